Background: an optimization exercise with open tools, aiming at small area and a short achievable clock period. Do not read the settings as production practice. At most, simulation tests tie the RTL to the original design; equivalence was not proved. Order is by start time. A run may have started before the one above it ended, and the first run may already hold edits. The series may have gaps, and a smaller design here may also do less where the tests do not look. The RTL of runs 1 to 12, 15, 17 to 19 and 21 was laid out without a check of its function.

==> design/flow/design.v <==
`timescale 1ps/1ps
module neural_predictor(input clk, input rst, input current_pc_valid, input[15:0]current_pc, input result_valid, input [15:0]result_pc, input result,
	output current_should_jump);
	wire [3:0]hash_addr = current_pc[3 - 1:0];
	wire [3:0]result_hash_addr = result_pc[3 - 1:0];
	wire [6:0]hash_base = {hash_addr[2:0], 4'd0};
	wire [6:0]result_hash_base = {result_hash_addr[2:0], 4'd0};
	reg [8 - 1 : 0]history;
	reg [8 - 1 : 0]history_valid;
	reg signed [8 - 1:0]perceptron_table[2**3 * 16 - 1 : 0];
	wire signed [8 - 1 : 0]current_perceptron_weights[8 : 0];  
	wire signed [8 - 1 : 0]result_perceptron_weights[8 : 0];
	wire signed [31:0]adder_outs[8 : 0];
	assign adder_outs[0] = 1 * current_perceptron_weights[0];
	integer init;
	generate
		genvar i;
		for(i = 0; i < 8 + 1; i = i + 1) begin
			localparam [6:0] OFF = i;
			assign current_perceptron_weights[i] = perceptron_table[hash_base + OFF];
		end
		for(i = 0; i < 8 + 1; i = i + 1) begin
			localparam [6:0] OFF = i;
			assign result_perceptron_weights[i] = perceptron_table[result_hash_base + OFF];
		end
		for(i = 1; i < 8 + 1; i = i + 1) begin
			wire signed [31:0]mult = ~history_valid[i-1] ? 0 : (history[i-1] == 1 ? current_perceptron_weights[i] * 1 : current_perceptron_weights[i] * -1);
			adder a(adder_outs[i-1], mult, adder_outs[i]);
		end
	endgenerate
	wire signed [31:0]Y_weight_dot = adder_outs[8];
	assign current_should_jump = Y_weight_dot > 0;
	wire buff_valid;
	wire signed [31:0]buff_next;
	buffer wait_for_results(clk, rst, result_valid, current_pc_valid, Y_weight_dot, buff_valid, buff_next);
	wire [31:0]abs_Y_buff = buff_next[31] ? -buff_next : buff_next;
	integer j;
	always @(posedge clk) begin
		if(rst) begin
			for(init = 0; init < 2**3 * 16; init = init + 1) begin
				perceptron_table[init] <= 0;
			end
			history <= 0;
			history_valid <= 0;
		end
		else if(result_valid & buff_valid) begin
			if((~result ^ buff_next[31]) | (abs_Y_buff < 29)) begin  
				for(j = 0; j < 8 + 1; j = j + 1) begin
					if(result) begin
						if(j == 0) begin
							perceptron_table[result_hash_base + j[6:0]] <= result_perceptron_weights[j] + 1;
						end
						else if(history_valid[j-1]) begin
							perceptron_table[result_hash_base + j[6:0]] <= result_perceptron_weights[j] + history[j-1];
						end
					end
					else begin
						if(j == 0) begin
							perceptron_table[result_hash_base + j[6:0]] <= result_perceptron_weights[j] - 1;
						end
						else if(history_valid[j-1]) begin
							perceptron_table[result_hash_base + j[6:0]] <= result_perceptron_weights[j] - history[j-1];
						end
					end
				end
			end
			history <= (history << 1) | result;
			history_valid <= (history_valid << 1) | 1;
		end
	end
endmodule
module adder(input [31:0]p1, input [31:0]p2, output [31:0]out);
	assign out = p1 + p2;
endmodule
module buffer(input clk, input rst, input taken, input v_in, input [31:0]next, output v_out, output [31:0]next_Y);
reg [7:0]next_empty;
reg [7:0]next_pointer;
reg [31:0]data[7:0];
reg valid[7:0];
integer p;
assign next_Y = data[next_pointer];
assign v_out = valid[next_pointer];
always @(posedge clk) begin
	if(rst) begin
		for(p = 0; p < 8; p = p+1) begin
			valid[p] <= 0;
		end
		next_empty <= 0;
		next_pointer <= 0;
	end
	else begin
	if(v_in) begin
		data[next_empty] <= next;
		valid[next_empty] <= 1;
		next_empty <= (next_empty + 1) % 8;
	end
	if(taken) begin
		valid[next_pointer] <= 0;
		data[next_pointer] <= 0;
		next_pointer <= (next_pointer + 1) % 8;
	end
	end
end
endmodule
==> design/flow/run.sh <==
#!/bin/bash
# synth_recipe.tcl (not shown) runs the flow's synth.tcl, then flattens the netlist and writes it again
# the make line also repeats each setting of config.mk as NAME=value (left out here)
make -C /OpenROAD-flow-scripts/flow DESIGN_CONFIG=/design/flow/config.mk WORK_HOME=/design/flow/orfs CLKGATE_MAP_FILE= SYNTH_SCRIPT=/design/flow/synth_recipe.tcl finish
==> design/flow/config.mk <==
export PLATFORM = sky130hd
export DESIGN_NAME = neural_predictor
export DESIGN_NICKNAME = neural_predictor
export VERILOG_FILES = /design/flow/design.v
export SDC_FILE = /design/flow/constraint.sdc
export NUM_CORES = 4
export LEC_CHECK = 0
export CAP_MARGIN = 20
export CORE_MARGIN = 2
export CORE_UTILIZATION = 35
export PLACE_DENSITY = 0.55
export SLEW_MARGIN = 20
==> design/flow/constraint.sdc <==
create_clock -name core_clock -period 17.0 [get_ports {clk}]
set_input_delay 3.4000 -clock core_clock [delete_from_list [all_inputs] [get_ports {clk}]]
set_output_delay 3.4000 -clock core_clock [all_outputs]
set_load 0.01 [all_outputs]
==> notes.md, run 1 <==
Post-Synthesis Cells=roughly 5400; top-area cell type share of the netlist area=31.9%; Area contributors post-synth=edfxtp_1, dfxtp_1, fa_1, mux4_2, nor2_1; vias=between 40000 and 50000; Design Area, Final=between 0.05 and 0.06 mm²; starting density of the core=35.2%; final setup vio count=0; Core Area=around 0.15 mm²; endpoints failing hold=0; Filler Cell Count=between 15000 and 20000; Critical Path Source Type=input port; measured slew at the worst slew-check pin=~1.1 ns; fmax=61.6 MHz; Fin Setup TNS=0 ns; period utilisation layout=~96%; multi-input combinational cell area=around 0.029 mm²; die width=398 µm; first-pass GRT wire length=279 mm; Post-Syn Area=0.0543 mm²; DR DRC count=0; largest net degree at the start of global routing=59; chip height=a little under 400 µm; # H-tree levels=3; Slew Viols, Final=0; Post-Place Worst Slack=just under 0.7 ns; Layout Skew=roughly 0.076 ns; leading area contributor after synthesis=edfxtp_1; Worst EP arrival=roughly 13 ns; overall routed net length=189 mm; post-CTS setup buffers=0; CTS Hold Buffers Added=0; final core utilization=just under 40%; post-synthesis adder-cell area fraction=11.5%; Slew headroom=between 20% and 30%; P&R area growth vs syn=10.4%; drt initial violations=approximately 4600; synthesis-stage register bit count=~870; # rows=around 140; number of global-route vias before repair=about 42000; type of the worst setup path=input port to primary output; antenna-violating nets left=0; initial antenna violation count=2; DRT Pass-1 Iters=6; DP Area=between 0.05 and 0.06 mm²; Congestion Overflow GR=0; post-route worst setup slack=between 0.7 and 0.8 ns; register area share after synthesis=between 40 and 50%; Clock Latency Late Sink=between 0.7 and 0.8 ns; hold crit path type=register to register; post-DR wirelength/cell=about 26 µm; top_reg_cell synth=edfxtp_1; Synth Area in Simple Gates=between 10% and 20%; Synth Area in XOR/XNOR=between 1.5 and 2%; vias per inst=about 5.8; num ports=38; gr usage total=between 20% and 30%; post-DP HPWL=between 100 and 150 mm; layout cells sized above 1=between 10% and 20%; clk buf depth=3; data required time at the worst endpoint=13.60 ns; Storage cell area=between 0.02 and 0.025 mm²; Synth Area per Inst=10.0 µm²; Syn Nets=5832; Die Footprint=approximately 0.16 mm²; Setup crit end kind=primary output; CTS buffer count=96; status=no timing/DRC/antenna violations; combinational family with the most area after synthesis=simple AND/OR/NAND/NOR gates; gpl congestion=roughly 0.94; Async S/R FF share, synth=0%; Clk pin slew, worst setup/hold paths=roughly 0.06 ns; multiplexer area fraction after synthesis=around 11%; Final nets=approximately 5700; minimum clock period=around 16 ns; crit path max fanout=34; Post-synth EDFFs=roughly 580; top cells by count, synth=nor2_1, edfxtp_1, nand2_1; CTS tree=built; clk root buf=clkbuf_16; clock sink count=about 870; Compound-Gate Fraction of Synth Area=between 10 and 15%; yosys warns=2; IO buf count=11; diodes inserted=0; Unique masters post-synth=between 80 and 90; max_cap viols=0; top-count cell post-synth=nor2_1; unrepaired setup endpoints after global routing=false
final timing paths:
kind / from / end / slack, ns / depth (start not counted)
worst min register to register: wait_for_results.data[5][8] / wait_for_results.data[5][8] / 0.45 / 2
worst max-delay path: current_pc[1] / current_should_jump / 0.76 / 28
worst min-delay path: wait_for_results.data[5][8] / wait_for_results.data[5][8] / 0.45 / 2
worst max register to register: perceptron_table[118][1] / wait_for_results.data[5][30] / 7.39 / 28
critical path, stage by stage:
cell,delay [ns]
buf_6,0.32
buf_4,0.50
mux4_2,0.37
mux2i_1,0.55
and2_1,0.26
and3_1,0.36
nand3_1,0.13
ha_1,0.28
a21oi_1,0.25
fa_1,0.53
fa_1,0.56
fa_1,0.55
fa_1,0.54
ha_1,0.36
o21a_1,0.12
o21a_1,0.18
o21ai_0,0.24
o21ba_2,0.25
a311oi_1,0.59
o31ai_1,0.22
o21ai_0,0.35
nor2_1,0.17
a211oi_1,0.28
xnor2_1,0.18
buf_4,0.24
nand2b_1,0.13
o31a_1,0.27
clkdlybuf4s50_1,0.59
logic make-up after synthesis:
kind of cell,after synthesis
simple gates,1901
compound gates,1072
flops,865
buf+inv,709
mux,378
fa+ha+maj,376
xor+xnor,118
area by class of cell:
type / instances / share of cell area, %
timing repair buffer: 141 / 2.04
inverter: 321 / 2.01
multi-input combinational: 3845 / 47.8
sequential: 865 / 38.5
clock inverter: 49 / 1.05
tap: 2044 / 4.27
clock buffer: 128 / 4.34
metal layers:
layer	global-route usage (%)	up-vias	wire length (µm)
li1	-	19000	-
met1	32.3	21400	79700
met2	37.6	2070	86800
met3	3.73	365	16200
met4	8.22	0	6260
met5	0	-	0
sequential cells by signal, indices dropped and copies added, names as in the netlist, named ones only:
signal and count:
wait_for_results.next_pointer 3, wait_for_results.data 256, perceptron_table 576, wait_for_results.valid 8
history 8, wait_for_results.next_empty 3, history_valid 8
per-stage QoR:
step	cells	hold WS (ns)
floorplan	5419	0.433
global placement	7211	0.439
CTS	7390	0.454
detailed placement	7213	0.446
finish	7393	0.453
global route	7393	0.473
placed cells by master, fill, tap and decap left out, types with 39 or more instances in the layout:
master / instances
mux4_2: 172
a21o_1: 116
ha_1: 169
nand3_1: 107
fa_1: 207
a22oi_1: 70
clkbuf_16: 96
a211oi_1: 48
o22ai_1: 230
nand2b_1: 39
buf_4: 123
dfxtp_1: 287
edfxtp_1: 576
xnor2_1: 79
nor4_1: 63
a21oi_1: 321
o21ai_0: 117
inv_1: 320
nand2_1: 496
nor2_1: 922
mux2i_1: 166
timing repair:
| item | 4_1_cts | 5_1_grt |
|---|---|---|
| hold endpoints to repair | 0 | 0 |
| endpoints found under the setup margin | 0 | 1 |
| gates resized for setup | 0 | 1 |
Power of run 1 is not shown: the default activity estimate is doubtful for this run.
==> inputs of run 2 (changes only) <==
==> design/flow/design.v (replaced) <==
module neural_predictor(input clk, input rst, input current_pc_valid, input [15:0] current_pc,
	input result_valid, input [15:0] result_pc, input result,
	output current_should_jump);
	localparam THRESHOLD = 29;
	reg [7:0] history;
	reg [7:0] history_valid;
	reg [575:0] wt;
	reg [7:0] slot_valid;
	reg [7:0] slot_neg;
	reg [7:0] slot_small;
	reg [2:0] wp;
	reg [2:0] rp;
	wire [7:0] pos_sel = history_valid & history;    
	wire [7:0] neg_sel = history_valid & ~history;   
	wire [3:0] neg_cnt = neg_sel[0] + neg_sel[1] + neg_sel[2] + neg_sel[3]
	                   + neg_sel[4] + neg_sel[5] + neg_sel[6] + neg_sel[7];
	wire [2:0] cp = current_pc[2:0];
	wire [7:0] cw [0:8];
	wire signed [11:0] term [0:8];
	genvar p, k;
	generate
		for (k = 0; k < 9; k = k + 1) begin : rd
			wire [63:0] col;
			for (p = 0; p < 8; p = p + 1) begin : c
				assign col[p*8 +: 8] = wt[(p*9+k)*8 +: 8];
			end
			assign cw[k] = col[cp*8 +: 8];
			if (k == 0) begin : b
				assign term[0] = {{4{cw[0][7]}}, cw[0]};
			end else begin : t
				wire [7:0] m = (cw[k] & {8{pos_sel[k-1]}}) | (~cw[k] & {8{neg_sel[k-1]}});
				assign term[k] = {{4{m[7]}}, m};
			end
		end
	endgenerate
	wire signed [11:0] y = term[0] + term[1] + term[2] + term[3] + term[4]
	                     + term[5] + term[6] + term[7] + term[8] + $signed({8'd0, neg_cnt});
	assign current_should_jump = y > 0;
	wire cur_neg = y[11];
	wire cur_small = (y > -THRESHOLD) && (y < THRESHOLD);
	wire [2:0] r = result_pc[2:0];
	wire pop_valid = result_valid & slot_valid[rp];
	wire s_neg = slot_neg[rp];
	wire s_small = slot_small[rp];
	wire train = pop_valid & (s_small | (result ? s_neg : ~s_neg));
	wire [7:0] rw [0:8];
	wire [7:0] nw [0:8];
	generate
		for (k = 0; k < 9; k = k + 1) begin : upd
			wire [63:0] col;
			for (p = 0; p < 8; p = p + 1) begin : c
				assign col[p*8 +: 8] = wt[(p*9+k)*8 +: 8];
			end
			assign rw[k] = col[r*8 +: 8];
			assign nw[k] = rst ? 8'd0 : (rw[k] + {{7{~result}}, 1'b1});
		end
	endgenerate
	generate
		for (p = 0; p < 8; p = p + 1) begin : wr
			for (k = 0; k < 9; k = k + 1) begin : wk
				wire hbit;
				if (k == 0) begin : b
					assign hbit = 1'b1;
				end else begin : h
					assign hbit = pos_sel[k-1];
				end
				always @(posedge clk)
					if (rst | (train & (r == p) & hbit))
						wt[(p*9+k)*8 +: 8] <= nw[k];
			end
		end
	endgenerate
	always @(posedge clk) begin
		if (rst) begin
			history <= 8'd0;
			history_valid <= 8'd0;
			slot_valid <= 8'd0;
			wp <= 3'd0;
			rp <= 3'd0;
		end else begin
			if (pop_valid) begin
				history <= {history[6:0], result};
				history_valid <= {history_valid[6:0], 1'b1};
			end
			if (current_pc_valid) begin
				slot_valid[wp] <= 1'b1;
				slot_neg[wp] <= cur_neg;
				slot_small[wp] <= cur_small;
				wp <= wp + 3'd1;
			end
			if (result_valid) begin
				slot_valid[rp] <= 1'b0;
				rp <= rp + 3'd1;
			end
		end
	end
endmodule
==> notes.md, run 2 <==
clk root buf=clkbuf_16; post-CTS setup buffers=0; most frequent cells in the layout=edfxtp_1, mux4_2, nand2_1, nor2_1, mux2i_1; top cells by count, synth=edfxtp_1, mux4_2, nand2_1; Worst EP arrival=~11 ns; P&R area growth vs syn=10.7%; CTS tree=built; Post-synth EDFFs=about 600; synthesis-stage register bit count=roughly 620; Hold Crit Depth=2; crit path max fanout=68; type of the worst setup path=input port to primary output; CP Cell Sequence=buf_8 -> buf_4 -> mux4_2 -> mux2i_1 -> xor2_1 -> and2_1 -> fa_1 -> fa_1 -> inv_1 -> fa_1 -> fa_1 -> inv_1 -> fa_1 -> ha_1 -> a211o_1 -> a211oi_2 -> nor3_1 -> or3_1 -> nor4_1 -> a21boi_0 -> clkdlybuf4s50_1; post-DR wirelength/cell=approximately 24 µm; Area contributors post-synth=edfxtp_1, mux4_2, fa_1, ha_1, mux2i_1; number of global-route vias before repair=21100; FF-to-FF path depth=25; DR DRC count=0; critical path's most frequent cell=fa_1; Fin Setup TNS=0 ns; antenna-violating nets left=0; Congestion Overflow GR=0; num ports=38; Worst R2R Start=history[3]; Slew Viols, Final=0; top-area cell type share of the netlist area=51.3%; Syn Nets=2482; worst path bufs/invs=5; Post-Syn Area=~0.035 mm²; post_cts resized=0; yosys warns=1; hold crit path type=register to register; Layout Skew=approximately 0.029 ns; Critical Path Source Type=input port; vias=19800; Core Area=~0.1 mm²; CTS Hold Buffers Added=0; Synth Area per Inst=between 15 and 20 µm²; register area share after synthesis=approximately 53%; largest net degree at the start of global routing=112; Final nets=roughly 2500; Post-Synthesis Cells=roughly 2300; unrepaired setup endpoints after global routing=false; diodes inserted=0; clk buf depth=3; layout cells sized above 1=between 20% and 30%; vias per inst=5.49; final setup vio count=0; crit path launch=current_pc[0]; post-DP HPWL=54.7 mm; CTS buffer count=slightly above 70; DRT Pass-1 Iters=7; gpl congestion=0.805; chip height=about 320 µm; Unique masters post-synth=63; data required time at the worst endpoint=roughly 14 ns; Async S/R FF share, synth=0%; Slew headroom=24.7%; max_cap viols=0; period utilisation layout=85.1%; status=no timing/DRC/antenna violations; initial antenna violation count=0; top-count cell post-synth=edfxtp_1; Clock Latency Late Sink=roughly 0.64 ns; CP delay by family, top=adder cells; Largest Register=wt; minimum clock period=between 10 and 15 ns; hold_ws=between 0.5 and 0.6 ns; Setup crit end kind=primary output; leading area contributor after synthesis=edfxtp_1; drt initial violations=about 1800; first-pass GRT wire length=about 130 mm; measured slew at the worst slew-check pin=approximately 1.1 ns; RR Endpoint=slot_small[5]; Clk pin slew, worst setup/hold paths=around 0.06 ns; crit path to=current_should_jump; clock sink count=roughly 620; endpoints failing hold=0; fmax=69.1 MHz; IO buf count=11; # rows=~120; WP depth=21; Worst R2R Setup Slack=between 8 and 9 ns; CP peak stage delay=~0.65 ns; overall routed net length=slightly below 90 mm; most common cell after layout, fill and taps aside=edfxtp_1; starting density of the core=approximately a third; Slowest cell on crit path=buf_8; top_reg_cell synth=edfxtp_1; die width=roughly 320 µm; max reg flops=about 580; gr usage total=~17%; Die Footprint=0.102 mm²; # H-tree levels=3
==> run 2: cell types whose count changed after synthesis, sizes merged, moves of 69 or more <==
cell,delta
dfxtp,-259
a21o,-89
mux4,+122
clkbuf,-224
a21oi,-289
a22oi,-69
inv,-231
nor2,-766
ha,-79
nand2,-248
o22ai,-230
fa,-133
mux2i,-72
nand3,-108
==> run 2: through the flow <==
step                util, %  setup WS [ns]  cells  cell area, µm²
global route           39.1           2.06   3606           38400
floorplan                 -           4.16   2281           34700
detailed placement     36.7           2.42   3477           36100
global placement       36.7           2.48   3477           36100
finish                 39.1           2.52   3606           38400
CTS                    39.0           2.42   3603           38400
==> run 2: worst register-to-register path, cell delays in order, from the launching register on <==
cell,delay (ns)
dfxtp_1,0.67
nor2b_1,0.16
fa_1,0.57
inv_1,0.06
fa_1,0.50
fa_1,0.55
inv_1,0.05
ha_1,0.23
fa_1,0.44
xnor2_1,0.19
fa_1,0.46
fa_1,0.40
fa_1,0.51
inv_1,0.05
fa_1,0.48
inv_1,0.05
fa_1,0.47
inv_1,0.04
ha_1,0.34
o211a_1,0.28
a211oi_2,0.31
nor3_1,0.11
or3_1,0.36
nor4_1,0.38
a2bb2oi_2,0.23
o21ai_0,0.23
==> run 2: routing by layer <==
metal	GRT usage (%)	routed length, µm	up-vias
met5	0	0	-
met3	2.90	4910	117
met2	29.0	43300	534
met1	22.6	36600	10400
met4	5.22	2010	0
li1	-	-	8796
==> run 2: area by class of cell <==
class                      instances  area, µm²
fill                            8980      59900
sequential                       622      18400
multi-input combinational       1441      15400
clock buffer                      86       1890
tap                             1287       1610
clock inverter                    40        410
timing repair buffer              40        365
inverter                          90        339
==> run 2: worst min-delay path by stage <==
stage,start,to,slack (ns)
final,slot_valid[4],slot_valid[4],0.54
after global routing,slot_valid[0],slot_valid[0],0.56
after CTS,slot_valid[4],slot_valid[4],0.54
after detailed placement,slot_valid[4],slot_valid[4],0.53
after global placement,slot_valid[4],slot_valid[4],0.52
after floorplan,slot_valid[4],slot_valid[4],0.48
==> run 2: logic make-up (layout without fill, tap and decap cells) <==
family / count (synthesis) / count (layout) / share of synthesized area (%)
DFF: 622 / 622 / 53.0
and+or+nand+nor: 553 / 553 / 7.05
muxes: 411 / 411 / 22.7
buffers and inverters: 218 / 256 / 2.62
AOI/OAI and AO/OA: 203 / 203 / 4.30
adders and majority gates: 164 / 164 / 7.52
xor gates and xnor gates: 110 / 110 / 2.82
Power of run 2 is not shown: the default activity estimate is doubtful for this run.
==> inputs of run 3 (changes only) <==
==> design/flow/design.v (replaced) <==
module neural_predictor(input clk, input rst, input current_pc_valid, input [15:0] current_pc,
	input result_valid, input [15:0] result_pc, input result,
	output current_should_jump);
	reg [7:0] history;
	reg [7:0] history_valid;
	reg [575:0] wt;
	reg [7:0] slot_valid;
	reg [7:0] slot_neg;
	reg [7:0] slot_small;
	reg [2:0] wp;
	reg [2:0] rp;
	wire [7:0] pos_sel = history_valid & history;
	wire [7:0] neg_sel = history_valid & ~history;
	wire [3:0] pos_cnt = pos_sel[0] + pos_sel[1] + pos_sel[2] + pos_sel[3]
	                   + pos_sel[4] + pos_sel[5] + pos_sel[6] + pos_sel[7];
	wire y0 = pos_cnt >= 4'd2;
	wire y1 = pos_cnt >= 4'd4;
	wire [3:0] pa = pos_cnt - {2'd0, y0 & y1, y0 ^ y1, 1'b0};
	wire x0 = pa > 4'd0;
	wire x1 = pa > 4'd1;
	wire x2 = pa > 4'd2;
	wire x3 = pa > 4'd3;
	wire [7:0] cp_oh = 8'd1 << current_pc[2:0];
	wire [7:0] r_oh = 8'd1 << result_pc[2:0];
	wire [7:0] cw [0:8];   
	wire [7:0] rw [0:8];   
	genvar p, k, l;
	generate
		for (k = 0; k < 9; k = k + 1) begin : rd
			wire [7:0] ca [0:8];
			wire [7:0] ra [0:8];
			assign ca[0] = 8'd0;
			assign ra[0] = 8'd0;
			for (p = 0; p < 8; p = p + 1) begin : o
				assign ca[p+1] = ca[p] | (wt[(p*9+k)*8 +: 8] & {8{cp_oh[p]}});
				assign ra[p+1] = ra[p] | (wt[(p*9+k)*8 +: 8] & {8{r_oh[p]}});
			end
			assign cw[k] = ca[8];
			assign rw[k] = ra[8];
		end
	endgenerate
	wire [7:0] op0 = cw[0];
	wire [7:0] op1, op2, op3, op4, op5, op6, op7, op8;
	wire [7:0] m [1:8];
	generate
		for (k = 1; k < 9; k = k + 1) begin : sel
			assign m[k] = (~cw[k] & {8{pos_sel[k-1]}}) | (cw[k] & {8{neg_sel[k-1]}});
		end
	endgenerate
	assign op1 = m[1];
	assign op2 = m[2];
	assign op3 = m[3];
	assign op4 = m[4];
	assign op5 = m[5];
	assign op6 = m[6];
	assign op7 = m[7];
	assign op8 = m[8];
	wire s1 = op0[0] ^ op1[0] ^ op2[0];
	wire c2 = (op0[0] & op1[0]) | (op0[0] & op2[0]) | (op1[0] & op2[0]);
	wire s3 = x0 ^ op3[0] ^ op4[0];
	wire c4 = (x0 & op3[0]) | (x0 & op4[0]) | (op3[0] & op4[0]);
	wire s5 = op0[1] ^ op1[1] ^ op2[1];
	wire c6 = (op0[1] & op1[1]) | (op0[1] & op2[1]) | (op1[1] & op2[1]);
	wire s7 = op3[1] ^ op4[1] ^ op5[1];
	wire c8 = (op3[1] & op4[1]) | (op3[1] & op5[1]) | (op4[1] & op5[1]);
	wire s9 = y0 ^ op6[1] ^ op7[1];
	wire c10 = (y0 & op6[1]) | (y0 & op7[1]) | (op6[1] & op7[1]);
	wire s11 = op0[2] ^ op1[2] ^ op2[2];
	wire c12 = (op0[2] & op1[2]) | (op0[2] & op2[2]) | (op1[2] & op2[2]);
	wire s13 = op3[2] ^ op4[2] ^ op5[2];
	wire c14 = (op3[2] & op4[2]) | (op3[2] & op5[2]) | (op4[2] & op5[2]);
	wire s15 = op6[2] ^ op7[2] ^ op8[2];
	wire c16 = (op6[2] & op7[2]) | (op6[2] & op8[2]) | (op7[2] & op8[2]);
	wire s17 = op0[3] ^ op1[3] ^ op2[3];
	wire c18 = (op0[3] & op1[3]) | (op0[3] & op2[3]) | (op1[3] & op2[3]);
	wire s19 = op3[3] ^ op4[3] ^ op5[3];
	wire c20 = (op3[3] & op4[3]) | (op3[3] & op5[3]) | (op4[3] & op5[3]);
	wire s21 = op6[3] ^ op7[3] ^ op8[3];
	wire c22 = (op6[3] & op7[3]) | (op6[3] & op8[3]) | (op7[3] & op8[3]);
	wire s23 = op0[4] ^ op1[4] ^ op2[4];
	wire c24 = (op0[4] & op1[4]) | (op0[4] & op2[4]) | (op1[4] & op2[4]);
	wire s25 = op3[4] ^ op4[4] ^ op5[4];
	wire c26 = (op3[4] & op4[4]) | (op3[4] & op5[4]) | (op4[4] & op5[4]);
	wire s27 = op6[4] ^ op7[4] ^ op8[4];
	wire c28 = (op6[4] & op7[4]) | (op6[4] & op8[4]) | (op7[4] & op8[4]);
	wire s29 = op0[5] ^ op1[5] ^ op2[5];
	wire c30 = (op0[5] & op1[5]) | (op0[5] & op2[5]) | (op1[5] & op2[5]);
	wire s31 = op3[5] ^ op4[5] ^ op5[5];
	wire c32 = (op3[5] & op4[5]) | (op3[5] & op5[5]) | (op4[5] & op5[5]);
	wire s33 = op6[5] ^ op7[5] ^ op8[5];
	wire c34 = (op6[5] & op7[5]) | (op6[5] & op8[5]) | (op7[5] & op8[5]);
	wire s35 = op0[6] ^ op1[6] ^ op2[6];
	wire c36 = (op0[6] & op1[6]) | (op0[6] & op2[6]) | (op1[6] & op2[6]);
	wire s37 = op3[6] ^ op4[6] ^ op5[6];
	wire c38 = (op3[6] & op4[6]) | (op3[6] & op5[6]) | (op4[6] & op5[6]);
	wire s39 = op6[6] ^ op7[6] ^ op8[6];
	wire c40 = (op6[6] & op7[6]) | (op6[6] & op8[6]) | (op7[6] & op8[6]);
	wire s41 = op0[7] ^ ~op1[7] ^ ~op2[7];
	wire c42 = (op0[7] & ~op1[7]) | (op0[7] & ~op2[7]) | (~op1[7] & ~op2[7]);
	wire s43 = ~op3[7] ^ ~op4[7] ^ ~op5[7];
	wire c44 = (~op3[7] & ~op4[7]) | (~op3[7] & ~op5[7]) | (~op4[7] & ~op5[7]);
	wire s45 = ~op6[7] ^ ~op7[7] ^ ~op8[7];
	wire c46 = (~op6[7] & ~op7[7]) | (~op6[7] & ~op8[7]) | (~op7[7] & ~op8[7]);
	wire s47 = op5[0] ^ op6[0] ^ op7[0];
	wire c48 = (op5[0] & op6[0]) | (op5[0] & op7[0]) | (op6[0] & op7[0]);
	wire s49 = op8[1] ^ c2 ^ c4;
	wire c50 = (op8[1] & c2) | (op8[1] & c4) | (c2 & c4);
	wire s51 = y1 ^ s5 ^ s7;
	wire c52 = (y1 & s5) | (y1 & s7) | (s5 & s7);
	wire s53 = c10 ^ c6 ^ c8;
	wire c54 = (c10 & c6) | (c10 & c8) | (c6 & c8);
	wire s55 = s11 ^ s13 ^ s15;
	wire c56 = (s11 & s13) | (s11 & s15) | (s13 & s15);
	wire s57 = c12 ^ c14 ^ c16;
	wire c58 = (c12 & c14) | (c12 & c16) | (c14 & c16);
	wire s59 = s17 ^ s19 ^ s21;
	wire c60 = (s17 & s19) | (s17 & s21) | (s19 & s21);
	wire s61 = c18 ^ c20 ^ c22;
	wire c62 = (c18 & c20) | (c18 & c22) | (c20 & c22);
	wire s63 = s23 ^ s25 ^ s27;
	wire c64 = (s23 & s25) | (s23 & s27) | (s25 & s27);
	wire s65 = c24 ^ c26 ^ c28;
	wire c66 = (c24 & c26) | (c24 & c28) | (c26 & c28);
	wire s67 = s29 ^ s31 ^ s33;
	wire c68 = (s29 & s31) | (s29 & s33) | (s31 & s33);
	wire s69 = c30 ^ c32 ^ c34;
	wire c70 = (c30 & c32) | (c30 & c34) | (c32 & c34);
	wire s71 = s35 ^ s37 ^ s39;
	wire c72 = (s35 & s37) | (s35 & s39) | (s37 & s39);
	wire s73 = c36 ^ c38 ^ c40;
	wire c74 = (c36 & c38) | (c36 & c40) | (c38 & c40);
	wire s75 = s41 ^ s43 ^ s45;
	wire c76 = (s41 & s43) | (s41 & s45) | (s43 & s45);
	wire s77 = op0[7] ^ c42 ^ c44;
	wire c78 = (op0[7] & c42) | (op0[7] & c44) | (c42 & c44);
	wire s79 = x1 ^ op8[0] ^ s1;
	wire c80 = (x1 & op8[0]) | (x1 & s1) | (op8[0] & s1);
	wire s81 = c48 ^ s9 ^ s49;
	wire c82 = (c48 & s9) | (c48 & s49) | (s9 & s49);
	wire s83 = c50 ^ c52 ^ s53;
	wire c84 = (c50 & c52) | (c50 & s53) | (c52 & s53);
	wire s85 = c54 ^ c56 ^ s57;
	wire c86 = (c54 & c56) | (c54 & s57) | (c56 & s57);
	wire s87 = c58 ^ c60 ^ s61;
	wire c88 = (c58 & c60) | (c58 & s61) | (c60 & s61);
	wire s89 = c62 ^ c64 ^ s65;
	wire c90 = (c62 & c64) | (c62 & s65) | (c64 & s65);
	wire s91 = c66 ^ c68 ^ s69;
	wire c92 = (c66 & c68) | (c66 & s69) | (c68 & s69);
	wire s93 = c70 ^ c72 ^ s73;
	wire c94 = (c70 & c72) | (c70 & s73) | (c72 & s73);
	wire s95 = c46 ^ c74 ^ c76;
	wire c96 = (c46 & c74) | (c46 & c76) | (c74 & c76);
	wire s97 = x2 ^ s3 ^ s47;
	wire c98 = (x2 & s3) | (x2 & s47) | (s3 & s47);
	wire s99 = c80 ^ s51 ^ s81;
	wire c100 = (c80 & s51) | (c80 & s81) | (s51 & s81);
	wire s101 = s55 ^ c82 ^ s83;
	wire c102 = (s55 & c82) | (s55 & s83) | (c82 & s83);
	wire s103 = s59 ^ c84 ^ s85;
	wire c104 = (s59 & c84) | (s59 & s85) | (c84 & s85);
	wire s105 = s63 ^ c86 ^ s87;
	wire c106 = (s63 & c86) | (s63 & s87) | (c86 & s87);
	wire s107 = s67 ^ c88 ^ s89;
	wire c108 = (s67 & c88) | (s67 & s89) | (c88 & s89);
	wire s109 = s71 ^ c90 ^ s91;
	wire c110 = (s71 & c90) | (s71 & s91) | (c90 & s91);
	wire s111 = s75 ^ c92 ^ s93;
	wire c112 = (s75 & c92) | (s75 & s93) | (c92 & s93);
	wire s113 = s77 ^ c94 ^ s95;
	wire c114 = (s77 & c94) | (s77 & s95) | (c94 & s95);
	wire s115 = op0[7] ^ c78 ^ c96;
	wire c116 = (op0[7] & c78) | (op0[7] & c96) | (c78 & c96);
	wire [11:0] ts = {1'b1, ~op0[7], c114, c112, c110, c108, c106, c104, c102, c100, c98, s79};
	wire [11:0] tc = {1'b0, c116, s115, s113, s111, s109, s107, s105, s103, s101, s99, s97};
	wire [11:0] gg [0:4];
	wire [11:0] pp [0:4];
	assign gg[0] = (ts & tc) | {11'd0, (ts[0] ^ tc[0]) & x3};
	assign pp[0] = ts ^ tc;
	generate
		for (l = 0; l < 4; l = l + 1) begin : ks
			for (k = 0; k < 12; k = k + 1) begin : b
				if (k >= (1 << l)) begin : c
					assign gg[l+1][k] = gg[l][k] | (pp[l][k] & gg[l][k - (1 << l)]);
					assign pp[l+1][k] = pp[l][k] & pp[l][k - (1 << l)];
				end else begin : n
					assign gg[l+1][k] = gg[l][k];
					assign pp[l+1][k] = pp[l][k];
				end
			end
		end
	endgenerate
	wire [11:0] z = pp[0] ^ {gg[4][10:0], x3};
	assign current_should_jump = z[11];
	wire cur_neg = ~z[11] & (|z[10:0]);
	wire cur_small = $signed(z) >= -12'sd28 && $signed(z) <= 12'sd28;
	wire pop_valid = result_valid & slot_valid[rp];
	wire s_neg = slot_neg[rp];
	wire s_small = slot_small[rp];
	wire train = pop_valid & (s_small | (result ? s_neg : ~s_neg));
	wire [7:0] nw [0:8];
	generate
		for (k = 0; k < 9; k = k + 1) begin : upd
			if (k == 0) begin : nb
				assign nw[k] = rst ? 8'd0 : (rw[k] + {{7{result}}, 1'b1});
			end else begin : nk
				assign nw[k] = rst ? 8'd0 : (rw[k] + {{7{~result}}, 1'b1});
			end
		end
		for (p = 0; p < 8; p = p + 1) begin : wr
			for (k = 0; k < 9; k = k + 1) begin : wk
				wire hbit;
				if (k == 0) begin : b
					assign hbit = 1'b1;
				end else begin : h
					assign hbit = pos_sel[k-1];
				end
				always @(posedge clk)
					if (rst | (train & r_oh[p] & hbit))
						wt[(p*9+k)*8 +: 8] <= nw[k];
			end
		end
	endgenerate
	always @(posedge clk) begin
		if (rst) begin
			history <= 8'd0;
			history_valid <= 8'd0;
			slot_valid <= 8'd0;
			wp <= 3'd0;
			rp <= 3'd0;
		end else begin
			if (pop_valid) begin
				history <= {history[6:0], result};
				history_valid <= {history_valid[6:0], 1'b1};
			end
			if (current_pc_valid) begin
				slot_valid[wp] <= 1'b1;
				slot_neg[wp] <= cur_neg;
				slot_small[wp] <= cur_small;
				wp <= wp + 3'd1;
			end
			if (result_valid) begin
				slot_valid[rp] <= 1'b0;
				rp <= rp + 3'd1;
			end
		end
	end
endmodule
==> notes.md, run 3 <==
Post-Synthesis Cells=about 2600; diodes inserted=0; Largest Register=wt; Critical Path Source Type=input port; overall routed net length=109 mm; measured slew at the worst slew-check pin=~1.2 ns; Filler Cell Count=about 8400; clk root buf=clkbuf_16; Layout Skew=between 0.06 and 0.07 ns; Unique masters post-synth=71; CTS tree=built; fmax=between 70 and 80 MHz; type of the worst setup path=input port to primary output; Slowest cell on crit path=and3b_4; data required time at the worst endpoint=about 14 ns; initial antenna violation count=0; gpl congestion=between 0.9 and 1; post-DP HPWL=around 65 mm; most frequent cells in the layout=edfxtp_1, a22oi_1, nor2_1, nand2_1, nand4_1; unrepaired setup endpoints after global routing=false; multi-input combinational cell area=approximately 0.013 mm²; endpoints failing hold=0; chip height=a little over 300 µm; first-pass GRT wire length=between 150 and 200 mm; DRT Pass-1 Iters=6; Post-synth EDFFs=approximately 590; final setup vio count=0; Syn Nets=approximately 2800; max reg flops=between 500 and 600; CTS buffer count=72; minimum clock period=around 14 ns; # rows=111; synthesis-stage register bit count=a little over 600; CP delay by family, top=adder cells; Core Area=0.0918 mm²; drt initial violations=~3500; gr usage total=roughly 23%; yosys warns=1; post-DR wirelength/cell=28.5 µm; vias per inst=6.26; clk buf depth=3; worst path bufs/invs=5; post-CTS setup buffers=0; Storage cell area=~0.018 mm²; top_reg_cell synth=edfxtp_1; Congestion Overflow GR=0; largest net degree at the start of global routing=between 70 and 80; Async S/R FF share, synth=0%; crit path max fanout=37; Synth Area per Inst=about 13 µm²; clock sink count=622; Clock Latency Late Sink=approximately 0.65 ns; vias=about 24000; number of global-route vias before repair=23800; Area contributors post-synth=edfxtp_1, a22oi_1, fa_1, ha_1, xor2_1; CP Cell Sequence=clkdlybuf4s50_1 -> and3b_4 -> buf_4 -> a22oi_1 -> nand4_1 -> xor2_1 -> nand2_1 -> fa_1 -> fa_1 -> inv_1 -> fa_1 -> fa_1 -> ha_1 -> and2_4 -> a221o_1 -> or3_4 -> a41o_1 -> inv_1 -> clkdlybuf4s50_1; max_cap viols=0; P&R area growth vs syn=11.5%; status=no timing/DRC/antenna violations; hold_ws=around 0.53 ns; critical path's most frequent cell=fa_1; Setup crit end kind=primary output; top-area cell type share of the netlist area=a little over half; Slew Viols, Final=0; period utilisation layout=a little over four fifths; die width=roughly 310 µm; antenna-violating nets left=0; DR DRC count=0; Final nets=between 2000 and 3000; top-count cell post-synth=edfxtp_1; leading area contributor after synthesis=edfxtp_1; num ports=38; CP peak stage delay=0.92 ns; IO buf count=11; register area share after synthesis=56.6%; # H-tree levels=3; most common cell after layout, fill and taps aside=edfxtp_1; top cells by count, synth=edfxtp_1, a22oi_1, nor2_1; post_cts resized=0; starting density of the core=roughly 35%; Slew headroom=around 22%; CTS Hold Buffers Added=0; Worst EP arrival=roughly 11 ns; Post-Syn Area=about 0.032 mm²; hold crit path type=register to register; Clk pin slew, worst setup/hold paths=~0.060 ns; Fin Setup TNS=0 ns; layout cells sized above 1=9.39%; Die Footprint=approximately 0.095 mm²
[run 3: final cells by class]
class,count,area share [%]
sequential,622,50.7
multi-input combinational,1698,36.3
clock buffer,84,5.18
tap,1243,4.29
timing repair buffer,59,1.46
clock inverter,48,1.12
inverter,87,0.905
[run 3: path summary, 6_finish.rpt]
path / start / slack (ns) / cells after the start / endpoint
max: current_pc[1] / 2.80 / 19 / current_should_jump
min: slot_valid[4] / 0.53 / 2 / slot_valid[4]
max reg2reg: history_valid[0] / 8.49 / 24 / slot_small[5]
min reg2reg: slot_valid[4] / 0.53 / 2 / slot_valid[4]
[run 3: kinds of logic after synthesis]
kind of cell | after synthesis | synth area share [%]
flip-flops | 622 | 56.6
AO/OA/AOI/OAI | 758 | 17.3
buffers and inverters | 267 | 3.17
adder cells (fa/ha/maj) | 150 | 7.47
multiplexers | 86 | 3.37
XOR/XNOR | 115 | 3.10
AND/OR/NAND/NOR | 589 | 8.96
[run 3: tightest hold or removal path: cells and delay by family, from the launching register on]
family	cells	cell delay, ns
AND/OR/NAND/NOR	1	0.05
AO/OA/AOI/OAI	1	0.11
flip-flops	1	0.32
[run 3: stage by stage]
step | utilization (%) | worst slack [ns] | cell area, µm² | instances
floorplan | - | 4.86 | 32500 | 2587
global placement | 36.9 | 2.91 | 33900 | 3708
detailed placement | 36.9 | 2.85 | 33900 | 3708
CTS | 39.4 | 2.84 | 36200 | 3840
global route | 39.5 | 2.55 | 36200 | 3841
finish | 39.5 | 2.80 | 36200 | 3841
[run 3: metal layers]
layer	global-route usage, %	wire, µm	vias to the layer above
met2	35.6	49600	1498
met5	0	0	-
met4	8.88	4420	0
met3	3.97	10700	281
li1	-	-	10100
met1	30.9	44700	12100
Power of run 3 is not shown: the default activity estimate is doubtful for this run.
==> inputs of run 4 (changes only) <==
--- a/design/flow/config.mk
+++ b/design/flow/config.mk
@@ -10,3 +10,4 @@
 export CORE_UTILIZATION = 35
 export PLACE_DENSITY = 0.55
+export SETUP_SLACK_MARGIN = 5
 export SLEW_MARGIN = 20
==> notes.md, run 4 <==
status=no timing/DRC/antenna violations; top cells by count, synth=edfxtp_1, a22oi_1, nor2_1; max_cap viols=0; CP delay by family, top=adder cells; top-area cell type share of the netlist area=between 50 and 60%; register area share after synthesis=around 57%; worst path bufs/invs=6; yosys warns=1; Clock Latency Late Sink=about 0.63 ns; Syn Nets=~2800; overall routed net length=between 100 and 150 mm; endpoints failing hold=0; Clk pin slew, worst setup/hold paths=~0.06 ns; clk buf depth=3; Slew Viols, Final=0; largest net degree at the start of global routing=54; Fin Setup TNS=0 ns; Post-Synthesis Cells=around 2600; period utilisation layout=about 70%; multi-input combinational cell area=0.0134 mm²; CTS buffer count=between 70 and 80; measured slew at the worst slew-check pin=roughly 1.2 ns; crit path max fanout=12; hold crit path type=register to register; top-count cell post-synth=edfxtp_1; clock sink count=about 620; unrepaired setup endpoints after global routing=true; data required time at the worst endpoint=around 14 ns; final core utilization=about two fifths; Async S/R FF share, synth=0%; Storage cell area=0.0184 mm²; most common cell after layout, fill and taps aside=edfxtp_1; CP peak stage delay=~0.60 ns; vias=24600; initial antenna violation count=3; minimum clock period=between 10 and 15 ns; Setup crit end kind=primary output; IO buf count=11; Largest Register=wt; # H-tree levels=3; Slowest cell on crit path=fa_1; Unique masters post-synth=71; Congestion Overflow GR=0; fmax=around 83 MHz; Filler Cell Count=8491; gpl congestion=approximately 0.92; CTS Hold Buffers Added=0; max reg flops=approximately 580; number of global-route vias before repair=roughly 24000; synthesis-stage register bit count=622; antenna-violating nets left=0; clk root buf=clkbuf_16; gr usage total=about 24%; post-DR wirelength/cell=roughly 30 µm; DRT Pass-1 Iters=6; starting density of the core=between 30% and 40%; top_reg_cell synth=edfxtp_1; Core Area=roughly 0.09 mm²; Post-synth EDFFs=592; P&R area growth vs syn=14.8%; leading area contributor after synthesis=edfxtp_1; die width=between 300 and 400 µm; num ports=38; Die Footprint=about 0.095 mm²; layout cells sized above 1=between 10 and 15%; chip height=between 300 and 400 µm; vias per inst=between 6 and 7; DR DRC count=0; Worst EP arrival=8.66 ns; Worst R2R Setup Slack=between 8 and 9 ns; Layout Skew=around 0.028 ns; type of the worst setup path=input port to primary output; Area contributors post-synth=edfxtp_1, a22oi_1, fa_1, ha_1, xor2_1; Post-Syn Area=0.0325 mm²; final setup vio count=0; post-DP HPWL=between 60 and 70 mm; CTS tree=built; Final nets=between 2000 and 3000; first-pass GRT wire length=about 170 mm; # rows=between 100 and 150; drt initial violations=roughly 3600; CP Cell Sequence=buf_8 -> and3b_4 -> buf_6 -> buf_12 -> a22oi_2 -> nand4_1 -> xor2_1 -> nand2_1 -> fa_2 -> inv_1 -> fa_2 -> fa_1 -> fa_1 -> ha_4 -> and2_4 -> a221o_1 -> or3_4 -> a41o_4 -> inv_2 -> buf_6; Synth Area per Inst=12.6 µm²; most frequent cells in the layout=edfxtp_1, a22oi_1, nor2_1, nand2_1, nand4_1; Critical Path Source Type=input port; Slew headroom=between 20% and 30%
## run 4: worst min-delay path, cell delays in order, from the launching register on
cell,delay [ns]
dfxtp_1,0.32
a21oi_1,0.11
nor3_1,0.05
## run 4: layout make-up
| type | instances | area share (%) |
|---|---|---|
| well taps | 1243 | 4.17 |
| clock buffers | 96 | 5.21 |
| clock inverters | 30 | 0.806 |
| inverters | 87 | 0.880 |
| diodes | 1 | 0.00671 |
| multi-input cells | 1703 | 35.8 |
| repair buffers | 114 | 3.79 |
| flip-flops and latches | 622 | 49.3 |
## run 4: repair_timing
action	4_1_cts	5_1_grt
pin swaps	34	21
setup endpoints to repair	1	1
gates cloned	15	5
gates resized for setup	91	21
buffers inserted	24	13
## run 4: final timing paths
kind	start	end	cells after the start
worst min-delay path	slot_valid[4]	slot_valid[4]	2
worst max register to register	history[3]	slot_neg[7]	27
worst max-delay path	current_pc[2]	current_should_jump	20
worst min register to register	slot_valid[4]	slot_valid[4]	2
## run 4: kinds of logic (layout without fill, tap and decap cells)
kind of cell | after synthesis | count (layout) | share of synthesized area, %
xor+xnor | 115 | 115 | 3.10
simple gates | 589 | 594 | 8.96
flops | 622 | 622 | 56.6
fa+ha+maj | 150 | 150 | 7.47
buf+inv | 267 | 327 | 3.17
other cells | 0 | 1 | 0
mux | 86 | 86 | 3.37
compound gates | 758 | 758 | 17.3
## run 4: through the flow
step | cells | instance area [µm²] | hold WS (ns) | setup WS, ns
global placement | 3711 | 34000 | 0.531 | 2.89
finish | 3896 | 37300 | 0.532 | 4.94
floorplan | 2587 | 32500 | 0.482 | 5.00
detailed placement | 3711 | 34000 | 0.529 | 2.81
global route | 3895 | 37300 | 0.562 | 4.88
CTS | 3876 | 37000 | 0.540 | 5.00
## run 4: layer usage
metal	wire length (µm)	track usage, %	vias to the layer above
met3	13100	4.93	272
met2	53300	37.6	1553
met1	47900	32.7	12500
li1	-	-	10300
met4	4820	9.70	0
met5	0	0	-
Power of run 4 is not shown: the default activity estimate is doubtful for this run.
==> inputs of run 5 (changes only) <==
--- a/design/flow/config.mk
+++ b/design/flow/config.mk
@@ -6,4 +6,5 @@
 export NUM_CORES = 4
 export LEC_CHECK = 0
+export ABC_CLOCK_PERIOD_IN_PS = 3000
 export CAP_MARGIN = 20
 export CORE_MARGIN = 2
==> notes.md, run 5 <==
status=no timing/DRC/antenna violations; minimum clock period=about 12 ns; Post-Syn Area=between 0.03 and 0.04 mm²; leading area contributor after synthesis=edfxtp_1; chip height=just over 300 µm; most frequent cells in the layout=edfxtp_1, a22oi_1, nor2_1, nand2_1, nand4_1; Core Area=between 0.09 and 0.1 mm²; period utilisation layout=70.9%; RR Endpoint=slot_neg[7]; Clock Latency Late Sink=0.63 ns; DRT Pass-1 Iters=6; unrepaired setup endpoints after global routing=true; top_reg_cell synth=edfxtp_1; gr usage total=24.0%; Final nets=between 2000 and 3000; Layout Skew=about 0.028 ns; num ports=38; Synth Area per Inst=12.6 µm²; Slew Viols, Final=0; # rows=approximately 110; register area share after synthesis=a little under three fifths; Storage cell area=about 0.018 mm²; Largest Register=wt; CTS tree=built; Critical Path Source Type=input port; type of the worst setup path=input port to primary output; most common cell after layout, fill and taps aside=edfxtp_1; post-DR wirelength/cell=30.6 µm; antenna-violating nets left=0; Post-synth EDFFs=a little under 600; Die Footprint=0.0952 mm²; overall routed net length=about 120 mm; synthesis-stage register bit count=622; Hold Crit Depth=2; endpoints failing hold=0; multi-input combinational cell area=roughly 0.013 mm²; Area contributors post-synth=edfxtp_1, a22oi_1, fa_1, ha_1, xor2_1; clock sink count=roughly 620; Congestion Overflow GR=0; Filler Cell Count=between 8000 and 9000; number of global-route vias before repair=roughly 24000; CTS Hold Buffers Added=0; Worst R2R Start=history[3]; max_cap viols=0; top cells by count, synth=edfxtp_1, a22oi_1, nor2_1; yosys warns=1; Syn Nets=2774; crit path max fanout=12; DR DRC count=0; Post-Synthesis Cells=~2600; Worst R2R Setup Slack=between 8 and 9 ns; measured slew at the worst slew-check pin=between 1 and 1.5 ns; post-route worst setup slack=4.94 ns; top-area cell type share of the netlist area=between 50% and 60%; die width=just over 300 µm; starting density of the core=between 30% and 40%; vias per inst=6.30; clk root buf=clkbuf_16; clk buf depth=3; FF-to-FF path depth=27; Post-Place Worst Slack=2.81 ns; Hold Crit Start=slot_valid[4]; post-DP HPWL=around 65 mm; Clk pin slew, worst setup/hold paths=roughly 0.060 ns; hold_ws=approximately 0.53 ns; Setup crit end kind=primary output; hold crit path type=register to register; layout cells sized above 1=12.1%; initial antenna violation count=3; gpl congestion=just over 0.9; # H-tree levels=3; max reg flops=576; Slew headroom=between 20% and 30%; top-count cell post-synth=edfxtp_1; largest net degree at the start of global routing=54; CTS buffer count=71; vias=roughly 25000; worst min-delay path endpoint=slot_valid[4]; final setup vio count=0; fmax=between 80 and 90 MHz; data required time at the worst endpoint=between 10 and 15 ns; P&R area growth vs syn=14.8%; Async S/R FF share, synth=0%; first-pass GRT wire length=~170 mm; Worst EP arrival=slightly below 9 ns; drt initial violations=3572; Fin Setup TNS=0 ns; Unique masters post-synth=between 70 and 80; IO buf count=11
-- run 5: logic make-up after synthesis --
kind of cell             share of synthesized area (%)
AO/OA/AOI/OAI                                     17.3
flip-flops                                        56.6
AND/OR/NAND/NOR                                   8.96
buffers and inverters                             3.17
adder cells (fa/ha/maj)                           7.47
XOR/XNOR                                          3.10
multiplexers                                      3.37
-- run 5: worst max-delay path: stages --
cell and delay [ns]:
buf_8 0.15, and3b_4 0.24, buf_6 0.15, buf_12 0.16, a22oi_2 0.18, nand4_1 0.38, xor2_1 0.28, nand2_1 0.11
fa_2 0.56, inv_1 0.06, fa_2 0.36, fa_1 0.47, fa_1 0.60, ha_4 0.24, and2_4 0.14, a221o_1 0.33
or3_4 0.36, a41o_4 0.28, inv_2 0.08, buf_6 0.10
-- run 5: final cells by class --
cell class	instances	share of cell area, %
multi-input cells	1703	35.8
flip-flops and latches	622	49.3
clock buffers	96	5.21
inverters	87	0.880
diodes	1	0.00671
well taps	1243	4.17
repair buffers	114	3.79
clock inverters	30	0.806
-- run 5: what timing repair did --
action                                  CTS  global route
cloned                                   15             5
endpoints found under the setup margin    1             1
pin swaps                                34            21
setup buffers                            24            13
resized for setup                        91            21
-- run 5: per-layer routing --
metal	global-route usage, %	routed length, µm	vias to the layer above
met2	37.6	53300	1553
met1	32.7	47900	12500
met5	0	0	-
li1	-	-	10300
met3	4.93	13100	272
met4	9.70	4820	0
-- run 5: metrics by stage --
step           instances  cell area [µm²]  utilization [%]
2_1_floorplan       2587            32500                -
3_3_place_gp        3711            34000             37.0
3_5_place_dp        3711            34000             37.0
4_1_cts             3876            37000             40.3
5_1_grt             3895            37300             40.6
6_report            3896            37300             40.6
-- run 5: how the worst max path moves through the flow --
stage                       start                   to  slack [ns]  cells past startpoint
floorplan           current_pc[1]  current_should_jump        5.00                     20
global placement    current_pc[1]  current_should_jump        2.89                     19
detailed placement  current_pc[1]  current_should_jump        2.81                     19
CTS                 current_pc[0]  current_should_jump        5.00                     19
global route        current_pc[0]  current_should_jump        4.88                     20
finish              current_pc[2]  current_should_jump        4.94                     20
Power of run 5 is not shown: the default activity estimate is doubtful for this run.
==> inputs of run 6 (changes only) <==
==> design/flow/flow/run.sh (new file) <==
#!/bin/bash
# The standard layout, with timing repair aiming for 9 ns of setup slack.
set -euo pipefail
bash standard.sh SETUP_SLACK_MARGIN=9 finish > make_finish.log 2>&1
==> design/flow/standard.sh (new file) <==
#!/bin/bash
# synth_recipe.tcl (not shown) runs the flow's synth.tcl, then flattens the netlist and writes it again
# the make line also repeats each setting of config.mk as NAME=value (left out here)
make -C /OpenROAD-flow-scripts/flow DESIGN_CONFIG=/design/flow/config.mk WORK_HOME=/design/flow/orfs CLKGATE_MAP_FILE= SYNTH_SCRIPT=/design/flow/synth_recipe.tcl "${@:-finish}"
--- a/design/flow/config.mk
+++ b/design/flow/config.mk
@@ -6,9 +6,7 @@
 export NUM_CORES = 4
 export LEC_CHECK = 0
-export ABC_CLOCK_PERIOD_IN_PS = 3000
 export CAP_MARGIN = 20
 export CORE_MARGIN = 2
 export CORE_UTILIZATION = 35
 export PLACE_DENSITY = 0.55
-export SETUP_SLACK_MARGIN = 5
 export SLEW_MARGIN = 20
removed: design/flow/run.sh
==> notes.md, run 6 <==
status=no timing/DRC/antenna violations; Critical Path Source Type=input port; CTS tree=built; Area contributors post-synth=edfxtp_1, a22oi_1, fa_1, ha_1, xor2_1; most common cell after layout, fill and taps aside=edfxtp_1; most frequent cells in the layout=edfxtp_1, a22oi_1, nor2_1, buf_4, nand2_1; top-count cell post-synth=edfxtp_1; largest net degree at the start of global routing=68; P&R area growth vs syn=19.6%; max_cap viols=0; post-DR wirelength/cell=approximately 31 µm; clk buf depth=3; # rows=between 100 and 150; crit path max fanout=7; starting density of the core=35.4%; Slew Viols, Final=0; antenna-violating nets left=0; top cells by count, synth=edfxtp_1, a22oi_1, nor2_1; Final nets=~2900; Worst EP arrival=~8.7 ns; leading area contributor after synthesis=edfxtp_1; # H-tree levels=3; Post-Syn Area=0.0325 mm²; chip height=309 µm; IO buf count=11; max reg flops=between 500 and 600; Storage cell area=between 0.015 and 0.02 mm²; Fin Setup TNS=0 ns; initial antenna violation count=2; Post-synth EDFFs=slightly below 600; unrepaired setup endpoints after global routing=true; hold crit path type=register to register; DR DRC count=0; post-DP HPWL=66.4 mm; number of global-route vias before repair=25200; drt initial violations=between 3000 and 4000; data required time at the worst endpoint=~14 ns; Layout Skew=approximately 0.035 ns; vias=roughly 25000; gr usage total=between 20% and 30%; period utilisation layout=71.1%; Core Area=slightly above 0.09 mm²; multi-input combinational cell area=roughly 0.014 mm²; final setup vio count=0; CTS buffer count=72; Largest Register=wt; measured slew at the worst slew-check pin=approximately 1.2 ns; overall routed net length=about 120 mm; Syn Nets=between 2000 and 3000; synthesis-stage register bit count=about 620; DRT Pass-1 Iters=8; clock sink count=~620; register area share after synthesis=a little under three fifths; Clk pin slew, worst setup/hold paths=about 0.05 ns; gpl congestion=~0.94; type of the worst setup path=input port to primary output; Clock Latency Late Sink=0.65 ns; Unique masters post-synth=71; die width=about 300 µm; layout cells sized above 1=about 18%; Slew headroom=between 10% and 20%; top_reg_cell synth=edfxtp_1; Synth Area per Inst=around 13 µm²; Die Footprint=between 0.09 and 0.1 mm²; yosys warns=1; Async S/R FF share, synth=0%; Congestion Overflow GR=0; Filler Cell Count=8289; CTS Hold Buffers Added=0; endpoints failing hold=0; Setup crit end kind=primary output; fmax=between 80 and 90 MHz; first-pass GRT wire length=roughly 180 mm; minimum clock period=12.09 ns; Post-Synthesis Cells=2587; num ports=38; top-area cell type share of the netlist area=54.7%; clk root buf=clkbuf_16; vias per inst=approximately 6.4
run 6: metal layers:
layer / track usage [%] / wire length [µm] / vias to the layer above
met5: 0 / 11 / -
met4: 13.3 / 6820 / 2
met3: 7.14 / 15600 / 408
met2: 38.6 / 54500 / 1770
met1: 33.8 / 47900 / 12800
li1: - / - / 10400
run 6: final timing paths:
path	from	endpoint	slack [ns]	depth (start not counted)
worst max-delay path	current_pc[1]	current_should_jump	4.91	22
worst min-delay path	slot_valid[4]	slot_valid[4]	0.52	2
worst max register to register	history[1]	slot_small[1]	8.69	26
worst min register to register	slot_valid[4]	slot_valid[4]	0.52	2
run 6: cells by family (layout without fill, tap and decap cells):
logic type / count (synthesis) / after routing / synth area share, %
compound gates: 758 / 758 / 17.3
xor+xnor: 115 / 115 / 3.10
fa+ha+maj: 150 / 150 / 7.47
buf+inv: 267 / 414 / 3.17
flops: 622 / 622 / 56.6
mux: 86 / 86 / 3.37
other cells: 0 / 1 / 0
simple gates: 589 / 593 / 8.96
run 6: worst max-delay path, stage by stage:
cell	delay, ns
buf_16	0.11
nor3b_4	0.15
buf_12	0.13
buf_16	0.15
buf_16	0.17
buf_6	0.14
a22oi_2	0.13
nand4_1	0.28
xor2_1	0.26
nand2_1	0.13
fa_2	0.58
inv_2	0.04
fa_2	0.36
fa_1	0.47
fa_1	0.58
ha_4	0.23
and2_4	0.16
a221o_1	0.32
or3_4	0.36
a41o_4	0.32
inv_4	0.07
buf_6	0.10
run 6: timing repair:
| action | CTS | global route |
|---|---|---|
| endpoints found under the setup margin | 17 | 17 |
| setup buffers | 90 | 20 |
| hold endpoints to repair | 0 | 0 |
| gates resized for setup | 158 | 29 |
| pin swaps | 50 | 43 |
| gates cloned | 25 | 1 |
run 6: cell type report:
class / count / area share, %
flip-flops and latches: 622 / 47.3
multi-input cells: 1702 / 35.3
repair buffers: 195 / 6.43
clock buffers: 95 / 5.05
well taps: 1243 / 4.00
clock inverters: 37 / 1.07
inverters: 87 / 0.851
diodes: 1 / 0.00644
run 6: metrics by stage:
stage | cell area, µm² | hold WS, ns | utilization [%] | worst slack (ns) | std cells
after floorplan | 33000 | 0.482 | - | 5.64 | 2587
after global placement | 34100 | 0.515 | 37.1 | 2.97 | 3709
after detailed placement | 34100 | 0.507 | 37.1 | 2.93 | 3710
after CTS | 38500 | 0.518 | 41.9 | 5.03 | 3957
after global routing | 38800 | 0.561 | 42.3 | 4.85 | 3981
final | 38800 | 0.517 | 42.3 | 4.91 | 3982
Power of run 6 is not shown: the default activity estimate is doubtful for this run.
==> inputs of run 7 (changes only) <==
==> design/flow/flow/run.sh (replaced) <==
#!/bin/bash
# The standard layout, with timing repair aiming for 7 ns of setup slack.
set -euo pipefail
bash standard.sh SETUP_SLACK_MARGIN=7 finish > make_finish.log 2>&1
==> notes.md, run 7 <==
chip height=approximately 300 µm; DR DRC count=0; Area contributors post-synth=edfxtp_1, a22oi_1, fa_1, ha_1, xor2_1; Hold Crit Start=slot_valid[4]; largest net degree at the start of global routing=between 60 and 70; Core Area=0.0918 mm²; Layout Skew=0.0564 ns; clk buf depth=3; minimum clock period=12.01 ns; top-count cell post-synth=edfxtp_1; diodes inserted=0; top_reg_cell synth=edfxtp_1; starting density of the core=between 30% and 40%; yosys warns=1; initial antenna violation count=2; Worst R2R Setup Slack=between 8 and 9 ns; hold_ws=0.521 ns; Post-synth EDFFs=approximately 590; IO buf count=11; gpl congestion=0.911; die width=309 µm; fmax=between 80 and 90 MHz; Clk pin slew, worst setup/hold paths=around 0.05 ns; RR Endpoint=slot_small[5]; hold crit path type=register to register; unrepaired setup endpoints after global routing=true; Congestion Overflow GR=0; crit path max fanout=5; drt initial violations=~3700; top-area cell type share of the netlist area=between 50% and 60%; layout cells sized above 1=between 10% and 20%; number of global-route vias before repair=approximately 24000; max_cap viols=0; endpoints failing hold=0; final setup vio count=0; clock sink count=slightly above 600; max reg flops=~580; clk root buf=clkbuf_16; CTS tree=built; CTS Hold Buffers Added=0; most frequent cells in the layout=edfxtp_1, a22oi_1, nor2_1, nand2_1, nand4_1; Async S/R FF share, synth=0%; synthesis-stage register bit count=roughly 620; antenna-violating nets left=0; Slew headroom=16.9%; Post-Place Worst Slack=between 2 and 3 ns; num ports=38; Unique masters post-synth=just over 70; Hold Crit Depth=2; Setup crit end kind=primary output; vias per inst=about 6.3; Clock Latency Late Sink=0.66 ns; first-pass GRT wire length=166 mm; Critical Path Source Type=input port; overall routed net length=117 mm; data required time at the worst endpoint=between 10 and 15 ns; Post-Synthesis Cells=about 2600; final core utilization=41.2%; Post-Syn Area=0.0325 mm²; gr usage total=approximately a quarter; # rows=~110; register area share after synthesis=between 50% and 60%; # H-tree levels=3; P&R area growth vs syn=16.4%; Worst R2R Start=history[1]; Synth Area per Inst=about 13 µm²; FF-to-FF path depth=26; post-route worst setup slack=~5 ns; top cells by count, synth=edfxtp_1, a22oi_1, nor2_1; Worst EP arrival=8.61 ns; Final nets=2809; post-DR wirelength/cell=30.0 µm; Slew Viols, Final=0; DRT Pass-1 Iters=6; measured slew at the worst slew-check pin=1.24 ns; vias=between 20000 and 25000; CTS buffer count=approximately 70; status=no timing/DRC/antenna violations; worst min-delay path endpoint=slot_valid[4]; period utilisation layout=a little over 70%; leading area contributor after synthesis=edfxtp_1; post-DP HPWL=around 65 mm; Largest Register=wt; Die Footprint=between 0.09 and 0.1 mm²; most common cell after layout, fill and taps aside=edfxtp_1; type of the worst setup path=input port to primary output; Fin Setup TNS=0 ns; Syn Nets=between 2000 and 3000
[run 7: cell counts after synthesis]
No cell type changed its count.
[run 7: worst max path at each step]
stage / start / endpoint / slack (ns)
detailed placement: current_pc[1] / current_should_jump / 2.94
global placement: current_pc[1] / current_should_jump / 3.00
finish: current_pc[2] / current_should_jump / 4.99
CTS: current_pc[2] / current_should_jump / 4.98
floorplan: current_pc[1] / current_should_jump / 5.63
global route: current_pc[2] / current_should_jump / 4.91
[run 7: through the flow]
stage	cell area, µm²	cells
6_report	37800	3919
2_1_floorplan	33000	2587
4_1_cts	37400	3891
3_3_place_gp	34000	3710
5_1_grt	37800	3919
3_5_place_dp	34100	3711
[run 7: logic make-up after synthesis]
kind of cell	synth area share, %
AO/OA/AOI/OAI	17.3
flip-flops	56.6
AND/OR/NAND/NOR	8.96
buffers and inverters	3.17
adder cells (fa/ha/maj)	7.47
XOR/XNOR	3.10
multiplexers	3.37
[run 7: area by class of cell]
class | count | area (µm²)
timing repair buffer | 137 | 1750
multi-input combinational | 1702 | 13500
inverter | 87 | 330
clock inverter | 32 | 354
clock buffer | 96 | 1930
tap | 1243 | 1560
fill | 8415 | 54000
sequential | 622 | 18400
[run 7: metal layers]
layer	track usage [%]	vias up	part of all wire, %
li1	-	10300	-
met1	32.5	12400	40
met2	37.3	1579	45
met3	5.01	298	11
met4	10.6	0	4.0
met5	0	-	0
[run 7: timing repair]
action | in CTS | in global routing
gates resized for setup | 97 | 35
setup buffers | 38 | 22
endpoints found under the setup margin | 17 | 1
pin swaps | 44 | 58
gates cloned | 14 | 4
[run 7: critical path, cell delays in order]
cell and delay, ns:
buf_16 0.12, nor3b_4 0.16, buf_6 0.12, buf_16 0.14, buf_16 0.15, buf_12 0.14, a22oi_1 0.20, nand4_1 0.36
xor2_1 0.29, nand2_1 0.12, fa_2 0.56, inv_1 0.06, fa_1 0.42, fa_1 0.46, fa_2 0.58, ha_4 0.23
a21oi_2 0.17, nand2_1 0.09, or3_4 0.38, a41o_4 0.30, inv_4 0.07, buf_6 0.09
Power of run 7 is not shown: the default activity estimate is doubtful for this run.
==> inputs of run 8 (changes only) <==
--- a/design/flow/design.v
+++ b/design/flow/design.v
@@ -3,5 +3,4 @@
 	output current_should_jump);
 	reg [7:0] history;
-	reg [7:0] history_valid;
 	reg [575:0] wt;
 	reg [7:0] slot_valid;
@@ -10,11 +9,10 @@
 	reg [2:0] wp;
 	reg [2:0] rp;
-	wire [7:0] pos_sel = history_valid & history;
-	wire [7:0] neg_sel = history_valid & ~history;
-	wire [3:0] pos_cnt = pos_sel[0] + pos_sel[1] + pos_sel[2] + pos_sel[3]
-	                   + pos_sel[4] + pos_sel[5] + pos_sel[6] + pos_sel[7];
-	wire y0 = pos_cnt >= 4'd2;
-	wire y1 = pos_cnt >= 4'd4;
-	wire [3:0] pa = pos_cnt - {2'd0, y0 & y1, y0 ^ y1, 1'b0};
+	wire [7:0] one_sel = ~history;
+	wire [3:0] cnt = one_sel[0] + one_sel[1] + one_sel[2] + one_sel[3]
+	               + one_sel[4] + one_sel[5] + one_sel[6] + one_sel[7];
+	wire y0 = cnt >= 4'd2;
+	wire y1 = cnt >= 4'd4;
+	wire [3:0] pa = cnt - {2'd0, y0 & y1, y0 ^ y1, 1'b0};
 	wire x0 = pa > 4'd0;
 	wire x1 = pa > 4'd1;
@@ -23,37 +21,107 @@
 	wire [7:0] cp_oh = 8'd1 << current_pc[2:0];
 	wire [7:0] r_oh = 8'd1 << result_pc[2:0];
-	wire [7:0] cw [0:8];   
-	wire [7:0] rw [0:8];   
+	wire [7:0] z_gt;         
+	wire [95:0] z_all;       
 	genvar p, k, l;
 	generate
-		for (k = 0; k < 9; k = k + 1) begin : rd
-			wire [7:0] ca [0:8];
+		for (p = 0; p < 8; p = p + 1) begin : perc
+			wire [7:0] op [0:8];
+			assign op[0] = wt[p*72 +: 8];
+			for (k = 1; k < 9; k = k + 1) begin : sel
+				wire [7:0] w = wt[(p*9+k)*8 +: 8];
+				assign op[k] = w ^ {8{~history[k-1]}};
+			end
+			wire [11:0] ts, tc;
+			csa_tree tree(op[0], op[1], op[2], op[3], op[4], op[5], op[6], op[7], op[8],
+				x0, x1, x2, y0, y1, ts, tc);
+			wire [11:0] gg [0:4];
+			wire [11:0] pp [0:4];
+			assign gg[0] = (ts & tc) | {11'd0, (ts[0] ^ tc[0]) & x3};
+			assign pp[0] = ts ^ tc;
+			for (l = 0; l < 4; l = l + 1) begin : ks
+				for (k = 0; k < 12; k = k + 1) begin : b
+					if (k >= (1 << l)) begin : c
+						assign gg[l+1][k] = gg[l][k] | (pp[l][k] & gg[l][k - (1 << l)]);
+						assign pp[l+1][k] = pp[l][k] & pp[l][k - (1 << l)];
+					end else begin : n
+						assign gg[l+1][k] = gg[l][k];
+						assign pp[l+1][k] = pp[l][k];
+					end
+				end
+			end
+			wire [11:0] z = pp[0] ^ {gg[4][10:0], x3};
+			wire zero = &(pp[0] ~^ {ts[10:0] | tc[10:0], x3});
+			assign z_gt[p] = ~z[11] & ~zero;
+			assign z_all[p*12 +: 12] = z;
+		end
+	endgenerate
+	assign current_should_jump = |(z_gt & cp_oh);
+	wire [11:0] zs [0:8];
+	assign zs[0] = 12'd0;
+	generate
+		for (p = 0; p < 8; p = p + 1) begin : zsel
+			assign zs[p+1] = zs[p] | (z_all[p*12 +: 12] & {12{cp_oh[p]}});
+		end
+	endgenerate
+	wire [11:0] zc = zs[8];
+	wire cur_neg = zc[11];
+	wire cur_small = $signed(zc) >= -12'sd28 && $signed(zc) <= 12'sd28;
+	wire pop_valid = result_valid & slot_valid[rp];
+	wire s_neg = slot_neg[rp];
+	wire s_small = slot_small[rp];
+	wire train = pop_valid & (s_small | (result ? s_neg : ~s_neg));
+	wire [7:0] rw [0:8];   
+	wire [7:0] nw [0:8];
+	generate
+		for (k = 0; k < 9; k = k + 1) begin : upd
 			wire [7:0] ra [0:8];
-			assign ca[0] = 8'd0;
 			assign ra[0] = 8'd0;
 			for (p = 0; p < 8; p = p + 1) begin : o
-				assign ca[p+1] = ca[p] | (wt[(p*9+k)*8 +: 8] & {8{cp_oh[p]}});
 				assign ra[p+1] = ra[p] | (wt[(p*9+k)*8 +: 8] & {8{r_oh[p]}});
 			end
-			assign cw[k] = ca[8];
 			assign rw[k] = ra[8];
+			assign nw[k] = rst ? 8'd0 : (rw[k] + {{7{~result}}, 1'b1});
+		end
+		for (p = 0; p < 8; p = p + 1) begin : wr
+			for (k = 0; k < 9; k = k + 1) begin : wk
+				wire hbit;
+				if (k == 0) begin : b
+					assign hbit = 1'b1;
+				end else begin : h
+					assign hbit = history[k-1];
+				end
+				always @(posedge clk)
+					if (rst | (train & r_oh[p] & hbit))
+						wt[(p*9+k)*8 +: 8] <= nw[k];
+			end
 		end
 	endgenerate
-	wire [7:0] op0 = cw[0];
-	wire [7:0] op1, op2, op3, op4, op5, op6, op7, op8;
-	wire [7:0] m [1:8];
-	generate
-		for (k = 1; k < 9; k = k + 1) begin : sel
-			assign m[k] = (~cw[k] & {8{pos_sel[k-1]}}) | (cw[k] & {8{neg_sel[k-1]}});
-		end
-	endgenerate
-	assign op1 = m[1];
-	assign op2 = m[2];
-	assign op3 = m[3];
-	assign op4 = m[4];
-	assign op5 = m[5];
-	assign op6 = m[6];
-	assign op7 = m[7];
-	assign op8 = m[8];
+	always @(posedge clk) begin
+		if (rst) begin
+			history <= 8'd0;
+			slot_valid <= 8'd0;
+			wp <= 3'd0;
+			rp <= 3'd0;
+		end else begin
+			if (pop_valid) begin
+				history <= {history[6:0], result};
+			end
+			if (current_pc_valid) begin
+				slot_valid[wp] <= 1'b1;
+				slot_neg[wp] <= cur_neg;
+				slot_small[wp] <= cur_small;
+				wp <= wp + 3'd1;
+			end
+			if (result_valid) begin
+				slot_valid[rp] <= 1'b0;
+				rp <= rp + 3'd1;
+			end
+		end
+	end
+endmodule
+module csa_tree(input [7:0] op0, input [7:0] op1, input [7:0] op2, input [7:0] op3,
+	input [7:0] op4, input [7:0] op5, input [7:0] op6, input [7:0] op7, input [7:0] op8,
+	input x0, input x1, input x2, input y0, input y1,
+	output [11:0] ts, output [11:0] tc);
 	wire s1 = op0[0] ^ op1[0] ^ op2[0];
 	wire c2 = (op0[0] & op1[0]) | (op0[0] & op2[0]) | (op1[0] & op2[0]);
@@ -172,77 +240,5 @@
 	wire s115 = op0[7] ^ c78 ^ c96;
 	wire c116 = (op0[7] & c78) | (op0[7] & c96) | (c78 & c96);
-	wire [11:0] ts = {1'b1, ~op0[7], c114, c112, c110, c108, c106, c104, c102, c100, c98, s79};
-	wire [11:0] tc = {1'b0, c116, s115, s113, s111, s109, s107, s105, s103, s101, s99, s97};
-	wire [11:0] gg [0:4];
-	wire [11:0] pp [0:4];
-	assign gg[0] = (ts & tc) | {11'd0, (ts[0] ^ tc[0]) & x3};
-	assign pp[0] = ts ^ tc;
-	generate
-		for (l = 0; l < 4; l = l + 1) begin : ks
-			for (k = 0; k < 12; k = k + 1) begin : b
-				if (k >= (1 << l)) begin : c
-					assign gg[l+1][k] = gg[l][k] | (pp[l][k] & gg[l][k - (1 << l)]);
-					assign pp[l+1][k] = pp[l][k] & pp[l][k - (1 << l)];
-				end else begin : n
-					assign gg[l+1][k] = gg[l][k];
-					assign pp[l+1][k] = pp[l][k];
-				end
-			end
-		end
-	endgenerate
-	wire [11:0] z = pp[0] ^ {gg[4][10:0], x3};
-	assign current_should_jump = z[11];
-	wire cur_neg = ~z[11] & (|z[10:0]);
-	wire cur_small = $signed(z) >= -12'sd28 && $signed(z) <= 12'sd28;
-	wire pop_valid = result_valid & slot_valid[rp];
-	wire s_neg = slot_neg[rp];
-	wire s_small = slot_small[rp];
-	wire train = pop_valid & (s_small | (result ? s_neg : ~s_neg));
-	wire [7:0] nw [0:8];
-	generate
-		for (k = 0; k < 9; k = k + 1) begin : upd
-			if (k == 0) begin : nb
-				assign nw[k] = rst ? 8'd0 : (rw[k] + {{7{result}}, 1'b1});
-			end else begin : nk
-				assign nw[k] = rst ? 8'd0 : (rw[k] + {{7{~result}}, 1'b1});
-			end
-		end
-		for (p = 0; p < 8; p = p + 1) begin : wr
-			for (k = 0; k < 9; k = k + 1) begin : wk
-				wire hbit;
-				if (k == 0) begin : b
-					assign hbit = 1'b1;
-				end else begin : h
-					assign hbit = pos_sel[k-1];
-				end
-				always @(posedge clk)
-					if (rst | (train & r_oh[p] & hbit))
-						wt[(p*9+k)*8 +: 8] <= nw[k];
-			end
-		end
-	endgenerate
-	always @(posedge clk) begin
-		if (rst) begin
-			history <= 8'd0;
-			history_valid <= 8'd0;
-			slot_valid <= 8'd0;
-			wp <= 3'd0;
-			rp <= 3'd0;
-		end else begin
-			if (pop_valid) begin
-				history <= {history[6:0], result};
-				history_valid <= {history_valid[6:0], 1'b1};
-			end
-			if (current_pc_valid) begin
-				slot_valid[wp] <= 1'b1;
-				slot_neg[wp] <= cur_neg;
-				slot_small[wp] <= cur_small;
-				wp <= wp + 3'd1;
-			end
-			if (result_valid) begin
-				slot_valid[rp] <= 1'b0;
-				rp <= rp + 3'd1;
-			end
-		end
-	end
+	assign ts = {1'b1, ~op0[7], c114, c112, c110, c108, c106, c104, c102, c100, c98, s79};
+	assign tc = {1'b0, c116, s115, s113, s111, s109, s107, s105, s103, s101, s99, s97};
 endmodule
==> design/flow/run.sh (new file) <==
#!/bin/bash
# synth_recipe.tcl (not shown) runs the flow's synth.tcl, then flattens the netlist and writes it again
# the make line also repeats each setting of config.mk as NAME=value (left out here)
make -C /OpenROAD-flow-scripts/flow DESIGN_CONFIG=/design/flow/config.mk WORK_HOME=/design/flow/orfs CLKGATE_MAP_FILE= SYNTH_SCRIPT=/design/flow/synth_recipe.tcl finish
--- a/design/flow/config.mk
+++ b/design/flow/config.mk
@@ -10,3 +10,4 @@
 export CORE_UTILIZATION = 35
 export PLACE_DENSITY = 0.55
+export SETUP_SLACK_MARGIN = 5
 export SLEW_MARGIN = 20
removed: design/flow/flow/run.sh
removed: design/flow/standard.sh
==> notes.md, run 8 <==
measured slew at the worst slew-check pin=between 1 and 1.5 ns; Clk pin slew, worst setup/hold paths=0.06 ns; M3 GR Usage=4.83%; Slew headroom=roughly 15%; final core utilization=38.6%; Post-Synthesis Cells=just over 4000; max reg flops=about 580; Fin Setup TNS=0 ns; critical path's most frequent cell=fa_1; drt initial violations=between 4000 and 5000; leading area contributor after synthesis=edfxtp_1; period utilisation layout=a little over two thirds; status=no timing/DRC/antenna violations; top_reg_cell synth=edfxtp_1; layout cells sized above 1=under 10%; chip height=between 300 and 400 µm; initial antenna violation count=0; most frequent cells in the layout=inv_1, edfxtp_1, xor2_1, fa_1, a22oi_1; Final nets=between 4000 and 5000; M1 GR Usage=a little over a third; Post-Syn Area=0.0482 mm²; first-pass GRT wire length=between 200 and 300 mm; clk buf depth=3; Die Footprint=about 0.14 mm²; unrepaired setup endpoints after global routing=false; top-count cell post-synth=inv_1; worst path bufs/invs=6; top-area cell type share of the netlist area=between 30% and 40%; Core Area=0.137 mm²; hold_ws=between 0.5 and 0.6 ns; starting density of the core=between 30% and 40%; DR DRC count=0; CTS tree=built; endpoints failing hold=0; minimum clock period=between 10 and 15 ns; Syn Nets=between 4000 and 5000; crit path max fanout=10; hold crit path type=register to register; most common cell after layout, fill and taps aside=inv_1; clk root buf=clkbuf_16; max_cap viols=0; Unique masters post-synth=84; gpl congestion=~1.1; multi-input combinational cell area=around 0.027 mm²; Storage cell area=~0.018 mm²; diodes inserted=0; Async S/R FF share, synth=0%; fmax=roughly 84 MHz; clock sink count=614; DRT Pass-1 Iters=6; die width=roughly 380 µm; post-DR wirelength/cell=about 31 µm; IO buf count=11; number of global-route vias before repair=32300; Critical Path Source Type=register; overall routed net length=about 190 mm; register area share after synthesis=37.8%; Synth Area per Inst=between 10 and 15 µm²; yosys warns=1; Layout Skew=0.0320 ns; Slew Viols, Final=0; Clock Latency Late Sink=0.66 ns; # rows=about 140; Area contributors post-synth=edfxtp_1, fa_1, xor2_1, ha_1, inv_1; top cells by count, synth=inv_1, edfxtp_1, xor2_1; CTS Hold Buffers Added=0; num ports=38; Setup crit end kind=primary output; CP delay by family, top=adder cells; P&R area growth vs syn=9.71%; CTS buffer count=73; # H-tree levels=3; vias per inst=~5.5; synthesis-stage register bit count=614; final setup vio count=0; Congestion Overflow GR=0; CP peak stage delay=roughly 0.57 ns; most heavily used metal layer in global routing=met2; data required time at the worst endpoint=roughly 14 ns; gr usage total=between 20% and 30%; Filler Cell Count=13200; Worst EP arrival=8.44 ns; Post-synth EDFFs=592; antenna-violating nets left=0; largest net degree at the start of global routing=51; vias=~33000; met2 usage=between 30% and 40%; Largest Register=wt; type of the worst setup path=register to primary output; Slowest cell on crit path=fa_1; post-DP HPWL=around 150 mm
[run 8: timing repair]
action / 4_1_cts / 5_1_grt
resized for setup: 13 / 22
setup buffers: 8 / 1
setup endpoints to repair: 1 / 1
gates cloned: 0 / 0
hold endpoints to repair: 0 / 0
pin swaps: 0 / 3
[run 8: final timing paths]
| path | startpoint | endpoint | slack [ns] | cells past startpoint |
|---|---|---|---|---|
| hold reg to reg | slot_valid[4] | slot_valid[4] | 0.51 | 2 |
| setup / recovery | history[0] | current_should_jump | 5.16 | 26 |
| setup reg to reg | history[0] | slot_small[5] | 7.80 | 28 |
| hold / removal | slot_valid[4] | slot_valid[4] | 0.51 | 2 |
[run 8: final cells by class]
cell class	count	share of cell area, %
Clock inverter	43	0.733
Tap cell	1794	4.24
Sequential cell	614	34.5
Clock buffer	86	3.54
Inverter	641	4.55
Multi-Input combinational cell	2709	51.2
Timing Repair Buffer	80	1.22
[run 8: per-stage QoR]
step | cell area (µm²) | setup WS (ns) | cells
after floorplan | 48200 | 5.71 | 4144
after global placement | 50400 | 4.45 | 5825
after detailed placement | 50400 | 4.49 | 5826
after CTS | 52800 | 5.08 | 5963
after global routing | 52900 | 5.00 | 5967
final | 52900 | 5.16 | 5967
[run 8: per-layer routing]
layer | wire length, µm | up-vias
met2 | 81000 | 1689
li1 | - | 14000
met5 | 0 | -
met3 | 15700 | 325
met4 | 13100 | 0
met1 | 76900 | 16700
[run 8: worst register-to-register path: cells and delay by family, from the launching register on]
family / cells / cell delay [ns]
AOI/OAI and AO/OA: 8 / 1.95
adders and majority gates: 10 / 4.51
buffers and inverters: 5 / 0.43
DFF: 1 / 0.34
muxes: 1 / 0.35
and+or+nand+nor: 4 / 1.48
[run 8: cell families (layout without fill, tap and decap cells)]
| kind of cell | count (synthesis) | in the layout | synth area share, % |
|---|---|---|---|
| buf+inv | 821 | 850 | 6.46 |
| fa+ha+maj | 727 | 727 | 26.5 |
| xor+xnor | 692 | 692 | 12.6 |
| compound gates | 690 | 690 | 10.1 |
| flops | 614 | 614 | 37.8 |
| simple gates | 578 | 578 | 5.97 |
| mux | 22 | 22 | 0.638 |
Power of run 8 is not shown: the default activity estimate is doubtful for this run.
==> inputs of run 9 (changes only) <==
--- a/design/flow/design.v
+++ b/design/flow/design.v
@@ -9,62 +9,56 @@
 	reg [2:0] wp;
 	reg [2:0] rp;
-	wire [7:0] one_sel = ~history;
-	wire [3:0] cnt = one_sel[0] + one_sel[1] + one_sel[2] + one_sel[3]
-	               + one_sel[4] + one_sel[5] + one_sel[6] + one_sel[7];
-	wire y0 = cnt >= 4'd2;
-	wire y1 = cnt >= 4'd4;
-	wire [3:0] pa = cnt - {2'd0, y0 & y1, y0 ^ y1, 1'b0};
-	wire x0 = pa > 4'd0;
-	wire x1 = pa > 4'd1;
-	wire x2 = pa > 4'd2;
-	wire x3 = pa > 4'd3;
+	reg x0, x1, x2, x3, y0, y1;
+	wire [3:0] cnt_next = (!history[0] + !history[1] + !history[2] + !history[3])
+	                    + (!history[4] + !history[5] + !history[6] + !result);
+	wire ny0 = cnt_next >= 4'd2;
+	wire ny1 = cnt_next >= 4'd4;
+	wire [3:0] npa = cnt_next - {2'd0, ny0 & ny1, ny0 ^ ny1, 1'b0};
 	wire [7:0] cp_oh = 8'd1 << current_pc[2:0];
 	wire [7:0] r_oh = 8'd1 << result_pc[2:0];
-	wire [7:0] z_gt;         
-	wire [95:0] z_all;       
+	wire [7:0] cw [0:8];
 	genvar p, k, l;
 	generate
-		for (p = 0; p < 8; p = p + 1) begin : perc
-			wire [7:0] op [0:8];
-			assign op[0] = wt[p*72 +: 8];
-			for (k = 1; k < 9; k = k + 1) begin : sel
-				wire [7:0] w = wt[(p*9+k)*8 +: 8];
-				assign op[k] = w ^ {8{~history[k-1]}};
-			end
-			wire [11:0] ts, tc;
-			csa_tree tree(op[0], op[1], op[2], op[3], op[4], op[5], op[6], op[7], op[8],
-				x0, x1, x2, y0, y1, ts, tc);
-			wire [11:0] gg [0:4];
-			wire [11:0] pp [0:4];
-			assign gg[0] = (ts & tc) | {11'd0, (ts[0] ^ tc[0]) & x3};
-			assign pp[0] = ts ^ tc;
-			for (l = 0; l < 4; l = l + 1) begin : ks
-				for (k = 0; k < 12; k = k + 1) begin : b
-					if (k >= (1 << l)) begin : c
-						assign gg[l+1][k] = gg[l][k] | (pp[l][k] & gg[l][k - (1 << l)]);
-						assign pp[l+1][k] = pp[l][k] & pp[l][k - (1 << l)];
-					end else begin : n
-						assign gg[l+1][k] = gg[l][k];
-						assign pp[l+1][k] = pp[l][k];
-					end
+		for (k = 0; k < 9; k = k + 1) begin : rd
+			wire [7:0] ca [0:8];
+			assign ca[0] = 8'd0;
+			for (p = 0; p < 8; p = p + 1) begin : o
+				assign ca[p+1] = ca[p] | (wt[(p*9+k)*8 +: 8] & {8{cp_oh[p]}});
+			end
+			assign cw[k] = ca[8];
+		end
+	endgenerate
+	wire [7:0] op [0:8];
+	assign op[0] = cw[0];
+	generate
+		for (k = 1; k < 9; k = k + 1) begin : sel
+			assign op[k] = cw[k] ^ {8{~history[k-1]}};
+		end
+	endgenerate
+	wire [11:0] ts, tc;
+	csa_tree tree(op[0], op[1], op[2], op[3], op[4], op[5], op[6], op[7], op[8],
+		x0, x1, x2, y0, y1, ts, tc);
+	wire [11:0] gg [0:4];
+	wire [11:0] pp [0:4];
+	assign gg[0] = (ts & tc) | {11'd0, (ts[0] ^ tc[0]) & x3};
+	assign pp[0] = ts ^ tc;
+	generate
+		for (l = 0; l < 4; l = l + 1) begin : ks
+			for (k = 0; k < 12; k = k + 1) begin : b
+				if (k >= (1 << l)) begin : c
+					assign gg[l+1][k] = gg[l][k] | (pp[l][k] & gg[l][k - (1 << l)]);
+					assign pp[l+1][k] = pp[l][k] & pp[l][k - (1 << l)];
+				end else begin : n
+					assign gg[l+1][k] = gg[l][k];
+					assign pp[l+1][k] = pp[l][k];
 				end
 			end
-			wire [11:0] z = pp[0] ^ {gg[4][10:0], x3};
-			wire zero = &(pp[0] ~^ {ts[10:0] | tc[10:0], x3});
-			assign z_gt[p] = ~z[11] & ~zero;
-			assign z_all[p*12 +: 12] = z;
-		end
-	endgenerate
-	assign current_should_jump = |(z_gt & cp_oh);
-	wire [11:0] zs [0:8];
-	assign zs[0] = 12'd0;
-	generate
-		for (p = 0; p < 8; p = p + 1) begin : zsel
-			assign zs[p+1] = zs[p] | (z_all[p*12 +: 12] & {12{cp_oh[p]}});
-		end
-	endgenerate
-	wire [11:0] zc = zs[8];
-	wire cur_neg = zc[11];
-	wire cur_small = $signed(zc) >= -12'sd28 && $signed(zc) <= 12'sd28;
+		end
+	endgenerate
+	wire [11:0] y = pp[0] ^ {gg[4][10:0], x3};
+	wire zero = &(pp[0] ~^ {ts[10:0] | tc[10:0], x3});
+	assign current_should_jump = ~y[11] & ~zero;
+	wire cur_neg = y[11];
+	wire cur_small = $signed(y) >= -12'sd28 && $signed(y) <= 12'sd28;
 	wire pop_valid = result_valid & slot_valid[rp];
 	wire s_neg = slot_neg[rp];
@@ -100,4 +94,5 @@
 		if (rst) begin
 			history <= 8'd0;
+			{x0, x1, x2, x3, y0, y1} <= 6'b111111;
 			slot_valid <= 8'd0;
 			wp <= 3'd0;
@@ -106,4 +101,5 @@
 			if (pop_valid) begin
 				history <= {history[6:0], result};
+				{x0, x1, x2, x3, y0, y1} <= {npa > 4'd0, npa > 4'd1, npa > 4'd2, npa > 4'd3, ny0, ny1};
 			end
 			if (current_pc_valid) begin
==> notes.md, run 9 <==
CP Cell Sequence=buf_12 -> nor3b_4 -> buf_6 -> buf_16 -> buf_12 -> a22oi_2 -> nand4_1 -> xnor2_2 -> fa_1 -> fa_2 -> fa_1 -> fa_2 -> ha_4 -> o21a_1 -> o22ai_2 -> a21o_1 -> o21bai_1 -> a21oi_1 -> o21a_4 -> a41oi_4 -> buf_6; status=no timing/DRC/antenna violations; top-area cell type share of the netlist area=about 56%; num ports=38; Final nets=about 2700; clk buf depth=3; vias=23900; data required time at the worst endpoint=13.60 ns; CTS buffer count=70; Worst R2R Setup Slack=10.77 ns; Die Footprint=0.0937 mm²; DRT Pass-1 Iters=8; vias per inst=around 6.5; Critical Path Source Type=input port; crit path max fanout=10; initial antenna violation count=1; overall routed net length=117 mm; Post-Syn Area=around 0.032 mm²; worst min-delay path endpoint=x3; Worst R2R Start=history[2]; hold_ws=0.498 ns; clock sink count=620; WP depth=21; Layout Skew=between 0.02 and 0.025 ns; Hold Crit Start=x3; synthesis-stage register bit count=620; measured slew at the worst slew-check pin=approximately 1.2 ns; DR DRC count=0; drt initial violations=approximately 3600; P&R area growth vs syn=16.0%; fmax=roughly 83 MHz; most common cell after layout, fill and taps aside=edfxtp_1; clk root buf=clkbuf_16; type of the worst setup path=input port to primary output; Area contributors post-synth=edfxtp_1, a22oi_1, fa_1, ha_1, nand4_1; Clock Latency Late Sink=slightly above 0.6 ns; Slew headroom=between 15 and 20%; minimum clock period=approximately 12 ns; starting density of the core=a little over a third; antenna-violating nets left=0; Largest Register=wt; top_reg_cell synth=edfxtp_1; Post-synth EDFFs=592; Fin Setup TNS=0 ns; Hold Crit Depth=2; die width=around 310 µm; yosys warns=1; final setup vio count=0; placed insts=between 3000 and 4000; top-count cell post-synth=edfxtp_1; leading area contributor after synthesis=edfxtp_1; CTS Hold Buffers Added=0; layout cells sized above 1=13.9%; Async S/R FF share, synth=0%; Post-Synthesis Cells=~2400; top cells by count, synth=edfxtp_1, a22oi_1, nor2_1; first-pass GRT wire length=162 mm; Congestion Overflow GR=0; Setup crit end kind=primary output; # H-tree levels=3; IO buf count=11; max_cap viols=0; Clk pin slew, worst setup/hold paths=0.06 ns; CP peak stage delay=between 0.5 and 0.6 ns; endpoints failing hold=0; Slew Viols, Final=0; hold crit path type=register to register; post-DR wirelength/cell=31.7 µm; Syn Nets=~2600; register area share after synthesis=57.4%; Slowest cell on crit path=fa_1; largest net degree at the start of global routing=between 40 and 50; CTS tree=built; post-DP HPWL=roughly 62 mm; CP delay by family, top=adder cells; Worst EP arrival=roughly 8.6 ns; number of global-route vias before repair=23600; Synth Area per Inst=about 13 µm²; fin cells=between 3000 and 4000; most frequent cells in the layout=edfxtp_1, a22oi_1, nor2_1, nand4_1, inv_1; Unique masters post-synth=between 70 and 80; FF-to-FF path depth=15; unrepaired setup endpoints after global routing=true; chip height=306 µm; max reg flops=between 500 and 600; RR Endpoint=slot_small[4]; Core Area=around 0.09 mm²; gpl congestion=a little under 0.9; worst path bufs/invs=5; period utilisation layout=70.5%; gr usage total=23.7%; # rows=110
-- run 9: changes by cell type in the layout (fill, tap and decap cells not counted), sizes merged, moves of 70 or more --
cell	delta
xor2	-461
fa	-420
xnor2	-108
nor2	-98
inv	-552
a22oi	+216
a21oi	-70
ha	-146
-- run 9: timing repair --
action / in CTS / in global routing
cloned: 10 / 9
setup buffers: 25 / 11
endpoints found under the setup margin: 1 / 1
gates resized for setup: 102 / 73
pin swaps: 39 / 54
hold endpoints to repair: 0 / 0
-- run 9: layout make-up --
| type | count | area, µm² |
|---|---|---|
| sequential | 620 | 18300 |
| multi-input combinational | 1575 | 13200 |
| clock buffer | 93 | 1940 |
| timing repair buffer | 103 | 1450 |
| clock inverter | 32 | 263 |
| tap | 1176 | 1470 |
| antenna | 2 | 5.00 |
| fill | 8212 | 53200 |
| inverter | 92 | 348 |
-- run 9: worst max-delay path by stage --
stage | start | endpoint | slack [ns]
after floorplan | current_pc[1] | current_should_jump | 5.28
after global placement | current_pc[0] | current_should_jump | 2.64
after detailed placement | current_pc[1] | current_should_jump | 2.66
after CTS | current_pc[1] | current_should_jump | 5.02
after global routing | current_pc[2] | current_should_jump | 4.88
final | current_pc[2] | current_should_jump | 5.01
-- run 9: per-layer routing --
metal	share of wire (%)	vias up	track usage (%)
met2	45	1708	36.8
met1	39	12100	31.9
li1	-	9826	-
met3	12	311	4.85
met5	0	-	0
met4	4.1	0	10.8
-- run 9: through the flow --
stage	setup WS (ns)	instance area (µm²)	utilization (%)
6_report	5.01	37000	41.0
5_1_grt	4.88	37000	41.0
4_1_cts	5.02	36300	40.2
3_5_place_dp	2.66	33300	36.8
3_3_place_gp	2.64	33300	36.8
2_1_floorplan	5.28	32000	-
-- run 9: cell families (layout without fill, tap and decap cells) --
logic type / after synthesis / in the layout / share of synthesized area, %
AO/OA/AOI/OAI: 772 / 772 / 18.0
XOR/XNOR: 123 / 123 / 3.37
adder cells (fa/ha/maj): 161 / 161 / 8.02
buffers and inverters: 255 / 320 / 3.19
flip-flops: 620 / 620 / 57.4
multiplexers: 70 / 70 / 2.59
other: 0 / 2 / 0
AND/OR/NAND/NOR: 447 / 449 / 7.45
-- run 9: worst reg2reg max path, cell delays in order, from the launching register on --
cell	delay, ns
dfxtp_1	0.69
clkinv_1	0.44
xnor2_1	0.26
fa_2	0.36
fa_1	0.53
inv_1	0.05
fa_1	0.56
fa_2	0.49
fa_1	0.46
a211oi_2	0.33
o211ai_1	0.21
and4b_1	0.23
nor3_1	0.25
nand4_1	0.13
o2bb2ai_1	0.78
mux2_2	0.30
Power of run 9 is not shown: the default activity estimate is doubtful for this run.
==> inputs of run 10 (changes only) <==
==> design/flow/flow/run.sh (new file) <==
#!/bin/bash
# The standard layout, with timing repair aiming for 7 ns of setup slack.
set -euo pipefail
bash standard.sh SETUP_SLACK_MARGIN=7 finish > standard_finish.log 2>&1
==> design/flow/standard.sh (new file) <==
#!/bin/bash
# synth_recipe.tcl (not shown) runs the flow's synth.tcl, then flattens the netlist and writes it again
# the make line also repeats each setting of config.mk as NAME=value (left out here)
make -C /OpenROAD-flow-scripts/flow DESIGN_CONFIG=/design/flow/config.mk WORK_HOME=/design/flow/orfs CLKGATE_MAP_FILE= SYNTH_SCRIPT=/design/flow/synth_recipe.tcl "${@:-finish}"
--- a/design/flow/config.mk
+++ b/design/flow/config.mk
@@ -10,4 +10,3 @@
 export CORE_UTILIZATION = 35
 export PLACE_DENSITY = 0.55
-export SETUP_SLACK_MARGIN = 5
 export SLEW_MARGIN = 20
removed: design/flow/run.sh
==> notes.md, run 10 <==
status=no timing/DRC/antenna violations; gpl congestion=about 0.87; overall routed net length=between 100 and 150 mm; RR Endpoint=slot_small[0]; Layout Skew=just under 0.03 ns; final setup vio count=0; top-area cell type share of the netlist area=between 50% and 60%; Slew Viols, Final=0; Storage cell area=~0.018 mm²; Fin Setup TNS=0 ns; drt initial violations=roughly 3600; Clk pin slew, worst setup/hold paths=around 0.060 ns; number of global-route vias before repair=23700; top-count cell post-synth=edfxtp_1; antenna-violating nets left=0; Post-synth EDFFs=between 500 and 600; Largest Register=wt; CP delay by family, top=adder cells; CP Cell Sequence=buf_12 -> nor3b_4 -> buf_6 -> buf_16 -> buf_12 -> a22oi_1 -> nand4_1 -> xnor2_2 -> fa_2 -> inv_2 -> fa_2 -> fa_1 -> fa_2 -> ha_4 -> o21a_1 -> o22ai_2 -> a21o_1 -> o21bai_1 -> a21oi_1 -> o21a_2 -> a41oi_2 -> buf_4; gr usage total=around 24%; Final nets=between 2000 and 3000; Slowest cell on crit path=fa_2; Setup crit end kind=primary output; leading area contributor after synthesis=edfxtp_1; # rows=110; max reg flops=roughly 580; # H-tree levels=3; Post-Synthesis Cells=roughly 2400; diodes inserted=0; Clock Latency Late Sink=roughly 0.63 ns; Hold Crit Start=y1; Synth Area per Inst=between 10 and 15 µm²; Slew headroom=10.9%; yosys warns=1; Syn Nets=~2600; post-DR wirelength/cell=approximately 32 µm; Critical Path Source Type=input port; first-pass GRT wire length=approximately 170 mm; layout cells sized above 1=14.8%; DRT Pass-1 Iters=6; CP peak stage delay=0.54 ns; Area contributors post-synth=edfxtp_1, a22oi_1, fa_1, ha_1, nand4_1; Core Area=roughly 0.090 mm²; worst path bufs/invs=6; largest net degree at the start of global routing=53; chip height=a little over 300 µm; register area share after synthesis=~57%; Worst R2R Start=history[1]; Congestion Overflow GR=0; Worst R2R Setup Slack=~11 ns; hold_ws=0.482 ns; clk buf depth=3; num ports=38; top_reg_cell synth=edfxtp_1; P&R area growth vs syn=16.4%; Hold Crit Depth=2; endpoints failing hold=0; data required time at the worst endpoint=about 14 ns; max_cap viols=0; initial antenna violation count=1; vias=23800; die width=between 300 and 400 µm; clk root buf=clkbuf_16; period utilisation layout=a little over two thirds; Async S/R FF share, synth=0%; measured slew at the worst slew-check pin=1.34 ns; minimum clock period=around 12 ns; Die Footprint=0.0937 mm²; fmax=roughly 84 MHz; Unique masters post-synth=72; most frequent cells in the layout=edfxtp_1, a22oi_1, nor2_1, nand4_1, inv_1; worst min-delay path endpoint=y1; Worst EP arrival=8.45 ns; clock sink count=620; DR DRC count=0; vias per inst=approximately 6.4; top cells by count, synth=edfxtp_1, a22oi_1, nor2_1; multi-input combinational cell area=between 0.01 and 0.015 mm²; FF-to-FF path depth=15; starting density of the core=between 30% and 40%; most common cell after layout, fill and taps aside=edfxtp_1; Filler Cell Count=around 8000; IO buf count=11; critical path's most frequent cell=fa_2; crit path max fanout=10; Post-Syn Area=approximately 0.032 mm²; unrepaired setup endpoints after global routing=true; post-DP HPWL=roughly 63 mm; CTS tree=built; hold crit path type=register to register; type of the worst setup path=input port to primary output; synthesis-stage register bit count=between 600 and 700; CTS buffer count=70
run 10: layout make-up:
cell class / count / area share (%)
Sequential cell: 620 / 49.3
Multi-Input combinational cell: 1576 / 35.6
Clock buffer: 90 / 5.11
Timing Repair Buffer: 114 / 4.35
Tap cell: 1176 / 3.96
Inverter: 92 / 0.935
Clock inverter: 36 / 0.784
run 10: layer usage:
layer	global-route usage (%)	vias up	part of all wire [%]	wire length [µm]
li1	-	9885	-	-
met2	38.5	1584	45	52900
met5	0	-	0.012	14
met4	10.9	2	4.8	5580
met1	31.5	12000	39	45200
met3	6.68	353	11	13400
run 10: kinds of logic (layout without fill, tap and decap cells):
group | after synthesis | count (layout) | synth area share (%)
xor+xnor | 123 | 123 | 3.37
mux | 70 | 70 | 2.59
fa+ha+maj | 161 | 161 | 8.02
simple gates | 447 | 450 | 7.45
compound gates | 772 | 772 | 18.0
flops | 620 | 620 | 57.4
buf+inv | 255 | 332 | 3.19
run 10: worst max path at each step:
stage | start | endpoint | slack [ns] | depth (start not counted)
3_3_place_gp | current_pc[0] | current_should_jump | 3.14 | 20
6_report | current_pc[0] | current_should_jump | 5.15 | 22
3_5_place_dp | current_pc[1] | current_should_jump | 3.08 | 22
5_1_grt | current_pc[1] | current_should_jump | 5.04 | 23
2_1_floorplan | current_pc[2] | current_should_jump | 5.82 | 20
4_1_cts | current_pc[1] | current_should_jump | 5.24 | 22
run 10: timing repair:
action	CTS	global route
pin swaps	67	44
gates resized for setup	149	16
hold endpoints to repair	0	0
hold buffers	0	0
buffers inserted	45	4
cloned	18	0
setup endpoints to repair	9	1
run 10: metrics by stage:
| step | worst slack (ns) | utilization, % | instance area (µm²) | instances |
|---|---|---|---|---|
| 3_3_place_gp | 3.14 | 37.0 | 33400 | 3511 |
| 3_5_place_dp | 3.08 | 37.0 | 33400 | 3511 |
| 4_1_cts | 5.24 | 41.0 | 37100 | 3700 |
| 5_1_grt | 5.04 | 41.2 | 37200 | 3704 |
| 2_1_floorplan | 5.82 | - | 32300 | 2448 |
| 6_report | 5.15 | 41.2 | 37200 | 3704 |
run 10: worst register-to-register path, delay by kind of cell, from the launching register on:
| kind | cells | cell delay, ns |
|---|---|---|
| multiplexers | 1 | 0.29 |
| AND/OR/NAND/NOR | 3 | 0.67 |
| AO/OA/AOI/OAI | 3 | 1.19 |
| adder cells (fa/ha/maj) | 5 | 2.44 |
| flip-flops | 1 | 0.97 |
| buffers and inverters | 2 | 0.23 |
| XOR/XNOR | 1 | 0.24 |
Power of run 10 is not shown: the default activity estimate is doubtful for this run.
==> inputs of run 11 (changes only) <==
==> design/flow/run.sh (new file) <==
#!/bin/bash
# synth_recipe.tcl (not shown) runs the flow's synth.tcl, then flattens the netlist and writes it again
# the make line also repeats each setting of config.mk as NAME=value (left out here)
make -C /OpenROAD-flow-scripts/flow DESIGN_CONFIG=/design/flow/config.mk WORK_HOME=/design/flow/orfs CLKGATE_MAP_FILE= SYNTH_SCRIPT=/design/flow/synth_recipe.tcl finish
--- a/design/flow/config.mk
+++ b/design/flow/config.mk
@@ -9,4 +9,8 @@
 export CORE_MARGIN = 2
 export CORE_UTILIZATION = 35
+export CTS_BUF_LIST = sky130_fd_sc_hd__clkbuf_16
+export CTS_CLUSTER_DIAMETER = 80
+export CTS_CLUSTER_SIZE = 28
 export PLACE_DENSITY = 0.55
+export SETUP_SLACK_MARGIN = 5
 export SLEW_MARGIN = 20
removed: design/flow/flow/run.sh
removed: design/flow/standard.sh
==> notes.md, run 11 <==
status=no timing/DRC/antenna violations; Slew Viols, Final=0; period utilisation layout=70.7%; post-route worst setup slack=roughly 5.0 ns; max reg flops=576; drt initial violations=approximately 3400; Filler Cell Count=roughly 8300; Slew headroom=16.9%; initial antenna violation count=0; num ports=38; starting density of the core=between 30 and 40%; first-pass GRT wire length=161 mm; Syn Nets=2646; gpl congestion=around 0.9; clk root buf=clkbuf_16; measured slew at the worst slew-check pin=1.24 ns; max_cap viols=0; synthesis-stage register bit count=620; vias per inst=6.49; Largest Register=wt; hold_ws=roughly 0.5 ns; Unique masters post-synth=between 70 and 80; vias=about 23000; P&R area growth vs syn=12.0%; IO buf count=11; hold crit path type=register to register; crit path max fanout=17; gr usage total=a little under a quarter; layout cells sized above 1=between 10% and 20%; Post-Synthesis Cells=~2400; Area contributors post-synth=edfxtp_1, a22oi_1, fa_1, ha_1, nand4_1; post-DP HPWL=just over 60 mm; CTS tree=built; number of global-route vias before repair=approximately 23000; clock sink count=620; unrepaired setup endpoints after global routing=false; # rows=110; Critical Path Source Type=input port; type of the worst setup path=input port to primary output; die width=around 310 µm; Final nets=around 2600; CTS buffer count=31; Clock Latency Late Sink=about 0.65 ns; yosys warns=1; Worst EP arrival=between 8 and 9 ns; Die Footprint=0.0937 mm²; chip height=306 µm; Post-Place Worst Slack=~2.7 ns; Post-synth EDFFs=slightly below 600; Async S/R FF share, synth=0%; data required time at the worst endpoint=13.60 ns; diodes inserted=0; top_reg_cell synth=edfxtp_1; fmax=roughly 83 MHz; multi-input combinational cell area=about 0.013 mm²; Layout Skew=~0.02 ns; endpoints failing hold=0; # H-tree levels=1; final setup vio count=0; Worst R2R Start=history[2]; Hold Crit Start=x3; leading area contributor after synthesis=edfxtp_1; top-area cell type share of the netlist area=55.6%; register area share after synthesis=a little under three fifths; Storage cell area=approximately 0.018 mm²; Clk pin slew, worst setup/hold paths=0.09 ns; crit path launch=current_pc[2]; overall routed net length=114 mm; Setup crit end kind=primary output; Core Area=between 0.09 and 0.1 mm²; top-count cell post-synth=edfxtp_1; clk buf depth=3; Fin Setup TNS=0 ns; most common cell after layout, fill and taps aside=edfxtp_1; largest net degree at the start of global routing=46; most frequent cells in the layout=edfxtp_1, a22oi_1, nor2_1, nand4_1, inv_1; DR DRC count=0; top cells by count, synth=edfxtp_1, a22oi_1, nor2_1; antenna-violating nets left=0; Congestion Overflow GR=0; post-DR wirelength/cell=31.7 µm; Synth Area per Inst=13.1 µm²; DRT Pass-1 Iters=5; minimum clock period=12.01 ns; Post-Syn Area=between 0.03 and 0.04 mm²
run 11: cell counts after synthesis:
No cell type changed its count.
run 11: layer usage:
metal / track usage [%] / vias up / wire length, µm
li1: - / 9717 / -
met1: 31.7 / 12000 / 45800
met2: 37.3 / 1499 / 52800
met3: 4.54 / 242 / 12000
met4: 8.69 / 0 / 3730
met5: 0 / - / 0
run 11: layout make-up:
cell class,instances,share of cell area (%)
clock buffer,31,2.17
inverter,92,0.972
clock inverter,22,1.00
timing repair buffer,97,3.49
tap,1176,4.11
sequential,620,51.2
multi-input combinational,1575,37.0
run 11: repair_timing:
item,4_1_cts,5_1_grt
gates cloned,12,4
setup endpoints to repair,1,1
pin swaps,33,63
resized for setup,103,69
hold buffers,0,0
setup buffers,25,8
run 11: worst paths after layout:
path | end | slack, ns | cells past startpoint
hold / removal | x3 | 0.50 | 2
hold reg to reg | x3 | 0.50 | 2
setup / recovery | current_should_jump | 4.99 | 21
setup reg to reg | slot_small[4] | 10.72 | 15
run 11: logic make-up (layout without fill, tap and decap cells):
logic type      Yosys count  in the layout  share of synthesized area [%]
mux                      70             70                           2.59
compound gates          772            772                           18.0
fa+ha+maj               161            161                           8.02
flops                   620            620                           57.4
xor+xnor                123            123                           3.37
buf+inv                 255            242                           3.19
simple gates            447            449                           7.45
run 11: per-stage QoR:
step	instance area (µm²)	std cells	util, %
floorplan	32000	2448	-
global placement	33300	3508	36.8
finish	35800	3613	39.6
global route	35800	3613	39.6
detailed placement	33300	3509	36.8
CTS	35300	3599	39.1
run 11: critical path, stage by stage:
cell and delay (ns):
buf_8 0.14, nor3b_4 0.16, buf_4 0.15, buf_16 0.18
a22oi_1 0.19, nand4_1 0.39, xnor2_2 0.31, fa_2 0.59
inv_1 0.06, fa_2 0.39, fa_1 0.52, fa_2 0.48
ha_4 0.31, o21a_1 0.16, o22ai_2 0.09, a21o_1 0.18
o21bai_1 0.12, a21oi_1 0.09, o21a_4 0.22, a41oi_4 0.30
buf_6 0.16
Power of run 11 is not shown: the default activity estimate is doubtful for this run.
==> inputs of run 12 (changes only) <==
==> design/flow/config.mk (replaced) <==
export PLATFORM = sky130hd
export DESIGN_NAME = neural_predictor
export DESIGN_NICKNAME = neural_predictor
export VERILOG_FILES = /design/flow/design.v
export SDC_FILE = /design/flow/constraint.sdc
export NUM_CORES = 4
export LEC_CHECK = 0
export CAP_MARGIN = 20
export CORE_MARGIN = 2
export CORE_UTILIZATION = 55
export CTS_BUF_LIST = sky130_fd_sc_hd__clkbuf_8
export CTS_CLUSTER_DIAMETER = 50
export CTS_CLUSTER_SIZE = 16
export PLACE_DENSITY = 0.7
export SETUP_SLACK_MARGIN = 5
export SLEW_MARGIN = 20
==> notes.md, run 12 <==
status=no timing/DRC/antenna violations; final setup vio count=0; vias per inst=approximately 7.3; Worst EP arrival=8.51 ns; top cells by count, synth=edfxtp_1, a22oi_1, nor2_1; measured slew at the worst slew-check pin=around 1.3 ns; CTS Hold Buffers Added=0; max reg flops=576; Syn Nets=between 2000 and 3000; gr usage total=about 34%; post-DR wirelength/cell=32.0 µm; Slew Viols, Final=0; minimum clock period=~12 ns; unrepaired setup endpoints after global routing=false; most frequent cells in the layout=edfxtp_1, a22oi_1, nor2_1, nand4_1, inv_1; Critical Path Source Type=input port; DR DRC count=0; Synth Area per Inst=13.1 µm²; Congestion Overflow GR=0; Slowest cell on crit path=fa_1; overall routed net length=between 100 and 150 mm; fmax=approximately 84 MHz; M1 WL=38.3 mm; max_cap viols=0; endpoints failing hold=0; Largest Register=wt; vias=23700; CTS tree=built; top_reg_cell synth=edfxtp_1; Area contributors post-synth=edfxtp_1, a22oi_1, fa_1, ha_1, nand4_1; number of global-route vias before repair=approximately 23000; Unique masters post-synth=between 70 and 80; P&R area growth vs syn=9.89%; leading area contributor after synthesis=edfxtp_1; Clk pin slew, worst setup/hold paths=0.07 ns; CP Cell Sequence=buf_6 -> nor3b_4 -> buf_12 -> buf_4 -> buf_16 -> a22oi_1 -> nand4_1 -> xor2_1 -> fa_1 -> fa_1 -> fa_1 -> fa_1 -> ha_4 -> xor2_1 -> nand3b_1 -> nor4_4 -> a41oi_2 -> buf_2; initial antenna violation count=1; Slew headroom=between 10% and 20%; largest net degree at the start of global routing=54; crit path max fanout=16; clock sink count=a little over 600; critical path's most frequent cell=fa_1; DRT Pass-1 Iters=6; Post-Syn Area=0.0320 mm²; IO buf count=11; # H-tree levels=3; Clock Latency Late Sink=0.72 ns; clk root buf=clkbuf_8; top-count cell post-synth=edfxtp_1; Layout Skew=between 0.05 and 0.06 ns; data required time at the worst endpoint=~14 ns; antenna-violating nets left=0; synthesis-stage register bit count=620; layout cells sized above 1=a little under an eighth; metal3 WL=around 14 mm; post-DP HPWL=57.5 mm; hold_ws=approximately 0.49 ns; Fin Setup TNS=0 ns; # rows=between 80 and 90; yosys warns=1; starting density of the core=a little under three fifths; Max Used Layer=met4; gpl congestion=around 0.94; hold crit path type=register to register; period utilisation layout=about 70%; Post-synth EDFFs=between 500 and 600; most common cell after layout, fill and taps aside=edfxtp_1; Post-Synthesis Cells=approximately 2400; num ports=38; Async S/R FF share, synth=0%; chip height=between 200 and 250 µm; clk buf depth=3; Die Footprint=around 0.06 mm²; drt initial violations=~3700; CP peak stage delay=0.56 ns; die width=245 µm; type of the worst setup path=input port to primary output; register area share after synthesis=a little under three fifths; Core Area=~0.058 mm²; top-area cell type share of the netlist area=between 50% and 60%; Final nets=about 2600; first-pass GRT wire length=149 mm; CTS buffer count=between 60 and 70; Setup crit end kind=primary output; met2 WL=45.7 mm
## run 12: routing by layer
| layer | vias up | track usage [%] |
|---|---|---|
| li1 | 9784 | - |
| met1 | 11700 | 45.8 |
| met2 | 1868 | 51.0 |
| met3 | 368 | 8.85 |
| met4 | 0 | 18.9 |
| met5 | - | 0 |
## run 12: timing repair
| item | 4_1_cts | 5_1_grt |
|---|---|---|
| setup buffers | 19 | 3 |
| gates cloned | 8 | 2 |
| gates resized for setup | 76 | 32 |
| pin swaps | 22 | 33 |
| endpoints found under the setup margin | 1 | 1 |
## run 12: final cells by class
type | count | area [µm²]
fill | 4301 | 22500
sequential | 620 | 18300
multi-input combinational | 1576 | 13000
clock buffer | 72 | 991
tap | 765 | 957
timing repair buffer | 74 | 885
clock inverter | 55 | 568
inverter | 92 | 348
antenna | 2 | 5.00
## run 12: metrics by stage
stage	worst slack [ns]	cell area [µm²]	utilization (%)	instances
after floorplan	5.28	32000	-	2448
after global placement	3.11	32700	56.8	3095
after detailed placement	3.06	32700	56.8	3095
after CTS	5.03	34900	60.6	3249
after global routing	5.00	35100	61.0	3255
final	5.09	35100	61.0	3256
## run 12: logic make-up after synthesis
kind of cell / synth area share (%)
buffers and inverters: 3.19
muxes: 2.59
and+or+nand+nor: 7.45
xor gates and xnor gates: 3.37
adders and majority gates: 8.02
AOI/OAI and AO/OA: 18.0
DFF: 57.4
## run 12: path summary, 6_finish.rpt
| path | start | to | slack, ns | cells past startpoint |
|---|---|---|---|---|
| max | current_pc[1] | current_should_jump | 5.09 | 18 |
| min | y1 | y1 | 0.49 | 2 |
| max reg2reg | wt[520] | slot_small[5] | 10.98 | 17 |
| min reg2reg | y1 | y1 | 0.49 | 2 |
## run 12: worst max-delay path, delay by kind of cell
family	cells	cell delay, ns
xor+xnor	2	0.43
compound gates	2	0.36
fa+ha+maj	5	2.44
simple gates	4	1.00
buf+inv	5	0.84
Power of run 12 is not shown: the default activity estimate is doubtful for this run.
==> inputs of run 13 (changes only) <==
--- a/design/flow/design.v
+++ b/design/flow/design.v
@@ -60,5 +60,5 @@
 	assign current_should_jump = ~y[11] & ~zero;
 	wire cur_neg = y[11];
-	wire cur_small = $signed(y) >= -12'sd28 && $signed(y) <= 12'sd28;
+	wire cur_small = (y + 12'd28) <= 12'd56;
 	wire pop_valid = result_valid & slot_valid[rp];
 	wire s_neg = slot_neg[rp];
==> design/flow/config.mk (replaced) <==
export PLATFORM = sky130hd
export DESIGN_NAME = neural_predictor
export DESIGN_NICKNAME = neural_predictor
export VERILOG_FILES = /design/flow/design.v
export SDC_FILE = /design/flow/constraint.sdc
export NUM_CORES = 4
export LEC_CHECK = 0
export CAP_MARGIN = 20
export CORE_MARGIN = 2
export CORE_UTILIZATION = 35
export CTS_BUF_LIST = sky130_fd_sc_hd__clkbuf_16
export CTS_CLUSTER_DIAMETER = 80
export CTS_CLUSTER_SIZE = 28
export PLACE_DENSITY = 0.55
export SETUP_SLACK_MARGIN = 5
export SLEW_MARGIN = 20
==> notes.md, run 13 <==
status=no timing/DRC/antenna violations; post-DR wirelength/cell=31.1 µm; clk root buf=clkbuf_16; Filler Cell Count=roughly 8400; Die Footprint=a little over 0.09 mm²; vias=around 23000; max_cap viols=0; Slowest cell on crit path=fa_2; IO buf count=11; unrepaired setup endpoints after global routing=false; chip height=a little over 300 µm; CTS Hold Buffers Added=0; met2 WL=51.8 mm; Post-synth EDFFs=592; CP Cell Sequence=buf_6 -> nor3b_4 -> buf_12 -> buf_16 -> a22oi_1 -> nand4_1 -> xnor2_2 -> fa_1 -> fa_2 -> fa_2 -> inv_1 -> fa_2 -> ha_4 -> a21o_4 -> and2_1 -> a41o_1 -> o21a_1 -> nor2_4 -> nor2_2 -> buf_2; Largest Register=wt; drt initial violations=about 3300; Critical Path Source Type=input port; period utilisation layout=about 70%; clk buf depth=3; num ports=38; Post-Syn Area=0.0318 mm²; worst path bufs/invs=5; CP delay by family, top=adder cells; Async S/R FF share, synth=0%; Setup crit end kind=primary output; minimum clock period=approximately 12 ns; max reg flops=576; Layout Skew=a little under 0.05 ns; synthesis-stage register bit count=620; Unique masters post-synth=between 70 and 80; Slew headroom=between 10% and 20%; most common cell after layout, fill and taps aside=edfxtp_1; Slew Viols, Final=0; Syn Nets=between 2000 and 3000; overall routed net length=roughly 110 mm; multi-input combinational cell area=around 0.013 mm²; layout cells sized above 1=between 10% and 20%; top_reg_cell synth=edfxtp_1; Worst EP arrival=8.46 ns; metal3 WL=between 10 and 15 mm; initial antenna violation count=2; type of the worst setup path=input port to primary output; hold crit path type=register to register; P&R area growth vs syn=12.2%; leading area contributor after synthesis=edfxtp_1; most frequent cells in the layout=edfxtp_1, a22oi_1, nor2_1, nand4_1, inv_1; critical path's most frequent cell=fa_2; Post-Synthesis Cells=roughly 2500; Storage cell area=between 0.015 and 0.02 mm²; Core Area=between 0.09 and 0.1 mm²; post-DP HPWL=59.8 mm; number of global-route vias before repair=between 20000 and 25000; final setup vio count=0; DRT Pass-1 Iters=7; Final nets=roughly 2600; top-area cell type share of the netlist area=about 56%; fmax=approximately 84 MHz; gr usage total=between 20% and 30%; starting density of the core=35.3%; Area contributors post-synth=edfxtp_1, a22oi_1, fa_1, ha_1, nand4_1; Synth Area per Inst=~13 µm²; Clk pin slew, worst setup/hold paths=0.09 ns; M1 WL=~43 mm; DR DRC count=0; Congestion Overflow GR=0; yosys warns=1; measured slew at the worst slew-check pin=1.26 ns; data required time at the worst endpoint=between 10 and 15 ns; clock sink count=between 600 and 700; # rows=110; endpoints failing hold=0; Fin Setup TNS=0 ns; CP peak stage delay=approximately 0.64 ns; register area share after synthesis=57.6%; die width=between 300 and 400 µm; gpl congestion=between 0.8 and 0.9; largest net degree at the start of global routing=roughly 50; top-count cell post-synth=edfxtp_1; Clock Latency Late Sink=~0.6 ns; antenna-violating nets left=0; CTS buffer count=37; first-pass GRT wire length=~160 mm; vias per inst=~6.4; # H-tree levels=2; crit path max fanout=18; top cells by count, synth=edfxtp_1, a22oi_1, nor2_1; CTS tree=built; Max Used Layer=met5
-- run 13: cells by family after synthesis --
| logic type | after synthesis | synth area share (%) |
|---|---|---|
| AOI/OAI and AO/OA | 739 | 17.2 |
| xor gates and xnor gates | 132 | 3.63 |
| adders and majority gates | 162 | 8.10 |
| buffers and inverters | 255 | 3.14 |
| DFF | 620 | 57.6 |
| muxes | 43 | 1.99 |
| and+or+nand+nor | 502 | 8.28 |
-- run 13: cell type report --
class                      count  area share, %
sequential                   620           51.4
multi-input combinational   1582           36.4
tap                         1176           4.12
timing repair buffer          90           3.22
clock buffer                  39           2.73
clock inverter                26           1.09
inverter                      95           1.01
antenna                        1        0.00701
-- run 13: what timing repair did --
item / CTS / global route
setup endpoints to repair: 1 / 1
gates cloned: 14 / 4
pin swaps: 31 / 41
resized for setup: 109 / 31
setup buffers: 20 / 9
-- run 13: final timing paths --
| path | slack [ns] | depth (start not counted) | from | end |
|---|---|---|---|---|
| setup / recovery | 5.14 | 20 | current_pc[1] | current_should_jump |
| hold / removal | 0.50 | 2 | x1 | x1 |
| setup reg to reg | 10.32 | 17 | history[0] | slot_small[5] |
| hold reg to reg | 0.50 | 2 | x1 | x1 |
-- run 13: through the flow --
step / cell area, µm² / utilization [%] / std cells / setup WS (ns) / hold WS (ns)
after detailed placement: 33100 / 36.8 / 3515 / 2.76 / 0.484
after global routing: 35700 / 39.6 / 3628 / 5.06 / 0.554
final: 35700 / 39.6 / 3629 / 5.14 / 0.503
after floorplan: 31800 / - / 2453 / 5.16 / 0.445
after global placement: 33100 / 36.8 / 3515 / 2.83 / 0.477
after CTS: 35300 / 39.3 / 3614 / 5.01 / 0.508
-- run 13: layer usage --
metal,vias up,track usage [%]
li1,9708,-
met1,11700,29.8
met2,1579,37.3
met3,300,4.83
met4,2,11.0
met5,-,0
-- run 13: tightest hold or removal path, delay by kind of cell, from the launching register on --
family        cells  cell delay, ns
flops             1            0.35
mux               1            0.07
simple gates      1            0.06
Power of run 13 is not shown: the default activity estimate is doubtful for this run.
==> inputs of run 14 (changes only) <==
--- a/design/flow/config.mk
+++ b/design/flow/config.mk
@@ -8,9 +8,9 @@
 export CAP_MARGIN = 20
 export CORE_MARGIN = 2
-export CORE_UTILIZATION = 35
+export CORE_UTILIZATION = 55
 export CTS_BUF_LIST = sky130_fd_sc_hd__clkbuf_16
 export CTS_CLUSTER_DIAMETER = 80
 export CTS_CLUSTER_SIZE = 28
-export PLACE_DENSITY = 0.55
+export PLACE_DENSITY = 0.7
 export SETUP_SLACK_MARGIN = 5
 export SLEW_MARGIN = 20
==> notes.md, run 14 <==
CTS tree=built; Final nets=~2600; largest net degree at the start of global routing=between 60 and 70; Post-Synthesis Cells=roughly 2500; DR DRC count=0; starting density of the core=about 55%; most frequent cells in the layout=edfxtp_1, a22oi_1, nor2_1, nand4_1, inv_1; unrepaired setup endpoints after global routing=false; P&R area growth vs syn=9.68%; leading area contributor after synthesis=edfxtp_1; num ports=38; top-count cell post-synth=edfxtp_1; Unique masters post-synth=77; crit path max fanout=14; overall routed net length=just over 100 mm; initial antenna violation count=2; Clock Latency Late Sink=around 0.6 ns; Clk pin slew, worst setup/hold paths=0.10 ns; layout cells sized above 1=10.8%; Largest Register=wt; post-synthesis adder-cell area fraction=just over 8%; Worst R2R Start=wt[152]; Synth Area in Simple Gates=8.28%; Filler Cell Count=between 4000 and 5000; Syn Nets=2652; Hold Crit Depth=2; max reg flops=between 500 and 600; multi-input combinational cell area=approximately 0.013 mm²; endpoints failing hold=0; clk buf depth=3; Core Area=0.0575 mm²; top_reg_cell synth=edfxtp_1; period utilisation layout=a little over two thirds; CP peak stage delay=0.61 ns; number of global-route vias before repair=22900; Async S/R FF share, synth=0%; Slowest cell on crit path=fa_2; max_cap viols=0; Worst R2R Setup Slack=between 10 and 15 ns; multiplexer area fraction after synthesis=approximately 2%; antenna-violating nets left=0; DRT Pass-1 Iters=6; Synth Area per Inst=about 13 µm²; register area share after synthesis=roughly 58%; CP delay by family, top=adder cells; data required time at the worst endpoint=roughly 14 ns; RR Endpoint=slot_small[1]; Congestion Overflow GR=0; top-area cell type share of the netlist area=~56%; CP Cell Sequence=buf_6 -> and3_4 -> buf_6 -> a22oi_1 -> nand4_1 -> xor2_2 -> fa_2 -> fa_1 -> fa_1 -> inv_1 -> fa_2 -> ha_4 -> a211oi_4 -> o311ai_4 -> a41o_1 -> o21a_1 -> nor2_4 -> nor2_1 -> buf_2; vias per inst=7.31; Slew Viols, Final=0; Setup crit end kind=primary output; worst path bufs/invs=4; gpl congestion=0.918; Storage cell area=~0.018 mm²; yosys warns=1; Critical Path Source Type=input port; fmax=~84 MHz; Fin Setup TNS=0 ns; post-DP HPWL=55.1 mm; # H-tree levels=2; post-DR wirelength/cell=about 32 µm; Area contributors post-synth=edfxtp_1, a22oi_1, fa_1, ha_1, nand4_1; Slew headroom=about 17%; drt initial violations=~3700; Post-synth EDFFs=roughly 590; final setup vio count=0; IO buf count=11; Synth Area in XOR/XNOR=between 3 and 4%; minimum clock period=around 12 ns; die width=between 200 and 250 µm; gr usage total=~34%; top cells by count, synth=edfxtp_1, a22oi_1, nor2_1; Compound-Gate Fraction of Synth Area=between 15 and 20%; measured slew at the worst slew-check pin=around 1.2 ns; Worst EP arrival=8.51 ns; vias=roughly 23000; diodes inserted=0; most common cell after layout, fill and taps aside=edfxtp_1; Layout Skew=0.0256 ns; Hold Crit Start=x2; clock sink count=620; CTS buffer count=34; type of the worst setup path=input port to primary output; Post-Syn Area=roughly 0.032 mm²; hold crit path type=register to register; Die Footprint=~0.060 mm²; chip height=roughly 240 µm; CTS Hold Buffers Added=0; status=no timing/DRC/antenna violations; first-pass GRT wire length=around 150 mm; FF-to-FF path depth=19; worst min-delay path endpoint=x2; clk root buf=clkbuf_16; # rows=slightly below 90; combinational family with the most area after synthesis=compound AO/OA/AOI/OAI gates; synthesis-stage register bit count=620
run 14: cell counts after synthesis:
Identical to the previous run, type by type.
run 14: worst max path at each step:
stage	from	to	cells after the start
after floorplan	current_pc[1]	current_should_jump	18
after global placement	current_pc[1]	current_should_jump	19
after detailed placement	current_pc[2]	current_should_jump	20
after CTS	current_pc[1]	current_should_jump	19
after global routing	current_pc[1]	current_should_jump	20
final	current_pc[1]	current_should_jump	19
run 14: what timing repair did:
item	in CTS	in global routing
gates resized for setup	107	34
endpoints found under the setup margin	1	1
gates cloned	13	3
pin swaps	34	40
setup buffers	24	4
run 14: layout make-up:
| type | count | share of cell area [%] |
|---|---|---|
| repair buffers | 83 | 3.06 |
| multi-input cells | 1584 | 37.2 |
| well taps | 765 | 2.74 |
| clock buffers | 37 | 2.65 |
| clock inverters | 23 | 0.800 |
| inverters | 95 | 1.03 |
| flip-flops and latches | 620 | 52.6 |
run 14: cell families (layout without fill, tap and decap cells):
| logic type | after synthesis | count (layout) |
|---|---|---|
| AOI/OAI and AO/OA | 739 | 739 |
| xor gates and xnor gates | 132 | 132 |
| adders and majority gates | 162 | 162 |
| buffers and inverters | 255 | 238 |
| DFF | 620 | 620 |
| muxes | 43 | 43 |
| and+or+nand+nor | 502 | 508 |
run 14: tightest hold or removal path: stages (launching register included):
cell,delay (ns)
dfxtp_1,0.37
a21oi_1,0.07
nand2_1,0.05
run 14: per-layer routing:
| metal | GRT usage [%] | wire [µm] | up-vias | part of all wire (%) |
|---|---|---|---|---|
| li1 | - | - | 9691 | - |
| met1 | 44.7 | 37100 | 11500 | 36 |
| met2 | 51.3 | 45600 | 1871 | 44 |
| met3 | 9.73 | 14800 | 397 | 14 |
| met4 | 17.8 | 6120 | 6 | 5.9 |
| met5 | 0 | 63 | - | 0.061 |
run 14: per-stage QoR:
step           std cells  setup slack, ns  hold WS (ns)  cell area, µm²  util (%)
3_5_place_dp        3103             2.76         0.470           32600      56.7
2_1_floorplan       2453             5.16         0.445           31800         -
6_report            3207             5.09         0.513           34900      60.7
3_3_place_gp        3103             2.86         0.458           32600      56.7
4_1_cts             3200             5.01         0.492           34600      60.3
5_1_grt             3207             4.98         0.539           34900      60.7
Power of run 14 is not shown: the default activity estimate is doubtful for this run.
==> inputs of run 15 (changes only) <==
--- a/design/flow/design.v
+++ b/design/flow/design.v
@@ -4,4 +4,5 @@
 	reg [7:0] history;
 	reg [575:0] wt;
+	reg [7:0] bh;
 	reg [7:0] slot_valid;
 	reg [7:0] slot_neg;
@@ -29,6 +30,7 @@
 		end
 	endgenerate
-	wire [7:0] op [0:8];
-	assign op[0] = cw[0];
+	wire cbh = |(bh & cp_oh);
+	wire [7:0] op [1:8];
+	wire [8:0] op0 = {cbh, cw[0]};
 	generate
 		for (k = 1; k < 9; k = k + 1) begin : sel
@@ -37,10 +39,10 @@
 	endgenerate
 	wire [11:0] ts, tc;
-	csa_tree tree(op[0], op[1], op[2], op[3], op[4], op[5], op[6], op[7], op[8],
+	csa_tree tree(op0, op[1], op[2], op[3], op[4], op[5], op[6], op[7], op[8],
 		x0, x1, x2, y0, y1, ts, tc);
 	wire [11:0] gg [0:4];
 	wire [11:0] pp [0:4];
-	assign gg[0] = (ts & tc) | {11'd0, (ts[0] ^ tc[0]) & x3};
-	assign pp[0] = ts ^ tc;
+	assign gg[0] = (ts & tc) | {11'd0, (ts[0] | tc[0]) & x3};
+	assign pp[0] = ts | tc;
 	generate
 		for (l = 0; l < 4; l = l + 1) begin : ks
@@ -56,9 +58,8 @@
 		end
 	endgenerate
-	wire [11:0] y = pp[0] ^ {gg[4][10:0], x3};
-	wire zero = &(pp[0] ~^ {ts[10:0] | tc[10:0], x3});
-	assign current_should_jump = ~y[11] & ~zero;
-	wire cur_neg = y[11];
-	wire cur_small = (y + 12'd28) <= 12'd56;
+	assign current_should_jump = ~(ts[11] ^ tc[11] ^ gg[4][10]);
+	wire [11:0] tv = ts ^ tc ^ {gg[4][10:0], x3};
+	wire cur_neg = tv[11] & ~(&tv[10:0]);
+	wire cur_small = (tv + 12'd29) <= 12'd56;
 	wire pop_valid = result_valid & slot_valid[rp];
 	wire s_neg = slot_neg[rp];
@@ -67,4 +68,8 @@
 	wire [7:0] rw [0:8];   
 	wire [7:0] nw [0:8];
+	wire [7:0] rb = rw[0] + 8'd1;
+	wire [7:0] nb = rb + {{7{~result}}, 1'b1};
+	wire [8:0] nb9 = {nb[7], nb} - 9'd1;
+	wire nbh = rst | nb9[8];
 	generate
 		for (k = 0; k < 9; k = k + 1) begin : upd
@@ -75,5 +80,9 @@
 			end
 			assign rw[k] = ra[8];
-			assign nw[k] = rst ? 8'd0 : (rw[k] + {{7{~result}}, 1'b1});
+			if (k == 0) begin : nb
+				assign nw[k] = rst ? 8'hff : nb9[7:0];
+			end else begin : nk
+				assign nw[k] = rst ? 8'd0 : (rw[k] + {{7{~result}}, 1'b1});
+			end
 		end
 		for (p = 0; p < 8; p = p + 1) begin : wr
@@ -88,4 +97,9 @@
 					if (rst | (train & r_oh[p] & hbit))
 						wt[(p*9+k)*8 +: 8] <= nw[k];
+				if (k == 0) begin : bhr
+					always @(posedge clk)
+						if (rst | (train & r_oh[p]))
+							bh[p] <= nbh;
+				end
 			end
 		end
@@ -116,5 +130,5 @@
 	end
 endmodule
-module csa_tree(input [7:0] op0, input [7:0] op1, input [7:0] op2, input [7:0] op3,
+module csa_tree(input [8:0] op0, input [7:0] op1, input [7:0] op2, input [7:0] op3,
 	input [7:0] op4, input [7:0] op5, input [7:0] op6, input [7:0] op7, input [7:0] op8,
 	input x0, input x1, input x2, input y0, input y1,
@@ -196,6 +210,6 @@
 	wire s75 = s41 ^ s43 ^ s45;
 	wire c76 = (s41 & s43) | (s41 & s45) | (s43 & s45);
-	wire s77 = op0[7] ^ c42 ^ c44;
-	wire c78 = (op0[7] & c42) | (op0[7] & c44) | (c42 & c44);
+	wire s77 = op0[8] ^ c42 ^ c44;
+	wire c78 = (op0[8] & c42) | (op0[8] & c44) | (c42 & c44);
 	wire s79 = x1 ^ op8[0] ^ s1;
 	wire c80 = (x1 & op8[0]) | (x1 & s1) | (op8[0] & s1);
@@ -234,7 +248,7 @@
 	wire s113 = s77 ^ c94 ^ s95;
 	wire c114 = (s77 & c94) | (s77 & s95) | (c94 & s95);
-	wire s115 = op0[7] ^ c78 ^ c96;
-	wire c116 = (op0[7] & c78) | (op0[7] & c96) | (c78 & c96);
-	assign ts = {1'b1, ~op0[7], c114, c112, c110, c108, c106, c104, c102, c100, c98, s79};
+	wire s115 = op0[8] ^ c78 ^ c96;
+	wire c116 = (op0[8] & c78) | (op0[8] & c96) | (c78 & c96);
+	assign ts = {1'b1, ~op0[8], c114, c112, c110, c108, c106, c104, c102, c100, c98, s79};
 	assign tc = {1'b0, c116, s115, s113, s111, s109, s107, s105, s103, s101, s99, s97};
 endmodule
--- a/design/flow/config.mk
+++ b/design/flow/config.mk
@@ -9,7 +9,7 @@
 export CORE_MARGIN = 2
 export CORE_UTILIZATION = 55
-export CTS_BUF_LIST = sky130_fd_sc_hd__clkbuf_16
-export CTS_CLUSTER_DIAMETER = 80
-export CTS_CLUSTER_SIZE = 28
+export CTS_BUF_LIST = sky130_fd_sc_hd__clkbuf_8
+export CTS_CLUSTER_DIAMETER = 50
+export CTS_CLUSTER_SIZE = 16
 export PLACE_DENSITY = 0.7
 export SETUP_SLACK_MARGIN = 5
==> notes.md, run 15 <==
most frequent cells in the layout=edfxtp_1, a22oi_1, nor2_1, nand4_1, inv_1; Worst R2R Setup Slack=between 10 and 15 ns; Fin Setup TNS=0 ns; synthesis-stage register bit count=between 600 and 700; clock sink count=around 630; met2 usage=around 52%; leading area contributor after synthesis=edfxtp_1; Synth Area per Inst=approximately 13 µm²; Unique masters post-synth=between 70 and 80; vias=about 24000; initial antenna violation count=5; top cells by count, synth=edfxtp_1, a22oi_1, nor2_1; num ports=38; Syn Nets=approximately 2700; yosys warns=1; Setup crit end kind=primary output; Slew headroom=between 20% and 30%; Post-Synthesis Cells=roughly 2500; Layout Skew=0.0389 ns; endpoints failing hold=0; post-DP HPWL=roughly 56 mm; fmax=roughly 84 MHz; first-pass GRT wire length=about 150 mm; Slew Viols, Final=0; Hold Crit Start=x3; M3 GR Usage=between 10% and 20%; measured slew at the worst slew-check pin=around 1.2 ns; worst min-delay path endpoint=x3; Post-Syn Area=around 0.032 mm²; Die Footprint=approximately 0.060 mm²; Area contributors post-synth=edfxtp_1, a22oi_1, fa_1, ha_1, nand4_1; DR DRC count=0; die width=roughly 250 µm; overall routed net length=~100 mm; top-area cell type share of the netlist area=between 50% and 60%; Worst R2R Start=history[2]; final setup vio count=0; Clk pin slew, worst setup/hold paths=0.09 ns; largest net degree at the start of global routing=slightly above 60; CTS Hold Buffers Added=0; CTS buffer count=66; Core Area=between 0.05 and 0.06 mm²; Post-synth EDFFs=600; number of global-route vias before repair=between 20000 and 25000; clk buf depth=3; IO buf count=11; most heavily used metal layer in global routing=met2; Congestion Overflow GR=0; top-count cell post-synth=edfxtp_1; Final nets=2646; max_cap viols=0; chip height=245 µm; hold crit path type=register to register; data required time at the worst endpoint=13.60 ns; M1 GR Usage=a little over two fifths; Largest Register=wt; gr usage total=33.5%; FF-to-FF path depth=16; max reg flops=between 500 and 600; # H-tree levels=3; post-DR wirelength/cell=around 31 µm; layout cells sized above 1=10.5%; P&R area growth vs syn=9.87%; # rows=88; CTS tree=built; clk root buf=clkbuf_8; most common cell after layout, fill and taps aside=edfxtp_1; gpl congestion=about 0.89; RR Endpoint=slot_neg[0]; register area share after synthesis=58.1%; top_reg_cell synth=edfxtp_1; Critical Path Source Type=input port; minimum clock period=around 12 ns; type of the worst setup path=input port to primary output; vias per inst=7.21; Worst EP arrival=about 8.5 ns; Hold Crit Depth=1; DRT Pass-1 Iters=8; status=no timing/DRC/antenna violations; Clock Latency Late Sink=between 0.7 and 0.8 ns; Filler Cell Count=4266; drt initial violations=about 3800; Async S/R FF share, synth=0%; period utilisation layout=between 60 and 70%; crit path max fanout=12; starting density of the core=between 50% and 60%; antenna-violating nets left=0; unrepaired setup endpoints after global routing=false
[run 15: cell types whose count changed after synthesis, sizes merged, moves of 8 or more]
| cell | before | now |
|---|---|---|
| and3 | 18 | 10 |
| nor2 | 164 | 177 |
| nor4 | 13 | 2 |
| nand2 | 60 | 48 |
| mux2 | 5 | 13 |
| edfxtp | 592 | 600 |
| a22o | 4 | 12 |
| inv | 94 | 110 |
| o21ai | 32 | 23 |
| a21o | 41 | 31 |
| nor2b | 14 | 24 |
| nand4 | 143 | 134 |
[run 15: cell type report]
class / count / area, µm² / area share (%)
inverter: 111 / 418 / 1.19
antenna: 4 / 10.0 / 0.0285
tap: 765 / 957 / 2.72
clock inverter: 45 / 531 / 1.51
multi-input combinational: 1564 / 12600 / 35.7
clock buffer: 71 / 977 / 2.78
sequential: 628 / 18600 / 52.8
timing repair buffer: 79 / 1130 / 3.21
[run 15: how the worst max path moves through the flow]
stage                        from                   to  slack [ns]
finish              current_pc[2]  current_should_jump        5.13
global route        current_pc[0]  current_should_jump        5.00
CTS                 current_pc[2]  current_should_jump        5.02
detailed placement  current_pc[1]  current_should_jump        3.35
global placement    current_pc[2]  current_should_jump        3.45
floorplan           current_pc[1]  current_should_jump        5.53
[run 15: cells by family after synthesis]
kind of cell	count (synthesis)	share of synthesized area, %
buf+inv	271	3.32
simple gates	483	7.81
flops	628	58.1
fa+ha+maj	159	7.93
mux	43	1.87
xor+xnor	139	3.80
compound gates	737	17.2
[run 15: stage by stage]
| step | instance area [µm²] | setup WS, ns | util [%] | instances | hold slack, ns |
|---|---|---|---|---|---|
| 4_1_cts | 35100 | 5.02 | 60.9 | 3262 | 0.522 |
| 3_3_place_gp | 32800 | 3.45 | 57.0 | 3117 | 0.491 |
| 2_1_floorplan | 32000 | 5.53 | - | 2460 | 0.479 |
| 5_1_grt | 35200 | 5.00 | 61.0 | 3264 | 0.543 |
| 6_report | 35200 | 5.13 | 61.1 | 3267 | 0.518 |
| 3_5_place_dp | 32800 | 3.35 | 57.0 | 3117 | 0.502 |
[run 15: metal layers]
metal  wire length [µm]  vias up
met2              46400     1923
met3              14300      361
li1                   -     9705
met4               4890        4
met1              36600    11600
met5                 33        -
[run 15: what timing repair did]
item	CTS	global route
buffers inserted	14	1
resized for setup	69	16
pin swaps	7	6
gates cloned	15	0
setup endpoints to repair	1	1
[run 15: worst max-delay path: stages]
cell       delay, ns
buf_6           0.16
nor3b_4         0.19
buf_4           0.17
bufbuf_16       0.31
a22oi_1         0.19
nand4_1         0.27
xnor2_1         0.41
fa_1            0.53
fa_1            0.42
inv_1           0.09
fa_1            0.41
fa_1            0.59
inv_1           0.05
ha_1            0.23
nor2b_1         0.15
o21bai_1        0.23
a21oi_1         0.15
a41oi_4         0.30
clkbuf_2        0.19
Power of run 15 is not shown: the default activity estimate is doubtful for this run.
==> inputs of run 16 (changes only) <==
==> design/flow/design.v: back to that of run 13 <==
--- a/design/flow/config.mk
+++ b/design/flow/config.mk
@@ -9,8 +9,8 @@
 export CORE_MARGIN = 2
 export CORE_UTILIZATION = 55
-export CTS_BUF_LIST = sky130_fd_sc_hd__clkbuf_8
-export CTS_CLUSTER_DIAMETER = 50
-export CTS_CLUSTER_SIZE = 16
+export CTS_BUF_LIST = sky130_fd_sc_hd__clkbuf_16
+export CTS_CLUSTER_DIAMETER = 80
+export CTS_CLUSTER_SIZE = 28
 export PLACE_DENSITY = 0.7
-export SETUP_SLACK_MARGIN = 5
+export SETUP_SLACK_MARGIN = 4
 export SLEW_MARGIN = 20
==> notes.md, run 16 <==
# rows=88; Area contributors post-synth=edfxtp_1, a22oi_1, fa_1, ha_1, nand4_1; data required time at the worst endpoint=~14 ns; Unique masters post-synth=77; FF-to-FF path depth=18; layout cells sized above 1=roughly 7.8%; met2 WL=~45 mm; CP delay by family, top=adder cells; unrepaired setup endpoints after global routing=false; post-DR wirelength/cell=about 31 µm; CP Cell Sequence=buf_2 -> nand2_1 -> nor2_4 -> buf_4 -> buf_6 -> a22oi_1 -> nand4_1 -> xor2_1 -> fa_1 -> fa_1 -> inv_1 -> fa_1 -> fa_1 -> ha_1 -> o21ai_0 -> nand2_1 -> a41o_1 -> o21a_1 -> nor2_4 -> nor2_1 -> clkdlybuf4s50_1; post-route worst setup slack=4.18 ns; WP depth=21; post-DP HPWL=around 55 mm; final setup vio count=0; minimum clock period=between 10 and 15 ns; CTS buffer count=34; Final nets=between 2000 and 3000; clk buf depth=3; Clk pin slew, worst setup/hold paths=around 0.1 ns; Syn Nets=roughly 2700; RR Endpoint=slot_small[1]; fmax=a little under 80 MHz; Fin Setup TNS=0 ns; measured slew at the worst slew-check pin=1.33 ns; DRT Pass-1 Iters=6; leading area contributor after synthesis=edfxtp_1; Post-Place Worst Slack=between 2 and 3 ns; period utilisation layout=roughly three quarters; Worst R2R Setup Slack=10.59 ns; hold crit path type=register to register; Filler Cell Count=about 4400; Congestion Overflow GR=0; Post-Syn Area=approximately 0.032 mm²; most frequent cells in the layout=edfxtp_1, a22oi_1, nor2_1, nand4_1, inv_1; gr usage total=between 30% and 40%; Layout Skew=0.0236 ns; Slew Viols, Final=0; Critical Path Source Type=input port; starting density of the core=a little under three fifths; Slew headroom=a little under an eighth; chip height=between 200 and 250 µm; placed insts=between 3000 and 4000; Largest Register=wt; drt initial violations=about 3500; Storage cell area=around 0.018 mm²; critical path's most frequent cell=fa_1; first-pass GRT wire length=144 mm; type of the worst setup path=input port to primary output; synthesis-stage register bit count=620; DR DRC count=0; max_cap viols=0; crit path max fanout=21; CP peak stage delay=0.57 ns; number of global-route vias before repair=between 20000 and 25000; metal3 WL=~14 mm; CTS tree=built; max reg flops=roughly 580; Die Footprint=0.0598 mm²; status=no timing/DRC/antenna violations; yosys warns=1; fin cells=3185; initial antenna violation count=2; M1 WL=around 36 mm; Post-Synthesis Cells=2453; diodes inserted=0; worst path bufs/invs=5; gpl congestion=~0.92; Worst R2R Start=wt[329]; Core Area=between 0.05 and 0.06 mm²; Setup crit end kind=primary output; vias per inst=7.27; num ports=38; register area share after synthesis=between 50% and 60%; antenna-violating nets left=0; Async S/R FF share, synth=0%; P&R area growth vs syn=7.29%; top-area cell type share of the netlist area=55.9%; multi-input combinational cell area=0.0127 mm²; clk root buf=clkbuf_16; most common cell after layout, fill and taps aside=edfxtp_1; largest net degree at the start of global routing=73; Clock Latency Late Sink=around 0.60 ns; top cells by count, synth=edfxtp_1, a22oi_1, nor2_1; top-count cell post-synth=edfxtp_1; # H-tree levels=2; clock sink count=a little over 600; Synth Area per Inst=13.0 µm²; Max Used Layer=met5; IO buf count=11; Post-synth EDFFs=592; Worst EP arrival=~9.4 ns; overall routed net length=about 100 mm; endpoints failing hold=0; vias=about 23000; crit path to=current_should_jump; Slowest cell on crit path=fa_1; die width=between 200 and 250 µm; top_reg_cell synth=edfxtp_1; crit path launch=current_pc[2]
run 16: area by class of cell:
cell class                      count  share of cell area, %
Sequential cell                   620                   53.7
Multi-Input combinational cell   1584                   37.1
Tap cell                          765                   2.80
Clock buffer                       37                   2.71
Timing Repair Buffer               61                   1.79
Inverter                           95                   1.05
Clock inverter                     23                  0.818
run 16: metrics by stage:
step	hold WS [ns]	cell area [µm²]	util, %
finish	0.514	34100	59.4
floorplan	0.445	31800	-
global route	0.539	34100	59.4
CTS	0.492	34000	59.2
detailed placement	0.470	32600	56.7
global placement	0.458	32600	56.7
run 16: cell families after synthesis:
kind of cell             count (synthesis)  share of synthesized area [%]
AND/OR/NAND/NOR                        502                           8.28
flip-flops                             620                           57.6
buffers and inverters                  255                           3.14
XOR/XNOR                               132                           3.63
adder cells (fa/ha/maj)                162                           8.10
AO/OA/AOI/OAI                          739                           17.2
multiplexers                            43                           1.99
run 16: tightest hold or removal path: stages, from the launching register on:
cell and delay, ns:
dfxtp_1 0.35, mux2i_1 0.08, nand2_1 0.06
run 16: how the worst min path moves through the flow:
stage | from | to | slack (ns) | depth (start not counted)
6_report | x1 | x1 | 0.51 | 2
5_1_grt | x1 | x1 | 0.54 | 2
4_1_cts | x1 | x1 | 0.49 | 2
3_5_place_dp | x1 | x1 | 0.47 | 2
3_3_place_gp | x1 | x1 | 0.46 | 2
2_1_floorplan | x1 | x1 | 0.44 | 2
run 16: what timing repair did:
item                       in CTS  in global routing
resized for setup              33                 23
hold buffers                    0                  0
setup endpoints to repair       1                  1
buffers inserted               10                  3
pin swaps                       5                  5
gates cloned                    6                  3
run 16: per-layer routing:
| layer | up-vias | GRT usage, % |
|---|---|---|
| li1 | 9624 | - |
| met1 | 11400 | 43.9 |
| met2 | 1817 | 49.9 |
| met3 | 366 | 7.63 |
| met4 | 2 | 17.0 |
| met5 | - | 0 |
Power of run 16 is not shown: the default activity estimate is doubtful for this run.
==> inputs of run 17 (changes only) <==
==> design/flow/design.v: back to that of run 15 <==
==> design/flow/flow/run.sh (new file) <==
#!/bin/bash
# The standard layout, with timing repair aiming for 6 ns of setup slack.
set -euo pipefail
bash standard.sh SETUP_SLACK_MARGIN=6 finish > standard_finish.log 2>&1
==> design/flow/standard.sh (new file) <==
#!/bin/bash
# synth_recipe.tcl (not shown) runs the flow's synth.tcl, then flattens the netlist and writes it again
# the make line also repeats each setting of config.mk as NAME=value (left out here)
make -C /OpenROAD-flow-scripts/flow DESIGN_CONFIG=/design/flow/config.mk WORK_HOME=/design/flow/orfs CLKGATE_MAP_FILE= SYNTH_SCRIPT=/design/flow/synth_recipe.tcl "${@:-finish}"
--- a/design/flow/config.mk
+++ b/design/flow/config.mk
@@ -13,4 +13,3 @@
 export CTS_CLUSTER_SIZE = 28
 export PLACE_DENSITY = 0.7
-export SETUP_SLACK_MARGIN = 4
 export SLEW_MARGIN = 20
removed: design/flow/run.sh
==> notes.md, run 17 <==
status=no timing/DRC/antenna violations; largest net degree at the start of global routing=64; num ports=38; Fin Setup TNS=0 ns; Die Footprint=about 0.060 mm²; Area contributors post-synth=edfxtp_1, a22oi_1, fa_1, ha_1, nand4_1; type of the worst setup path=input port to primary output; top_reg_cell synth=edfxtp_1; chip height=approximately 250 µm; Core Area=roughly 0.058 mm²; initial antenna violation count=3; max_cap viols=0; clk root buf=clkbuf_16; number of global-route vias before repair=about 23000; most frequent cells in the layout=edfxtp_1, a22oi_1, nor2_1, nand4_1, inv_1; die width=roughly 250 µm; layout cells sized above 1=between 10% and 20%; clk buf depth=3; leading area contributor after synthesis=edfxtp_1; Layout Skew=0.0313 ns; synthesis-stage register bit count=between 600 and 700; CTS buffer count=35; gpl congestion=slightly below 0.9; # H-tree levels=2; # rows=88; Async S/R FF share, synth=0%; Post-synth EDFFs=600; drt initial violations=between 3000 and 4000; Setup crit end kind=primary output; DR DRC count=0; post-DR wirelength/cell=about 32 µm; gr usage total=between 30% and 40%; vias per inst=7.23; period utilisation layout=a little under 70%; CTS tree=built; starting density of the core=a little under three fifths; DRT Pass-1 Iters=6; IO buf count=11; unrepaired setup endpoints after global routing=true; antenna-violating nets left=0; Clk pin slew, worst setup/hold paths=around 0.1 ns; minimum clock period=~12 ns; clock sink count=628; top-area cell type share of the netlist area=between 50% and 60%; data required time at the worst endpoint=around 14 ns; Synth Area per Inst=between 10 and 15 µm²; Unique masters post-synth=between 70 and 80; hold_ws=0.539 ns; Worst EP arrival=8.27 ns; measured slew at the worst slew-check pin=1.28 ns; Largest Register=wt; Post-Syn Area=0.0320 mm²; crit path max fanout=10; yosys warns=1; Syn Nets=between 2000 and 3000; Final nets=between 2000 and 3000; post-DP HPWL=between 50 and 60 mm; vias=between 20000 and 25000; P&R area growth vs syn=9.29%; register area share after synthesis=58.1%; Slew headroom=14.6%; Congestion Overflow GR=0; Clock Latency Late Sink=0.61 ns; overall routed net length=slightly above 100 mm; fmax=around 86 MHz; Critical Path Source Type=input port; Slew Viols, Final=0; final setup vio count=0; Post-Synthesis Cells=approximately 2500; hold crit path type=register to register; top-count cell post-synth=edfxtp_1; max reg flops=around 580; most common cell after layout, fill and taps aside=edfxtp_1; top cells by count, synth=edfxtp_1, a22oi_1, nor2_1; first-pass GRT wire length=147 mm; endpoints failing hold=0
run 17: per-layer routing:
layer / vias up / track usage, % / share of wire, % / wire length [µm]
met5: - / 0 / 0 / 0
met4: 0 / 18.0 / 5.8 / 5860
met3: 391 / 7.89 / 13 / 13400
met1: 11300 / 43.6 / 36 / 36200
met2: 1828 / 52.6 / 45 / 46000
li1: 9618 / - / - / -
run 17: layout make-up:
class | instances | area [µm²]
antenna | 2 | 5.00
inverter | 111 | 418
timing repair buffer | 78 | 1010
clock buffer | 37 | 926
fill | 4274 | 22600
clock inverter | 24 | 329
multi-input combinational | 1563 | 12800
sequential | 628 | 18600
tap | 765 | 957
run 17: through the flow:
stage          instance area (µm²)  setup WS (ns)  utilization, %  std cells
2_1_floorplan                32300           6.00               -       2460
3_3_place_gp                 32900           3.50            57.1       3115
3_5_place_dp                 32900           3.42            57.1       3115
4_1_cts                      35000           5.51            60.7       3206
5_1_grt                      35000           5.27            60.7       3208
6_report                     35000           5.33            60.7       3208
run 17: cells by family (layout without fill, tap and decap cells):
| group | count (synthesis) | in the layout | synth area share (%) |
|---|---|---|---|
| other | 0 | 2 | 0 |
| AND/OR/NAND/NOR | 483 | 485 | 7.81 |
| multiplexers | 43 | 43 | 1.87 |
| adder cells (fa/ha/maj) | 159 | 159 | 7.93 |
| buffers and inverters | 271 | 250 | 3.32 |
| flip-flops | 628 | 628 | 58.1 |
| XOR/XNOR | 139 | 139 | 3.80 |
| AO/OA/AOI/OAI | 737 | 737 | 17.2 |
run 17: critical path, cell delays in order:
cell      delay [ns]
buf_12          0.13
and3_4          0.25
buf_6           0.15
buf_12          0.16
a22oi_2         0.18
nand4_1         0.35
xor2_2          0.31
fa_2            0.59
inv_1           0.08
fa_1            0.47
fa_1            0.46
fa_1            0.53
inv_1           0.08
ha_4            0.18
nand2b_1        0.16
a21oi_2         0.16
nor2_2          0.08
a41oi_4         0.32
buf_2           0.19
run 17: final timing paths:
path / start / end / cells past startpoint / slack, ns
max: current_pc[1] / current_should_jump / 19 / 5.33
min: x3 / x3 / 1 / 0.54
max reg2reg: wt[69] / slot_neg[0] / 17 / 11.09
min reg2reg: x3 / x3 / 1 / 0.54
run 17: timing repair:
item / 4_1_cts / 5_1_grt
cloned: 10 / 0
resized for setup: 111 / 0
pin swaps: 39 / 2
buffers inserted: 20 / 0
hold buffers: 0 / 0
endpoints found under the setup margin: 1 / 1
Power of run 17 is not shown: the default activity estimate is doubtful for this run.
==> inputs of run 18 (changes only) <==
--- a/design/flow/design.v
+++ b/design/flow/design.v
@@ -4,5 +4,4 @@
 	reg [7:0] history;
 	reg [575:0] wt;
-	reg [7:0] bh;
 	reg [7:0] slot_valid;
 	reg [7:0] slot_neg;
@@ -18,4 +17,6 @@
 	wire [7:0] cp_oh = 8'd1 << current_pc[2:0];
 	wire [7:0] r_oh = 8'd1 << result_pc[2:0];
+	wire [7:0] cp_ohn = ~cp_oh;
+	wire [7:0] r_ohn = ~r_oh;
 	wire [7:0] cw [0:8];
 	genvar p, k, l;
@@ -23,14 +24,13 @@
 		for (k = 0; k < 9; k = k + 1) begin : rd
 			wire [7:0] ca [0:8];
-			assign ca[0] = 8'd0;
+			assign ca[0] = 8'hff;
 			for (p = 0; p < 8; p = p + 1) begin : o
-				assign ca[p+1] = ca[p] | (wt[(p*9+k)*8 +: 8] & {8{cp_oh[p]}});
+				assign ca[p+1] = ca[p] & (wt[(p*9+k)*8 +: 8] | {8{cp_ohn[p]}});
 			end
 			assign cw[k] = ca[8];
 		end
 	endgenerate
-	wire cbh = |(bh & cp_oh);
-	wire [7:0] op [1:8];
-	wire [8:0] op0 = {cbh, cw[0]};
+	wire [7:0] op [0:8];
+	assign op[0] = cw[0];
 	generate
 		for (k = 1; k < 9; k = k + 1) begin : sel
@@ -39,10 +39,10 @@
 	endgenerate
 	wire [11:0] ts, tc;
-	csa_tree tree(op0, op[1], op[2], op[3], op[4], op[5], op[6], op[7], op[8],
+	csa_tree tree(op[0], op[1], op[2], op[3], op[4], op[5], op[6], op[7], op[8],
 		x0, x1, x2, y0, y1, ts, tc);
 	wire [11:0] gg [0:4];
 	wire [11:0] pp [0:4];
-	assign gg[0] = (ts & tc) | {11'd0, (ts[0] | tc[0]) & x3};
-	assign pp[0] = ts | tc;
+	assign gg[0] = (ts & tc) | {11'd0, (ts[0] ^ tc[0]) & x3};
+	assign pp[0] = ts ^ tc;
 	generate
 		for (l = 0; l < 4; l = l + 1) begin : ks
@@ -58,8 +58,9 @@
 		end
 	endgenerate
-	assign current_should_jump = ~(ts[11] ^ tc[11] ^ gg[4][10]);
-	wire [11:0] tv = ts ^ tc ^ {gg[4][10:0], x3};
-	wire cur_neg = tv[11] & ~(&tv[10:0]);
-	wire cur_small = (tv + 12'd29) <= 12'd56;
+	wire [11:0] y = pp[0] ^ {gg[4][10:0], x3};
+	wire zero = &(pp[0] ~^ {ts[10:0] | tc[10:0], x3});
+	assign current_should_jump = ~y[11] & ~zero;
+	wire cur_neg = y[11];
+	wire cur_small = (y + 12'd28) <= 12'd56;
 	wire pop_valid = result_valid & slot_valid[rp];
 	wire s_neg = slot_neg[rp];
@@ -68,21 +69,13 @@
 	wire [7:0] rw [0:8];   
 	wire [7:0] nw [0:8];
-	wire [7:0] rb = rw[0] + 8'd1;
-	wire [7:0] nb = rb + {{7{~result}}, 1'b1};
-	wire [8:0] nb9 = {nb[7], nb} - 9'd1;
-	wire nbh = rst | nb9[8];
 	generate
 		for (k = 0; k < 9; k = k + 1) begin : upd
 			wire [7:0] ra [0:8];
-			assign ra[0] = 8'd0;
+			assign ra[0] = 8'hff;
 			for (p = 0; p < 8; p = p + 1) begin : o
-				assign ra[p+1] = ra[p] | (wt[(p*9+k)*8 +: 8] & {8{r_oh[p]}});
+				assign ra[p+1] = ra[p] & (wt[(p*9+k)*8 +: 8] | {8{r_ohn[p]}});
 			end
 			assign rw[k] = ra[8];
-			if (k == 0) begin : nb
-				assign nw[k] = rst ? 8'hff : nb9[7:0];
-			end else begin : nk
-				assign nw[k] = rst ? 8'd0 : (rw[k] + {{7{~result}}, 1'b1});
-			end
+			assign nw[k] = rst ? 8'd0 : (rw[k] + {{7{~result}}, 1'b1});
 		end
 		for (p = 0; p < 8; p = p + 1) begin : wr
@@ -97,9 +90,4 @@
 					if (rst | (train & r_oh[p] & hbit))
 						wt[(p*9+k)*8 +: 8] <= nw[k];
-				if (k == 0) begin : bhr
-					always @(posedge clk)
-						if (rst | (train & r_oh[p]))
-							bh[p] <= nbh;
-				end
 			end
 		end
@@ -130,5 +118,5 @@
 	end
 endmodule
-module csa_tree(input [8:0] op0, input [7:0] op1, input [7:0] op2, input [7:0] op3,
+module csa_tree(input [7:0] op0, input [7:0] op1, input [7:0] op2, input [7:0] op3,
 	input [7:0] op4, input [7:0] op5, input [7:0] op6, input [7:0] op7, input [7:0] op8,
 	input x0, input x1, input x2, input y0, input y1,
@@ -210,6 +198,6 @@
 	wire s75 = s41 ^ s43 ^ s45;
 	wire c76 = (s41 & s43) | (s41 & s45) | (s43 & s45);
-	wire s77 = op0[8] ^ c42 ^ c44;
-	wire c78 = (op0[8] & c42) | (op0[8] & c44) | (c42 & c44);
+	wire s77 = op0[7] ^ c42 ^ c44;
+	wire c78 = (op0[7] & c42) | (op0[7] & c44) | (c42 & c44);
 	wire s79 = x1 ^ op8[0] ^ s1;
 	wire c80 = (x1 & op8[0]) | (x1 & s1) | (op8[0] & s1);
@@ -248,7 +236,7 @@
 	wire s113 = s77 ^ c94 ^ s95;
 	wire c114 = (s77 & c94) | (s77 & s95) | (c94 & s95);
-	wire s115 = op0[8] ^ c78 ^ c96;
-	wire c116 = (op0[8] & c78) | (op0[8] & c96) | (c78 & c96);
-	assign ts = {1'b1, ~op0[8], c114, c112, c110, c108, c106, c104, c102, c100, c98, s79};
+	wire s115 = op0[7] ^ c78 ^ c96;
+	wire c116 = (op0[7] & c78) | (op0[7] & c96) | (c78 & c96);
+	assign ts = {1'b1, ~op0[7], c114, c112, c110, c108, c106, c104, c102, c100, c98, s79};
 	assign tc = {1'b0, c116, s115, s113, s111, s109, s107, s105, s103, s101, s99, s97};
 endmodule
==> design/flow/run.sh (new file) <==
#!/bin/bash
# synth_recipe.tcl (not shown) runs the flow's synth.tcl, then flattens the netlist and writes it again
# the make line also repeats each setting of config.mk as NAME=value (left out here)
make -C /OpenROAD-flow-scripts/flow DESIGN_CONFIG=/design/flow/config.mk WORK_HOME=/design/flow/orfs CLKGATE_MAP_FILE= SYNTH_SCRIPT=/design/flow/synth_recipe.tcl finish
--- a/design/flow/config.mk
+++ b/design/flow/config.mk
@@ -13,3 +13,4 @@
 export CTS_CLUSTER_SIZE = 28
 export PLACE_DENSITY = 0.7
+export SETUP_SLACK_MARGIN = 5
 export SLEW_MARGIN = 20
removed: design/flow/flow/run.sh
removed: design/flow/standard.sh
==> notes.md, run 18 <==
status=no timing/DRC/antenna violations; CTS buffer count=30; Slowest cell on crit path=fa_1; Layout Skew=around 0.023 ns; Async S/R FF share, synth=0%; Setup crit end kind=primary output; vias per inst=~7.4; Largest Register=wt; data required time at the worst endpoint=between 10 and 15 ns; multi-input combinational cell area=between 0.01 and 0.015 mm²; DP Area=0.0325 mm²; Congestion Overflow GR=0; Post-synth EDFFs=592; most common cell after layout, fill and taps aside=edfxtp_1; starting density of the core=55.8%; RR Endpoint=slot_small[7]; max_cap viols=0; worst path bufs/invs=9; largest net degree at the start of global routing=62; clk root buf=clkbuf_16; top_reg_cell synth=edfxtp_1; initial antenna violation count=3; FF-to-FF path depth=18; post-DR wirelength/cell=roughly 33 µm; Slew headroom=22.2%; crit path max fanout=14; Final nets=between 2000 and 3000; crit path launch=current_pc[0]; gpl congestion=around 0.98; fmax=83.7 MHz; num ports=38; Die Footprint=0.0595 mm²; Syn Nets=between 2000 and 3000; chip height=244 µm; Unique masters post-synth=between 70 and 80; unrepaired setup endpoints after global routing=false; WP depth=23; crit path to=current_should_jump; vias=25000; gr usage total=a little over a third; measured slew at the worst slew-check pin=~1.2 ns; Area contributors post-synth=edfxtp_1, o22ai_1, fa_1, ha_1, nor2_1; endpoints failing hold=0; first-pass GRT wire length=156 mm; top-area cell type share of the netlist area=between 50 and 60%; DRT Pass-1 Iters=6; Critical Path Source Type=input port; CTS tree=built; IO buf count=11; leading area contributor after synthesis=edfxtp_1; Clk pin slew, worst setup/hold paths=around 0.11 ns; clk buf depth=3; critical path's most frequent cell=fa_1; Worst R2R Setup Slack=10.78 ns; # H-tree levels=1; antenna-violating nets left=0; drt initial violations=4117; Filler Cell Count=around 4000; Worst EP arrival=approximately 8.6 ns; CTS Hold Buffers Added=0; top cells by count, synth=edfxtp_1, o22ai_1, nor2_1; # rows=between 80 and 90; Worst R2R Start=history[2]; CP delay by family, top=adder cells; Fin Setup TNS=0 ns; Post-Syn Area=around 0.032 mm²; final setup vio count=0; type of the worst setup path=input port to primary output; max reg flops=576; clock sink count=620; die width=roughly 240 µm; CP Cell Sequence=buf_12 -> nand3b_1 -> buf_4 -> buf_8 -> buf_16 -> buf_12 -> buf_4 -> o22ai_1 -> nor4_2 -> xnor2_1 -> fa_1 -> fa_1 -> inv_1 -> fa_1 -> inv_1 -> fa_1 -> ha_4 -> o21ai_2 -> nor2_4 -> o22ai_4 -> o211a_4 -> nor2_2 -> buf_2; number of global-route vias before repair=between 20000 and 25000; synthesis-stage register bit count=620; minimum clock period=between 10 and 15 ns; Design Area, Final=between 0.03 and 0.04 mm²; period utilisation layout=between 70% and 80%; Clock Latency Late Sink=0.64 ns; CP peak stage delay=roughly 0.54 ns; yosys warns=1; Post-Synthesis Cells=approximately 2600; Slew Viols, Final=0; post-DP HPWL=59.7 mm; DR DRC count=0; overall routed net length=around 110 mm; hold crit path type=register to register; most frequent cells in the layout=edfxtp_1, o22ai_1, nor2_1, inv_1, buf_4; Core Area=roughly 0.057 mm²; top-count cell post-synth=edfxtp_1; Synth Area per Inst=about 12 µm²; P&R area growth vs syn=14.5%; Storage cell area=roughly 0.018 mm²; register area share after synthesis=approximately 58%; layout cells sized above 1=15.5%
## run 18: worst min-delay path, cell delays in order, from the launching register on
cell     delay [ns]
dfxtp_1        0.33
a21oi_1        0.11
nor3_1         0.05
## run 18: layout make-up
cell class | count | share of cell area (%)
Timing Repair Buffer | 166 | 5.77
Sequential cell | 620 | 50.6
Clock buffer | 31 | 2.14
Inverter | 111 | 1.15
Clock inverter | 25 | 0.548
Antenna cell | 4 | 0.0276
Tap cell | 756 | 2.61
Multi-Input combinational cell | 1676 | 37.2
## run 18: cell families after synthesis
| group | synth area share, % |
|---|---|
| mux | 2.22 |
| flops | 57.9 |
| simple gates | 9.47 |
| buf+inv | 3.41 |
| fa+ha+maj | 8.09 |
| compound gates | 15.4 |
| xor+xnor | 3.47 |
## run 18: what timing repair did
item,in CTS,in global routing
gates resized for setup,203,58
setup endpoints to repair,1,1
buffers inserted,61,32
pin swaps,48,57
gates cloned,19,3
## run 18: per-layer routing
| layer | track usage, % | part of all wire (%) | up-vias | wire length (µm) |
|---|---|---|---|---|
| met2 | 54.6 | 44 | 2202 | 48700 |
| met1 | 46.1 | 35 | 12100 | 38300 |
| met5 | 0 | 0.014 | - | 15 |
| met4 | 19.8 | 6.7 | 2 | 7420 |
| met3 | 10.0 | 15 | 490 | 16200 |
| li1 | - | - | 10200 | - |
## run 18: per-stage QoR
stage	std cells	setup slack, ns	util (%)	hold slack [ns]
final	3389	5.05	64.0	0.521
after global routing	3385	4.91	63.9	0.562
after CTS	3350	5.00	62.8	0.524
after detailed placement	3214	2.85	57.3	0.505
after global placement	3214	2.90	57.3	0.498
after floorplan	2568	5.37	-	0.479
## run 18: worst min path at each step
stage,startpoint,end,slack (ns),cells after the start
global placement,y1,y1,0.50,1
finish,slot_valid[4],slot_valid[4],0.52,2
global route,x2,x2,0.56,1
detailed placement,slot_valid[4],slot_valid[4],0.51,2
floorplan,x3,x3,0.48,1
CTS,slot_valid[4],slot_valid[4],0.52,2
Power of run 18 is not shown: the default activity estimate is doubtful for this run.
==> inputs of run 19 (changes only) <==
--- a/design/flow/design.v
+++ b/design/flow/design.v
@@ -4,4 +4,5 @@
 	reg [7:0] history;
 	reg [575:0] wt;
+	reg [7:0] bh;
 	reg [7:0] slot_valid;
 	reg [7:0] slot_neg;
@@ -16,7 +17,6 @@
 	wire [3:0] npa = cnt_next - {2'd0, ny0 & ny1, ny0 ^ ny1, 1'b0};
 	wire [7:0] cp_oh = 8'd1 << current_pc[2:0];
-	wire [7:0] r_oh = 8'd1 << result_pc[2:0];
-	wire [7:0] cp_ohn = ~cp_oh;
-	wire [7:0] r_ohn = ~r_oh;
+	wire [7:0] r_oh = rst ? 8'd0 : 8'd1 << result_pc[2:0];
+	wire [7:0] r_we = rst ? 8'hff : 8'd1 << result_pc[2:0];
 	wire [7:0] cw [0:8];
 	genvar p, k, l;
@@ -24,13 +24,14 @@
 		for (k = 0; k < 9; k = k + 1) begin : rd
 			wire [7:0] ca [0:8];
-			assign ca[0] = 8'hff;
+			assign ca[0] = 8'd0;
 			for (p = 0; p < 8; p = p + 1) begin : o
-				assign ca[p+1] = ca[p] & (wt[(p*9+k)*8 +: 8] | {8{cp_ohn[p]}});
+				assign ca[p+1] = ca[p] | (wt[(p*9+k)*8 +: 8] & {8{cp_oh[p]}});
 			end
 			assign cw[k] = ca[8];
 		end
 	endgenerate
-	wire [7:0] op [0:8];
-	assign op[0] = cw[0];
+	wire cbh = |(bh & cp_oh);
+	wire [7:0] op [1:8];
+	wire [8:0] op0 = {cbh, cw[0]};
 	generate
 		for (k = 1; k < 9; k = k + 1) begin : sel
@@ -39,10 +40,10 @@
 	endgenerate
 	wire [11:0] ts, tc;
-	csa_tree tree(op[0], op[1], op[2], op[3], op[4], op[5], op[6], op[7], op[8],
+	csa_tree tree(op0, op[1], op[2], op[3], op[4], op[5], op[6], op[7], op[8],
 		x0, x1, x2, y0, y1, ts, tc);
 	wire [11:0] gg [0:4];
 	wire [11:0] pp [0:4];
-	assign gg[0] = (ts & tc) | {11'd0, (ts[0] ^ tc[0]) & x3};
-	assign pp[0] = ts ^ tc;
+	assign gg[0] = (ts & tc) | {11'd0, (ts[0] | tc[0]) & x3};
+	assign pp[0] = ts | tc;
 	generate
 		for (l = 0; l < 4; l = l + 1) begin : ks
@@ -58,9 +59,8 @@
 		end
 	endgenerate
-	wire [11:0] y = pp[0] ^ {gg[4][10:0], x3};
-	wire zero = &(pp[0] ~^ {ts[10:0] | tc[10:0], x3});
-	assign current_should_jump = ~y[11] & ~zero;
-	wire cur_neg = y[11];
-	wire cur_small = (y + 12'd28) <= 12'd56;
+	assign current_should_jump = ~(ts[11] ^ tc[11] ^ gg[4][10]);
+	wire [11:0] tv = ts ^ tc ^ {gg[4][10:0], x3};
+	wire cur_neg = tv[11] & ~(&tv[10:0]);
+	wire cur_small = (tv + 12'd29) <= 12'd56;
 	wire pop_valid = result_valid & slot_valid[rp];
 	wire s_neg = slot_neg[rp];
@@ -69,13 +69,21 @@
 	wire [7:0] rw [0:8];   
 	wire [7:0] nw [0:8];
+	wire [7:0] rb = rw[0] + 8'd1;
+	wire [7:0] nb = rb + {{7{~result}}, 1'b1};
+	wire [8:0] nb9 = {nb[7], nb} - 9'd1;
+	wire nbh = rst | nb9[8];
 	generate
 		for (k = 0; k < 9; k = k + 1) begin : upd
 			wire [7:0] ra [0:8];
-			assign ra[0] = 8'hff;
+			assign ra[0] = 8'd0;
 			for (p = 0; p < 8; p = p + 1) begin : o
-				assign ra[p+1] = ra[p] & (wt[(p*9+k)*8 +: 8] | {8{r_ohn[p]}});
+				assign ra[p+1] = ra[p] | (wt[(p*9+k)*8 +: 8] & {8{r_oh[p]}});
 			end
 			assign rw[k] = ra[8];
-			assign nw[k] = rst ? 8'd0 : (rw[k] + {{7{~result}}, 1'b1});
+			if (k == 0) begin : nb
+				assign nw[k] = rst ? 8'hff : nb9[7:0];
+			end else begin : nk
+				assign nw[k] = rw[k] + {{7{~result & ~rst}}, ~rst};
+			end
 		end
 		for (p = 0; p < 8; p = p + 1) begin : wr
@@ -88,6 +96,11 @@
 				end
 				always @(posedge clk)
-					if (rst | (train & r_oh[p] & hbit))
+					if ((rst | train) & r_we[p] & (rst | hbit))
 						wt[(p*9+k)*8 +: 8] <= nw[k];
+				if (k == 0) begin : bhr
+					always @(posedge clk)
+						if ((rst | train) & r_we[p])
+							bh[p] <= nbh;
+				end
 			end
 		end
@@ -118,5 +131,5 @@
 	end
 endmodule
-module csa_tree(input [7:0] op0, input [7:0] op1, input [7:0] op2, input [7:0] op3,
+module csa_tree(input [8:0] op0, input [7:0] op1, input [7:0] op2, input [7:0] op3,
 	input [7:0] op4, input [7:0] op5, input [7:0] op6, input [7:0] op7, input [7:0] op8,
 	input x0, input x1, input x2, input y0, input y1,
@@ -198,6 +211,6 @@
 	wire s75 = s41 ^ s43 ^ s45;
 	wire c76 = (s41 & s43) | (s41 & s45) | (s43 & s45);
-	wire s77 = op0[7] ^ c42 ^ c44;
-	wire c78 = (op0[7] & c42) | (op0[7] & c44) | (c42 & c44);
+	wire s77 = op0[8] ^ c42 ^ c44;
+	wire c78 = (op0[8] & c42) | (op0[8] & c44) | (c42 & c44);
 	wire s79 = x1 ^ op8[0] ^ s1;
 	wire c80 = (x1 & op8[0]) | (x1 & s1) | (op8[0] & s1);
@@ -236,7 +249,7 @@
 	wire s113 = s77 ^ c94 ^ s95;
 	wire c114 = (s77 & c94) | (s77 & s95) | (c94 & s95);
-	wire s115 = op0[7] ^ c78 ^ c96;
-	wire c116 = (op0[7] & c78) | (op0[7] & c96) | (c78 & c96);
-	assign ts = {1'b1, ~op0[7], c114, c112, c110, c108, c106, c104, c102, c100, c98, s79};
+	wire s115 = op0[8] ^ c78 ^ c96;
+	wire c116 = (op0[8] & c78) | (op0[8] & c96) | (c78 & c96);
+	assign ts = {1'b1, ~op0[8], c114, c112, c110, c108, c106, c104, c102, c100, c98, s79};
 	assign tc = {1'b0, c116, s115, s113, s111, s109, s107, s105, s103, s101, s99, s97};
 endmodule
==> design/flow/flow/run.sh (new file) <==
#!/bin/bash
# The standard layout, with timing repair aiming for 6 ns of setup slack.
set -euo pipefail
bash standard.sh SETUP_SLACK_MARGIN=6 finish > standard_finish.log 2>&1
==> design/flow/standard.sh (new file) <==
#!/bin/bash
# synth_recipe.tcl (not shown) runs the flow's synth.tcl, then flattens the netlist and writes it again
# the make line also repeats each setting of config.mk as NAME=value (left out here)
make -C /OpenROAD-flow-scripts/flow DESIGN_CONFIG=/design/flow/config.mk WORK_HOME=/design/flow/orfs CLKGATE_MAP_FILE= SYNTH_SCRIPT=/design/flow/synth_recipe.tcl "${@:-finish}"
--- a/design/flow/config.mk
+++ b/design/flow/config.mk
@@ -13,4 +13,3 @@
 export CTS_CLUSTER_SIZE = 28
 export PLACE_DENSITY = 0.7
-export SETUP_SLACK_MARGIN = 5
 export SLEW_MARGIN = 20
removed: design/flow/run.sh
==> notes.md, run 19 <==
period utilisation layout=~69%; Hold Crit Depth=2; layout cells sized above 1=12.7%; Synth Area in XOR/XNOR=roughly 4.2%; diodes inserted=0; CP delay by family, top=adder cells; starting density of the core=between 50% and 60%; die width=around 240 µm; Die Footprint=0.0591 mm²; Core Area=0.0565 mm²; Worst EP arrival=slightly above 8 ns; Post-Place Worst Slack=~3.5 ns; gr usage total=roughly 33%; Layout Skew=0.0259 ns; num ports=38; gpl congestion=approximately 0.92; vias=around 23000; drt initial violations=between 3000 and 4000; post-synthesis adder-cell area fraction=8.46%; post-DP HPWL=roughly 53 mm; Fin Setup TNS=0 ns; Slew headroom=23.3%; fmax=about 86 MHz; clock sink count=about 630; endpoints failing hold=0; IO buf count=11; DR DRC count=0; # rows=87; Largest Register=wt; type of the worst setup path=input port to primary output; Post-Synthesis Cells=2342; leading area contributor after synthesis=edfxtp_1; Worst R2R Start=history[0]; most heavily used metal layer in global routing=met2; Slowest cell on crit path=fa_1; largest net degree at the start of global routing=between 50 and 60; final setup vio count=0; FF-to-FF path depth=16; top_reg_cell synth=edfxtp_1; CP peak stage delay=about 0.57 ns; Unique masters post-synth=69; Syn Nets=between 2000 and 3000; Synth Area in Simple Gates=~6.4%; met2 usage=52.2%; Post-Syn Area=roughly 0.031 mm²; clk buf depth=3; minimum clock period=around 12 ns; CP Cell Sequence=buf_16 -> and3_4 -> buf_4 -> bufbuf_16 -> a22oi_2 -> nand4_1 -> xor2_2 -> fa_2 -> fa_1 -> inv_1 -> fa_1 -> fa_1 -> ha_1 -> a21oi_2 -> nand3_2 -> a221oi_4 -> a21oi_2 -> buf_6 -> buf_6; critical path's most frequent cell=fa_1; final core utilization=a little over three fifths; Post-synth EDFFs=600; top-area cell type share of the netlist area=roughly 57%; Area contributors post-synth=edfxtp_1, a22oi_1, fa_1, ha_1, nand4_1; top-count cell post-synth=edfxtp_1; M1 GR Usage=a little over two fifths; Congestion Overflow GR=0; Clock Latency Late Sink=~0.63 ns; Slew Viols, Final=0; WP depth=19; worst path bufs/invs=6; hold crit path type=register to register; yosys warns=1; vias per inst=7.28; crit path launch=current_pc[1]; overall routed net length=between 100 and 150 mm; CTS buffer count=29; # H-tree levels=1; crit path max fanout=16; most frequent cells in the layout=edfxtp_1, a22oi_1, nand4_1, inv_1, nor2_1; chip height=roughly 240 µm; Critical Path Source Type=input port; multiplexer area fraction after synthesis=less than 1%; first-pass GRT wire length=between 100 and 150 mm; Clk pin slew, worst setup/hold paths=0.09 ns; DRT Pass-1 Iters=6; M3 GR Usage=between 6 and 7%; Setup crit end kind=primary output; antenna-violating nets left=0; synthesis-stage register bit count=between 600 and 700; Async S/R FF share, synth=0%; post-DR wirelength/cell=about 32 µm; post-route worst setup slack=approximately 5.3 ns; Synth Area per Inst=13.4 µm²; initial antenna violation count=1; max_cap viols=0; status=no timing/DRC/antenna violations; top cells by count, synth=edfxtp_1, a22oi_1, nand4_1; Filler Cell Count=around 4000; register area share after synthesis=roughly three fifths; data required time at the worst endpoint=around 14 ns; most common cell after layout, fill and taps aside=edfxtp_1; P&R area growth vs syn=12.1%; clk root buf=clkbuf_16; unrepaired setup endpoints after global routing=true; combinational family with the most area after synthesis=compound AO/OA/AOI/OAI gates; CTS tree=built; Compound-Gate Fraction of Synth Area=about 18%; max reg flops=about 580; measured slew at the worst slew-check pin=1.15 ns; number of global-route vias before repair=about 22000; Final nets=~2600; Hold Crit Start=x1; CTS Hold Buffers Added=0
run 19: kinds of logic (layout without fill, tap and decap cells):
logic type	after synthesis	count (layout)
buffers and inverters	271	294
AOI/OAI and AO/OA	736	736
muxes	19	19
and+or+nand+nor	370	373
adders and majority gates	169	169
xor gates and xnor gates	149	149
DFF	628	628
run 19: layer usage:
layer / routed length (µm) / vias to the layer above
met2: 45900 / 1813
met1: 35200 / 11200
li1: - / 9330
met4: 6750 / 0
met3: 12800 / 417
met5: 0 / -
run 19: per-stage QoR:
| step | hold slack, ns | area (µm²) | std cells |
|---|---|---|---|
| after CTS | 0.518 | 34900 | 3117 |
| after global routing | 0.538 | 35300 | 3124 |
| after global placement | 0.467 | 32400 | 2991 |
| final | 0.522 | 35300 | 3124 |
| after floorplan | 0.445 | 31900 | 2342 |
| after detailed placement | 0.495 | 32400 | 2991 |
run 19: worst min-delay path, stage by stage, from the launching register on:
cell and delay (ns):
dfxtp_1 0.35, mux2i_1 0.08, nand2_1 0.07
run 19: final cells by class:
cell class | instances | area (µm²) | share of cell area (%)
Sequential cell | 628 | 18600 | 52.7
Multi-Input combinational cell | 1446 | 12400 | 35.3
Timing Repair Buffer | 128 | 1930 | 5.48
Tap cell | 756 | 946 | 2.68
Clock buffer | 30 | 751 | 2.13
Inverter | 118 | 443 | 1.26
Clock inverter | 18 | 163 | 0.461
run 19: timing repair:
action                     CTS  global route
setup endpoints to repair    1             1
gates resized for setup    110            57
pin swaps                   22            52
gates cloned                26             0
buffers inserted            52             7
run 19: final timing paths:
| path | to | slack (ns) |
|---|---|---|
| hold / removal | x1 | 0.52 |
| hold reg to reg | x1 | 0.52 |
| setup reg to reg | slot_neg[0] | 10.99 |
| setup / recovery | current_should_jump | 5.35 |
Power of run 19 is not shown: the default activity estimate is doubtful for this run.
==> inputs of run 20 (changes only) <==
--- a/design/flow/design.v
+++ b/design/flow/design.v
@@ -4,5 +4,4 @@
 	reg [7:0] history;
 	reg [575:0] wt;
-	reg [7:0] bh;
 	reg [7:0] slot_valid;
 	reg [7:0] slot_neg;
@@ -31,7 +30,6 @@
 		end
 	endgenerate
-	wire cbh = |(bh & cp_oh);
-	wire [7:0] op [1:8];
-	wire [8:0] op0 = {cbh, cw[0]};
+	wire [7:0] op [0:8];
+	assign op[0] = cw[0];
 	generate
 		for (k = 1; k < 9; k = k + 1) begin : sel
@@ -40,10 +38,10 @@
 	endgenerate
 	wire [11:0] ts, tc;
-	csa_tree tree(op0, op[1], op[2], op[3], op[4], op[5], op[6], op[7], op[8],
+	csa_tree tree(op[0], op[1], op[2], op[3], op[4], op[5], op[6], op[7], op[8],
 		x0, x1, x2, y0, y1, ts, tc);
 	wire [11:0] gg [0:4];
 	wire [11:0] pp [0:4];
-	assign gg[0] = (ts & tc) | {11'd0, (ts[0] | tc[0]) & x3};
-	assign pp[0] = ts | tc;
+	assign gg[0] = (ts & tc) | {11'd0, (ts[0] ^ tc[0]) & x3};
+	assign pp[0] = ts ^ tc;
 	generate
 		for (l = 0; l < 4; l = l + 1) begin : ks
@@ -59,8 +57,9 @@
 		end
 	endgenerate
-	assign current_should_jump = ~(ts[11] ^ tc[11] ^ gg[4][10]);
-	wire [11:0] tv = ts ^ tc ^ {gg[4][10:0], x3};
-	wire cur_neg = tv[11] & ~(&tv[10:0]);
-	wire cur_small = (tv + 12'd29) <= 12'd56;
+	wire [11:0] y = pp[0] ^ {gg[4][10:0], x3};
+	wire zero = &(pp[0] ~^ {ts[10:0] | tc[10:0], x3});
+	assign current_should_jump = ~y[11] & ~zero;
+	wire cur_neg = y[11];
+	wire cur_small = (y + 12'd28) <= 12'd56;
 	wire pop_valid = result_valid & slot_valid[rp];
 	wire s_neg = slot_neg[rp];
@@ -69,8 +68,4 @@
 	wire [7:0] rw [0:8];   
 	wire [7:0] nw [0:8];
-	wire [7:0] rb = rw[0] + 8'd1;
-	wire [7:0] nb = rb + {{7{~result}}, 1'b1};
-	wire [8:0] nb9 = {nb[7], nb} - 9'd1;
-	wire nbh = rst | nb9[8];
 	generate
 		for (k = 0; k < 9; k = k + 1) begin : upd
@@ -81,9 +76,5 @@
 			end
 			assign rw[k] = ra[8];
-			if (k == 0) begin : nb
-				assign nw[k] = rst ? 8'hff : nb9[7:0];
-			end else begin : nk
-				assign nw[k] = rw[k] + {{7{~result & ~rst}}, ~rst};
-			end
+			assign nw[k] = rw[k] + {{7{~result & ~rst}}, ~rst};
 		end
 		for (p = 0; p < 8; p = p + 1) begin : wr
@@ -98,9 +89,4 @@
 					if ((rst | train) & r_we[p] & (rst | hbit))
 						wt[(p*9+k)*8 +: 8] <= nw[k];
-				if (k == 0) begin : bhr
-					always @(posedge clk)
-						if ((rst | train) & r_we[p])
-							bh[p] <= nbh;
-				end
 			end
 		end
@@ -131,5 +117,5 @@
 	end
 endmodule
-module csa_tree(input [8:0] op0, input [7:0] op1, input [7:0] op2, input [7:0] op3,
+module csa_tree(input [7:0] op0, input [7:0] op1, input [7:0] op2, input [7:0] op3,
 	input [7:0] op4, input [7:0] op5, input [7:0] op6, input [7:0] op7, input [7:0] op8,
 	input x0, input x1, input x2, input y0, input y1,
@@ -211,6 +197,6 @@
 	wire s75 = s41 ^ s43 ^ s45;
 	wire c76 = (s41 & s43) | (s41 & s45) | (s43 & s45);
-	wire s77 = op0[8] ^ c42 ^ c44;
-	wire c78 = (op0[8] & c42) | (op0[8] & c44) | (c42 & c44);
+	wire s77 = op0[7] ^ c42 ^ c44;
+	wire c78 = (op0[7] & c42) | (op0[7] & c44) | (c42 & c44);
 	wire s79 = x1 ^ op8[0] ^ s1;
 	wire c80 = (x1 & op8[0]) | (x1 & s1) | (op8[0] & s1);
@@ -249,7 +235,7 @@
 	wire s113 = s77 ^ c94 ^ s95;
 	wire c114 = (s77 & c94) | (s77 & s95) | (c94 & s95);
-	wire s115 = op0[8] ^ c78 ^ c96;
-	wire c116 = (op0[8] & c78) | (op0[8] & c96) | (c78 & c96);
-	assign ts = {1'b1, ~op0[8], c114, c112, c110, c108, c106, c104, c102, c100, c98, s79};
+	wire s115 = op0[7] ^ c78 ^ c96;
+	wire c116 = (op0[7] & c78) | (op0[7] & c96) | (c78 & c96);
+	assign ts = {1'b1, ~op0[7], c114, c112, c110, c108, c106, c104, c102, c100, c98, s79};
 	assign tc = {1'b0, c116, s115, s113, s111, s109, s107, s105, s103, s101, s99, s97};
 endmodule
==> design/flow/run.sh (new file) <==
#!/bin/bash
# synth_recipe.tcl (not shown) runs the flow's synth.tcl, then flattens the netlist and writes it again
# the make line also repeats each setting of config.mk as NAME=value (left out here)
make -C /OpenROAD-flow-scripts/flow DESIGN_CONFIG=/design/flow/config.mk WORK_HOME=/design/flow/orfs CLKGATE_MAP_FILE= SYNTH_SCRIPT=/design/flow/synth_recipe.tcl finish
--- a/design/flow/config.mk
+++ b/design/flow/config.mk
@@ -13,3 +13,4 @@
 export CTS_CLUSTER_SIZE = 28
 export PLACE_DENSITY = 0.7
+export SETUP_SLACK_MARGIN = 5
 export SLEW_MARGIN = 20
removed: design/flow/flow/run.sh
removed: design/flow/standard.sh
==> notes.md, run 20 <==
Syn Nets=between 2000 and 3000; CTS tree=built; vias=between 20000 and 25000; Filler Cell Count=around 4200; first-pass GRT wire length=roughly 140 mm; endpoints failing hold=0; CTS buffer count=30; Unique masters post-synth=between 60 and 70; layout cells sized above 1=~8.3%; max reg flops=about 580; met2 WL=43.5 mm; Post-Synthesis Cells=~2300; post-DR wirelength/cell=about 31 µm; top_reg_cell synth=edfxtp_1; drt initial violations=around 3800; chip height=242 µm; measured slew at the worst slew-check pin=about 1.2 ns; Critical Path Source Type=input port; fmax=around 85 MHz; yosys warns=1; largest net degree at the start of global routing=58; hold crit path type=register to register; M1 WL=roughly 35 mm; overall routed net length=between 90 and 100 mm; CP peak stage delay=0.58 ns; crit path max fanout=22; minimum clock period=11.83 ns; Setup crit end kind=primary output; Slew Viols, Final=0; antenna-violating nets left=0; # H-tree levels=1; post-DP HPWL=52.0 mm; P&R area growth vs syn=8.17%; top cells by count, synth=edfxtp_1, a22oi_1, nand4_1; Layout Skew=around 0.034 ns; Post-Syn Area=roughly 0.031 mm²; register area share after synthesis=around three fifths; status=no timing/DRC/antenna violations; leading area contributor after synthesis=edfxtp_1; top-area cell type share of the netlist area=a little under three fifths; top-count cell post-synth=edfxtp_1; initial antenna violation count=0; IO buf count=11; period utilisation layout=a little over two thirds; final setup vio count=0; Area contributors post-synth=edfxtp_1, a22oi_1, fa_1, ha_1, nand4_1; unrepaired setup endpoints after global routing=false; Synth Area per Inst=about 13 µm²; max_cap viols=0; Clock Latency Late Sink=0.64 ns; num ports=38; CTS Hold Buffers Added=0; data required time at the worst endpoint=~14 ns; most common cell after layout, fill and taps aside=edfxtp_1; Slowest cell on crit path=fa_2; critical path's most frequent cell=fa_2; CP Cell Sequence=buf_6 -> nor3b_4 -> buf_4 -> clkbuf_16 -> a22oi_1 -> nand4_1 -> xor2_1 -> fa_2 -> fa_1 -> inv_1 -> fa_2 -> fa_2 -> ha_4 -> xnor2_1 -> nor4_1 -> nand4_1 -> nor4_4 -> nor2_1 -> clkbuf_2; Async S/R FF share, synth=0%; Congestion Overflow GR=0; most frequent cells in the layout=edfxtp_1, a22oi_1, nand4_1, inv_1, nor2_1; gr usage total=31.4%; synthesis-stage register bit count=620; gpl congestion=between 0.8 and 0.9; Post-synth EDFFs=between 500 and 600; starting density of the core=about 55%; Max Used Layer=met4; die width=roughly 240 µm; Final nets=about 2500; DRT Pass-1 Iters=7; clk buf depth=3; clk root buf=clkbuf_16; DR DRC count=0; type of the worst setup path=input port to primary output; Fin Setup TNS=0 ns; Largest Register=wt; Die Footprint=between 0.05 and 0.06 mm²; clock sink count=620; Worst EP arrival=around 8.4 ns; number of global-route vias before repair=between 20000 and 25000; # rows=slightly below 90; metal3 WL=roughly 12 mm; Core Area=around 0.056 mm²; Slew headroom=approximately a fifth; vias per inst=7.20; Clk pin slew, worst setup/hold paths=about 0.090 ns
run 20: cell types whose count changed after synthesis, sizes merged, moves of 5 or more:
cell    previous run  this run
o21bai            18        27
buf               21        26
edfxtp           600       592
and4               5         0
xor2              58        63
a22o              14         8
run 20: cells by family after synthesis:
group | count (synthesis) | share of synthesized area (%)
AO/OA/AOI/OAI | 748 | 17.7
flip-flops | 620 | 59.0
AND/OR/NAND/NOR | 362 | 6.01
buffers and inverters | 274 | 3.37
adder cells (fa/ha/maj) | 172 | 8.68
XOR/XNOR | 153 | 4.31
multiplexers | 20 | 0.897
run 20: cell type report:
class	count	area, µm²	area share [%]
Sequential cell	620	18300	54.5
Multi-Input combinational cell	1457	12100	35.9
Tap cell	756	946	2.81
Timing Repair Buffer	71	855	2.54
Clock buffer	31	776	2.31
Inverter	120	450	1.34
Clock inverter	20	203	0.603
Antenna cell	1	2.50	0.00744
run 20: critical path: cells and delay by family:
| family | cells | cell delay [ns] |
|---|---|---|
| adders and majority gates | 5 | 2.36 |
| and+or+nand+nor | 6 | 1.33 |
| buffers and inverters | 5 | 0.69 |
| xor gates and xnor gates | 2 | 0.39 |
| AOI/OAI and AO/OA | 1 | 0.23 |
run 20: stage by stage:
stage          hold slack, ns  worst slack (ns)  instance area, µm²  util, %  instances
2_1_floorplan           0.445              5.51               31100        -       2349
3_3_place_gp            0.459              3.35               31900     56.9       2997
3_5_place_dp            0.471              3.26               31900     56.9       2997
4_1_cts                 0.507              5.01               33400     59.5       3064
5_1_grt                 0.528              5.03               33600     59.9       3075
6_report                0.511              5.17               33600     59.9       3076
run 20: worst paths after layout:
path            startpoint                  end  slack (ns)  depth (start not counted)
max          current_pc[2]  current_should_jump        5.17                         19
min reg2reg             x1                   x1        0.51                          2
max reg2reg     history[2]        slot_small[4]       10.92                         19
min                     x1                   x1        0.51                          2
run 20: per-layer routing:
layer  global-route usage (%)  vias to the layer above
met1                     41.9                    10900
met2                     50.2                     1671
met3                     5.34                      338
li1                         -                     9199
met5                        0                        -
met4                     15.3                        0
run 20: timing repair:
item                                    in CTS  in global routing
pin swaps                                   18                 25
setup buffers                                9                  7
cloned                                       7                  4
hold endpoints to repair                     0                  0
endpoints found under the setup margin       1                  1
resized for setup                           72                 35
Power of run 20 is not shown: the default activity estimate is doubtful for this run.
==> inputs of run 21 (changes only) <==
==> design/flow/design.v: back to that of run 19 <==
==> notes.md, run 21 <==
status=no timing/DRC/antenna violations; period utilisation layout=69.8%; synthesis-stage register bit count=roughly 630; Slew headroom=around 23%; hold crit path type=register to register; top cells by count, synth=edfxtp_1, a22oi_1, nand4_1; minimum clock period=between 10 and 15 ns; CTS tree=built; Slowest cell on crit path=fa_2; layout cells sized above 1=slightly below 9%; drt initial violations=approximately 4000; top_reg_cell synth=edfxtp_1; clock sink count=628; Clk pin slew, worst setup/hold paths=around 0.090 ns; post-route worst setup slack=5.13 ns; die width=243 µm; multiplexer area fraction after synthesis=0.915%; Core Area=about 0.056 mm²; gr usage total=around a third; Final nets=between 2000 and 3000; CTS buffer count=30; fin cells=3078; DRT Pass-1 Iters=8; Clock Latency Late Sink=approximately 0.65 ns; data required time at the worst endpoint=13.60 ns; overall routed net length=between 90 and 100 mm; Unique masters post-synth=just under 70; Async S/R FF share, synth=0%; worst path bufs/invs=6; unrepaired setup endpoints after global routing=false; max reg flops=approximately 580; CP Cell Sequence=buf_6 -> and3_4 -> buf_12 -> a22oi_1 -> nand4_1 -> xor2_2 -> fa_2 -> inv_1 -> fa_1 -> fa_1 -> fa_1 -> inv_1 -> ha_2 -> or2b_1 -> a21oi_2 -> nor3_2 -> a221oi_2 -> a21oi_1 -> buf_4 -> clkbuf_2; Syn Nets=roughly 2500; num ports=38; Area contributors post-synth=edfxtp_1, a22oi_1, fa_1, ha_1, nand4_1; chip height=between 200 and 250 µm; most common cell after layout, fill and taps aside=edfxtp_1; largest net degree at the start of global routing=49; CTS Hold Buffers Added=0; Post-Synthesis Cells=2342; CP peak stage delay=0.56 ns; Congestion Overflow GR=0; placed insts=around 3000; DR DRC count=0; Worst EP arrival=about 8.5 ns; yosys warns=1; critical path's most frequent cell=fa_1; post-synthesis adder-cell area fraction=between 8 and 9%; crit path max fanout=37; initial antenna violation count=1; clk root buf=clkbuf_16; # H-tree levels=1; Synth Area in Simple Gates=between 6 and 7%; Fin Setup TNS=0 ns; gpl congestion=between 0.9 and 1; post-DP HPWL=53.2 mm; CP delay by family, top=adder cells; combinational family with the most area after synthesis=compound AO/OA/AOI/OAI gates; top-count cell post-synth=edfxtp_1; post-DR wirelength/cell=32.5 µm; final setup vio count=0; Layout Skew=roughly 0.033 ns; measured slew at the worst slew-check pin=1.16 ns; type of the worst setup path=input port to primary output; vias=between 20000 and 25000; number of global-route vias before repair=22300; Largest Register=wt; endpoints failing hold=0; final core utilization=just over 60%; Post-Place Worst Slack=around 3.4 ns; first-pass GRT wire length=approximately 140 mm; Die Footprint=roughly 0.059 mm²; most frequent cells in the layout=edfxtp_1, a22oi_1, nand4_1, inv_1, nor2_1; register area share after synthesis=between 50 and 60%; Compound-Gate Fraction of Synth Area=about 18%; fmax=around 84 MHz; Critical Path Source Type=input port; # rows=87; Post-synth EDFFs=600; clk buf depth=3; vias per inst=between 7 and 8; Setup crit end kind=primary output; Post-Syn Area=approximately 0.031 mm²; antenna-violating nets left=0; starting density of the core=a little under three fifths; leading area contributor after synthesis=edfxtp_1; P&R area growth vs syn=8.77%; max_cap viols=0; IO buf count=11; Synth Area in XOR/XNOR=between 4 and 5%; top-area cell type share of the netlist area=roughly 57%; Synth Area per Inst=13.4 µm²; Slew Viols, Final=0
## run 21: cell families (layout without fill, tap and decap cells)
kind of cell | after synthesis | count (layout)
other cells | 0 | 1
mux | 19 | 19
fa+ha+maj | 169 | 169
xor+xnor | 149 | 149
buf+inv | 271 | 247
compound gates | 736 | 736
flops | 628 | 628
simple gates | 370 | 373
## run 21: through the flow
step                      area, µm²  hold slack (ns)
final                         34200            0.503
after CTS                     33800            0.499
after global routing          34200            0.534
after detailed placement      32300            0.475
after floorplan               31500            0.445
after global placement        32300            0.468
## run 21: per-layer routing
| metal | vias up | part of all wire, % | track usage, % |
|---|---|---|---|
| met5 | - | 0 | 0 |
| met4 | 0 | 5.2 | 15.6 |
| met3 | 353 | 14 | 7.85 |
| met2 | 1932 | 45 | 50.4 |
| met1 | 11200 | 36 | 43.0 |
| li1 | 9230 | - | - |
## run 21: what timing repair did
action,in CTS,in global routing
pin swaps,8,26
setup buffers,13,16
cloned,13,3
gates resized for setup,58,39
endpoints found under the setup margin,1,1
## run 21: final cells by class
type / instances / area [µm²]
Antenna cell: 1 / 2.50
Clock buffer: 31 / 776
Clock inverter: 15 / 159
Fill cell: 4145 / 22300
Inverter: 118 / 443
Multi-Input combinational cell: 1446 / 12100
Sequential cell: 628 / 18600
Tap cell: 756 / 946
Timing Repair Buffer: 83 / 1180
## run 21: worst reg2reg max path, cell delays in order (launching register included)
cell       delay (ns)
edfxtp_1         0.42
a22oi_1          0.21
nand4_1          0.35
xor2_2           0.32
fa_1             0.58
inv_1            0.05
fa_1             0.40
inv_1            0.08
fa_1             0.43
fa_1             0.52
inv_1            0.05
ha_1             0.20
nor2b_1          0.17
a2111oi_2        0.43
o221ai_2         0.17
xnor2_1          0.17
or4_1            0.54
nor2_2           0.17
nand3b_2         0.20
a22o_1           0.25
## run 21: path summary, 6_finish.rpt
| kind | startpoint | endpoint | slack (ns) | cells after the start |
|---|---|---|---|---|
| max reg2reg | wt[138] | slot_neg[2] | 11.04 | 19 |
| min reg2reg | x1 | x1 | 0.50 | 2 |
| min | x1 | x1 | 0.50 | 2 |
| max | current_pc[0] | current_should_jump | 5.13 | 20 |
Power of run 21 is not shown: the default activity estimate is doubtful for this run.
==> inputs of run 22 (changes only) <==
==> design/flow/design.v: back to that of run 20 <==
--- a/design/flow/config.mk
+++ b/design/flow/config.mk
@@ -8,9 +8,9 @@
 export CAP_MARGIN = 20
 export CORE_MARGIN = 2
-export CORE_UTILIZATION = 55
+export CORE_UTILIZATION = 65
 export CTS_BUF_LIST = sky130_fd_sc_hd__clkbuf_16
 export CTS_CLUSTER_DIAMETER = 80
 export CTS_CLUSTER_SIZE = 28
-export PLACE_DENSITY = 0.7
+export PLACE_DENSITY = 0.8
 export SETUP_SLACK_MARGIN = 5
 export SLEW_MARGIN = 20
==> notes.md, run 22 <==
CP peak stage delay=between 0.6 and 0.7 ns; CTS buffer count=29; metal3 WL=16.6 mm; clk root buf=clkbuf_16; Post-Synthesis Cells=2349; Worst R2R Start=history[2]; Max Used Layer=met4; clk buf depth=3; Worst EP arrival=8.91 ns; Largest Register=wt; top-area cell type share of the netlist area=57.2%; minimum clock period=~12 ns; post-DP HPWL=about 51 mm; CP delay by family, top=adder cells; Syn Nets=2558; Die Footprint=just under 0.05 mm²; DRT Pass-1 Iters=9; synthesis-stage register bit count=620; Slowest cell on crit path=xnor2_2; worst min-delay path endpoint=slot_valid[4]; FF-to-FF path depth=18; # H-tree levels=1; antenna-violating nets left=0; Async S/R FF share, synth=0%; critical path's most frequent cell=inv_1; Slew headroom=between 10% and 20%; DR DRC count=0; Hold Crit Start=slot_valid[4]; CTS tree=built; Worst R2R Setup Slack=10.46 ns; Setup crit end kind=primary output; Core Area=0.0474 mm²; vias=23200; Unique masters post-synth=just over 60; worst path bufs/invs=8; drt initial violations=approximately 4600; post-DR wirelength/cell=34.3 µm; number of global-route vias before repair=22600; largest net degree at the start of global routing=45; CP Cell Sequence=buf_6 -> nor3b_4 -> buf_4 -> buf_16 -> a22oi_1 -> nand4_1 -> xnor2_2 -> fa_1 -> inv_1 -> fa_1 -> inv_1 -> fa_2 -> inv_1 -> fa_2 -> buf_4 -> ha_4 -> o211ai_1 -> o21ai_1 -> o2111ai_1 -> a21o_2 -> nor2_1 -> dlygate4sd2_1; register area share after synthesis=approximately 59%; Final nets=2526; IO buf count=11; Post-synth EDFFs=approximately 590; max reg flops=576; vias per inst=between 7 and 8; P&R area growth vs syn=8.85%; clock sink count=between 600 and 700; starting density of the core=between 60 and 70%; Slew Viols, Final=0; num ports=38; overall routed net length=101 mm; gr usage total=39.1%; period utilisation layout=between 70 and 80%; layout cells sized above 1=9.70%; Area contributors post-synth=edfxtp_1, a22oi_1, fa_1, ha_1, nand4_1; most common cell after layout, fill and taps aside=edfxtp_1; Layout Skew=between 0.02 and 0.03 ns; data required time at the worst endpoint=~14 ns; Synth Area per Inst=13.2 µm²; top-count cell post-synth=edfxtp_1; Clk pin slew, worst setup/hold paths=0.10 ns; Post-Syn Area=between 0.03 and 0.04 mm²; chip height=223 µm; crit path max fanout=18; Critical Path Source Type=input port; RR Endpoint=slot_small[4]; max_cap viols=0; Fin Setup TNS=0 ns; Clock Latency Late Sink=approximately 0.65 ns; first-pass GRT wire length=142 mm; measured slew at the worst slew-check pin=around 1.3 ns; gpl congestion=roughly 0.9; status=no timing/DRC/antenna violations; M1 WL=approximately 32 mm; hold crit path type=register to register; endpoints failing hold=0; most frequent cells in the layout=edfxtp_1, a22oi_1, nand4_1, inv_1, nor2_1; final setup vio count=0; top_reg_cell synth=edfxtp_1; unrepaired setup endpoints after global routing=false; type of the worst setup path=input port to primary output; leading area contributor after synthesis=edfxtp_1; Hold Crit Depth=2; yosys warns=1; fmax=slightly above 80 MHz; met2 WL=between 40 and 50 mm; Filler Cell Count=2930; # rows=80; die width=about 220 µm; initial antenna violation count=2; top cells by count, synth=edfxtp_1, a22oi_1, nand4_1; Congestion Overflow GR=0
==> run 22: changes by cell type after synthesis, moves of 6 or more <==
cell and change:
a21oi_2 +6, edfxtp_1 -8, o21ai_0 -13, o21ai_1 +9
a21oi_4 -6, o21bai_1 +10
==> run 22: routing by layer <==
metal	vias to the layer above	GRT usage [%]
li1	9240	-
met1	11100	48.9
met5	-	0
met2	2296	58.9
met4	0	25.3
met3	552	12.9
==> run 22: kinds of logic (layout without fill, tap and decap cells) <==
| logic type | count (synthesis) | in the layout | share of synthesized area (%) |
|---|---|---|---|
| compound gates | 748 | 748 | 17.7 |
| flops | 620 | 620 | 59.0 |
| simple gates | 362 | 364 | 6.01 |
| buf+inv | 274 | 263 | 3.37 |
| fa+ha+maj | 172 | 172 | 8.68 |
| xor+xnor | 153 | 153 | 4.31 |
| mux | 20 | 20 | 0.897 |
| other cells | 0 | 1 | 0 |
==> run 22: timing repair <==
item | in CTS | in global routing
buffers inserted | 17 | 11
setup endpoints to repair | 1 | 1
resized for setup | 58 | 51
pin swaps | 23 | 40
hold buffers | 0 | 0
gates cloned | 13 | 7
==> run 22: through the flow <==
step                      worst slack [ns]  cell area (µm²)  hold WS, ns  utilization (%)  cells
final                                 4.69            33800        0.529             71.3   2956
after detailed placement              3.40            31800        0.482             67.0   2853
after floorplan                       5.51            31100        0.445                -   2349
after global placement                3.47            31800        0.464             67.0   2853
after global routing                  4.64            33800        0.545             71.3   2955
after CTS                             5.03            33400        0.505             70.4   2937
==> run 22: worst min-delay path: cells and delay by family (launching register included) <==
kind	cells	cell delay (ns)
compound gates	1	0.11
flops	1	0.32
simple gates	1	0.05
==> run 22: how the worst max path moves through the flow <==
stage                           to  slack (ns)  cells after the start           from
6_report       current_should_jump        4.69                     22  current_pc[0]
5_1_grt        current_should_jump        4.64                     19  current_pc[0]
4_1_cts        current_should_jump        5.03                     20  current_pc[0]
3_5_place_dp   current_should_jump        3.40                     18  current_pc[0]
3_3_place_gp   current_should_jump        3.47                     18  current_pc[0]
2_1_floorplan  current_should_jump        5.51                     18  current_pc[1]
==> run 22: final cells by class <==
| cell class | count | area, µm² | share of cell area (%) |
|---|---|---|---|
| well taps | 615 | 769 | 2.27 |
| clock inverters | 25 | 184 | 0.543 |
| flip-flops and latches | 620 | 18300 | 54.2 |
| multi-input cells | 1457 | 12200 | 36.0 |
| clock buffers | 29 | 726 | 2.14 |
| diodes | 1 | 2.50 | 0.00739 |
| repair buffers | 89 | 1180 | 3.48 |
| inverters | 120 | 450 | 1.33 |
Power of run 22 is not shown: the default activity estimate is doubtful for this run.
==> inputs of run 23 (changes only) <==
==> design/flow/flow/run.sh (new file) <==
#!/bin/bash
# The standard layout, with the adders left to ABC instead of full-adder cells.
set -euo pipefail
bash standard.sh ADDER_MAP_FILE= finish > standard_finish.log 2>&1
==> design/flow/standard.sh (new file) <==
#!/bin/bash
# synth_recipe.tcl (not shown) runs the flow's synth.tcl, then flattens the netlist and writes it again
# the make line also repeats each setting of config.mk as NAME=value (left out here)
make -C /OpenROAD-flow-scripts/flow DESIGN_CONFIG=/design/flow/config.mk WORK_HOME=/design/flow/orfs CLKGATE_MAP_FILE= SYNTH_SCRIPT=/design/flow/synth_recipe.tcl "${@:-finish}"
--- a/design/flow/config.mk
+++ b/design/flow/config.mk
@@ -8,9 +8,9 @@
 export CAP_MARGIN = 20
 export CORE_MARGIN = 2
-export CORE_UTILIZATION = 65
+export CORE_UTILIZATION = 55
 export CTS_BUF_LIST = sky130_fd_sc_hd__clkbuf_16
 export CTS_CLUSTER_DIAMETER = 80
 export CTS_CLUSTER_SIZE = 28
-export PLACE_DENSITY = 0.8
+export PLACE_DENSITY = 0.7
 export SETUP_SLACK_MARGIN = 5
 export SLEW_MARGIN = 20
removed: design/flow/run.sh
==> notes.md, run 23 <==
top-area cell type share of the netlist area=a little over half; gpl congestion=slightly below 0.9; status=no timing/DRC/antenna violations; chip height=about 250 µm; fin cells=approximately 3300; antenna-violating nets left=0; Critical Path Source Type=input port; type of the worst setup path=input port to primary output; Worst EP arrival=around 8.6 ns; Final nets=2570; CTS Hold Buffers Added=0; met2 usage=between 50% and 60%; Async S/R FF share, synth=0%; max reg flops=between 500 and 600; drt initial violations=approximately 3900; clk buf depth=3; unrepaired setup endpoints after global routing=true; die width=between 200 and 250 µm; Clock Latency Late Sink=between 0.6 and 0.7 ns; most heavily used metal layer in global routing=met2; vias=around 24000; Post-synth EDFFs=between 500 and 600; measured slew at the worst slew-check pin=approximately 1.3 ns; Fin Setup TNS=0 ns; minimum clock period=approximately 12 ns; register area share after synthesis=a little under three fifths; clock sink count=620; CTS tree=built; worst path bufs/invs=4; CP peak stage delay=0.72 ns; Storage cell area=roughly 0.018 mm²; synthesis-stage register bit count=620; Post-Synthesis Cells=between 2000 and 3000; initial antenna violation count=1; Layout Skew=0.0656 ns; top_reg_cell synth=edfxtp_1; number of global-route vias before repair=23600; overall routed net length=between 100 and 150 mm; post-DR wirelength/cell=between 30 and 40 µm; Setup crit end kind=primary output; clk root buf=clkbuf_16; multi-input combinational cell area=between 0.01 and 0.015 mm²; crit path max fanout=24; gr usage total=34.1%; most common cell after layout, fill and taps aside=edfxtp_1; Die Footprint=slightly above 0.06 mm²; max_cap viols=0; M3 GR Usage=under 10%; Worst R2R Setup Slack=10.38 ns; # rows=just under 90; placed insts=3202; data required time at the worst endpoint=around 14 ns; top-count cell post-synth=edfxtp_1; most frequent cells in the layout=edfxtp_1, xnor2_1, nor2_1, a22oi_1, mux2i_1; M1 GR Usage=between 40% and 50%; Clk pin slew, worst setup/hold paths=about 0.10 ns; yosys warns=1; layout cells sized above 1=between 10% and 20%; CP Cell Sequence=buf_16 -> inv_2 -> a21oi_1 -> xor2_1 -> maj3_1 -> xnor2_1 -> xnor2_2 -> xnor3_2 -> maj3_2 -> or3b_1 -> o32a_1 -> a31o_1 -> buf_4 -> o211ai_1 -> o22ai_2 -> a21oi_4 -> o21a_4 -> buf_6; Congestion Overflow GR=0; CTS buffer count=31; # H-tree levels=1; leading area contributor after synthesis=edfxtp_1; Filler Cell Count=between 4000 and 5000; P&R area growth vs syn=9.54%; num ports=38; Synth Area per Inst=~13 µm²; Post-Syn Area=roughly 0.033 mm²; CP delay by family, top=compound AO/OA/AOI/OAI gates; Core Area=between 0.05 and 0.06 mm²; final setup vio count=0; starting density of the core=about 56%; period utilisation layout=between 70% and 80%; largest net degree at the start of global routing=73; Slew headroom=between 10% and 20%; fmax=~83 MHz; Slew Viols, Final=0; first-pass GRT wire length=~160 mm; Unique masters post-synth=a little over 90; DR DRC count=0; endpoints failing hold=0; top cells by count, synth=edfxtp_1, xnor2_1, nor2_1; Syn Nets=~2600; hold crit path type=register to register; Area contributors post-synth=edfxtp_1, xnor2_1, a22oi_1, mux2i_1, a222oi_1; post-DP HPWL=around 62 mm; Slowest cell on crit path=inv_2; DRT Pass-1 Iters=11; Largest Register=wt; IO buf count=11; vias per inst=7.30
[run 23: worst register-to-register path, delay by kind of cell, from the launching register on]
kind,cells,cell delay [ns]
compound gates,7,1.87
xor+xnor,1,0.44
fa+ha+maj,1,0.35
buf+inv,12,1.50
flops,1,0.84
simple gates,5,1.36
[run 23: area by class of cell]
class	instances	area share (%)
Timing Repair Buffer	120	4.29
Tap cell	773	2.67
Inverter	39	0.415
Multi-Input combinational cell	1721	39.0
Antenna cell	2	0.0138
Clock inverter	20	0.771
Clock buffer	31	2.14
Sequential cell	620	50.7
[run 23: final timing paths]
path | to | from | depth (start not counted)
setup / recovery | current_should_jump | current_pc[0] | 18
setup reg to reg | slot_small[6] | history[0] | 26
hold / removal | x1 | x1 | 1
hold reg to reg | x1 | x1 | 1
[run 23: per-stage QoR]
| step | util (%) | setup slack [ns] | hold WS, ns | area (µm²) |
|---|---|---|---|---|
| floorplan | - | 5.66 | 0.450 | 33000 |
| global placement | 56.8 | 3.05 | 0.462 | 33700 |
| detailed placement | 56.8 | 2.90 | 0.473 | 33700 |
| CTS | 60.5 | 5.02 | 0.494 | 35800 |
| global route | 61.1 | 4.88 | 0.521 | 36200 |
| finish | 61.1 | 4.98 | 0.494 | 36200 |
[run 23: kinds of logic after synthesis]
group	share of synthesized area (%)
AOI/OAI and AO/OA	15.0
DFF	55.5
and+or+nand+nor	7.42
xor gates and xnor gates	9.36
buffers and inverters	3.19
muxes	7.21
adders and majority gates	2.27
[run 23: layer usage]
| metal | part of all wire (%) | vias to the layer above |
|---|---|---|
| li1 | - | 10100 |
| met1 | 36 | 11900 |
| met2 | 45 | 1906 |
| met3 | 13 | 414 |
| met4 | 6.1 | 0 |
| met5 | 0 | - |
[run 23: repair_timing]
item                       CTS  global route
gates cloned                13             2
resized for setup          106            21
pin swaps                   31            20
hold endpoints to repair     0             0
setup endpoints to repair    1             1
setup buffers               34            22
Power of run 23 is not shown: the default activity estimate is doubtful for this run.
==> inputs of run 24 (changes only) <==
==> design/flow/flow/run.sh (replaced) <==
#!/bin/bash
# The standard layout, with timing repair aiming for 5.5 ns of setup slack.
set -euo pipefail
bash standard.sh SETUP_SLACK_MARGIN=5.5 finish > standard_finish.log 2>&1
--- a/design/flow/config.mk
+++ b/design/flow/config.mk
@@ -13,4 +13,3 @@
 export CTS_CLUSTER_SIZE = 28
 export PLACE_DENSITY = 0.7
-export SETUP_SLACK_MARGIN = 5
 export SLEW_MARGIN = 20
==> notes.md, run 24 <==
clk buf depth=3; Setup crit end kind=primary output; clk root buf=clkbuf_16; Critical Path Source Type=input port; DRT Pass-1 Iters=6; max_cap viols=0; Clk pin slew, worst setup/hold paths=0.10 ns; Slew headroom=between 10% and 20%; data required time at the worst endpoint=between 10 and 15 ns; multi-input combinational cell area=between 0.01 and 0.015 mm²; measured slew at the worst slew-check pin=1.22 ns; most common cell after layout, fill and taps aside=edfxtp_1; yosys warns=1; synthesis-stage register bit count=between 600 and 700; clock sink count=620; vias per inst=roughly 7.3; gpl congestion=approximately 0.86; leading area contributor after synthesis=edfxtp_1; unrepaired setup endpoints after global routing=true; DR DRC count=0; Slowest cell on crit path=fa_1; starting density of the core=a little under three fifths; Fin Setup TNS=0 ns; minimum clock period=11.72 ns; number of global-route vias before repair=22500; antenna-violating nets left=0; Slew Viols, Final=0; Unique masters post-synth=a little over 60; # H-tree levels=1; Largest Register=wt; IO buf count=11; top-count cell post-synth=edfxtp_1; crit path max fanout=8; CTS Hold Buffers Added=0; fmax=~85 MHz; Post-Synthesis Cells=2349; vias=around 23000; max reg flops=576; overall routed net length=~99 mm; Post-synth EDFFs=592; Layout Skew=0.0227 ns; final setup vio count=0; Final nets=2552; largest net degree at the start of global routing=58; chip height=242 µm; CTS tree=built; register area share after synthesis=between 50% and 60%; P&R area growth vs syn=11.3%; Post-Syn Area=0.0311 mm²; layout cells sized above 1=approximately an eighth; Congestion Overflow GR=0; most frequent cells in the layout=edfxtp_1, a22oi_1, nand4_1, nor2_1, inv_1; CP Cell Sequence=bufbuf_16 -> nor3b_4 -> buf_12 -> buf_16 -> buf_4 -> a22oi_1 -> nand4_1 -> xor2_2 -> fa_2 -> fa_2 -> fa_1 -> inv_1 -> fa_1 -> inv_1 -> ha_1 -> xnor2_1 -> nor3_1 -> nand4_1 -> nor4_4 -> nor2_1 -> buf_2; post-DP HPWL=just over 50 mm; top_reg_cell synth=edfxtp_1; CP peak stage delay=between 0.5 and 0.6 ns; post-DR wirelength/cell=31.9 µm; Clock Latency Late Sink=between 0.6 and 0.7 ns; top cells by count, synth=edfxtp_1, a22oi_1, nand4_1; Area contributors post-synth=edfxtp_1, a22oi_1, fa_1, ha_1, nand4_1; period utilisation layout=69.0%; endpoints failing hold=0; initial antenna violation count=0; Synth Area per Inst=roughly 13 µm²; drt initial violations=3654; first-pass GRT wire length=approximately 140 mm; Die Footprint=between 0.05 and 0.06 mm²; Filler Cell Count=slightly above 4000; Syn Nets=roughly 2600; Core Area=about 0.056 mm²; gr usage total=between 30% and 40%; Storage cell area=roughly 0.018 mm²; status=no timing/DRC/antenna violations; CTS buffer count=30; Worst EP arrival=about 8.3 ns; top-area cell type share of the netlist area=around 57%; # rows=slightly below 90; hold crit path type=register to register; num ports=38; die width=between 200 and 250 µm; Async S/R FF share, synth=0%; type of the worst setup path=input port to primary output
-- run 24: cell types whose count changed after synthesis, moves of 54 or more --
cell	before	now
a22oi_1	171	571
nand4_1	19	142
ha_1	0	99
mux2i_1	109	11
xnor2_1	184	90
inv_1	36	115
nand3_1	85	7
fa_1	0	73
a221oi_1	72	3
a222oi_1	69	0
maj3_1	60	0
nand2_1	96	40
nor2_1	177	123
-- run 24: final timing paths --
path                                     from                   to  slack (ns)  depth (start not counted)
worst max-delay path            current_pc[0]  current_should_jump        5.28                         21
worst min-delay path                       x1                   x1        0.51                          2
worst max register to register     history[4]        slot_small[4]       10.68                         20
worst min register to register             x1                   x1        0.51                          2
-- run 24: area by class of cell --
class                           instances  share of cell area, %
Sequential cell                       620                   53.0
Multi-Input combinational cell       1457                   35.5
Timing Repair Buffer                  114                   4.68
Tap cell                              756                   2.73
Clock buffer                           31                   2.24
Inverter                              120                   1.30
Clock inverter                         20                  0.586
Antenna cell                            2                 0.0145
-- run 24: timing repair --
action / 4_1_cts / 5_1_grt
endpoints found under the hold margin: 0 / 0
endpoints found under the setup margin: 1 / 1
setup buffers: 47 / 1
gates resized for setup: 187 / 1
cloned: 22 / 0
pin swaps: 94 / 9
-- run 24: stage by stage --
step	cell area (µm²)	hold slack [ns]	worst slack (ns)	cells	util (%)
after floorplan	31100	0.445	5.51	2349	-
after global routing	34600	0.528	5.16	3118	61.6
after detailed placement	31900	0.471	3.26	2997	56.9
after global placement	31900	0.459	3.35	2997	56.9
final	34600	0.512	5.28	3120	61.6
after CTS	34600	0.507	5.40	3117	61.6
-- run 24: layer usage --
layer,GRT usage [%],vias to the layer above,wire length [µm]
met5,0,-,0
met2,51.5,1861,44300
li1,-,9292,-
met3,6.89,405,12600
met4,21.1,0,7360
met1,43.6,11100,35200
-- run 24: critical path, delay by kind of cell --
kind	cells	cell delay, ns
compound gates	1	0.07
xor+xnor	2	0.39
fa+ha+maj	5	2.15
buf+inv	7	1.06
simple gates	6	1.24
-- run 24: cell families (layout without fill, tap and decap cells) --
kind of cell               count (synthesis)  in the layout  synth area share (%)
AOI/OAI and AO/OA                        748            748                  17.7
xor gates and xnor gates                 153            153                  4.31
adders and majority gates                172            172                  8.68
buffers and inverters                    274            285                  3.37
DFF                                      620            620                  59.0
muxes                                     20             20                 0.897
other                                      0              2                     0
and+or+nand+nor                          362            364                  6.01
Power of run 24 is not shown: the default activity estimate is doubtful for this run.

[what the ideal ports hide]
Ports are ideal in the flow. The routed layouts listed here were re-timed in OpenROAD.
Step 1 (the two cells are an assumption about what drives the block):
set clk [get_ports {clk}]
set_driving_cell -lib_cell sky130_fd_sc_hd__clkbuf_16 $clk
set_driving_cell -lib_cell sky130_fd_sc_hd__buf_2 [delete_from_list [all_inputs] $clk]
Step 2 also shifts input and output timing later by t, the mid clock arrival at the registers, as if the neighbouring blocks saw the same clock.
a / b / c = ideal ports / drivers / drivers and shift; a / b = the first two.
| run | t, ns | setup WS [ns] | hold WS [ns] | latest minus earliest clock arrival (ns) | worst register clock-pin slew, ns |
|---|---|---|---|---|---|
| run 1 | 0.804 | 0.763 / 0.722 / 0.722 | 0.453 / 0.453 / 0.453 | 0.076 / 0.075 | 0.08 / 0.08 |
| run 2 | 0.685 | 2.525 / 2.470 / 2.470 | 0.541 / 0.541 / 0.541 | 0.030 / 0.030 | 0.06 / 0.06 |
| run 3 | 0.687 | 2.795 / 2.769 / 2.769 | 0.533 / 0.533 / 0.533 | 0.062 / 0.062 | 0.06 / 0.06 |
| run 4 | 0.685 | 4.943 / 4.815 / 4.815 | 0.532 / 0.532 / 0.532 | 0.031 / 0.031 | 0.06 / 0.06 |
| run 5 | 0.685 | 4.943 / 4.815 / 4.815 | 0.532 / 0.532 / 0.532 | 0.031 / 0.031 | 0.06 / 0.06 |
| run 6 | 0.700 | 4.914 / 4.812 / 4.812 | 0.517 / 0.517 / 0.517 | 0.036 / 0.036 | 0.06 / 0.06 |
| run 7 | 0.709 | 4.994 / 4.903 / 4.903 | 0.521 / 0.521 / 0.521 | 0.056 / 0.057 | 0.06 / 0.06 |
| run 8 | 0.722 | 5.165 / 5.091 / 5.813 | 0.512 / 0.512 / 0.512 | 0.033 / 0.033 | 0.07 / 0.07 |
| run 9 | 0.683 | 5.012 / 4.962 / 4.962 | 0.498 / 0.498 / 0.498 | 0.026 / 0.026 | 0.06 / 0.06 |
| run 10 | 0.680 | 5.154 / 5.103 / 5.103 | 0.482 / 0.482 / 0.482 | 0.031 / 0.032 | 0.06 / 0.06 |
| run 11 | 0.706 | 4.987 / 4.936 / 4.936 | 0.500 / 0.500 / 0.500 | 0.021 / 0.021 | 0.11 / 0.11 |
| run 12 | 0.750 | 5.087 / 5.042 / 5.042 | 0.486 / 0.486 / 0.486 | 0.053 / 0.054 | 0.10 / 0.10 |
| run 13 | 0.651 | 5.136 / 5.103 / 5.103 | 0.503 / 0.503 / 0.503 | 0.049 / 0.049 | 0.11 / 0.11 |
| run 14 | 0.655 | 5.086 / 5.036 / 5.036 | 0.513 / 0.513 / 0.513 | 0.025 / 0.025 | 0.11 / 0.11 |
| run 15 | 0.754 | 5.130 / 5.087 / 5.087 | 0.518 / 0.518 / 0.518 | 0.045 / 0.044 | 0.10 / 0.10 |
| run 16 | 0.649 | 4.184 / 4.154 / 4.154 | 0.514 / 0.514 / 0.514 | 0.025 / 0.025 | 0.11 / 0.11 |
| run 17 | 0.659 | 5.334 / 5.285 / 5.285 | 0.539 / 0.539 / 0.539 | 0.031 / 0.031 | 0.11 / 0.11 |
| run 18 | 0.691 | 5.051 / 4.965 / 4.965 | 0.521 / 0.521 / 0.521 | 0.024 / 0.024 | 0.11 / 0.11 |
| run 19 | 0.679 | 5.348 / 5.220 / 5.220 | 0.522 / 0.522 / 0.522 | 0.026 / 0.026 | 0.11 / 0.11 |
| run 20 | 0.685 | 5.169 / 5.139 / 5.139 | 0.511 / 0.511 / 0.511 | 0.036 / 0.035 | 0.11 / 0.11 |
| run 21 | 0.690 | 5.128 / 5.092 / 5.092 | 0.503 / 0.503 / 0.503 | 0.033 / 0.033 | 0.11 / 0.11 |
| run 22 | 0.690 | 4.692 / 4.658 / 4.658 | 0.529 / 0.529 / 0.529 | 0.034 / 0.034 | 0.11 / 0.11 |
| run 23 | 0.726 | 4.981 / 4.778 / 4.778 | 0.494 / 0.494 / 0.494 | 0.066 / 0.066 | 0.11 / 0.11 |
| run 24 | 0.683 | 5.277 / 5.194 / 5.194 | 0.512 / 0.512 / 0.512 | 0.025 / 0.025 | 0.11 / 0.11 |
After both steps every run listed still meets setup and hold. The setup slack of run 23, which loses most, moves by -0.203 ns with the drivers and by -0.203 ns with both steps.
